Context: an optimization exercise on an open-source flow, tuned for a short achievable clock period and few clock cycles. The choices shown serve that exercise and are no tape-out recipe.
Where RTL was checked, it was by simulation tests only, not by an equivalence proof against the original.
Order is by start time. A run may have started before the one above it ended, and the first run may already hold edits.
Some runs may be left out. An edit can pass the tests and still lose a function that they never use.
Function not checked in runs 2 to 6: the RTL went through the layout flow alone.
Power is estimated from default activity; no workload was simulated.

`flow/run.sh`:
```
#!/bin/bash
# synth_recipe.tcl (not shown) runs the flow's synth.tcl, then flattens the netlist and writes it again
# the make line also repeats each setting of config.mk as NAME=value (left out here)
make -C /OpenROAD-flow-scripts/flow DESIGN_CONFIG=/design/flow/config.mk WORK_HOME=/design/flow/orfs CLKGATE_MAP_FILE= SYNTH_SCRIPT=/design/flow/synth_recipe.tcl finish
```
`flow/config.mk`:
```
export PLATFORM = sky130hd
export DESIGN_NAME = mips
export DESIGN_NICKNAME = mips
export VERILOG_FILES = /design/flow/design.v
export SDC_FILE = /design/flow/constraint.sdc
export NUM_CORES = 4
export LEC_CHECK = 0
export CAP_MARGIN = 20
export CORE_MARGIN = 2
export CORE_UTILIZATION = 40
export SLEW_MARGIN = 20
```
`flow/constraint.sdc`:
```
create_clock -name core_clock -period 10.5 [get_ports {clk}]
set_input_delay 2.1000 -clock core_clock [delete_from_list [all_inputs] [get_ports {clk}]]
set_output_delay 2.1000 -clock core_clock [all_outputs]
set_load 0.01 [all_outputs]
```
`flow/design.v`:
```
module mips(input         clk, reset,
            output [31:0] pc,
            input  [31:0] instr,
            output        memwrite,
            output [31:0] memaddr,
            output [31:0] memwritedata,
            input  [31:0] memreaddata);
  wire        signext, shiftl16, memtoreg, branch;
  wire        pcsrc, zero;
  wire        alusrc, regdst, regwrite, jump;
  wire [2:0]  alucontrol;
  controller c(.op         (instr[31:26]), 
			      .funct      (instr[5:0]), 
					.zero       (zero),
               .signext    (signext), 
               .shiftl16   (shiftl16), 
               .memtoreg   (memtoreg), 
					.memwrite   (memwrite), 
					.pcsrc      (pcsrc),
               .alusrc     (alusrc), 
					.regdst     (regdst), 
					.regwrite   (regwrite), 
					.jump       (jump),
               .alucontrol (alucontrol));
  datapath dp( .clk        (clk), 
			      .reset      (reset), 
					.signext    (signext), 
					.shiftl16   (shiftl16), 
					.memtoreg   (memtoreg), 
					.pcsrc      (pcsrc),
               .alusrc     (alusrc), 
					.regdst     (regdst), 
					.regwrite   (regwrite), 
					.jump       (jump),
               .alucontrol (alucontrol),
               .zero       (zero), 
					.pc         (pc), 
					.instr      (instr),
               .aluout     (memaddr), 
					.writedata  (memwritedata), 
					.readdata   (memreaddata));
endmodule
module controller(input  [5:0] op, funct,
                  input        zero,
                  output       signext,
                  output       shiftl16,
                  output       memtoreg, memwrite,
                  output       pcsrc, alusrc,
                  output       regdst, regwrite,
                  output       jump,
                  output [2:0] alucontrol);
  wire [1:0] aluop;
  wire       branch;
  maindec md( .op    (op), 
			     .signext   (signext), 
			     .shiftl16  (shiftl16), 
			     .memtoreg  (memtoreg), 
				  .memwrite  (memwrite), 
				  .branch    (branch),
              .alusrc    (alusrc), 
				  .regdst    (regdst), 
				  .regwrite  (regwrite), 
				  .jump      (jump),
              .aluop     (aluop));
  aludec  ad( .funct      (funct), 
			     .aluop      (aluop), 
				  .alucontrol (alucontrol));
  assign pcsrc = branch & zero;
endmodule
module maindec(input  [5:0] op,
               output       signext,
               output       shiftl16,
               output       memtoreg, memwrite,
               output       branch, alusrc,
               output       regdst, regwrite,
               output       jump,
               output [1:0] aluop);
  reg [10:0] controls;
  assign {signext, shiftl16, regwrite, regdst, 
			 alusrc, branch, memwrite,
          memtoreg, jump, aluop} = controls;
  always @(*)
    case(op)
      6'b000000: controls <= 11'b00110000011;  
      6'b100011: controls <= 11'b10101001000;  
      6'b101011: controls <= 11'b10001010000;  
      6'b000100: controls <= 11'b10000100001;  
      6'b001000, 
      6'b001001: controls <= 11'b10101000000;  
      6'b001101: controls <= 11'b00101000010;  
      6'b001111: controls <= 11'b01101000000;  
      6'b000010: controls <= 11'b00000000100;  
      default:   controls <= 11'bxxxxxxxxxxx;  
    endcase
endmodule
module aludec(input      [5:0] funct,
              input      [1:0] aluop,
              output reg [2:0] alucontrol);
  always @(*)
    case(aluop)
      2'b00: alucontrol <= 3'b010;   
      2'b01: alucontrol <= 3'b110;   
      2'b10: alucontrol <= 3'b001;   
      default: case(funct)           
          6'b100000,
          6'b100001: alucontrol <= 3'b010;  
          6'b100010,
          6'b100011: alucontrol <= 3'b110;  
          6'b100100: alucontrol <= 3'b000;  
          6'b100101: alucontrol <= 3'b001;  
          6'b101010: alucontrol <= 3'b111;  
          default:   alucontrol <= 3'bxxx;  
        endcase
    endcase
endmodule
module datapath(input         clk, reset,
                input         signext,
                input         shiftl16,
                input         memtoreg, pcsrc,
                input         alusrc, regdst,
                input         regwrite, jump,
                input  [2:0]  alucontrol,
                output        zero,
                output [31:0] pc,
                input  [31:0] instr,
                output [31:0] aluout, writedata,
                input  [31:0] readdata);
  wire [4:0]  writereg;
  wire [31:0] pcnext, pcnextbr, pcplus4, pcbranch;
  wire [31:0] signimm, signimmsh, shiftedimm;
  wire [31:0] srca, srcb;
  wire [31:0] result;
  wire        shift;
  flopr #(32) pcreg (.clk   (clk), 
			            .reset (reset), 
						   .d     (pcnext), 
						   .q     (pc));
  adder       pcadd1 (.a (pc), 
			             .b (32'b100), 
						 	 .y (pcplus4));
  sl2         immsh (.a (signimm), 
			            .y (signimmsh));
  adder       pcadd2 (.a (pcplus4), 
			             .b (signimmsh), 
							 .y (pcbranch));
  mux2 #(32)  pcbrmux(.d0  (pcplus4), 
			             .d1  (pcbranch), 
							 .s   (pcsrc), 
							 .y   (pcnextbr));
  mux2 #(32)  pcmux (.d0   (pcnextbr), 
			            .d1   ({pcplus4[31:28], instr[25:0], 2'b00}), 
                     .s    (jump), 
							.y    (pcnext));
  regfile     rf(.clk     (clk), 
			        .we      (regwrite), 
					  .ra1     (instr[25:21]),
					  .ra2     (instr[20:16]), 
					  .wa      (writereg),
                 .wd      (result), 
					  .rd1     (srca), 
					  .rd2     (writedata));
  mux2 #(5)   wrmux(.d0  (instr[20:16]), 
			           .d1  (instr[15:11]), 
						  .s   (regdst), 
						  .y   (writereg));
  mux2 #(32)  resmux(.d0 (aluout), 
			            .d1 (readdata), 
							.s  (memtoreg), 
							.y  (result));
  sign_zero_ext  sze(.a       (instr[15:0]), 
			            .signext (signext),
			            .y       (signimm[31:0]));
  shift_left_16 sl16(.a         (signimm[31:0]), 
			            .shiftl16  (shiftl16),
			            .y         (shiftedimm[31:0]));
  mux2 #(32)  srcbmux(.d0 (writedata), 
			             .d1 (shiftedimm[31:0]), 
							 .s  (alusrc), 
							 .y  (srcb));
  alu         alu( .a       (srca), 
			          .b       (srcb), 
						 .alucont (alucontrol),
						 .result  (aluout), 
						 .zero    (zero));
endmodule
module regfile(input         clk, 
               input         we, 
               input  [4:0]  ra1, ra2, wa, 
               input  [31:0] wd, 
               output [31:0] rd1, rd2);
  reg [31:0] rf[31:0];
  always @(posedge clk)
    if (we) rf[wa] <= wd;	
  assign rd1 = (ra1 != 0) ? rf[ra1] : 0;
  assign rd2 = (ra2 != 0) ? rf[ra2] : 0;
endmodule
module alu(input      [31:0] a, b, 
           input      [2:0]  alucont, 
           output reg [31:0] result,
           output            zero);
  wire [31:0] b2, sum, slt;
  assign b2 = alucont[2] ? ~b:b; 
  assign sum = a + b2 + alucont[2];
  assign slt = sum[31];
  always@(*)
    case(alucont[1:0])
      2'b00: result <= a & b;
      2'b01: result <= a | b;
      2'b10: result <= sum;
      2'b11: result <= slt;
    endcase
  assign zero = (result == 32'b0);
endmodule
module adder(input [31:0] a, b,
             output [31:0] y);
  assign y = a + b;
endmodule
module sl2(input  [31:0] a,
           output [31:0] y);
  assign y = {a[29:0], 2'b00};
endmodule
module sign_zero_ext(input      [15:0] a,
                     input             signext,
                     output reg [31:0] y);
   always @(*)
	begin
	   if (signext)  y <= {{16{a[15]}}, a[15:0]};
	   else          y <= {16'b0, a[15:0]};
	end
endmodule
module shift_left_16(input      [31:0] a,
		               input         shiftl16,
                     output reg [31:0] y);
   always @(*)
	begin
	   if (shiftl16) y = {a[15:0],16'b0};
	   else          y = a[31:0];
	end
endmodule
module flopr #(parameter WIDTH = 8)
              (input                  clk, reset,
               input      [WIDTH-1:0] d, 
               output reg [WIDTH-1:0] q);
  always @(posedge clk, posedge reset)
    if (reset) q <= 0;
    else       q <= d;
endmodule
module flopenr #(parameter WIDTH = 8)
                (input                  clk, reset,
                 input                  en,
                 input      [WIDTH-1:0] d, 
                 output reg [WIDTH-1:0] q);
  always @(posedge clk, posedge reset)
    if      (reset) q <= 0;
    else if (en)    q <= d;
endmodule
module mux2 #(parameter WIDTH = 8)
             (input  [WIDTH-1:0] d0, d1, 
              input              s, 
              output [WIDTH-1:0] y);
  assign y = s ? d1 : d0; 
endmodule
```
==> run notes, run 1 <==
most common cell type on the critical path sky130_fd_sc_hd__o21ai_0; Die X-Extent 375 um; routed length per placed instance 35.1 um; total core area 137000 sq um; CP Cell Sequence buf_8, mux4_2, mux2i_1, nor2_1, o21ai_0, or2_2, inv_1, fa_1, a211oi_1, o211ai_1, a221oi_1, a21oi_1, o21ai_0, nand2_1, a221o_1, a41oi_1, xnor2_1, o21ai_0, buf_4, clkdlybuf4s50_1; number of enable flip-flop cells after synthesis 1024; sum of buffers and inverters on the critical path 4; H-tree depth reported by CTS 3; DRT Wirelength 197000 um; Power, Total 13.3 mW; count of vias placed by the detailed router 36800; global-route wire length before repair 274000 um; Hold/Removal Path Class reg -> reg; crit share post-route 0.978; Post-Syn Area 55100 sq um; biggest cell delay along the critical path 0.62 ns; Post-Route Utilization 0.468; die height 375 um; proportion of synthesized area in mux cells 0.245; result of the run no timing/DRC/antenna violations; number of warning messages in the yosys log 7; setup skew after layout 0.0351 ns; ratio of cells with drive above 1 in the final layout 0.278; worst slew margin relative to its limit 0.165; DR DRC count 0; initial antenna violation count 8; number of endpoints with negative hold slack in the final report 0; number of buffers added on ports 160; most common cell after layout, fill and taps aside sky130_fd_sc_hd__edfxtp_1; DRT antenna net count 0; initial core utilization 0.402; number of buffers inserted during clock tree synthesis 112; gate count after technology mapping 3434; compound-gate portion of the synthesized area 0.0692; combinational family with the most area after synthesis multiplexers; total iterations of the first detailed-routing run 6; commonest non-fill, non-tap cells in the layout sky130_fd_sc_hd__edfxtp_1, sky130_fd_sc_hd__mux4_2, sky130_fd_sc_hd__buf_4; nature of the critical path startpoint primary input; Largest delay share family, worst path compound AO/OA/AOI/OAI gates; Die Area 141000 sq um; Max Fanout on Critical Path 40; number of nets in the layout 3840; top flip-flop cell by instance count after synthesis sky130_fd_sc_hd__edfxtp_1; Power Dens Cells 207 nW/um^2; Hold Buf Count CTS 0; number of I/O pins 163; final RePlAce weighted congestion 0.971; Lkg Pwr 21.4 nW; post-route minimum period 10.27 ns; number of distinct library cells after synthesis 95; vias in the first global route 35700; proportion of register bits with asynchronous set or reset after synthesis 0.0285; Max Fclk 0.0974 GHz; Post-Place Worst Slack 0.253 ns; iteration-0 DRC count of the detailed router 4716; placed inst area 60300 sq um; clock latency at the later pin of the worst-skew pair 0.76 ns; number of register bits inferred by synthesis 1054; synthesized area per cell 16.0 sq um; routed vias/inst 6.57; clock tree from TritonCTS done; count of final setup violators 0; transition time at the pin with the least slew margin 1.25 ns; Adder-Cell Fraction of Synth Area 0.0178; Worst Setup Slack, final 0.234 ns; row count 136; GR Overflow Total 0; IR Drop Worst-Case VDD 191 uV; Critical Path End Type output pin; final instance area 64100 sq um; Clock Sinks 1054; part of the Yosys area used for sequential elements 0.572; XOR/XNOR Fraction of Synth Area 0.0170; Final Slew Violations 0; Tot GR Track Use 0.277; Clock Path Buffers 3; cell chosen for the clock root sky130_fd_sc_hd__clkbuf_16; total negative slack 0 ns; relative area change from synthesis to final layout 16.5%; Worst path slowest cell sky130_fd_sc_hd__mux4_2; DP Wirelength 125000 um; Worst Path Class, Setup in -> out; unrepaired setup endpoints after global routing false; CTS clock-pin slew for the worst setup and hold paths 0.05 ns; simple logic cell fraction of the synthesized area 0.0536; required time reported for the critical path endpoint 8.40 ns; pin count of the biggest net entering global routing 70; data arrival time of the worst path 8.17 ns; number of max-cap violations 0
[per-stage QoR]
step | instances | hold slack, ns
2_1_floorplan | 3435 | 0.623
3_3_place_gp | 5391 | 0.594
3_5_place_dp | 5392 | 0.607
4_1_cts | 5597 | 0.620
5_1_grt | 5598 | 0.647
6_report | 5601 | 0.608
[sequential cells by signal (all words and copies together) (netlist names)]
register	cells
dp.pcreg.q	30
dp.rf.rf	1024
[path summary, 6_finish.rpt]
check	cells past startpoint	to	slack (ns)	start
max	20	memaddr[30]	0.23	instr[21]
min in group asynchronous	3	dp.pcreg.q[7]	1.75	reset
max in group asynchronous	3	dp.pcreg.q[18]	8.43	reset
max reg2reg	24	dp.pcreg.q[3]	2.90	dp.rf.rf[23][1]
min reg2reg	2	dp.pcreg.q[31]	0.61	dp.pcreg.q[31]
min	2	dp.pcreg.q[31]	0.61	dp.pcreg.q[31]
[synth_stat cells, types with 19 or more instances]
cell type	number	share of area
sky130_fd_sc_hd__nand4_1	19	0.0022
sky130_fd_sc_hd__mux2_2	57	0.012
sky130_fd_sc_hd__nand3_1	36	0.0033
sky130_fd_sc_hd__a22oi_1	26	0.0035
sky130_fd_sc_hd__buf_1	25	0.0017
sky130_fd_sc_hd__o21ai_0	85	0.0077
sky130_fd_sc_hd__edfxtp_1	1024	0.56
sky130_fd_sc_hd__a21o_1	38	0.0052
sky130_fd_sc_hd__mux4_2	486	0.20
sky130_fd_sc_hd__o22ai_1	37	0.0042
sky130_fd_sc_hd__xnor2_1	72	0.011
sky130_fd_sc_hd__buf_4	30	0.0041
sky130_fd_sc_hd__maj3_1	19	0.0035
sky130_fd_sc_hd__buf_2	62	0.0056
sky130_fd_sc_hd__clkbuf_1	126	0.0086
sky130_fd_sc_hd__and3_1	25	0.0028
sky130_fd_sc_hd__nor3_1	75	0.0068
sky130_fd_sc_hd__inv_1	44	0.0030
sky130_fd_sc_hd__ha_1	60	0.014
sky130_fd_sc_hd__mux2i_1	188	0.034
sky130_fd_sc_hd__a31oi_1	21	0.0024
sky130_fd_sc_hd__nor2b_1	24	0.0027
sky130_fd_sc_hd__a21oi_1	112	0.010
sky130_fd_sc_hd__a221oi_1	32	0.0051
sky130_fd_sc_hd__o221ai_1	26	0.0041
sky130_fd_sc_hd__a211oi_1	43	0.0059
sky130_fd_sc_hd__dfrtp_1	30	0.014
sky130_fd_sc_hd__nor2_1	190	0.013
sky130_fd_sc_hd__xor2_1	32	0.0051
sky130_fd_sc_hd__nand2_1	145	0.0099
[power breakdown]
part	internal [mW]	switching [mW]
combinational	1.23	2.27
clock	2.39	1.72
sequential	5.59	0.0993
total	9.22	4.08
[worst min-delay path, stage by stage, from the launching register on]
cell and delay, ns:
sky130_fd_sc_hd__dfrtp_1 0.36, sky130_fd_sc_hd__xnor2_1 0.14, sky130_fd_sc_hd__xnor2_1 0.07
[kinds of logic after synthesis]
logic type               Yosys count
flip-flops                      1054
multiplexers                     732
AND/OR/NAND/NOR                  613
AO/OA/AOI/OAI                    549
buffers and inverters            299
XOR/XNOR                         105
adder cells (fa/ha/maj)           81
other                              1
[routing by layer]
layer  vias to the layer above  track usage  part of all wire
met3                       390       0.0639              0.11
met4                         6        0.109             0.045
met1                     19300        0.392              0.40
met2                      2288        0.414              0.44
li1                      14800            -                 -
met5                         -            0           0.00019
[what timing repair did]
item | in CTS | in global routing
gates resized for setup | 0 | 3
endpoints found under the setup margin | 0 | 2
buffers inserted | 0 | 0
hold endpoints to repair | 0 | 0
[area by class of cell]
type	instances	area [sq um]
Clock inverter	81	892
Antenna cell	4	10.0
Sequential cell	1054	31500
Clock buffer	124	2890
Multi-Input combinational cell	2082	22600
Timing Repair Buffer	415	3850
Inverter	47	181
Tap cell	1794	2240
Fill cell	11700	72800
Testbench counts, summed over its fixed seeds: cycles 29,408.
==> run 2, diff against run 1 <==
==> flow/design.v (replaced) <==
module mips(input         clk, reset,
            output [31:0] pc,
            input  [31:0] instr,
            output        memwrite,
            output [31:0] memaddr,
            output [31:0] memwritedata,
            input  [31:0] memreaddata);
  reg [31:0] pc_f;
  reg        v_d;
  reg [31:0] ir_d, pcp4_d;
  reg [31:0] a_e, t_e, imm_e, tgt_e;
  reg        fa_m_e, fa_w_e, fa_r_e;           
  reg        ft_m_e, ft_w_e, ft_r_e;           
  reg        fb_m_e, fb_w_e, fb_r_e, fb_i_e;   
  reg        s_add_e, s_sub_e, s_and_e, s_or_e, s_slt_e;
  reg        we_e, mw_e, ld_e, cbeq_e;
  reg [4:0]  rd_e;
  reg [31:0] alu_m, wd_m;
  reg        we_m, mw_m, ld_m;
  reg [4:0]  rd_m;
  reg [31:0] res_w;
  reg        we_w;
  reg [4:0]  rd_w;
  reg [31:0] rf [1:31];
  assign pc = pc_f;
  wire [31:0] pcp4_f = pc_f + 32'd4;
  wire [5:0] op = ir_d[31:26];
  wire [5:0] fn = ir_d[5:0];
  wire [4:0] rs = ir_d[25:21];
  wire [4:0] rt = ir_d[20:16];
  wire [4:0] rdf = ir_d[15:11];
  wire is_r    = (op == 6'b000000);
  wire is_lw   = (op == 6'b100011);
  wire is_sw   = (op == 6'b101011);
  wire is_beq  = (op == 6'b000100);
  wire is_addi = (op == 6'b001000) | (op == 6'b001001);
  wire is_ori  = (op == 6'b001101);
  wire is_lui  = (op == 6'b001111);
  wire is_j    = (op == 6'b000010);
  wire f_add = is_r & (fn[5:1] == 5'b10000);
  wire f_sub = is_r & (fn[5:1] == 5'b10001);
  wire f_and = is_r & (fn == 6'b100100);
  wire f_or  = is_r & (fn == 6'b100101);
  wire f_slt = is_r & (fn == 6'b101010);
  wire ubeq = is_beq & (rs == rt);             
  wire cbeq = is_beq & (rs != rt);             
  wire use_rs = is_r | is_lw | is_sw | cbeq | is_addi | is_ori | is_lui;
  wire use_rt = is_r | is_sw | cbeq;
  wire use_imm = is_lw | is_sw | is_addi | is_ori | is_lui;
  wire [4:0] dst = is_r ? rdf : rt;
  wire writes = (is_r | is_lw | is_addi | is_ori | is_lui) & (dst != 5'd0);
  wire [31:0] sext = {{16{ir_d[15]}}, ir_d[15:0]};
  wire [31:0] imm_d = is_lui ? {ir_d[15:0], 16'h0} :
                      is_ori ? {16'h0, ir_d[15:0]} : sext;
  wire [31:0] btgt_d = pcp4_d + {sext[29:0], 2'b00};
  wire [31:0] jtgt_d = {pcp4_d[31:28], ir_d[25:0], 2'b00};
  wire [31:0] rf_rs = (rs == 5'd0) ? 32'h0 : (we_w & (rd_w == rs)) ? res_w : rf[rs];
  wire [31:0] rf_rt = (rt == 5'd0) ? 32'h0 : (we_w & (rd_w == rt)) ? res_w : rf[rt];
  wire rs_e = we_e & (rd_e == rs);
  wire rs_m = we_m & (rd_m == rs);
  wire rt_e = we_e & (rd_e == rt);
  wire rt_m = we_m & (rd_m == rt);
  wire stall_h = v_d & ld_e & ((use_rs & rs_e) | (use_rt & rt_e));
  wire [31:0] fa = ({32{fa_m_e}} & alu_m) | ({32{fa_w_e}} & res_w) | ({32{fa_r_e}} & a_e);
  wire [31:0] ft = ({32{ft_m_e}} & alu_m) | ({32{ft_w_e}} & res_w) | ({32{ft_r_e}} & t_e);
  wire [31:0] fb = ({32{fb_m_e}} & alu_m) | ({32{fb_w_e}} & res_w) | ({32{fb_r_e}} & t_e) |
                   ({32{fb_i_e}} & imm_e);
  wire [31:0] sum  = fa + fb;
  wire [31:0] diff = fa - fb;
  wire [31:0] alu  = ({32{s_add_e}} & sum) | ({32{s_sub_e}} & diff) |
                     ({32{s_and_e}} & (fa & fb)) | ({32{s_or_e}} & (fa | fb)) |
                     {31'h0, s_slt_e & diff[31]};
  wire ex_redirect = cbeq_e & (fa == ft);
  wire id_redirect = v_d & (is_j | ubeq);
  wire stall = stall_h & ~ex_redirect;
  wire flush_d = ex_redirect | id_redirect;    
  wire bubble_e = ex_redirect | stall_h | ~v_d;
  assign memaddr = alu_m;
  assign memwritedata = wd_m;
  assign memwrite = mw_m;
  always @(posedge clk or posedge reset)
    if (reset) begin
      pc_f <= 32'h0;
      v_d <= 1'b0;
      we_e <= 1'b0; mw_e <= 1'b0; ld_e <= 1'b0; cbeq_e <= 1'b0;
      we_m <= 1'b0; mw_m <= 1'b0;
      we_w <= 1'b0;
    end else begin
      if (ex_redirect)      pc_f <= tgt_e;
      else if (stall)       pc_f <= pc_f;
      else if (id_redirect) pc_f <= is_j ? jtgt_d : btgt_d;
      else                  pc_f <= pcp4_f;
      if (flush_d)    v_d <= 1'b0;
      else if (!stall) v_d <= 1'b1;
      we_e   <= ~bubble_e & writes;
      mw_e   <= ~bubble_e & is_sw;
      ld_e   <= ~bubble_e & is_lw;
      cbeq_e <= ~bubble_e & cbeq;
      we_m <= we_e;
      mw_m <= mw_e;
      we_w <= we_m;
    end
  always @(posedge clk) begin
    if (!stall) begin
      ir_d   <= instr;
      pcp4_d <= pcp4_f;
    end
    a_e   <= rf_rs;
    t_e   <= rf_rt;
    imm_e <= imm_d;
    tgt_e <= btgt_d;
    rd_e  <= dst;
    fa_m_e <= rs_e;
    fa_w_e <= ~rs_e & rs_m;
    fa_r_e <= ~rs_e & ~rs_m;
    ft_m_e <= rt_e;
    ft_w_e <= ~rt_e & rt_m;
    ft_r_e <= ~rt_e & ~rt_m;
    fb_m_e <= ~use_imm & rt_e;
    fb_w_e <= ~use_imm & ~rt_e & rt_m;
    fb_r_e <= ~use_imm & ~rt_e & ~rt_m;
    fb_i_e <= use_imm;
    s_add_e <= f_add | is_lw | is_sw | is_addi | is_lui;
    s_sub_e <= f_sub;
    s_and_e <= f_and;
    s_or_e  <= f_or | is_ori;
    s_slt_e <= f_slt;
    alu_m <= alu;
    wd_m  <= ft;
    ld_m  <= ld_e;
    rd_m  <= rd_e;
    res_w <= ld_m ? memreaddata : alu_m;
    rd_w  <= rd_m;
    if (we_w) rf[rd_w] <= res_w;
  end
endmodule
--- a/flow/config.mk
+++ b/flow/config.mk
@@ -5,7 +5,9 @@
 export SDC_FILE = /design/flow/constraint.sdc
 export NUM_CORES = 4
 export LEC_CHECK = 0
+export ABC_CLOCK_PERIOD_IN_PS = 2500
 export CAP_MARGIN = 20
 export CORE_MARGIN = 2
 export CORE_UTILIZATION = 40
+export SETUP_SLACK_MARGIN = 5
 export SLEW_MARGIN = 20
==> run 2 against run 1 <==
Still clean. Power is 8.1% higher. Register-to-register slack better by 3.0 ns. Synthesized cell count is 33% higher. Clock skew is 0.0072 ns lower. Core utilization is 1.1 points lower. Combinational power is 22% lower. Via count is 19% higher. Critical endpoint is now alu_m[28].
==> run notes, run 2 <==
count of final setup violators 0; commonest non-fill, non-tap cells in the layout sky130_fd_sc_hd__edfxtp_1, sky130_fd_sc_hd__mux4_2, sky130_fd_sc_hd__a21oi_1; top cell types by occurrence after synthesis sky130_fd_sc_hd__edfxtp_1, sky130_fd_sc_hd__mux4_2, sky130_fd_sc_hd__a21oi_1; die height 409 um; Post-Place Worst Slack 5.72 ns; Post-Syn Area 65600 sq um; reg2reg path depth 13; placed inst area 69900 sq um; DR DRC count 0; gate count after technology mapping 4574; pin count of the biggest net entering global routing 118; Die X-Extent 409 um; data arrival time of the worst path 5.36 ns; Endpoint, Worst Hold tgt_e[1]; DRT Wirelength 221000 um; number of endpoints with negative hold slack in the final report 0; total negative slack 0 ns; top flip-flop cell by instance count after synthesis sky130_fd_sc_hd__edfxtp_1; Final Slew Violations 0; number of register bits inferred by synthesis 1351; Worst Setup Slack, final 5.85 ns; GR Overflow Total 0; DRT antenna net count 0; relative area change from synthesis to final layout 13.5%; result of the run no timing/DRC/antenna violations; Post-Route Utilization 0.457; Die Area 167000 sq um; global-route wire length before repair 315000 um; final RePlAce weighted congestion 0.947; post-route minimum period 4.65 ns; iteration-0 DRC count of the detailed router 5862; row count 148; number of enable flip-flop cells after synthesis 1056; clock latency at the later pin of the worst-skew pair 0.79 ns; clock tree from TritonCTS done; worst slew margin relative to its limit 0.240; final instance area 74500 sq um; IR Drop Worst-Case VDD 189 uV; Hold/Removal Path Class reg -> reg; Resized Gates After CTS 0; number of max-cap violations 0; Worst path slowest cell sky130_fd_sc_hd__a222oi_1; Hold Buf Count CTS 0; Clock Path Buffers 3; number of I/O pins 163; required time reported for the critical path endpoint 11.22 ns; Max Fanout on Critical Path 36; flip-flop count of the largest register, all copies and words added 992; proportion of register bits with asynchronous set or reset after synthesis 0.0296; transition time at the pin with the least slew margin 1.13 ns; initial antenna violation count 7; Area contributors post-synth sky130_fd_sc_hd__edfxtp_1, sky130_fd_sc_hd__mux4_2, sky130_fd_sc_hd__dfxtp_1; cell chosen for the clock root sky130_fd_sc_hd__clkbuf_16; most common cell after layout, fill and taps aside sky130_fd_sc_hd__edfxtp_1; Tot GR Track Use 0.260; vias in the first global route 43900; part of the Yosys area used for sequential elements 0.576; setup skew after layout 0.0278 ns; CP Cell Sequence a222oi_1, inv_1, ha_1, nor3_1, a221oi_1, nor3_1, o32ai_2, o21ai_1, a221oi_1, and2_1, o221ai_1, and3_1, a22oi_1; capture instance of the worst register-to-register path alu_m[28]; Worst Path Class, Setup reg -> reg; Worst R2R Start res_w[4]; Post-CTS Setup Bufs 0; number of buffers added on ports 162; register-to-register setup slack 5.85 ns; area fraction of the dominant cell type after synthesis 0.483; Lkg Pwr 25.8 nW; H-tree depth reported by CTS 4; hold path depth 0; biggest cell delay along the critical path 0.68 ns; count of vias placed by the detailed router 43900; routed length per placed instance 31.7 um; total core area 163000 sq um; number of buffers inserted during clock tree synthesis 145; number of warning messages in the yosys log 1; unrepaired setup endpoints after global routing false; worst min-delay path startpoint pcp4_d[1]; Power Dens Cells 193 nW/um^2; Max Fclk 0.215 GHz; CTS clock-pin slew for the worst setup and hold paths 0.06 ns; largest reg by FF count rf; routed vias/inst 6.30; DP Wirelength 133000 um; cell type contributing the most total cell area after synthesis sky130_fd_sc_hd__edfxtp_1; synthesized area per cell 14.3 sq um; number of distinct library cells after synthesis 86; Critical Path End Type register; ratio of cells with drive above 1 in the final layout 0.198; total iterations of the first detailed-routing run 11; antenna diode instance count 0; crit share post-route 0.443; top-count cell post-synth sky130_fd_sc_hd__edfxtp_1; initial core utilization 0.403; Clock Sinks 1351; nature of the critical path startpoint register; number of nets in the layout 4873
-- run 2: cell count changes after synthesis, sizes merged, moves of 32 or more --
| cell | previous run | this run |
|---|---|---|
| clkbuf | 126 | 205 |
| mux4 | 486 | 430 |
| mux2 | 57 | 106 |
| a222oi | 0 | 64 |
| edfxtp | 1024 | 1056 |
| nor2 | 191 | 256 |
| ha | 60 | 126 |
| a21oi | 113 | 341 |
| a22oi | 26 | 69 |
| a221oi | 37 | 78 |
| dfxtp | 0 | 255 |
| inv | 46 | 152 |
| o21ai | 89 | 149 |
-- run 2: cell type report --
cell class	instances	area (sq um)
clock inverters	72	559
inverters	153	576
multi-input cells	2739	26100
well taps	2175	2720
fillers	14200	88300
clock buffers	193	4010
flip-flops and latches	1351	37800
repair buffers	288	2690
-- run 2: logic make-up (layout without fill, tap and decap cells) --
kind of cell             after synthesis  count (layout)  synth area share
flip-flops                          1351            1351             0.576
AO/OA/AOI/OAI                        991             991             0.101
AND/OR/NAND/NOR                      756             756            0.0539
multiplexers                         726             726             0.195
buffers and inverters                484             706            0.0304
XOR/XNOR                             137             137            0.0183
adder cells (fa/ha/maj)              129             129            0.0249
-- run 2: worst max-delay path by stage --
stage,startpoint,to
floorplan,res_w[1],pc_f[28]
global placement,res_w[0],alu_m[26]
detailed placement,res_w[0],alu_m[26]
CTS,res_w[0],alu_m[26]
global route,res_w[4],alu_m[28]
finish,res_w[4],alu_m[28]
-- run 2: power by group --
part / internal, mW / switching [mW] / total [mW]
Clock: 2.82 / 2.15 / 4.97
Sequential: 6.31 / 0.359 / 6.66
Combinational: 1.09 / 1.66 / 2.74
-- run 2: metrics by stage --
| stage | cells | total power [mW] | hold WS (ns) |
|---|---|---|---|
| final | 6971 | 14.4 | 0.385 |
| after global routing | 6971 | 14.9 | 0.399 |
| after CTS | 6970 | 14.4 | 0.382 |
| after detailed placement | 6705 | 9.48 | 0.358 |
| after global placement | 6705 | 9.46 | 0.356 |
| after floorplan | 4574 | 8.35 | 0.331 |
-- run 2: routing by layer --
layer,routed length [um],vias to the layer above,track usage
met3,17500,463,0.0471
met4,10100,8,0.115
met1,87100,22800,0.341
met2,106000,2309,0.421
li1,-,18400,-
met5,53,-,0
-- run 2: worst max-delay path, delay by kind of cell, from the launching register on --
kind	cells	cell delay [ns]
simple gates	4	0.75
buf+inv	1	0.14
fa+ha+maj	1	0.48
flops	1	0.66
compound gates	7	2.54
==> run 3, diff against run 2 <==
--- a/flow/design.v
+++ b/flow/design.v
@@ -22,8 +22,34 @@
   reg        we_w;
   reg [4:0]  rd_w;
   reg [31:0] rf [1:31];
+  localparam NB = 8;
+  reg [NB-1:0] bv;
+  reg [29:0]   btag [0:NB-1];
+  reg [31:0]   btgt [0:NB-1];
+  reg [31:0]   bword [0:NB-1];
+  reg [2:0]    bptr;
+  reg          pred_d, jpre_d;
+  reg          wdl_e;                        
+  reg [2:0]    pidx_d;
+  reg [31:0]   pword_d;
   assign pc = pc_f;
   wire [31:0] pcp4_f = pc_f + 32'd4;
+  reg  [NB-1:0] bhit;
+  reg  [31:0]   phit_tgt, phit_word;
+  reg  [2:0]    phit_idx;
+  integer k;
+  always @(*) begin
+    phit_tgt = 32'h0; phit_word = 32'h0; phit_idx = 3'd0;
+    for (k = 0; k < NB; k = k + 1) begin
+      bhit[k] = bv[k] & (btag[k] == pc_f[31:2]);
+      phit_tgt  = phit_tgt  | ({32{bhit[k]}} & btgt[k]);
+      phit_word = phit_word | ({32{bhit[k]}} & bword[k]);
+      phit_idx  = phit_idx  | ({3{bhit[k]}} & k[2:0]);
+    end
+  end
+  wire pred_f = |bhit;
+  wire jpre_f = (instr[31:26] == 6'b000010) & ~pred_f;
+  wire [31:0] jtgt_f = {pcp4_f[31:28], instr[25:0], 2'b00};
   wire [5:0] op = ir_d[31:26];
   wire [5:0] fn = ir_d[5:0];
   wire [4:0] rs = ir_d[25:21];
@@ -60,7 +86,8 @@
   wire rs_m = we_m & (rd_m == rs);
   wire rt_e = we_e & (rd_e == rt);
   wire rt_m = we_m & (rd_m == rt);
-  wire stall_h = v_d & ld_e & ((use_rs & rs_e) | (use_rt & rt_e));
+  wire wdl = is_sw & ld_e & rt_e;              
+  wire stall_h = v_d & ld_e & ((use_rs & rs_e) | (use_rt & ~is_sw & rt_e));
   wire [31:0] fa = ({32{fa_m_e}} & alu_m) | ({32{fa_w_e}} & res_w) | ({32{fa_r_e}} & a_e);
   wire [31:0] ft = ({32{ft_m_e}} & alu_m) | ({32{ft_w_e}} & res_w) | ({32{ft_r_e}} & t_e);
   wire [31:0] fb = ({32{fb_m_e}} & alu_m) | ({32{fb_w_e}} & res_w) | ({32{fb_r_e}} & t_e) |
@@ -71,7 +98,10 @@
                      ({32{s_and_e}} & (fa & fb)) | ({32{s_or_e}} & (fa | fb)) |
                      {31'h0, s_slt_e & diff[31]};
   wire ex_redirect = cbeq_e & (fa == ft);
-  wire id_redirect = v_d & (is_j | ubeq);
+  wire uncond = is_j | ubeq;
+  wire pred_ok = pred_d & (ir_d == pword_d);
+  wire id_redirect = v_d & (pred_d ? ~pred_ok : (uncond & ~jpre_d));
+  wire btb_wr = v_d & uncond & ~pred_ok & ~jpre_d & ~ex_redirect;
   wire stall = stall_h & ~ex_redirect;
   wire flush_d = ex_redirect | id_redirect;    
   wire bubble_e = ex_redirect | stall_h | ~v_d;
@@ -82,14 +112,22 @@
     if (reset) begin
       pc_f <= 32'h0;
       v_d <= 1'b0;
+      bv <= {NB{1'b0}};
+      bptr <= 3'd0;
       we_e <= 1'b0; mw_e <= 1'b0; ld_e <= 1'b0; cbeq_e <= 1'b0;
       we_m <= 1'b0; mw_m <= 1'b0;
       we_w <= 1'b0;
     end else begin
       if (ex_redirect)      pc_f <= tgt_e;
       else if (stall)       pc_f <= pc_f;
-      else if (id_redirect) pc_f <= is_j ? jtgt_d : btgt_d;
+      else if (id_redirect) pc_f <= ~uncond ? pcp4_d : is_j ? jtgt_d : btgt_d;
+      else if (pred_f)      pc_f <= phit_tgt;
+      else if (jpre_f)      pc_f <= jtgt_f;
       else                  pc_f <= pcp4_f;
+      if (btb_wr) begin
+        bv[pred_d ? pidx_d : bptr] <= 1'b1;
+        if (!pred_d) bptr <= bptr + 3'd1;
+      end
       if (flush_d)    v_d <= 1'b0;
       else if (!stall) v_d <= 1'b1;
       we_e   <= ~bubble_e & writes;
@@ -104,11 +142,21 @@
     if (!stall) begin
       ir_d   <= instr;
       pcp4_d <= pcp4_f;
+      pred_d <= pred_f;
+      jpre_d <= jpre_f;
+      pidx_d <= phit_idx;
+      pword_d <= phit_word;
+    end
+    if (btb_wr) begin
+      btag[pred_d ? pidx_d : bptr]  <= pcp4_d[31:2] - 30'd1;
+      btgt[pred_d ? pidx_d : bptr]  <= is_j ? jtgt_d : btgt_d;
+      bword[pred_d ? pidx_d : bptr] <= ir_d;
     end
     a_e   <= rf_rs;
     t_e   <= rf_rt;
     imm_e <= imm_d;
     tgt_e <= btgt_d;
+    wdl_e <= wdl;
     rd_e  <= dst;
     fa_m_e <= rs_e;
     fa_w_e <= ~rs_e & rs_m;
@@ -126,7 +174,7 @@
     s_or_e  <= f_or | is_ori;
     s_slt_e <= f_slt;
     alu_m <= alu;
-    wd_m  <= ft;
+    wd_m  <= wdl_e ? memreaddata : ft;
     ld_m  <= ld_e;
     rd_m  <= rd_e;
     res_w <= ld_m ? memreaddata : alu_m;
==> flow/flow/run.sh (new file) <==
#!/bin/bash
set -eo pipefail
TARGET_NS=${TARGET_NS:-3.4}
export SETUP_SLACK_MARGIN=$(python3 -c "print(round($FLOW_PERIOD_NS - $TARGET_NS, 3))")
echo "SETUP_SLACK_MARGIN=$SETUP_SLACK_MARGIN" > run_settings.log
cp standard.sh standard_sh.txt
bash standard.sh > standard.log 2>&1
==> flow/standard.sh (new file) <==
#!/bin/bash
# synth_recipe.tcl (not shown) runs the flow's synth.tcl, then flattens the netlist and writes it again
# the make line also repeats each setting of config.mk as NAME=value (left out here)
make -C /OpenROAD-flow-scripts/flow DESIGN_CONFIG=/design/flow/config.mk WORK_HOME=/design/flow/orfs CLKGATE_MAP_FILE= SYNTH_SCRIPT=/design/flow/synth_recipe.tcl "${@:-finish}"
--- a/flow/config.mk
+++ b/flow/config.mk
@@ -9,5 +9,4 @@
 export CAP_MARGIN = 20
 export CORE_MARGIN = 2
 export CORE_UTILIZATION = 40
-export SETUP_SLACK_MARGIN = 5
 export SLEW_MARGIN = 20
removed: flow/run.sh
==> run 3 against run 2 <==
Maximum frequency is 5.1% higher. Global-route usage rose by 4.2 points. Worst setup slack better by 0.23 ns. Via count up 57%. Clock-buffer cell count increased by 83. Register-to-register slack better by 0.23 ns. Non-clock buffer count up 695. Sequential cell count is 801 higher. Design area up 65%. Routed wire length increased by 74%. Sequential power grew 62%. Synthesized cell count grew 40%. Critical endpoint is now btgt[6][21]. Largest cell class unchanged.
==> run notes, run 3 <==
result of the run no timing/DRC/antenna violations; number of buffers added on ports 162; Clock Path Buffers 3; Final Slew Violations 0; routed length per placed instance 36.3 um; top-count cell post-synth sky130_fd_sc_hd__edfxtp_1; Critical Path End Type register; H-tree depth reported by CTS 4; number of enable flip-flop cells after synthesis 1845; number of nets in the layout 7388; Worst Path Class, Setup reg -> reg; flip-flop count of the largest register, all copies and words added 992; Hold/Removal Path Class reg -> reg; number of warning messages in the yosys log 1; area fraction of the dominant cell type after synthesis 0.571; total negative slack 0 ns; commonest non-fill, non-tap cells in the layout sky130_fd_sc_hd__edfxtp_1, sky130_fd_sc_hd__mux4_2, sky130_fd_sc_hd__buf_4; part of the Yosys area used for sequential elements 0.636; initial antenna violation count 21; Post-Route Utilization 0.509; Post-Syn Area 97100 sq um; number of distinct library cells after synthesis 96; GR Overflow Total 0; top flip-flop cell by instance count after synthesis sky130_fd_sc_hd__edfxtp_1; top cell types by occurrence after synthesis sky130_fd_sc_hd__edfxtp_1, sky130_fd_sc_hd__mux4_2, sky130_fd_sc_hd__xnor2_1; Clock Sinks 2152; number of filler cells placed in the layout 19500; registers with the most flip-flops rf x992, btgt x256, bword x256; Lkg Pwr 42.8 nW; worst slack on hold paths 0.377 ns; Die X-Extent 497 um; number of max-cap violations 0; Max Fanout on Critical Path 7; Largest delay share family, worst path simple AND/OR/NAND/NOR gates; cell type contributing the most total cell area after synthesis sky130_fd_sc_hd__edfxtp_1; number of buffers inserted during clock tree synthesis 222; CTS clock-pin slew for the worst setup and hold paths 0.06 ns; clock tree from TritonCTS done; Post-Place Worst Slack 4.66 ns; crit share post-route 0.421; data arrival time of the worst path 5.04 ns; Max Fclk 0.226 GHz; largest reg by FF count rf; DRT Wirelength 384000 um; Area contributors post-synth sky130_fd_sc_hd__edfxtp_1, sky130_fd_sc_hd__mux4_2, sky130_fd_sc_hd__dfxtp_1; number of endpoints with negative hold slack in the final report 0; number of I/O pins 163; vias in the first global route 66100; proportion of register bits with asynchronous set or reset after synthesis 0.0237; IR Drop Worst-Case VDD 167 uV; initial core utilization 0.403; count of vias placed by the detailed router 68800; Die Area 247000 sq um; transition time at the pin with the least slew margin 1.11 ns; total iterations of the first detailed-routing run 9; Power, Total 24.4 mW; Tot GR Track Use 0.301; iteration-0 DRC count of the detailed router 11100; nature of the critical path startpoint register; worst slew margin relative to its limit 0.260; relative area change from synthesis to final layout 26.4%; routed vias/inst 6.51; ratio of cells with drive above 1 in the final layout 0.308; DR DRC count 0; DRT antenna net count 0; global-route wire length before repair 522000 um; synthesized area per cell 15.2 sq um; number of register bits inferred by synthesis 2152; required time reported for the critical path endpoint 11.11 ns; cell chosen for the clock root sky130_fd_sc_hd__clkbuf_16; DP Wirelength 203000 um; Power Dens Cells 199 nW/um^2; sum of buffers and inverters on the critical path 12; clock latency at the later pin of the worst-skew pair 0.93 ns; biggest cell delay along the critical path 0.71 ns; CP Cell Sequence buf_12, a222oi_1, buf_4, buf_6, buf_6, buf_6, buf_6, xnor2_4, nand4_1, nor4_2, nand4_1, or4_4, nand3_4, inv_6, buf_12, nand2_8, buf_6, nor2_4, buf_12, buf_4, buf_16; die height 497 um; total core area 241000 sq um; most common cell type on the critical path sky130_fd_sc_hd__buf_6; setup skew after layout 0.0956 ns; gate count after technology mapping 6395; most common cell after layout, fill and taps aside sky130_fd_sc_hd__edfxtp_1; unrepaired setup endpoints after global routing true; Worst path slowest cell sky130_fd_sc_hd__or4_4; final RePlAce weighted congestion 0.947; count of final setup violators 0; Worst Setup Slack, final 6.08 ns; post-route minimum period 4.42 ns; row count 180; pin count of the biggest net entering global routing 54
run 3: cell count changes after synthesis, moves of 28 or more:
| cell | delta |
|---|---|
| sky130_fd_sc_hd__buf_1 | +42 |
| sky130_fd_sc_hd__a222oi_1 | +63 |
| sky130_fd_sc_hd__clkbuf_1 | +41 |
| sky130_fd_sc_hd__nand4_1 | +112 |
| sky130_fd_sc_hd__xor2_1 | +56 |
| sky130_fd_sc_hd__a22oi_1 | +124 |
| sky130_fd_sc_hd__nand2_1 | +91 |
| sky130_fd_sc_hd__xnor2_1 | +243 |
| sky130_fd_sc_hd__mux2i_1 | +45 |
| sky130_fd_sc_hd__nor2_1 | +53 |
| sky130_fd_sc_hd__nand3_1 | +28 |
| sky130_fd_sc_hd__edfxtp_1 | +789 |
run 3: worst paths after layout:
| kind | cells past startpoint | slack, ns | to | from |
|---|---|---|---|---|
| max | 21 | 6.08 | btgt[6][21] | fa_m_e |
| min in group asynchronous | 3 | 1.79 | mw_m | reset |
| max in group asynchronous | 3 | 7.83 | pc_f[25] | reset |
| min | 0 | 0.38 | tgt_e[1] | pcp4_d[1] |
| max reg2reg | 21 | 6.08 | btgt[6][21] | fa_m_e |
| min reg2reg | 0 | 0.38 | tgt_e[1] | pcp4_d[1] |
run 3: through the flow:
| stage | instance area, sq um | cells |
|---|---|---|
| final | 123000 | 10600 |
| after global routing | 123000 | 10600 |
| after CTS | 121000 | 10400 |
| after detailed placement | 103000 | 9532 |
| after global placement | 103000 | 9532 |
| after floorplan | 97500 | 6395 |
run 3: worst register-to-register path: stages, from the launching register on:
cell                       delay [ns]
sky130_fd_sc_hd__dfxtp_4         0.37
sky130_fd_sc_hd__buf_12          0.16
sky130_fd_sc_hd__a222oi_1        0.42
sky130_fd_sc_hd__buf_4           0.18
sky130_fd_sc_hd__buf_6           0.08
sky130_fd_sc_hd__buf_6           0.08
sky130_fd_sc_hd__buf_6           0.08
sky130_fd_sc_hd__buf_6           0.10
sky130_fd_sc_hd__xnor2_4         0.13
sky130_fd_sc_hd__nand4_1         0.13
sky130_fd_sc_hd__nor4_2          0.35
sky130_fd_sc_hd__nand4_1         0.20
sky130_fd_sc_hd__or4_4           0.71
sky130_fd_sc_hd__nand3_4         0.21
sky130_fd_sc_hd__inv_6           0.08
sky130_fd_sc_hd__buf_12          0.13
sky130_fd_sc_hd__nand2_8         0.08
sky130_fd_sc_hd__buf_6           0.12
sky130_fd_sc_hd__nor2_4          0.09
sky130_fd_sc_hd__buf_12          0.18
sky130_fd_sc_hd__buf_4           0.15
sky130_fd_sc_hd__buf_16          0.15
run 3: final cells by class:
| class | count | area [sq um] | area share |
|---|---|---|---|
| flip-flops and latches | 2152 | 62000 | 0.505 |
| multi-input cells | 3658 | 35500 | 0.289 |
| repair buffers | 983 | 13100 | 0.106 |
| clock buffers | 276 | 5850 | 0.0476 |
| well taps | 3185 | 3990 | 0.0325 |
| clock inverters | 134 | 1600 | 0.0130 |
| inverters | 171 | 679 | 0.00553 |
| diodes | 11 | 27.5 | 0.000224 |
run 3: layer usage:
| layer | global-route usage | up-vias | part of all wire |
|---|---|---|---|
| li1 | - | 27100 | - |
| met1 | 0.403 | 35300 | 0.37 |
| met2 | 0.458 | 5249 | 0.44 |
| met3 | 0.0757 | 1147 | 0.13 |
| met4 | 0.150 | 2 | 0.061 |
| met5 | 0 | - | 0.000034 |
run 3: power breakdown:
| group | internal (mW) | switching [mW] | total [mW] |
|---|---|---|---|
| Sequential | 10.2 | 0.589 | 10.8 |
| Combinational | 2.19 | 3.32 | 5.51 |
| Clock | 4.57 | 3.53 | 8.10 |
run 3: cell families (layout without fill, tap and decap cells):
logic type                 after synthesis  in the layout  share of synthesized area
muxes                                  802            802                      0.141
other                                    0             11                          0
buffers and inverters                  602           1564                     0.0250
xor gates and xnor gates               436            436                     0.0393
DFF                                   2152           2152                      0.636
AOI/OAI and AO/OA                     1185           1185                     0.0860
adders and majority gates              134            134                     0.0175
and+or+nand+nor                       1084           1101                     0.0542
run 3: what timing repair did:
action / 4_1_cts / 5_1_grt
gates cloned: 124 / 24
buffers inserted: 382 / 87
pin swaps: 130 / 104
hold endpoints to repair: 0 / 0
gates resized for setup: 1265 / 264
endpoints found under the setup margin: 1309 / 1176
hold buffers: 0 / 0
==> run 4, diff against run 3 <==
--- a/flow/design.v
+++ b/flow/design.v
@@ -15,7 +15,8 @@
   reg        s_add_e, s_sub_e, s_and_e, s_or_e, s_slt_e;
   reg        we_e, mw_e, ld_e, cbeq_e;
   reg [4:0]  rd_e;
-  reg [31:0] alu_m, wd_m;
+  reg [31:0] alu_m, wd_m, maddr_m;
+  reg        el_e;                           
   reg        we_m, mw_m, ld_m;
   reg [4:0]  rd_m;
   reg [31:0] res_w;
@@ -87,6 +88,8 @@
   wire rt_e = we_e & (rd_e == rt);
   wire rt_m = we_m & (rd_m == rt);
   wire wdl = is_sw & ld_e & rt_e;              
+  wire memop_e = ld_e | mw_e;
+  wire el = is_lw & (rs == 5'd0) & ~memop_e;
   wire stall_h = v_d & ld_e & ((use_rs & rs_e) | (use_rt & ~is_sw & rt_e));
   wire [31:0] fa = ({32{fa_m_e}} & alu_m) | ({32{fa_w_e}} & res_w) | ({32{fa_r_e}} & a_e);
   wire [31:0] ft = ({32{ft_m_e}} & alu_m) | ({32{ft_w_e}} & res_w) | ({32{ft_r_e}} & t_e);
@@ -94,18 +97,18 @@
                    ({32{fb_i_e}} & imm_e);
   wire [31:0] sum  = fa + fb;
   wire [31:0] diff = fa - fb;
-  wire [31:0] alu  = ({32{s_add_e}} & sum) | ({32{s_sub_e}} & diff) |
+  wire [31:0] alu  = ({32{el_e}} & memreaddata) | ({32{s_add_e}} & sum) | ({32{s_sub_e}} & diff) |
                      ({32{s_and_e}} & (fa & fb)) | ({32{s_or_e}} & (fa | fb)) |
                      {31'h0, s_slt_e & diff[31]};
   wire ex_redirect = cbeq_e & (fa == ft);
   wire uncond = is_j | ubeq;
   wire pred_ok = pred_d & (ir_d == pword_d);
   wire id_redirect = v_d & (pred_d ? ~pred_ok : (uncond & ~jpre_d));
-  wire btb_wr = v_d & uncond & ~pred_ok & ~jpre_d & ~ex_redirect;
+  wire btb_wr = v_d & uncond & ~pred_ok & ~jpre_d;
   wire stall = stall_h & ~ex_redirect;
   wire flush_d = ex_redirect | id_redirect;    
   wire bubble_e = ex_redirect | stall_h | ~v_d;
-  assign memaddr = alu_m;
+  assign memaddr = maddr_m;
   assign memwritedata = wd_m;
   assign memwrite = mw_m;
   always @(posedge clk or posedge reset)
@@ -114,7 +117,7 @@
       v_d <= 1'b0;
       bv <= {NB{1'b0}};
       bptr <= 3'd0;
-      we_e <= 1'b0; mw_e <= 1'b0; ld_e <= 1'b0; cbeq_e <= 1'b0;
+      we_e <= 1'b0; mw_e <= 1'b0; ld_e <= 1'b0; cbeq_e <= 1'b0; el_e <= 1'b0;
       we_m <= 1'b0; mw_m <= 1'b0;
       we_w <= 1'b0;
     end else begin
@@ -132,7 +135,8 @@
       else if (!stall) v_d <= 1'b1;
       we_e   <= ~bubble_e & writes;
       mw_e   <= ~bubble_e & is_sw;
-      ld_e   <= ~bubble_e & is_lw;
+      ld_e   <= ~bubble_e & is_lw & ~el;
+      el_e   <= ~bubble_e & el;
       cbeq_e <= ~bubble_e & cbeq;
       we_m <= we_e;
       mw_m <= mw_e;
@@ -168,12 +172,13 @@
     fb_w_e <= ~use_imm & ~rt_e & rt_m;
     fb_r_e <= ~use_imm & ~rt_e & ~rt_m;
     fb_i_e <= use_imm;
-    s_add_e <= f_add | is_lw | is_sw | is_addi | is_lui;
+    s_add_e <= f_add | (is_lw & ~el) | is_sw | is_addi | is_lui;
     s_sub_e <= f_sub;
     s_and_e <= f_and;
     s_or_e  <= f_or | is_ori;
     s_slt_e <= f_slt;
     alu_m <= alu;
+    maddr_m <= (~bubble_e & el) ? sext : sum;
     wd_m  <= wdl_e ? memreaddata : ft;
     ld_m  <= ld_e;
     rd_m  <= rd_e;
==> flow/flow/run.sh (replaced) <==
#!/bin/bash
set -eo pipefail
TARGET_NS=${TARGET_NS:-3.3}
export SETUP_SLACK_MARGIN=$(python3 -c "print(round($FLOW_PERIOD_NS - $TARGET_NS, 3))")
echo "SETUP_SLACK_MARGIN=$SETUP_SLACK_MARGIN" > run_settings.log
cp standard.sh standard_sh.txt
bash standard.sh > standard.log 2>&1
--- a/flow/config.mk
+++ b/flow/config.mk
@@ -8,5 +8,5 @@
 export ABC_CLOCK_PERIOD_IN_PS = 2500
 export CAP_MARGIN = 20
 export CORE_MARGIN = 2
-export CORE_UTILIZATION = 40
+export CORE_UTILIZATION = 55
 export SLEW_MARGIN = 20
==> run 4 against run 3 <==
Maximum frequency is 15% higher. Synthesized cell count is 2.7% higher. Routed wire length is 0.49% higher. Synthesized area is 2.0% higher. Register-to-register slack better by 0.57 ns. Largest power group unchanged. Sequential cell count is 33 higher. Highest routed layer unchanged. Power is 0.51% higher. Hold slack better by 0.0030 ns. Cell count is 6.9% lower.
==> run notes, run 4 <==
global-route layer with the greatest usage met2; unrepaired setup endpoints after global routing true; H-tree depth reported by CTS 4; Area contributors post-synth sky130_fd_sc_hd__edfxtp_1, sky130_fd_sc_hd__mux4_2, sky130_fd_sc_hd__dfxtp_1; non-filler instance count after layout 9838; clock latency at the later pin of the worst-skew pair 0.89 ns; setup skew after layout 0.0352 ns; Hold/Removal Path Class reg -> reg; Endpoint, Worst Hold tgt_e[0]; number of filler cells placed in the layout 12000; area fraction of the dominant cell type after synthesis 0.559; Die X-Extent 428 um; cell chosen for the clock root sky130_fd_sc_hd__clkbuf_16; Power Dens Cells 201 nW/um^2; Critical Path End Type register; flip-flop count of the largest register, all copies and words added 992; number of I/O pins 163; Max Fclk 0.259 GHz; transition time at the pin with the least slew margin 1.19 ns; Worst R2R Start fa_m_e; Post-Syn Area 99000 sq um; global routing usage on met2 0.621; total instance count after detailed placement 8807; total iterations of the first detailed-routing run 13; gate count after technology mapping 6565; CTS clock-pin slew for the worst setup and hold paths 0.07 ns; number of register bits inferred by synthesis 2185; Clock Path Buffers 3; hold path depth 0; number of buffers inserted during clock tree synthesis 221; Tot GR Track Use 0.402; global-route wire length before repair 516000 um; Die Area 183000 sq um; Hold Buf Count CTS 0; iteration-0 DRC count of the detailed router 11500; most common cell after layout, fill and taps aside sky130_fd_sc_hd__edfxtp_1; GR Overflow Total 0; nature of the critical path startpoint register; synthesized area per cell 15.1 sq um; post-route minimum period 3.85 ns; proportion of register bits with asynchronous set or reset after synthesis 0.0238; registers with the most flip-flops rf x992, btgt x256, bword x256; required time reported for the critical path endpoint 11.26 ns; number of warning messages in the yosys log 1; DRT antenna net count 0; Max Fanout on Critical Path 7; vias in the first global route 65400; part of the Yosys area used for sequential elements 0.631; pin count of the biggest net entering global routing 105; number of nets in the layout 7480; number of enable flip-flop cells after synthesis 1845; largest reg by FF count rf; relative area change from synthesis to final layout 23.5%; worst min-delay path startpoint pcp4_d[0]; routed vias/inst 7.08; met3 track demand over resource 0.0884; clock tree from TritonCTS done; DR DRC count 0; ratio of cells with drive above 1 in the final layout 0.317; IR Drop Worst-Case VDD 169 uV; DRT Wirelength 386000 um; Clock Sinks 2185; result of the run no timing/DRC/antenna violations; count of vias placed by the detailed router 69700; register-to-register setup slack 6.65 ns; cell type contributing the most total cell area after synthesis sky130_fd_sc_hd__edfxtp_1; Final Slew Violations 0; area of the multi-input gates 37600 sq um; reg2reg path depth 17; worst slew margin relative to its limit 0.206; total negative slack 0 ns; FF+latch area 62700 sq um; number of endpoints with negative hold slack in the final report 0; number of buffers added on ports 162; routed length per placed instance 39.2 um; top-count cell post-synth sky130_fd_sc_hd__edfxtp_1; top flip-flop cell by instance count after synthesis sky130_fd_sc_hd__edfxtp_1; global-route met1 utilization 0.529; total core area 179000 sq um; die height 428 um; initial core utilization 0.554; data arrival time of the worst path 4.62 ns; capture instance of the worst register-to-register path maddr_m[31]; row count 155; top cell types by occurrence after synthesis sky130_fd_sc_hd__edfxtp_1, sky130_fd_sc_hd__mux4_2, sky130_fd_sc_hd__nor2_1; DP Wirelength 206000 um; number of max-cap violations 0; Lkg Pwr 43.2 nW; Worst Path Class, Setup reg -> reg; initial antenna violation count 22; final RePlAce weighted congestion 0.948; crit share post-route 0.367; count of final setup violators 0; commonest non-fill, non-tap cells in the layout sky130_fd_sc_hd__edfxtp_1, sky130_fd_sc_hd__mux4_2, sky130_fd_sc_hd__buf_4; number of distinct library cells after synthesis 94
==> run 4: cell types whose count changed in the layout (fill, tap and decap cells not counted), sizes merged, moves of 33 or more <==
cell    change
nor2       +56
xor2       +58
a21oi      -71
buf        -64
a221oi     +33
clkbuf     +40
a211oi     +93
nand4      -51
nand2      -34
a22o       +68
mux2       -42
==> run 4: where the power goes <==
part	switching, mW	internal [mW]
Sequential	0.557	10.3
Combinational	3.39	2.43
Clock	3.44	4.42
==> run 4: layout make-up <==
type,count,area share
Inverter,203,0.00679
Antenna cell,10,0.000205
Clock buffer,310,0.0518
Timing Repair Buffer,929,0.0893
Tap cell,2355,0.0241
Sequential cell,2185,0.513
Timing Repair inverter,4,0.000450
Clock inverter,105,0.00687
Multi-Input combinational cell,3737,0.308
==> run 4: stage by stage <==
step	hold WS, ns	utilization	setup WS, ns	area, sq um	total power [mW]
2_1_floorplan	0.339	-	6.65	99500	13.3
3_3_place_gp	0.352	0.581	5.27	104000	15.1
3_5_place_dp	0.358	0.582	5.34	104000	15.2
4_1_cts	0.373	0.666	6.71	119000	23.9
5_1_grt	0.391	0.685	6.59	122000	25.1
6_report	0.380	0.685	6.65	122000	24.5
==> run 4: worst max-delay path, stage by stage (launching register included) <==
cell and delay [ns]:
sky130_fd_sc_hd__dfxtp_4 0.40, sky130_fd_sc_hd__buf_4 0.17, sky130_fd_sc_hd__buf_16 0.14, sky130_fd_sc_hd__a222oi_1 0.31
sky130_fd_sc_hd__buf_4 0.17, sky130_fd_sc_hd__buf_4 0.11, sky130_fd_sc_hd__inv_1 0.08, sky130_fd_sc_hd__ha_4 0.31
sky130_fd_sc_hd__inv_2 0.08, sky130_fd_sc_hd__o41ai_4 0.41, sky130_fd_sc_hd__nor3b_4 0.32, sky130_fd_sc_hd__o31a_1 0.24
sky130_fd_sc_hd__a41oi_2 0.21, sky130_fd_sc_hd__a21oi_2 0.25, sky130_fd_sc_hd__buf_4 0.18, sky130_fd_sc_hd__a31oi_2 0.09
sky130_fd_sc_hd__xor2_1 0.20, sky130_fd_sc_hd__o21ai_1 0.07
==> run 4: how the worst max path moves through the flow <==
stage,startpoint,slack [ns],end
floorplan,ir_d[30],6.65,btag[0][0]
global placement,res_w[25],5.27,pc_f[20]
detailed placement,res_w[25],5.34,pc_f[20]
CTS,fa_m_e,6.71,alu_m[30]
global route,fa_m_e,6.59,alu_m[27]
finish,fa_m_e,6.65,maddr_m[31]
==> run 4: cells by family (layout without fill, tap and decap cells) <==
family,Yosys count,in the layout,synth area share
flip-flops,2185,2185,0.631
AO/OA/AOI/OAI,1237,1237,0.0901
AND/OR/NAND/NOR,1095,1114,0.0532
multiplexers,791,791,0.140
buffers and inverters,662,1551,0.0279
XOR/XNOR,462,462,0.0409
adder cells (fa/ha/maj),133,133,0.0170
other,0,10,0
==> run 4: what timing repair did <==
item,CTS,global route
endpoints found under the setup margin,1380,1092
gates resized for setup,1191,366
cloned,57,30
pin swaps,229,214
buffers inserted,397,122
hold endpoints to repair,0,0
==> run 4: layer usage <==
metal / share of wire / up-vias
li1: - / 27600
met1: 0.35 / 35500
met2: 0.45 / 5267
met3: 0.12 / 1288
met4: 0.078 / 14
met5: 0.00020 / -
==> run 5, diff against run 4 <==
--- a/flow/design.v
+++ b/flow/design.v
@@ -6,6 +6,7 @@
             output [31:0] memwritedata,
             input  [31:0] memreaddata);
   reg [31:0] pc_f;
+  reg [31:0] pc_o;                           
   reg        v_d;
   reg [31:0] ir_d, pcp4_d;
   reg [31:0] a_e, t_e, imm_e, tgt_e;
@@ -18,6 +19,8 @@
   reg [31:0] alu_m, wd_m, maddr_m;
   reg        el_e;                           
   reg        we_m, mw_m, ld_m;
+  reg        redir;                          
+  reg [31:0] tgt_m;
   reg [4:0]  rd_m;
   reg [31:0] res_w;
   reg        we_w;
@@ -33,7 +36,7 @@
   reg          wdl_e;                        
   reg [2:0]    pidx_d;
   reg [31:0]   pword_d;
-  assign pc = pc_f;
+  assign pc = pc_o;
   wire [31:0] pcp4_f = pc_f + 32'd4;
   reg  [NB-1:0] bhit;
   reg  [31:0]   phit_tgt, phit_word;
@@ -95,19 +98,20 @@
   wire [31:0] ft = ({32{ft_m_e}} & alu_m) | ({32{ft_w_e}} & res_w) | ({32{ft_r_e}} & t_e);
   wire [31:0] fb = ({32{fb_m_e}} & alu_m) | ({32{fb_w_e}} & res_w) | ({32{fb_r_e}} & t_e) |
                    ({32{fb_i_e}} & imm_e);
-  wire [31:0] sum  = fa + fb;
-  wire [31:0] diff = fa - fb;
+  wire [31:0] sum, diff;
+  ksadd add_u (.a(fa), .b(fb),  .cin(1'b0), .y(sum));
+  ksadd sub_u (.a(fa), .b(~fb), .cin(1'b1), .y(diff));
   wire [31:0] alu  = ({32{el_e}} & memreaddata) | ({32{s_add_e}} & sum) | ({32{s_sub_e}} & diff) |
                      ({32{s_and_e}} & (fa & fb)) | ({32{s_or_e}} & (fa | fb)) |
                      {31'h0, s_slt_e & diff[31]};
-  wire ex_redirect = cbeq_e & (fa == ft);
+  wire taken_e = cbeq_e & (fa == ft);
   wire uncond = is_j | ubeq;
   wire pred_ok = pred_d & (ir_d == pword_d);
   wire id_redirect = v_d & (pred_d ? ~pred_ok : (uncond & ~jpre_d));
   wire btb_wr = v_d & uncond & ~pred_ok & ~jpre_d;
-  wire stall = stall_h & ~ex_redirect;
-  wire flush_d = ex_redirect | id_redirect;    
-  wire bubble_e = ex_redirect | stall_h | ~v_d;
+  wire stall = stall_h & ~redir;
+  wire flush_d = redir | id_redirect;          
+  wire bubble_e = redir | stall_h | ~v_d;      
   assign memaddr = maddr_m;
   assign memwritedata = wd_m;
   assign memwrite = mw_m;
@@ -118,10 +122,10 @@
       bv <= {NB{1'b0}};
       bptr <= 3'd0;
       we_e <= 1'b0; mw_e <= 1'b0; ld_e <= 1'b0; cbeq_e <= 1'b0; el_e <= 1'b0;
-      we_m <= 1'b0; mw_m <= 1'b0;
+      we_m <= 1'b0; redir <= 1'b0;
       we_w <= 1'b0;
     end else begin
-      if (ex_redirect)      pc_f <= tgt_e;
+      if (redir)            pc_f <= tgt_m;
       else if (stall)       pc_f <= pc_f;
       else if (id_redirect) pc_f <= ~uncond ? pcp4_d : is_j ? jtgt_d : btgt_d;
       else if (pred_f)      pc_f <= phit_tgt;
@@ -138,12 +142,24 @@
       ld_e   <= ~bubble_e & is_lw & ~el;
       el_e   <= ~bubble_e & el;
       cbeq_e <= ~bubble_e & cbeq;
-      we_m <= we_e;
-      mw_m <= mw_e;
+      we_m <= we_e & ~redir;
+      redir <= taken_e & ~redir;
       we_w <= we_m;
     end
   always @(posedge clk) begin
-    if (!stall) begin
+    if (reset) begin
+      pc_o <= 32'h0;
+      mw_m <= 1'b0;
+    end else begin
+      if (redir)            pc_o <= tgt_m;
+      else if (stall)       pc_o <= pc_f;
+      else if (id_redirect) pc_o <= ~uncond ? pcp4_d : is_j ? jtgt_d : btgt_d;
+      else if (pred_f)      pc_o <= phit_tgt;
+      else if (jpre_f)      pc_o <= jtgt_f;
+      else                  pc_o <= pcp4_f;
+      mw_m <= mw_e & ~redir;
+    end
+    if (!stall_h) begin
       ir_d   <= instr;
       pcp4_d <= pcp4_f;
       pred_d <= pred_f;
@@ -178,6 +194,7 @@
     s_or_e  <= f_or | is_ori;
     s_slt_e <= f_slt;
     alu_m <= alu;
+    tgt_m <= tgt_e;
     maddr_m <= (~bubble_e & el) ? sext : sum;
     wd_m  <= wdl_e ? memreaddata : ft;
     ld_m  <= ld_e;
@@ -187,3 +204,20 @@
     if (we_w) rf[rd_w] <= res_w;
   end
 endmodule
+module ksadd(input  [31:0] a, b,
+             input         cin,
+             output [31:0] y);
+  wire [31:0] p0 = a ^ b;
+  wire [31:0] g0 = (a & b) | {31'h0, p0[0] & cin};
+  wire [31:0] g1, p1, g2, p2, g3, p3, g4, p4, g5, p5;
+  assign g1 = g0 | (p0 & {g0[30:0], 1'b0});
+  assign p1 = p0 & {p0[30:0], 1'b0};
+  assign g2 = g1 | (p1 & {g1[29:0], 2'b0});
+  assign p2 = p1 & {p1[29:0], 2'b0};
+  assign g3 = g2 | (p2 & {g2[27:0], 4'b0});
+  assign p3 = p2 & {p2[27:0], 4'b0};
+  assign g4 = g3 | (p3 & {g3[23:0], 8'b0});
+  assign p4 = p3 & {p3[23:0], 8'b0};
+  assign g5 = g4 | (p4 & {g4[15:0], 16'b0});
+  assign y = p0 ^ {g5[30:0], cin};
+endmodule
==> run 5 against run 4 <==
Worst setup slack better by 0.12 ns. Clock-buffer cell count up 8. Global-route usage down 0.70 points. Cell count down 0.35%. Hold slack got worse by 0.059 ns. Sequential power hardly changed. Synthesized area increased by 1.3%. Design area hardly changed. Critical path depth grew 1. Via count down 1.2%.
==> run notes, run 5 <==
flip-flop count of the largest register, all copies and words added 992; gate count after technology mapping 6579; setup skew after layout 0.0450 ns; cell chosen for the clock root sky130_fd_sc_hd__clkbuf_16; synthesized area per cell 15.2 sq um; Die Area 186000 sq um; Hold/Removal Path Class reg -> reg; required time reported for the critical path endpoint 11.30 ns; DRT antenna net count 0; non-filler instance count after layout 9804; number of buffers inserted during clock tree synthesis 228; Worst path slowest cell sky130_fd_sc_hd__dfxtp_4; number of filler cells placed in the layout 12400; die height 431 um; proportion of register bits with asynchronous set or reset after synthesis 0.0231; total negative slack 0 ns; relative area change from synthesis to final layout 21.9%; Power Dens Cells 207 nW/um^2; count of final setup violators 0; most common cell after layout, fill and taps aside sky130_fd_sc_hd__edfxtp_1; number of buffers added on ports 162; Post-Syn Area 100000 sq um; Max Fanout on Critical Path 6; row count 156; clock latency at the later pin of the worst-skew pair 0.89 ns; registers with the most flip-flops rf x992, btgt x256, bword x256; data arrival time of the worst path 4.53 ns; nature of the critical path startpoint register; worst slew margin relative to its limit 0.199; number of endpoints with negative hold slack in the final report 0; most common cell type on the critical path sky130_fd_sc_hd__buf_4; part of the total power dissipated in the clock network 0.335; unrepaired setup endpoints after global routing true; Hold Buf Count CTS 0; total iterations of the first detailed-routing run 12; transition time at the pin with the least slew margin 1.20 ns; total instance count after detailed placement 8893; reported net switching power 7.43 mW; Tot GR Track Use 0.395; Die X-Extent 431 um; Area contributors post-synth sky130_fd_sc_hd__edfxtp_1, sky130_fd_sc_hd__mux4_2, sky130_fd_sc_hd__dfxtp_1; final RePlAce weighted congestion 0.938; biggest cell delay along the critical path 0.39 ns; H-tree depth reported by CTS 4; routed length per placed instance 38.6 um; sum of buffers and inverters on the critical path 6; crit share post-route 0.356; DRT Wirelength 378000 um; Clock Sinks 2250; count of vias placed by the detailed router 68800; top flip-flop cell by instance count after synthesis sky130_fd_sc_hd__edfxtp_1; number of max-cap violations 0; DP Wirelength 213000 um; global-route wire length before repair 510000 um; Reg power frac 0.442; commonest non-fill, non-tap cells in the layout sky130_fd_sc_hd__edfxtp_1, sky130_fd_sc_hd__mux4_2, sky130_fd_sc_hd__buf_4; largest reg by FF count rf; initial core utilization 0.554; number of enable flip-flop cells after synthesis 1845; number of I/O pins 163; initial antenna violation count 11; number of nets in the layout 7433; number of warning messages in the yosys log 1; Clock Path Buffers 3; routed vias/inst 7.02; cell type contributing the most total cell area after synthesis sky130_fd_sc_hd__edfxtp_1; CP Cell Sequence buf_8, buf_4, a222oi_1, buf_4, inv_2, ha_4, a211oi_4, o21bai_2, o211ai_1, buf_4, a31oi_4, o21ai_4, buf_6, a21oi_2, o21a_1, o21a_1, o311a_1, a21oi_2; top cell types by occurrence after synthesis sky130_fd_sc_hd__edfxtp_1, sky130_fd_sc_hd__mux4_2, sky130_fd_sc_hd__dfxtp_1; Max Fclk 0.268 GHz; number of distinct library cells after synthesis 95; power share of the combinational group 0.223; pin count of the biggest net entering global routing 65; GR Overflow Total 0; Critical Path End Type register; number of register bits inferred by synthesis 2250; Largest delay share family, worst path compound AO/OA/AOI/OAI gates; part of the Yosys area used for sequential elements 0.636; iteration-0 DRC count of the detailed router 11500; clock tree from TritonCTS done; Worst Path Class, Setup reg -> reg; CTS clock-pin slew for the worst setup and hold paths 0.06 ns; internal power component 17.9 mW; ratio of cells with drive above 1 in the final layout 0.309; switching fraction of total power 0.293; result of the run no timing/DRC/antenna violations; top-count cell post-synth sky130_fd_sc_hd__edfxtp_1; Final Slew Violations 0; total core area 181000 sq um; post-route minimum period 3.73 ns; vias in the first global route 65000; area fraction of the dominant cell type after synthesis 0.552; IR Drop Worst-Case VDD 154 uV; DR DRC count 0; Lkg Pwr 43.1 nW
==> run 5: cell type report <==
type,instances,area [sq um],area share
tap,2370,2970,0.0242
sequential,2250,64000,0.523
clock inverter,109,1340,0.0109
inverter,163,649,0.00531
antenna,3,7.51,0.0000614
multi-input combinational,3713,37200,0.304
timing repair buffer,878,9760,0.0798
clock buffer,318,6460,0.0528
==> run 5: metal layers <==
| metal | GRT usage | wire length, um |
|---|---|---|
| met5 | 0 | 80 |
| met4 | 0.181 | 21900 |
| met3 | 0.103 | 49800 |
| met2 | 0.595 | 168000 |
| met1 | 0.542 | 138000 |
==> run 5: repair_timing <==
| action | 4_1_cts | 5_1_grt |
|---|---|---|
| gates resized for setup | 1065 | 352 |
| endpoints found under the setup margin | 1390 | 881 |
| buffers inserted | 268 | 155 |
| gates cloned | 39 | 19 |
| pin swaps | 166 | 186 |
==> run 5: through the flow <==
stage                      util  setup slack (ns)  area [sq um]  total power, mW  hold WS (ns)
after detailed placement  0.583              5.48        106000             15.8         0.312
after CTS                 0.658              6.88        119000             24.7         0.321
after floorplan               -              6.86        101000             13.8         0.310
after global placement    0.583              5.46        105000             15.7         0.310
final                     0.676              6.77        122000             25.4         0.320
after global routing      0.676              6.70        122000             26.0         0.331
==> run 5: worst reg2reg max path: stages (launching register included) <==
cell and delay, ns:
sky130_fd_sc_hd__dfxtp_4 0.39, sky130_fd_sc_hd__buf_8 0.16, sky130_fd_sc_hd__buf_4 0.15, sky130_fd_sc_hd__a222oi_1 0.30, sky130_fd_sc_hd__buf_4 0.20, sky130_fd_sc_hd__inv_2 0.07
sky130_fd_sc_hd__ha_4 0.26, sky130_fd_sc_hd__a211oi_4 0.22, sky130_fd_sc_hd__o21bai_2 0.12, sky130_fd_sc_hd__o211ai_1 0.20, sky130_fd_sc_hd__buf_4 0.17, sky130_fd_sc_hd__a31oi_4 0.11
sky130_fd_sc_hd__o21ai_4 0.22, sky130_fd_sc_hd__buf_6 0.12, sky130_fd_sc_hd__a21oi_2 0.05, sky130_fd_sc_hd__o21a_1 0.20, sky130_fd_sc_hd__o21a_1 0.20, sky130_fd_sc_hd__o311a_1 0.37
sky130_fd_sc_hd__a21oi_2 0.16
==> run 5: final timing paths <==
path	from	end	slack (ns)	depth (start not counted)
worst max-delay path	fa_m_e	alu_m[25]	6.77	18
worst min-delay path	tgt_e[30]	tgt_m[30]	0.32	0
worst max register to register	fa_m_e	alu_m[25]	6.77	18
worst min register to register	tgt_e[30]	tgt_m[30]	0.32	0
max in group asynchronous	reset	pc_f[5]	7.76	4
min in group asynchronous	reset	pc_f[25]	1.94	4
==> run 5: power groups by stage <==
stage / Clock (mW) / Combinational [mW] / Sequential [mW]
after floorplan: 0 / 2.62 / 11.2
after detailed placement: 0 / 4.40 / 11.4
after global routing: 8.88 / 5.90 / 11.2
after CTS: 8.54 / 5.02 / 11.2
final: 8.50 / 5.66 / 11.2
after global placement: 0 / 4.37 / 11.4
==> run 5: cells by family after synthesis <==
logic type,count (synthesis),synth area share
AO/OA/AOI/OAI,1239,0.0886
XOR/XNOR,453,0.0396
adder cells (fa/ha/maj),133,0.0168
buffers and inverters,622,0.0258
flip-flops,2250,0.636
multiplexers,800,0.141
AND/OR/NAND/NOR,1082,0.0528
==> run 6, diff against run 5 <==
--- a/flow/design.v
+++ b/flow/design.v
@@ -9,10 +9,10 @@
   reg [31:0] pc_o;                           
   reg        v_d;
   reg [31:0] ir_d, pcp4_d;
-  reg [31:0] a_e, t_e, imm_e, tgt_e;
-  reg        fa_m_e, fa_w_e, fa_r_e;           
-  reg        ft_m_e, ft_w_e, ft_r_e;           
-  reg        fb_m_e, fb_w_e, fb_r_e, fb_i_e;   
+  reg [31:0] a_e, t_e, b_e, tgt_e;
+  reg        fa_m_e, fa_r_e;                   
+  reg        ft_m_e, ft_r_e;                   
+  reg        fb_m_e, fb_r_e;                   
   reg        s_add_e, s_sub_e, s_and_e, s_or_e, s_slt_e;
   reg        we_e, mw_e, ld_e, cbeq_e;
   reg [4:0]  rd_e;
@@ -90,14 +90,16 @@
   wire rs_m = we_m & (rd_m == rs);
   wire rt_e = we_e & (rd_e == rt);
   wire rt_m = we_m & (rd_m == rt);
+  wire [31:0] res_m = ld_m ? memreaddata : alu_m;
+  wire [31:0] v_rs = rs_m ? res_m : rf_rs;
+  wire [31:0] v_rt = rt_m ? res_m : rf_rt;
   wire wdl = is_sw & ld_e & rt_e;              
   wire memop_e = ld_e | mw_e;
   wire el = is_lw & (rs == 5'd0) & ~memop_e;
   wire stall_h = v_d & ld_e & ((use_rs & rs_e) | (use_rt & ~is_sw & rt_e));
-  wire [31:0] fa = ({32{fa_m_e}} & alu_m) | ({32{fa_w_e}} & res_w) | ({32{fa_r_e}} & a_e);
-  wire [31:0] ft = ({32{ft_m_e}} & alu_m) | ({32{ft_w_e}} & res_w) | ({32{ft_r_e}} & t_e);
-  wire [31:0] fb = ({32{fb_m_e}} & alu_m) | ({32{fb_w_e}} & res_w) | ({32{fb_r_e}} & t_e) |
-                   ({32{fb_i_e}} & imm_e);
+  wire [31:0] fa = ({32{fa_m_e}} & alu_m) | ({32{fa_r_e}} & a_e);
+  wire [31:0] ft = ({32{ft_m_e}} & alu_m) | ({32{ft_r_e}} & t_e);
+  wire [31:0] fb = ({32{fb_m_e}} & alu_m) | ({32{fb_r_e}} & b_e);
   wire [31:0] sum, diff;
   ksadd add_u (.a(fa), .b(fb),  .cin(1'b0), .y(sum));
   ksadd sub_u (.a(fa), .b(~fb), .cin(1'b1), .y(diff));
@@ -172,22 +174,18 @@
       btgt[pred_d ? pidx_d : bptr]  <= is_j ? jtgt_d : btgt_d;
       bword[pred_d ? pidx_d : bptr] <= ir_d;
     end
-    a_e   <= rf_rs;
-    t_e   <= rf_rt;
-    imm_e <= imm_d;
+    a_e   <= v_rs;
+    t_e   <= v_rt;
+    b_e   <= use_imm ? imm_d : v_rt;
     tgt_e <= btgt_d;
     wdl_e <= wdl;
     rd_e  <= dst;
     fa_m_e <= rs_e;
-    fa_w_e <= ~rs_e & rs_m;
-    fa_r_e <= ~rs_e & ~rs_m;
+    fa_r_e <= ~rs_e;
     ft_m_e <= rt_e;
-    ft_w_e <= ~rt_e & rt_m;
-    ft_r_e <= ~rt_e & ~rt_m;
+    ft_r_e <= ~rt_e;
     fb_m_e <= ~use_imm & rt_e;
-    fb_w_e <= ~use_imm & ~rt_e & rt_m;
-    fb_r_e <= ~use_imm & ~rt_e & ~rt_m;
-    fb_i_e <= use_imm;
+    fb_r_e <= use_imm | ~rt_e;
     s_add_e <= f_add | (is_lw & ~el) | is_sw | is_addi | is_lui;
     s_sub_e <= f_sub;
     s_and_e <= f_and;
@@ -199,7 +197,7 @@
     wd_m  <= wdl_e ? memreaddata : ft;
     ld_m  <= ld_e;
     rd_m  <= rd_e;
-    res_w <= ld_m ? memreaddata : alu_m;
+    res_w <= res_m;
     rd_w  <= rd_m;
     if (we_w) rf[rd_w] <= res_w;
   end
--- a/flow/config.mk
+++ b/flow/config.mk
@@ -8,5 +8,5 @@
 export ABC_CLOCK_PERIOD_IN_PS = 2500
 export CAP_MARGIN = 20
 export CORE_MARGIN = 2
-export CORE_UTILIZATION = 55
+export CORE_UTILIZATION = 50
 export SLEW_MARGIN = 20
==> run 6 against run 5 <==
Still clean. Sequential power barely moved. Clock-buffer cell count fell by 8. Combinational power fell by 8.0%. Largest cell class unchanged. Largest power group unchanged. Highest routed layer unchanged.
==> run notes, run 6 <==
number of warning messages in the yosys log 1; largest reg by FF count rf; number of buffers added on ports 162; count of vias placed by the detailed router 67100; top flip-flop cell by instance count after synthesis sky130_fd_sc_hd__edfxtp_1; number of I/O pins 163; crit share post-route 0.348; cell chosen for the clock root sky130_fd_sc_hd__clkbuf_16; clock latency at the later pin of the worst-skew pair 0.90 ns; area fraction of the dominant cell type after synthesis 0.552; DP Wirelength 197000 um; proportion of register bits with asynchronous set or reset after synthesis 0.0230; DRT Wirelength 361000 um; final RePlAce weighted congestion 0.953; worst slew margin relative to its limit 0.203; relative area change from synthesis to final layout 23.0%; registers with the most flip-flops rf x992, btgt x256, bword x256; part of the total power dissipated in the clock network 0.340; flip-flop count of the largest register, all copies and words added 992; most common cell type on the critical path sky130_fd_sc_hd__buf_4; Area contributors post-synth sky130_fd_sc_hd__edfxtp_1, sky130_fd_sc_hd__mux4_2, sky130_fd_sc_hd__dfxtp_1; row count 164; unrepaired setup endpoints after global routing true; iteration-0 DRC count of the detailed router 9962; vias in the first global route 64700; synthesized area per cell 15.4 sq um; total iterations of the first detailed-routing run 8; DR DRC count 0; switching fraction of total power 0.293; number of distinct library cells after synthesis 91; number of nets in the layout 7305; Die Area 204000 sq um; gate count after technology mapping 6519; Die X-Extent 452 um; setup skew after layout 0.0381 ns; Critical Path End Type register; Worst path slowest cell sky130_fd_sc_hd__dfxtp_4; Worst Path Class, Setup reg -> reg; required time reported for the critical path endpoint 11.27 ns; count of final setup violators 0; transition time at the pin with the least slew margin 1.19 ns; Clock Sinks 2256; internal power component 17.8 mW; placed inst area 106000 sq um; worst slack on hold paths 0.309 ns; DRT antenna net count 0; number of enable flip-flop cells after synthesis 1845; result of the run no timing/DRC/antenna violations; Clock Path Buffers 3; total negative slack 0 ns; power share of the combinational group 0.207; routed length per placed instance 36.2 um; most common cell after layout, fill and taps aside sky130_fd_sc_hd__edfxtp_1; total core area 200000 sq um; number of endpoints with negative hold slack in the final report 0; clock tree from TritonCTS done; initial antenna violation count 18; Max Fclk 0.273 GHz; Lkg Pwr 43.3 nW; Final Slew Violations 0; post-route minimum period 3.66 ns; IR Drop Worst-Case VDD 197 uV; top cell types by occurrence after synthesis sky130_fd_sc_hd__edfxtp_1, sky130_fd_sc_hd__mux4_2, sky130_fd_sc_hd__dfxtp_1; Tot GR Track Use 0.344; number of register bits inferred by synthesis 2256; Hold/Removal Path Class reg -> reg; Power Dens Cells 204 nW/um^2; ratio of cells with drive above 1 in the final layout 0.325; final instance area 124000 sq um; Reg power frac 0.453; number of buffers inserted during clock tree synthesis 232; reported net switching power 7.37 mW; GR Overflow Total 0; top-count cell post-synth sky130_fd_sc_hd__edfxtp_1; die height 452 um; number of filler cells placed in the layout 14500; commonest non-fill, non-tap cells in the layout sky130_fd_sc_hd__edfxtp_1, sky130_fd_sc_hd__mux4_2, sky130_fd_sc_hd__buf_4; cell type contributing the most total cell area after synthesis sky130_fd_sc_hd__edfxtp_1; biggest cell delay along the critical path 0.36 ns; pin count of the biggest net entering global routing 63; data arrival time of the worst path 4.43 ns; routed vias/inst 6.73; initial core utilization 0.503; nature of the critical path startpoint register; CP Cell Sequence buf_12, buf_16, a22oi_2, inv_2, buf_4, ha_4, nand2b_4, o311ai_4, a311oi_4, o21ai_2, a31o_4, o211ai_1, a21oi_2, o311ai_2, buf_4, a21oi_1, a22o_1; H-tree depth reported by CTS 4; part of the Yosys area used for sequential elements 0.636; CTS clock-pin slew for the worst setup and hold paths 0.06 ns; Post-Syn Area 100000 sq um; number of max-cap violations 0; global-route wire length before repair 495000 um; Max Fanout on Critical Path 8
[run 6: changes by cell type in the layout (fill, tap and decap cells not counted), sizes merged, moves of 31 or more]
cell	delta
a21oi	+31
a222oi	-64
a22o	+33
buf	-97
inv	+38
mux2	-48
mux4	+63
nand2	-70
nor2	+44
nor2b	-36
o21ai	-44
o22ai	+68
xnor2	-82
xor2	+81
[run 6: stage by stage]
step / utilization / total power [mW] / setup slack (ns) / cells
final: 0.619 / 25.2 / 6.84 / 9972
after floorplan: - / 13.7 / 6.65 / 6519
after global placement: 0.529 / 15.4 / 5.22 / 9067
after detailed placement: 0.529 / 15.4 / 5.17 / 9067
after global routing: 0.619 / 25.8 / 6.81 / 9970
after CTS: 0.603 / 24.6 / 6.84 / 9828
[run 6: path summary, 6_finish.rpt]
check / start / slack [ns] / depth (start not counted) / endpoint
hold reg to reg: tgt_e[31] / 0.31 / 0 / tgt_m[31]
max in group asynchronous: reset / 8.04 / 3 / redir
setup reg to reg: fa_m_e / 6.84 / 17 / alu_m[29]
min in group asynchronous: reset / 1.64 / 2 / pc_f[1]
setup / recovery: fa_m_e / 6.84 / 17 / alu_m[29]
hold / removal: tgt_e[31] / 0.31 / 0 / tgt_m[31]
[run 6: final cells by class]
class	count	area (sq um)	area share
repair inverters	6	93.8	0.000760
flip-flops and latches	2256	64200	0.520
inverters	201	820	0.00663
clock inverters	129	1500	0.0121
well taps	2656	3320	0.0269
repair buffers	789	9310	0.0754
multi-input cells	3620	37900	0.307
clock buffers	310	6370	0.0516
diodes	5	12.5	0.000101
[run 6: timing repair]
action | in CTS | in global routing
pin swaps | 151 | 176
resized for setup | 1227 | 413
endpoints found under the hold margin | 0 | 0
setup endpoints to repair | 1427 | 744
cloned | 54 | 14
setup buffers | 268 | 125
hold buffers | 0 | 0
[run 6: worst max-delay path: cells and delay by family, from the launching register on]
family          cells  cell delay (ns)
buf+inv             5             0.72
flops               1             0.36
simple gates        1             0.07
compound gates     10             2.23
fa+ha+maj           1             0.17
[run 6: power groups by stage]
stage / combinational [mW] / clock [mW] / sequential [mW]
floorplan: 2.49 / 0 / 11.2
global placement: 3.85 / 0 / 11.5
detailed placement: 3.88 / 0 / 11.5
CTS: 4.63 / 8.61 / 11.4
global route: 5.45 / 8.98 / 11.4
finish: 5.21 / 8.55 / 11.4
[run 6: cells by family (layout without fill, tap and decap cells)]
family / after synthesis / count (layout) / synth area share
compound gates: 1203 / 1204 / 0.0836
xor+xnor: 452 / 452 / 0.0394
fa+ha+maj: 133 / 133 / 0.0168
buf+inv: 649 / 1435 / 0.0267
flops: 2256 / 2256 / 0.636
mux: 809 / 809 / 0.148
other cells: 0 / 5 / 0
simple gates: 1017 / 1022 / 0.0489
[run 6: layer usage]
metal | up-vias | GRT usage | share of wire
met3 | 931 | 0.0698 | 0.10
met2 | 4304 | 0.529 | 0.45
met5 | - | 0 | 0.00020
li1 | 27100 | - | -
met4 | 10 | 0.169 | 0.062
met1 | 34700 | 0.469 | 0.38
==> run 7, diff against run 6 <==
==> flow/design.v (replaced) <==
module mips(input         clk, reset,
            output [31:0] pc,
            input  [31:0] instr,
            output        memwrite,
            output [31:0] memaddr,
            output [31:0] memwritedata,
            input  [31:0] memreaddata);
  reg [31:0] pc_f;
  reg [31:0] pc_o;                           
  reg        seq_f;                          
  reg        v_d;
  reg [31:0] ir_d, pcp4_d;
  reg        jpre_d, seq_d, unc_d, isj_d;
  reg [31:0] a_e, t_e, b_e, tgt_e;
  reg        fa_s_e, fa_d_e, fa_t_e, fa_l_e, fa_r_e;
  reg        fb_s_e, fb_d_e, fb_t_e, fb_l_e, fb_r_e;
  reg        ft_m_e, ft_r_e;                   
  reg        s_add_e, s_sub_e, s_and_e, s_or_e, s_slt_e;
  reg        we_e, mw_e, ld_e, cbeq_e;
  reg        el_e;                           
  reg        wdl_e;                          
  reg [4:0]  rd_e;
  reg [31:0] wd_m, maddr_m;
  reg [31:0] sum_m, diff_m, lo_m;              
  reg        slt_m;
  reg        s_add_m, s_sub_m, s_slt_m;      
  reg        we_m, mw_m, ld_m;
  reg        redir;                          
  reg [31:0] tgt_m;
  reg [4:0]  rd_m;
  reg [31:0] res_w;
  reg        we_w;
  reg [4:0]  rd_w;
  reg [31:0] rf [1:31];
  localparam NB = 8;
  reg [NB-1:0] bv;
  reg [29:0]   btag [0:NB-1];
  reg [31:0]   btgt [0:NB-1];
  reg [2:0]    bptr;
  assign pc = pc_o;
  wire [31:0] pcp4_f = pc_f + 32'd4;
  reg  [NB-1:0] bhit;
  reg  [31:0]   hit_tgt;
  integer k;
  always @(*) begin
    hit_tgt = 32'h0;
    for (k = 0; k < NB; k = k + 1) begin
      bhit[k] = bv[k] & (btag[k] == pc_f[31:2]);
      hit_tgt = hit_tgt | ({32{bhit[k]}} & btgt[k]);
    end
  end
  wire skip_f = |bhit;
  wire isj_f = (instr[31:26] == 6'b000010);
  wire unc_f = isj_f | ((instr[31:26] == 6'b000100) & (instr[25:21] == instr[20:16]));
  wire [31:0] jtgt_f = {pcp4_f[31:28], instr[25:0], 2'b00};
  wire [5:0] op = ir_d[31:26];
  wire [5:0] fn = ir_d[5:0];
  wire [4:0] rs = ir_d[25:21];
  wire [4:0] rt = ir_d[20:16];
  wire [4:0] rdf = ir_d[15:11];
  wire is_r    = (op == 6'b000000);
  wire is_lw   = (op == 6'b100011);
  wire is_sw   = (op == 6'b101011);
  wire is_beq  = (op == 6'b000100);
  wire is_addi = (op == 6'b001000) | (op == 6'b001001);
  wire is_ori  = (op == 6'b001101);
  wire is_lui  = (op == 6'b001111);
  wire f_add = is_r & (fn[5:1] == 5'b10000);
  wire f_sub = is_r & (fn[5:1] == 5'b10001);
  wire f_and = is_r & (fn == 6'b100100);
  wire f_or  = is_r & (fn == 6'b100101);
  wire f_slt = is_r & (fn == 6'b101010);
  wire cbeq = is_beq & (rs != rt);             
  wire use_rs = is_r | is_lw | is_sw | cbeq | is_addi | is_ori | is_lui;
  wire use_rt = is_r | is_sw | cbeq;
  wire use_imm = is_lw | is_sw | is_addi | is_ori | is_lui;
  wire [4:0] dst = is_r ? rdf : rt;
  wire writes = (is_r | is_lw | is_addi | is_ori | is_lui) & (dst != 5'd0);
  wire [31:0] sext = {{16{ir_d[15]}}, ir_d[15:0]};
  wire [31:0] imm_d = is_lui ? {ir_d[15:0], 16'h0} :
                      is_ori ? {16'h0, ir_d[15:0]} : sext;
  wire [31:0] btgt_d = pcp4_d + {sext[29:0], 2'b00};
  wire [31:0] jtgt_d = {pcp4_d[31:28], ir_d[25:0], 2'b00};
  wire [31:0] utgt_d = isj_d ? jtgt_d : btgt_d;
  wire [31:0] rf_rs = (rs == 5'd0) ? 32'h0 : (we_w & (rd_w == rs)) ? res_w : rf[rs];
  wire [31:0] rf_rt = (rt == 5'd0) ? 32'h0 : (we_w & (rd_w == rt)) ? res_w : rf[rt];
  wire [31:0] alu_m = lo_m | ({32{s_add_m}} & sum_m) | ({32{s_sub_m}} & diff_m) |
                      {31'h0, s_slt_m & slt_m};
  wire rs_e = we_e & (rd_e == rs);
  wire rs_m = we_m & (rd_m == rs);
  wire rt_e = we_e & (rd_e == rt);
  wire rt_m = we_m & (rd_m == rt);
  wire [31:0] res_m = ld_m ? memreaddata : alu_m;
  wire [31:0] v_rs = rs_m ? res_m : rf_rs;
  wire [31:0] v_rt = rt_m ? res_m : rf_rt;
  wire wdl = is_sw & ld_e & rt_e;              
  wire memop_e = ld_e | mw_e;
  wire el = is_lw & (rs == 5'd0) & ~memop_e;   
  wire stall_h = v_d & ld_e & ((use_rs & rs_e) | (use_rt & ~is_sw & rt_e));
  wire [31:0] fa = ({32{fa_s_e}} & sum_m) | ({32{fa_d_e}} & diff_m) | ({32{fa_l_e}} & lo_m) |
                   {31'h0, fa_t_e & slt_m} | ({32{fa_r_e}} & a_e);
  wire [31:0] fb = ({32{fb_s_e}} & sum_m) | ({32{fb_d_e}} & diff_m) | ({32{fb_l_e}} & lo_m) |
                   {31'h0, fb_t_e & slt_m} | ({32{fb_r_e}} & b_e);
  wire [31:0] ft = ({32{ft_m_e}} & alu_m) | ({32{ft_r_e}} & t_e);
  wire [31:0] sum, diff;
  ksadd add_u (.a(fa), .b(fb),  .cin(1'b0), .y(sum));
  ksadd sub_u (.a(fa), .b(~fb), .cin(1'b1), .y(diff));
  wire [31:0] lo   = ({32{el_e}} & memreaddata) | ({32{s_and_e}} & (fa & fb)) |
                     ({32{s_or_e}} & (fa | fb));
  wire taken_e = cbeq_e & (fa == ft);
  wire id_redirect = v_d & unc_d & ~jpre_d;    
  wire btb_wr = v_d & unc_d & seq_d;           
  wire stall = stall_h & ~redir;
  wire flush_d = redir | id_redirect;          
  wire bubble_e = redir | stall_h | ~v_d;      
  wire [31:0] npc = redir       ? tgt_m :
                    stall       ? pc_f :
                    id_redirect ? utgt_d :
                    isj_f       ? jtgt_f :
                    skip_f      ? hit_tgt : pcp4_f;
  wire nseq = ~redir & ~id_redirect & ~isj_f & ~skip_f;
  assign memaddr = maddr_m;
  assign memwritedata = wd_m;
  assign memwrite = mw_m;
  always @(posedge clk or posedge reset)
    if (reset) begin
      pc_f <= 32'h0;
      seq_f <= 1'b0;
      v_d <= 1'b0;
      bv <= {NB{1'b0}};
      bptr <= 3'd0;
      we_e <= 1'b0; mw_e <= 1'b0; ld_e <= 1'b0; cbeq_e <= 1'b0; el_e <= 1'b0;
      we_m <= 1'b0; redir <= 1'b0;
      we_w <= 1'b0;
    end else begin
      pc_f <= npc;
      if (!stall) seq_f <= nseq;
      if (btb_wr) begin
        bv[bptr] <= 1'b1;
        bptr <= bptr + 3'd1;
      end
      if (flush_d)    v_d <= 1'b0;
      else if (!stall) v_d <= 1'b1;
      we_e   <= ~bubble_e & writes;
      mw_e   <= ~bubble_e & is_sw;
      ld_e   <= ~bubble_e & is_lw & ~el;
      el_e   <= ~bubble_e & el;
      cbeq_e <= ~bubble_e & cbeq;
      we_m <= we_e & ~redir;
      redir <= taken_e & ~redir;
      we_w <= we_m;
    end
  always @(posedge clk) begin
    if (reset) begin
      pc_o <= 32'h0;
      mw_m <= 1'b0;
    end else begin
      pc_o <= npc;
      mw_m <= mw_e & ~redir;
    end
    if (!stall_h) begin
      ir_d   <= instr;
      pcp4_d <= pcp4_f;
      jpre_d <= isj_f;
      seq_d  <= seq_f;
      unc_d  <= unc_f;
      isj_d  <= isj_f;
    end
    if (btb_wr) begin
      btag[bptr] <= pcp4_d[31:2] - 30'd2;
      btgt[bptr] <= utgt_d;
    end
    a_e   <= v_rs;
    t_e   <= v_rt;
    b_e   <= use_imm ? imm_d : v_rt;
    tgt_e <= btgt_d;
    wdl_e <= wdl;
    rd_e  <= dst;
    fa_s_e <= rs_e & s_add_e;
    fa_d_e <= rs_e & s_sub_e;
    fa_t_e <= rs_e & s_slt_e;
    fa_l_e <= rs_e & (s_and_e | s_or_e | el_e);
    fa_r_e <= ~rs_e;
    fb_s_e <= ~use_imm & rt_e & s_add_e;
    fb_d_e <= ~use_imm & rt_e & s_sub_e;
    fb_t_e <= ~use_imm & rt_e & s_slt_e;
    fb_l_e <= ~use_imm & rt_e & (s_and_e | s_or_e | el_e);
    fb_r_e <= use_imm | ~rt_e;
    ft_m_e <= rt_e;
    ft_r_e <= ~rt_e;
    s_add_e <= f_add | (is_lw & ~el) | is_sw | is_addi | is_lui;
    s_sub_e <= f_sub;
    s_and_e <= f_and;
    s_or_e  <= f_or | is_ori;
    s_slt_e <= f_slt;
    sum_m <= sum;
    diff_m <= diff;
    lo_m <= lo;
    slt_m <= diff[31];
    s_add_m <= s_add_e;
    s_sub_m <= s_sub_e;
    s_slt_m <= s_slt_e;
    tgt_m <= tgt_e;
    maddr_m <= (~bubble_e & el) ? sext : sum;
    wd_m  <= wdl_e ? memreaddata : ft;
    ld_m  <= ld_e;
    rd_m  <= rd_e;
    res_w <= res_m;
    rd_w  <= rd_m;
    if (we_w) rf[rd_w] <= res_w;
  end
endmodule
module ksadd(input  [31:0] a, b,
             input         cin,
             output [31:0] y);
  wire [31:0] p0 = a ^ b;
  wire [31:0] g0 = (a & b) | {31'h0, p0[0] & cin};
  wire [31:0] g1, p1, g2, p2, g3, p3, g4, p4, g5, p5;
  assign g1 = g0 | (p0 & {g0[30:0], 1'b0});
  assign p1 = p0 & {p0[30:0], 1'b0};
  assign g2 = g1 | (p1 & {g1[29:0], 2'b0});
  assign p2 = p1 & {p1[29:0], 2'b0};
  assign g3 = g2 | (p2 & {g2[27:0], 4'b0});
  assign p3 = p2 & {p2[27:0], 4'b0};
  assign g4 = g3 | (p3 & {g3[23:0], 8'b0});
  assign p4 = p3 & {p3[23:0], 8'b0};
  assign g5 = g4 | (p4 & {g4[15:0], 16'b0});
  assign y = p0 ^ {g5[30:0], cin};
endmodule
==> run 7 against run 6 <==
Combinational power is 5.0% higher. Global-route usage down 0.41 points. First-iteration DRC count decreased by 8.9%. Design area shrank 11%. Hold slack gained 0.012 ns. Clock power decreased by 11%. Sequential share of layout area fell by 0.55 points. Largest cell class unchanged. Largest power group unchanged. Highest routed layer unchanged.
==> run notes, run 7 <==
cell type contributing the most total cell area after synthesis sky130_fd_sc_hd__edfxtp_1; total core area 183000 sq um; crit share post-route 0.354; number of I/O pins 163; nature of the critical path startpoint register; worst slew margin relative to its limit 0.173; Lkg Pwr 38.7 nW; GR Overflow Total 0; number of max-cap violations 0; required time reported for the critical path endpoint 11.24 ns; Max Fanout on Critical Path 10; Die Area 188000 sq um; global-route wire length before repair 446000 um; number of nets in the layout 6822; total negative slack 0 ns; result of the run no timing/DRC/antenna violations; Tot GR Track Use 0.340; Hold/Removal Path Class reg -> reg; count of vias placed by the detailed router 61500; row count 157; initial core utilization 0.503; die height 433 um; clock latency at the later pin of the worst-skew pair 0.89 ns; part of the Yosys area used for sequential elements 0.615; number of enable flip-flop cells after synthesis 1555; flip-flop count of the largest register, all copies and words added 992; pin count of the biggest net entering global routing 76; Clock Path Buffers 3; largest reg by FF count rf; vias in the first global route 58700; final instance area 111000 sq um; final RePlAce weighted congestion 0.965; Area contributors post-synth sky130_fd_sc_hd__edfxtp_1, sky130_fd_sc_hd__mux4_2, sky130_fd_sc_hd__dfxtp_1; count of final setup violators 0; met3 track demand over resource 0.0908; most common cell after layout, fill and taps aside sky130_fd_sc_hd__edfxtp_1; post-route minimum period 3.72 ns; top flip-flop cell by instance count after synthesis sky130_fd_sc_hd__edfxtp_1; global routing usage on met2 0.497; DR DRC count 0; number of register bits inferred by synthesis 2039; Final Slew Violations 0; area fraction of the dominant cell type after synthesis 0.507; data arrival time of the worst path 4.45 ns; DRT antenna net count 0; routed length per placed instance 35.0 um; number of distinct library cells after synthesis 90; Post-Route Utilization 0.604; relative area change from synthesis to final layout 20.0%; routed vias/inst 6.63; DP Wirelength 181000 um; global-route layer with the greatest usage met2; initial antenna violation count 10; H-tree depth reported by CTS 4; Worst Path Class, Setup reg -> reg; transition time at the pin with the least slew margin 1.21 ns; proportion of register bits with asynchronous set or reset after synthesis 0.0260; gate count after technology mapping 6197; placed inst area 97100 sq um; Critical Path End Type register; top-count cell post-synth sky130_fd_sc_hd__edfxtp_1; commonest non-fill, non-tap cells in the layout sky130_fd_sc_hd__edfxtp_1, sky130_fd_sc_hd__mux4_2, sky130_fd_sc_hd__dfxtp_1; number of buffers added on ports 162; global-route met1 utilization 0.477; ratio of cells with drive above 1 in the final layout 0.298; unrepaired setup endpoints after global routing true; registers with the most flip-flops rf x992, btgt x256, btag x240; DRT Wirelength 324000 um; Clock Sinks 2039; Power Dens Cells 212 nW/um^2; setup skew after layout 0.0465 ns; total iterations of the first detailed-routing run 6; iteration-0 DRC count of the detailed router 9079; Max Fclk 0.269 GHz; CTS clock-pin slew for the worst setup and hold paths 0.07 ns; Post-Syn Area 92100 sq um; synthesized area per cell 14.9 sq um; cell chosen for the clock root sky130_fd_sc_hd__clkbuf_16; Die X-Extent 433 um; number of buffers inserted during clock tree synthesis 211; top cell types by occurrence after synthesis sky130_fd_sc_hd__edfxtp_1, sky130_fd_sc_hd__mux4_2, sky130_fd_sc_hd__dfxtp_1; clock tree from TritonCTS done; number of endpoints with negative hold slack in the final report 0; number of warning messages in the yosys log 1; register-to-register setup slack 6.78 ns; IR Drop Worst-Case VDD 154 uV
==> run 7: power by group <==
part	internal, mW	total, mW	switching [mW]
Combinational	2.09	5.47	3.38
Sequential	9.75	10.3	0.583
Clock	4.34	7.58	3.25
Total	16.2	23.4	7.21
==> run 7: cell type report <==
class / count / area, sq um
diodes: 4 / 10.0
clock buffers: 283 / 5990
clock inverters: 116 / 975
fillers: 13900 / 72500
inverters: 199 / 779
multi-input cells: 3542 / 36000
flip-flops and latches: 2039 / 56900
well taps: 2464 / 3080
repair buffers: 630 / 6840
==> run 7: timing repair <==
action,CTS,global route
endpoints found under the setup margin,653,490
gates resized for setup,914,221
pin swaps,114,101
endpoints found under the hold margin,0,0
cloned,24,9
setup buffers,217,65
hold buffers,0,0
==> run 7: kinds of logic (layout without fill, tap and decap cells) <==
| logic type | Yosys count | after routing | share of synthesized area |
|---|---|---|---|
| AOI/OAI and AO/OA | 1058 | 1059 | 0.0793 |
| xor gates and xnor gates | 441 | 441 | 0.0419 |
| adders and majority gates | 133 | 133 | 0.0183 |
| buffers and inverters | 622 | 1228 | 0.0273 |
| DFF | 2039 | 2039 | 0.615 |
| muxes | 785 | 785 | 0.161 |
| other | 0 | 4 | 0 |
| and+or+nand+nor | 1119 | 1124 | 0.0578 |
==> run 7: metrics by stage <==
stage               hold slack [ns]  power (mW)  std cells  setup slack [ns]
global placement              0.310        14.9       8557              5.85
CTS                           0.315        23.0       9197              6.87
floorplan                     0.310        13.0       6197              6.41
finish                        0.321        23.4       9277              6.78
detailed placement            0.313        15.0       8557              5.83
global route                  0.333        24.0       9273              6.65
==> run 7: per-layer routing <==
| layer | up-vias | part of all wire |
|---|---|---|
| met5 | - | 0.00031 |
| met4 | 2 | 0.050 |
| li1 | 25200 | - |
| met1 | 31900 | 0.39 |
| met3 | 671 | 0.12 |
| met2 | 3802 | 0.44 |
==> run 7: final timing paths <==
| kind | end | start | cells after the start |
|---|---|---|---|
| setup / recovery | diff_m[30] | fb_r_e | 14 |
| hold / removal | tgt_m[5] | tgt_e[5] | 0 |
| setup reg to reg | diff_m[30] | fb_r_e | 14 |
| hold reg to reg | tgt_m[5] | tgt_e[5] | 0 |
| max in group asynchronous | pc_f[4] | reset | 4 |
| min in group asynchronous | seq_f | reset | 4 |
==> run 7: critical path, stage by stage, from the launching register on <==
cell and delay [ns]:
sky130_fd_sc_hd__dfxtp_4 0.39, sky130_fd_sc_hd__buf_12 0.16, sky130_fd_sc_hd__a22oi_1 0.19, sky130_fd_sc_hd__nand2_1 0.15, sky130_fd_sc_hd__ha_4 0.27, sky130_fd_sc_hd__buf_2 0.16
sky130_fd_sc_hd__nor4_4 0.31, sky130_fd_sc_hd__nand4_1 0.22, sky130_fd_sc_hd__or3_4 0.39, sky130_fd_sc_hd__a21oi_4 0.35, sky130_fd_sc_hd__o311ai_4 0.16, sky130_fd_sc_hd__a31oi_4 0.24
sky130_fd_sc_hd__a221o_1 0.25, sky130_fd_sc_hd__mux2i_1 0.21, sky130_fd_sc_hd__o2111ai_1 0.14
Testbench counts for the RTL of run 7, summed over its fixed seeds: cycles 28,873.
==> run 8, diff against run 7 <==
==> flow/flow/run.sh (replaced) <==
#!/bin/bash
set -eo pipefail
TARGET_NS=${TARGET_NS:-3.0}
export SETUP_SLACK_MARGIN=$(python3 -c "print(round($FLOW_PERIOD_NS - $TARGET_NS, 3))")
echo "SETUP_SLACK_MARGIN=$SETUP_SLACK_MARGIN" > run_settings.log
cp standard.sh standard_sh.txt
bash standard.sh > standard.log 2>&1
--- a/flow/config.mk
+++ b/flow/config.mk
@@ -5,7 +5,7 @@
 export SDC_FILE = /design/flow/constraint.sdc
 export NUM_CORES = 4
 export LEC_CHECK = 0
-export ABC_CLOCK_PERIOD_IN_PS = 2500
+export ABC_CLOCK_PERIOD_IN_PS = 1000
 export CAP_MARGIN = 20
 export CORE_MARGIN = 2
 export CORE_UTILIZATION = 50
==> run 8 against run 7 <==
Clock-buffer cell count up 4. Routed wire length up 5.8%. Critical path depth up 2. Sequential cell count unchanged. Core utilization up 2.5 points. Global-route usage up 1.6 points. Clock skew down 0.014 ns. Synthesized area unchanged. Maximum frequency up 3.7%. Design area up 4.2%. Largest cell class unchanged.
==> run notes, run 8 <==
cell chosen for the clock root sky130_fd_sc_hd__clkbuf_16; nature of the critical path startpoint register; transition time at the pin with the least slew margin 1.24 ns; relative area change from synthesis to final layout 25.0%; die height 433 um; initial core utilization 0.503; largest reg by FF count rf; CP Cell Sequence buf_12, a222oi_1, nand2_1, ha_2, inv_2, fa_2, nand2b_4, a21oi_4, o2111ai_4, a2111oi_4, buf_4, o41ai_4, o31ai_4, a211o_1, or4b_1, nand3_1; Clock Path Buffers 3; IR Drop Worst-Case VDD 154 uV; Largest delay share family, worst path compound AO/OA/AOI/OAI gates; Power Dens Cells 211 nW/um^2; Final Slew Violations 0; Critical Path End Type register; Max Fanout on Critical Path 5; top cell types by occurrence after synthesis sky130_fd_sc_hd__edfxtp_1, sky130_fd_sc_hd__mux4_2, sky130_fd_sc_hd__dfxtp_1; clock latency at the later pin of the worst-skew pair 0.88 ns; unrepaired setup endpoints after global routing true; gate count after technology mapping 6197; number of max-cap violations 0; worst min-delay path startpoint tgt_e[0]; initial antenna violation count 16; cell type contributing the most total cell area after synthesis sky130_fd_sc_hd__edfxtp_1; Lkg Pwr 40.7 nW; ratio of cells with drive above 1 in the final layout 0.352; pin count of the biggest net entering global routing 71; worst slack on hold paths 0.325 ns; number of distinct library cells after synthesis 90; iteration-0 DRC count of the detailed router 10100; Hold Buf Count CTS 0; DP Wirelength 191000 um; number of enable flip-flop cells after synthesis 1555; final RePlAce weighted congestion 0.964; number of warning messages in the yosys log 1; worst slew margin relative to its limit 0.171; top flip-flop cell by instance count after synthesis sky130_fd_sc_hd__edfxtp_1; Worst R2R Start fa_r_e; GR Overflow Total 0; proportion of register bits with asynchronous set or reset after synthesis 0.0260; hold path depth 0; Post-Syn Area 92100 sq um; total core area 183000 sq um; registers with the most flip-flops rf x992, btgt x256, btag x240; required time reported for the critical path endpoint 11.32 ns; Tot GR Track Use 0.356; row count 157; vias in the first global route 60400; Power, Total 24.3 mW; number of filler cells placed in the layout 13300; total negative slack 0 ns; result of the run no timing/DRC/antenna violations; Hold/Removal Path Class reg -> reg; Crit. Startpoint fa_r_e; routed vias/inst 6.71; CTS clock-pin slew for the worst setup and hold paths 0.06 ns; Clock Sinks 2039; DRT antenna net count 0; data arrival time of the worst path 4.40 ns; commonest non-fill, non-tap cells in the layout sky130_fd_sc_hd__edfxtp_1, sky130_fd_sc_hd__mux4_2, sky130_fd_sc_hd__buf_4; clock tree from TritonCTS done; biggest cell delay along the critical path 0.50 ns; number of register bits inferred by synthesis 2039; sum of buffers and inverters on the critical path 3; synthesized area per cell 14.9 sq um; part of the Yosys area used for sequential elements 0.615; Die Area 188000 sq um; area fraction of the dominant cell type after synthesis 0.507; Worst Path Class, Setup reg -> reg; most common cell after layout, fill and taps aside sky130_fd_sc_hd__edfxtp_1; Area contributors post-synth sky130_fd_sc_hd__edfxtp_1, sky130_fd_sc_hd__mux4_2, sky130_fd_sc_hd__dfxtp_1; number of nets in the layout 7050; number of endpoints with negative hold slack in the final report 0; global-route wire length before repair 465000 um; post-route minimum period 3.58 ns; Crit path depth 16; Post-Route Utilization 0.629; Worst path slowest cell sky130_fd_sc_hd__or4b_1; count of vias placed by the detailed router 63800; top-count cell post-synth sky130_fd_sc_hd__edfxtp_1; flip-flop count of the largest register, all copies and words added 992; DR DRC count 0; count of final setup violators 0; number of I/O pins 163; total iterations of the first detailed-routing run 6; number of buffers inserted during clock tree synthesis 210; reg2reg path depth 16; setup skew after layout 0.0325 ns; routed length per placed instance 36.1 um; crit share post-route 0.341; number of buffers added on ports 162; DRT Wirelength 343000 um; H-tree depth reported by CTS 4; Die X-Extent 433 um; Max Fclk 0.279 GHz
[run 8: where the power goes]
group,switching (mW),total (mW),internal (mW)
clock,3.27,7.60,4.33
combinational,3.70,6.36,2.66
sequential,0.619,10.4,9.75
total,7.59,24.3,16.7
[run 8: worst reg2reg max path: stages, from the launching register on]
cell	delay, ns
sky130_fd_sc_hd__dfxtp_4	0.37
sky130_fd_sc_hd__buf_12	0.13
sky130_fd_sc_hd__a222oi_1	0.21
sky130_fd_sc_hd__nand2_1	0.17
sky130_fd_sc_hd__ha_2	0.23
sky130_fd_sc_hd__inv_2	0.06
sky130_fd_sc_hd__fa_2	0.20
sky130_fd_sc_hd__nand2b_4	0.14
sky130_fd_sc_hd__a21oi_4	0.07
sky130_fd_sc_hd__o2111ai_4	0.26
sky130_fd_sc_hd__a2111oi_4	0.11
sky130_fd_sc_hd__buf_4	0.18
sky130_fd_sc_hd__o41ai_4	0.35
sky130_fd_sc_hd__o31ai_4	0.14
sky130_fd_sc_hd__a211o_1	0.32
sky130_fd_sc_hd__or4b_1	0.50
sky130_fd_sc_hd__nand3_1	0.09
[run 8: logic make-up (layout without fill, tap and decap cells)]
logic type,after synthesis,after routing,share of synthesized area
multiplexers,785,785,0.161
flip-flops,2039,2039,0.615
adder cells (fa/ha/maj),133,133,0.0183
XOR/XNOR,441,441,0.0419
AND/OR/NAND/NOR,1119,1123,0.0578
AO/OA/AOI/OAI,1058,1058,0.0793
buffers and inverters,622,1457,0.0273
other,0,9,0
[run 8: per-stage QoR]
step | area (sq um) | setup WS (ns) | cells
2_1_floorplan | 93000 | 6.48 | 6197
5_1_grt | 115000 | 6.82 | 9501
3_5_place_dp | 97400 | 5.65 | 8570
3_3_place_gp | 97400 | 5.68 | 8569
6_report | 115000 | 6.92 | 9509
4_1_cts | 112000 | 6.97 | 9325
[run 8: area by class of cell]
cell class,count,area [sq um],share of cell area
tap,2464,3080,0.0268
timing repair buffer,861,9780,0.0849
sequential,2039,56900,0.494
multi-input combinational,3540,37700,0.327
clock buffer,287,5860,0.0509
antenna,9,22.5,0.000196
inverter,199,787,0.00683
clock inverter,110,1090,0.00946
[run 8: worst paths after layout]
| path | slack, ns | end |
|---|---|---|
| worst max-delay path | 6.92 | maddr_m[30] |
| worst min-delay path | 0.32 | tgt_m[0] |
| worst max register to register | 6.92 | maddr_m[30] |
| worst min register to register | 0.32 | tgt_m[0] |
| max in group asynchronous | 7.99 | redir |
| min in group asynchronous | 1.86 | pc_f[27] |
[run 8: layer usage]
layer	up-vias	routed length (um)	GRT usage
met5	-	23	0
met4	4	17300	0.156
met3	792	45300	0.104
met2	4543	149000	0.512
met1	32900	131000	0.503
li1	25600	-	-
[run 8: what timing repair did]
item	4_1_cts	5_1_grt
setup buffers	320	157
setup endpoints to repair	1099	920
cloned	38	18
pin swaps	204	188
gates resized for setup	1254	353
==> run 9, diff against run 8 <==
--- a/flow/design.v
+++ b/flow/design.v
@@ -32,11 +32,11 @@
   reg        we_w;
   reg [4:0]  rd_w;
   reg [31:0] rf [1:31];
-  localparam NB = 8;
+  localparam NB = 4;
   reg [NB-1:0] bv;
   reg [29:0]   btag [0:NB-1];
   reg [31:0]   btgt [0:NB-1];
-  reg [2:0]    bptr;
+  reg [1:0]    bptr;
   assign pc = pc_o;
   wire [31:0] pcp4_f = pc_f + 32'd4;
   reg  [NB-1:0] bhit;
@@ -103,8 +103,8 @@
                    {31'h0, fb_t_e & slt_m} | ({32{fb_r_e}} & b_e);
   wire [31:0] ft = ({32{ft_m_e}} & alu_m) | ({32{ft_r_e}} & t_e);
   wire [31:0] sum, diff;
-  ksadd add_u (.a(fa), .b(fb),  .cin(1'b0), .y(sum));
-  ksadd sub_u (.a(fa), .b(~fb), .cin(1'b1), .y(diff));
+  ksadd #(.CIN(0)) add_u (.a(fa), .b(fb),  .y(sum));
+  ksadd #(.CIN(1)) sub_u (.a(fa), .b(~fb), .y(diff));
   wire [31:0] lo   = ({32{el_e}} & memreaddata) | ({32{s_and_e}} & (fa & fb)) |
                      ({32{s_or_e}} & (fa | fb));
   wire taken_e = cbeq_e & (fa == ft);
@@ -128,7 +128,7 @@
       seq_f <= 1'b0;
       v_d <= 1'b0;
       bv <= {NB{1'b0}};
-      bptr <= 3'd0;
+      bptr <= 2'd0;
       we_e <= 1'b0; mw_e <= 1'b0; ld_e <= 1'b0; cbeq_e <= 1'b0; el_e <= 1'b0;
       we_m <= 1'b0; redir <= 1'b0;
       we_w <= 1'b0;
@@ -137,7 +137,7 @@
       if (!stall) seq_f <= nseq;
       if (btb_wr) begin
         bv[bptr] <= 1'b1;
-        bptr <= bptr + 3'd1;
+        bptr <= bptr + 2'd1;
       end
       if (flush_d)    v_d <= 1'b0;
       else if (!stall) v_d <= 1'b1;
@@ -210,12 +210,14 @@
     if (we_w) rf[rd_w] <= res_w;
   end
 endmodule
-module ksadd(input  [31:0] a, b,
-             input         cin,
-             output [31:0] y);
+module ksadd #(parameter CIN = 0)
+             (input  [31:0] a, b,
+              output [31:0] y);
   wire [31:0] p0 = a ^ b;
-  wire [31:0] g0 = (a & b) | {31'h0, p0[0] & cin};
-  wire [31:0] g1, p1, g2, p2, g3, p3, g4, p4, g5, p5;
+  wire [31:0] g0;
+  assign g0[31:1] = a[31:1] & b[31:1];
+  assign g0[0] = CIN ? (a[0] | b[0]) : (a[0] & b[0]);
+  wire [31:0] g1, p1, g2, p2, g3, p3, g4, p4, g5;
   assign g1 = g0 | (p0 & {g0[30:0], 1'b0});
   assign p1 = p0 & {p0[30:0], 1'b0};
   assign g2 = g1 | (p1 & {g1[29:0], 2'b0});
@@ -225,5 +227,5 @@
   assign g4 = g3 | (p3 & {g3[23:0], 8'b0});
   assign p4 = p3 & {p3[23:0], 8'b0};
   assign g5 = g4 | (p4 & {g4[15:0], 16'b0});
-  assign y = p0 ^ {g5[30:0], cin};
+  assign y = p0 ^ {g5[30:0], (CIN != 0)};
 endmodule
==> run 9 against run 8 <==
Clock power decreased by 12%. Critical path type unchanged. Still clean. Highest routed layer unchanged. Clock-buffer cell count is 29 lower. Synthesized cell count shrank 7.4%.
==> run notes, run 9 <==
number of register bits inferred by synthesis 1786; commonest non-fill, non-tap cells in the layout sky130_fd_sc_hd__edfxtp_1, sky130_fd_sc_hd__mux4_2, sky130_fd_sc_hd__dfxtp_1; number of warning messages in the yosys log 1; top cell types by occurrence after synthesis sky130_fd_sc_hd__edfxtp_1, sky130_fd_sc_hd__mux4_2, sky130_fd_sc_hd__dfxtp_1; nature of the critical path startpoint register; sum of buffers and inverters on the critical path 3; data arrival time of the worst path 4.33 ns; post-route minimum period 3.60 ns; global-route met1 utilization 0.478; worst slew margin relative to its limit 0.237; Hold/Removal Path Class reg -> reg; total core area 165000 sq um; Final Slew Violations 0; part of the Yosys area used for sequential elements 0.591; initial antenna violation count 7; Tot GR Track Use 0.341; total negative slack 0 ns; Max Fanout on Critical Path 6; worst min-delay path startpoint tgt_e[30]; number of max-cap violations 0; number of nets in the layout 6442; Area contributors post-synth sky130_fd_sc_hd__edfxtp_1, sky130_fd_sc_hd__mux4_2, sky130_fd_sc_hd__dfxtp_1; biggest cell delay along the critical path 0.43 ns; DRT Wirelength 297000 um; total instance count after detailed placement 7782; IR Drop Worst-Case VDD 178 uV; initial core utilization 0.503; Hold Buf Count CTS 0; iteration-0 DRC count of the detailed router 8262; global-route layer with the greatest usage met2; most common cell after layout, fill and taps aside sky130_fd_sc_hd__edfxtp_1; number of distinct library cells after synthesis 94; global-route wire length before repair 410000 um; vias in the first global route 55100; count of vias placed by the detailed router 57600; number of enable flip-flop cells after synthesis 1307; H-tree depth reported by CTS 4; number of buffers added on ports 162; die height 412 um; clock tree from TritonCTS done; routed length per placed instance 34.6 um; setup skew after layout 0.0412 ns; DRT antenna net count 0; registers with the most flip-flops rf x992, btgt x128, btag x120; Lkg Pwr 36.4 nW; hold path depth 0; total iterations of the first detailed-routing run 26; number of I/O pins 163; top-count cell post-synth sky130_fd_sc_hd__edfxtp_1; number of endpoints with negative hold slack in the final report 0; GR Overflow Total 0; required time reported for the critical path endpoint 11.23 ns; area fraction of the dominant cell type after synthesis 0.473; relative area change from synthesis to final layout 23.7%; Critical Path End Type register; Die X-Extent 412 um; result of the run no timing/DRC/antenna violations; Post-Route Utilization 0.623; routed vias/inst 6.71; final RePlAce weighted congestion 0.933; synthesized area per cell 14.5 sq um; CP Cell Sequence buf_12, a222oi_1, nand2_1, buf_6, ha_4, inv_2, fa_2, nor2b_2, o21a_1, o21ai_4, a21oi_4, o221ai_4, a221o_1, a2111oi_4, nor3_2, o31ai_2; reg2reg path depth 16; global routing usage on met2 0.512; Largest delay share family, worst path compound AO/OA/AOI/OAI gates; Endpoint, Worst Hold tgt_m[30]; Clock Sinks 1786; CTS clock-pin slew for the worst setup and hold paths 0.06 ns; Worst path slowest cell sky130_fd_sc_hd__a2111oi_4; row count 149; Max Fclk 0.278 GHz; top flip-flop cell by instance count after synthesis sky130_fd_sc_hd__edfxtp_1; Post-Syn Area 83100 sq um; Worst Path Class, Setup reg -> reg; number of buffers inserted during clock tree synthesis 187; flip-flop count of the largest register, all copies and words added 992; crit share post-route 0.343; cell chosen for the clock root sky130_fd_sc_hd__clkbuf_16; clock latency at the later pin of the worst-skew pair 0.85 ns; Die Area 169000 sq um; transition time at the pin with the least slew margin 1.14 ns; proportion of register bits with asynchronous set or reset after synthesis 0.0269; capture instance of the worst register-to-register path maddr_m[20]; DP Wirelength 163000 um; pin count of the biggest net entering global routing 66; ratio of cells with drive above 1 in the final layout 0.352; unrepaired setup endpoints after global routing true; non-filler instance count after layout 8592; Worst R2R Start fa_l_e; met3 track demand over resource 0.0776; register-to-register setup slack 6.90 ns; largest reg by FF count rf; count of final setup violators 0; cell type contributing the most total cell area after synthesis sky130_fd_sc_hd__edfxtp_1; DR DRC count 0; gate count after technology mapping 5739; Power Dens Cells 203 nW/um^2; Clock Path Buffers 3
## run 9: cell count changes after synthesis, sizes merged, moves of 18 or more
cell	previous run	this run
o21ai	96	118
a22oi	211	182
edfxtp	1555	1307
xnor2	213	236
nor4	70	33
a222oi	61	29
nor3	61	43
xor2	228	80
nand3	81	45
nand4	51	73
## run 9: per-layer routing
layer  vias up  part of all wire
met1     29600              0.39
met4         2             0.049
li1      23500                 -
met3       727              0.12
met5         -          0.000037
met2      3778              0.45
## run 9: area by class of cell
cell class                 instances  area, sq um
multi-input combinational       3348        35600
sequential                      1786        49300
antenna                            3         7.51
inverter                         205          808
timing repair buffer             713         8130
clock inverter                    90          915
clock buffer                     258         5200
tap                             2189         2740
fill                           12000        62200
## run 9: worst max path at each step
stage	startpoint	end	slack (ns)	cells past startpoint
after floorplan	instr[26]	pc_o[7]	6.58	8
after global placement	instr[26]	pc_o[30]	5.02	9
after detailed placement	instr[26]	pc_o[30]	5.04	9
after CTS	fa_s_e	diff_m[31]	6.97	16
after global routing	fa_l_e	maddr_m[20]	6.81	16
final	fa_l_e	maddr_m[20]	6.90	16
## run 9: stage by stage
| step | hold WS, ns | worst slack [ns] | power [mW] | instance area (sq um) |
|---|---|---|---|---|
| 2_1_floorplan | 0.310 | 6.58 | 11.4 | 83700 |
| 3_3_place_gp | 0.310 | 5.02 | 12.9 | 87100 |
| 5_1_grt | 0.327 | 6.81 | 21.5 | 103000 |
| 3_5_place_dp | 0.312 | 5.04 | 12.9 | 87200 |
| 6_report | 0.325 | 6.90 | 20.9 | 103000 |
| 4_1_cts | 0.326 | 6.97 | 20.4 | 100000 |
## run 9: what timing repair did
| item | 4_1_cts | 5_1_grt |
|---|---|---|
| setup buffers | 272 | 129 |
| gates resized for setup | 1215 | 272 |
| setup endpoints to repair | 668 | 443 |
| pin swaps | 237 | 190 |
| gates cloned | 42 | 15 |
## run 9: logic make-up (layout without fill, tap and decap cells)
| group | after synthesis | in the layout | share of synthesized area |
|---|---|---|---|
| flops | 1786 | 1786 | 0.591 |
| fa+ha+maj | 135 | 135 | 0.0206 |
| buf+inv | 612 | 1266 | 0.0310 |
| compound gates | 1048 | 1049 | 0.0859 |
| simple gates | 1067 | 1073 | 0.0612 |
| other cells | 0 | 3 | 0 |
| xor+xnor | 316 | 316 | 0.0334 |
| mux | 775 | 775 | 0.177 |
## run 9: power breakdown
group          leakage (nW)  internal [mW]  total (mW)  switching [mW]
Combinational          17.3           2.30        5.08            2.79
Clock                  2.99           3.81        6.67            2.85
Sequential             16.1           8.44        9.15           0.714
Testbench counts for the RTL of run 9, summed over its fixed seeds: cycles 28,873.
==> run 10, diff against run 9 <==
==> flow/flow/run.sh (replaced) <==
#!/bin/bash
set -eo pipefail
TARGET_NS=${TARGET_NS:-2.8}
export SETUP_SLACK_MARGIN=$(python3 -c "print(round($FLOW_PERIOD_NS - $TARGET_NS, 3))")
echo "SETUP_SLACK_MARGIN=$SETUP_SLACK_MARGIN" > run_settings.log
cp standard.sh standard_sh.txt
bash standard.sh > standard.log 2>&1
--- a/flow/config.mk
+++ b/flow/config.mk
@@ -5,8 +5,10 @@
 export SDC_FILE = /design/flow/constraint.sdc
 export NUM_CORES = 4
 export LEC_CHECK = 0
-export ABC_CLOCK_PERIOD_IN_PS = 1000
+export ABC_CLOCK_PERIOD_IN_PS = 500
 export CAP_MARGIN = 20
 export CORE_MARGIN = 2
 export CORE_UTILIZATION = 50
+export CTS_CLUSTER_DIAMETER = 120
+export CTS_CLUSTER_SIZE = 24
 export SLEW_MARGIN = 20
==> run 10 against run 9 <==
Combinational power grew 5.5%. Sequential share of layout area up 0.59 points. Core utilization shrank 0.74 points. Highest routed layer unchanged. Synthesized area unchanged. Hold slack worse by 0.00056 ns. Maximum frequency down 1.1%. Die area unchanged. Register-to-register slack got worse by 0.04 ns. Worst setup slack lost 0.041 ns. Routed wire length increased by 1.8%. Still clean.
==> run notes, run 10 <==
number of enable flip-flop cells after synthesis 1307; crit share post-route 0.347; biggest cell delay along the critical path 0.43 ns; Hold Buf Count CTS 0; GR Overflow Total 0; post-route minimum period 3.64 ns; number of warning messages in the yosys log 1; Clock Path Buffers 3; area fraction of the dominant cell type after synthesis 0.473; Die Area 169000 sq um; Max Fanout on Critical Path 8; number of I/O pins 163; Post-Route Utilization 0.615; Critical Path End Type register; DR DRC count 0; clock tree from TritonCTS done; register-to-register setup slack 6.86 ns; worst min-delay path startpoint tgt_e[26]; DP Wirelength 166000 um; flip-flop count of the largest register, all copies and words added 992; proportion of register bits with asynchronous set or reset after synthesis 0.0269; die height 412 um; placed inst area 87300 sq um; cell chosen for the clock root sky130_fd_sc_hd__clkbuf_16; Worst path slowest cell sky130_fd_sc_hd__dfxtp_4; initial core utilization 0.503; count of final setup violators 0; cell type contributing the most total cell area after synthesis sky130_fd_sc_hd__edfxtp_1; number of buffers inserted during clock tree synthesis 84; CTS clock-pin slew for the worst setup and hold paths 0.11 ns; synthesized area per cell 14.5 sq um; initial antenna violation count 10; routed length per placed instance 35.7 um; DRT antenna net count 0; top cell types by occurrence after synthesis sky130_fd_sc_hd__edfxtp_1, sky130_fd_sc_hd__mux4_2, sky130_fd_sc_hd__dfxtp_1; reg2reg path depth 17; area of the multi-input gates 36600 sq um; total negative slack 0 ns; unrepaired setup endpoints after global routing true; Max Fclk 0.275 GHz; number of endpoints with negative hold slack in the final report 0; setup skew after layout 0.0500 ns; final instance area 102000 sq um; registers with the most flip-flops rf x992, btgt x128, btag x120; Hold/Removal Path Class reg -> reg; transition time at the pin with the least slew margin 1.14 ns; top flip-flop cell by instance count after synthesis sky130_fd_sc_hd__edfxtp_1; most common cell after layout, fill and taps aside sky130_fd_sc_hd__edfxtp_1; required time reported for the critical path endpoint 11.14 ns; global-route wire length before repair 418000 um; number of register bits inferred by synthesis 1786; total core area 165000 sq um; relative area change from synthesis to final layout 22.3%; pin count of the biggest net entering global routing 66; top-count cell post-synth sky130_fd_sc_hd__edfxtp_1; vias in the first global route 55300; number of filler cells placed in the layout 12200; Die X-Extent 412 um; data arrival time of the worst path 4.28 ns; part of the Yosys area used for sequential elements 0.591; Worst R2R Start fa_l_e; FF+latch area 49300 sq um; clock latency at the later pin of the worst-skew pair 0.77 ns; gate count after technology mapping 5739; routed vias/inst 6.77; number of max-cap violations 0; DRT Wirelength 302000 um; number of nets in the layout 6416; capture instance of the worst register-to-register path maddr_m[28]; result of the run no timing/DRC/antenna violations; number of distinct library cells after synthesis 94; H-tree depth reported by CTS 3; iteration-0 DRC count of the detailed router 8193; ratio of cells with drive above 1 in the final layout 0.366; Clock Sinks 1786; Tot GR Track Use 0.348; worst slew margin relative to its limit 0.232; count of vias placed by the detailed router 57300; Final Slew Violations 0; total iterations of the first detailed-routing run 26; IR Drop Worst-Case VDD 134 uV; Worst Path Class, Setup reg -> reg; Endpoint, Worst Hold tgt_m[26]; hold path depth 0; final RePlAce weighted congestion 0.919; row count 149; Post-Syn Area 83100 sq um; Lkg Pwr 35.5 nW; commonest non-fill, non-tap cells in the layout sky130_fd_sc_hd__edfxtp_1, sky130_fd_sc_hd__mux4_2, sky130_fd_sc_hd__buf_4; Power Dens Cells 181 nW/um^2; CP Cell Sequence buf_12, a222oi_1, nand2_1, buf_4, buf_6, ha_4, inv_2, fa_2, nor2b_1, o21a_1, o21ai_4, a211oi_4, o21ai_2, a211o_1, a31oi_4, xnor2_4, mux2_2; number of buffers added on ports 162; nature of the critical path startpoint register; largest reg by FF count rf; Area contributors post-synth sky130_fd_sc_hd__edfxtp_1, sky130_fd_sc_hd__mux4_2, sky130_fd_sc_hd__dfxtp_1
==> run 10: cell counts after synthesis <==
Identical to the previous run, type by type.
==> run 10: worst max-delay path: cells and delay by family, from the launching register on <==
kind                     cells  cell delay [ns]
AO/OA/AOI/OAI                7             1.51
buffers and inverters        4             0.43
AND/OR/NAND/NOR              2             0.26
multiplexers                 1             0.27
adder cells (fa/ha/maj)      2             0.48
XOR/XNOR                     1             0.13
flip-flops                   1             0.43
==> run 10: metal layers <==
layer / vias up / global-route usage / part of all wire
li1: 23300 / - / -
met1: 29700 / 0.471 / 0.37
met2: 3593 / 0.548 / 0.46
met3: 758 / 0.0706 / 0.11
met4: 10 / 0.153 / 0.056
met5: - / 0 / 0.00019
==> run 10: area by class of cell <==
class	instances	area share
clock buffers	138	0.0227
repair inverters	2	0.000173
multi-input cells	3348	0.361
diodes	4	0.0000986
inverters	205	0.00787
clock inverters	9	0.00122
repair buffers	788	0.0945
flip-flops and latches	1786	0.486
well taps	2189	0.0270
==> run 10: report_power, final <==
group / total [mW] / internal, mW / switching, mW / leakage, nW
registers: 9.21 / 8.43 / 0.777 / 16.1
logic: 5.36 / 2.49 / 2.87 / 18.3
clock network: 3.85 / 1.54 / 2.31 / 1.16
total: 18.4 / 12.5 / 5.95 / 35.5
==> run 10: how the worst max path moves through the flow <==
stage | start | endpoint | slack (ns) | cells after the start
global route | fa_s_e | diff_m[31] | 6.84 | 15
floorplan | instr[26] | pc_o[7] | 6.58 | 8
global placement | instr[26] | pc_o[30] | 5.43 | 9
detailed placement | instr[26] | pc_o[30] | 5.44 | 9
finish | fa_l_e | maddr_m[28] | 6.86 | 17
CTS | fa_s_e | diff_m[31] | 6.95 | 15
==> run 10: kinds of logic after synthesis <==
logic type,count (synthesis),share of synthesized area
compound gates,1048,0.0859
mux,775,0.177
buf+inv,612,0.0310
simple gates,1067,0.0612
xor+xnor,316,0.0334
flops,1786,0.591
fa+ha+maj,135,0.0206
==> run 10: what timing repair did <==
item                       4_1_cts  5_1_grt
cloned                          75       10
setup buffers                  295      148
setup endpoints to repair     1007      614
resized for setup             1419      327
pin swaps                      273      183
==> run 10: metrics by stage <==
step / instances / total power, mW / hold WS [ns] / worst slack, ns
finish: 8469 / 18.4 / 0.324 / 6.86
global route: 8465 / 19.0 / 0.327 / 6.84
CTS: 8307 / 17.8 / 0.325 / 6.95
detailed placement: 7790 / 12.9 / 0.312 / 5.44
global placement: 7790 / 12.9 / 0.310 / 5.43
floorplan: 5739 / 11.5 / 0.310 / 6.58
==> run 11, diff against run 10 <==
--- a/flow/design.v
+++ b/flow/design.v
@@ -12,18 +12,19 @@
   reg [31:0] ir_d, pcp4_d;
   reg        jpre_d, seq_d, unc_d, isj_d;
   reg [31:0] a_e, t_e, b_e, tgt_e;
-  reg        fa_s_e, fa_d_e, fa_t_e, fa_l_e, fa_r_e;
-  reg        fb_s_e, fb_d_e, fb_t_e, fb_l_e, fb_r_e;
+  reg        fa_s_e, fa_t_e, fa_l_e, fa_r_e;
+  reg        fb_s_e, fb_t_e, fb_l_e, fb_sn_e, fb_tn_e, fb_ln_e, fb_r_e;
+  reg        cin_e;
   reg        ft_m_e, ft_r_e;                   
-  reg        s_add_e, s_sub_e, s_and_e, s_or_e, s_slt_e;
+  reg        s_sum_e, s_and_e, s_or_e, s_slt_e;
   reg        we_e, mw_e, ld_e, cbeq_e;
   reg        el_e;                           
   reg        wdl_e;                          
   reg [4:0]  rd_e;
   reg [31:0] wd_m, maddr_m;
-  reg [31:0] sum_m, diff_m, lo_m;              
+  reg [31:0] sum_m, lo_m;                     
   reg        slt_m;
-  reg        s_add_m, s_sub_m, s_slt_m;      
+  reg        s_sum_m, s_slt_m;               
   reg        we_m, mw_m, ld_m;
   reg        redir;                          
   reg [31:0] tgt_m;
@@ -66,6 +67,7 @@
   wire is_ori  = (op == 6'b001101);
   wire is_lui  = (op == 6'b001111);
   wire f_add = is_r & (fn[5:1] == 5'b10000);
+  wire inv   = is_r & ((fn[5:1] == 5'b10001) | (fn == 6'b101010));    
   wire f_sub = is_r & (fn[5:1] == 5'b10001);
   wire f_and = is_r & (fn == 6'b100100);
   wire f_or  = is_r & (fn == 6'b100101);
@@ -84,8 +86,7 @@
   wire [31:0] utgt_d = isj_d ? jtgt_d : btgt_d;
   wire [31:0] rf_rs = (rs == 5'd0) ? 32'h0 : (we_w & (rd_w == rs)) ? res_w : rf[rs];
   wire [31:0] rf_rt = (rt == 5'd0) ? 32'h0 : (we_w & (rd_w == rt)) ? res_w : rf[rt];
-  wire [31:0] alu_m = lo_m | ({32{s_add_m}} & sum_m) | ({32{s_sub_m}} & diff_m) |
-                      {31'h0, s_slt_m & slt_m};
+  wire [31:0] alu_m = lo_m | ({32{s_sum_m}} & sum_m) | {31'h0, s_slt_m & slt_m};
   wire rs_e = we_e & (rd_e == rs);
   wire rs_m = we_m & (rd_m == rs);
   wire rt_e = we_e & (rd_e == rt);
@@ -97,14 +98,15 @@
   wire memop_e = ld_e | mw_e;
   wire el = is_lw & (rs == 5'd0) & ~memop_e;   
   wire stall_h = v_d & ld_e & ((use_rs & rs_e) | (use_rt & ~is_sw & rt_e));
-  wire [31:0] fa = ({32{fa_s_e}} & sum_m) | ({32{fa_d_e}} & diff_m) | ({32{fa_l_e}} & lo_m) |
+  wire [31:0] fa = ({32{fa_s_e}} & sum_m) | ({32{fa_l_e}} & lo_m) |
                    {31'h0, fa_t_e & slt_m} | ({32{fa_r_e}} & a_e);
-  wire [31:0] fb = ({32{fb_s_e}} & sum_m) | ({32{fb_d_e}} & diff_m) | ({32{fb_l_e}} & lo_m) |
-                   {31'h0, fb_t_e & slt_m} | ({32{fb_r_e}} & b_e);
+  wire [31:0] fb = ({32{fb_s_e}} & sum_m) | ({32{fb_sn_e}} & ~sum_m) |
+                   ({32{fb_l_e}} & lo_m) | ({32{fb_ln_e}} & ~lo_m) |
+                   {31'h0, fb_t_e & slt_m} | {{31{fb_tn_e}}, fb_tn_e & ~slt_m} |
+                   ({32{fb_r_e}} & b_e);
   wire [31:0] ft = ({32{ft_m_e}} & alu_m) | ({32{ft_r_e}} & t_e);
-  wire [31:0] sum, diff;
-  ksadd #(.CIN(0)) add_u (.a(fa), .b(fb),  .y(sum));
-  ksadd #(.CIN(1)) sub_u (.a(fa), .b(~fb), .y(diff));
+  wire [31:0] sum;
+  ksadd add_u (.a(fa), .b(fb), .cin(cin_e), .y(sum));
   wire [31:0] lo   = ({32{el_e}} & memreaddata) | ({32{s_and_e}} & (fa & fb)) |
                      ({32{s_or_e}} & (fa | fb));
   wire taken_e = cbeq_e & (fa == ft);
@@ -172,33 +174,32 @@
     end
     a_e   <= v_rs;
     t_e   <= v_rt;
-    b_e   <= use_imm ? imm_d : v_rt;
+    b_e   <= use_imm ? imm_d : inv ? ~v_rt : v_rt;
     tgt_e <= btgt_d;
     wdl_e <= wdl;
     rd_e  <= dst;
-    fa_s_e <= rs_e & s_add_e;
-    fa_d_e <= rs_e & s_sub_e;
+    fa_s_e <= rs_e & s_sum_e;
     fa_t_e <= rs_e & s_slt_e;
     fa_l_e <= rs_e & (s_and_e | s_or_e | el_e);
     fa_r_e <= ~rs_e;
-    fb_s_e <= ~use_imm & rt_e & s_add_e;
-    fb_d_e <= ~use_imm & rt_e & s_sub_e;
-    fb_t_e <= ~use_imm & rt_e & s_slt_e;
-    fb_l_e <= ~use_imm & rt_e & (s_and_e | s_or_e | el_e);
+    fb_s_e  <= ~use_imm & rt_e & s_sum_e & ~inv;
+    fb_t_e  <= ~use_imm & rt_e & s_slt_e & ~inv;
+    fb_l_e  <= ~use_imm & rt_e & (s_and_e | s_or_e | el_e) & ~inv;
+    fb_sn_e <= ~use_imm & rt_e & s_sum_e & inv;
+    fb_tn_e <= ~use_imm & rt_e & s_slt_e & inv;
+    fb_ln_e <= ~use_imm & rt_e & (s_and_e | s_or_e | el_e) & inv;
     fb_r_e <= use_imm | ~rt_e;
+    cin_e  <= inv;
     ft_m_e <= rt_e;
     ft_r_e <= ~rt_e;
-    s_add_e <= f_add | (is_lw & ~el) | is_sw | is_addi | is_lui;
-    s_sub_e <= f_sub;
+    s_sum_e <= f_add | f_sub | (is_lw & ~el) | is_sw | is_addi | is_lui;
     s_and_e <= f_and;
     s_or_e  <= f_or | is_ori;
     s_slt_e <= f_slt;
     sum_m <= sum;
-    diff_m <= diff;
     lo_m <= lo;
-    slt_m <= diff[31];
-    s_add_m <= s_add_e;
-    s_sub_m <= s_sub_e;
+    slt_m <= sum[31];
+    s_sum_m <= s_sum_e;
     s_slt_m <= s_slt_e;
     tgt_m <= tgt_e;
     maddr_m <= (~bubble_e & el) ? sext : sum;
@@ -210,13 +211,11 @@
     if (we_w) rf[rd_w] <= res_w;
   end
 endmodule
-module ksadd #(parameter CIN = 0)
-             (input  [31:0] a, b,
-              output [31:0] y);
+module ksadd(input  [31:0] a, b,
+             input         cin,
+             output [31:0] y);
   wire [31:0] p0 = a ^ b;
-  wire [31:0] g0;
-  assign g0[31:1] = a[31:1] & b[31:1];
-  assign g0[0] = CIN ? (a[0] | b[0]) : (a[0] & b[0]);
+  wire [31:0] g0 = (a & b) | {31'h0, p0[0] & cin};
   wire [31:0] g1, p1, g2, p2, g3, p3, g4, p4, g5;
   assign g1 = g0 | (p0 & {g0[30:0], 1'b0});
   assign p1 = p0 & {p0[30:0], 1'b0};
@@ -227,5 +226,5 @@
   assign g4 = g3 | (p3 & {g3[23:0], 8'b0});
   assign p4 = p3 & {p3[23:0], 8'b0};
   assign g5 = g4 | (p4 & {g4[15:0], 16'b0});
-  assign y = p0 ^ {g5[30:0], (CIN != 0)};
+  assign y = p0 ^ {g5[30:0], cin};
 endmodule
==> flow/flow/run.sh (replaced) <==
#!/bin/bash
set -eo pipefail
TARGET_NS=${TARGET_NS:-3.0}
export SETUP_SLACK_MARGIN=$(python3 -c "print(round($FLOW_PERIOD_NS - $TARGET_NS, 3))")
echo "SETUP_SLACK_MARGIN=$SETUP_SLACK_MARGIN" > run_settings.log
cp standard.sh standard_sh.txt
bash standard.sh > standard.log 2>&1
==> flow/config.mk (replaced) <==
export PLATFORM = sky130hd
export DESIGN_NAME = mips
export DESIGN_NICKNAME = mips
export VERILOG_FILES = /design/flow/design.v
export SDC_FILE = /design/flow/constraint.sdc
export NUM_CORES = 4
export LEC_CHECK = 0
export ABC_CLOCK_PERIOD_IN_PS = 1000
export CAP_MARGIN = 20
export CORE_MARGIN = 2
export CORE_UTILIZATION = 50
export SLEW_MARGIN = 20
==> run 11 against run 10 <==
Sequential share of layout area is 0.37 points higher. Die area is 2.5% lower. Routed wire length is 4.0% lower. Synthesized cell count is 4.6% lower. Sequential power is 2.7% lower. First-iteration DRC count is 1.4% higher. Via count is 3.1% lower. Combinational power is about 20% lower.
==> run notes, run 11 <==
Final Slew Violations 0; proportion of register bits with asynchronous set or reset after synthesis 0.0274; commonest non-fill, non-tap cells in the layout sky130_fd_sc_hd__edfxtp_1, sky130_fd_sc_hd__mux4_2, sky130_fd_sc_hd__buf_4; number of buffers inserted during clock tree synthesis 185; total core area 161000 sq um; clock latency at the later pin of the worst-skew pair 0.85 ns; data arrival time of the worst path 4.51 ns; unrepaired setup endpoints after global routing true; IR Drop Worst-Case VDD 188 uV; nature of the critical path startpoint register; Hold Buf Count CTS 0; number of distinct library cells after synthesis 86; worst slew margin relative to its limit 0.234; DP Wirelength 159000 um; Hold/Removal Path Class reg -> reg; cell type contributing the most total cell area after synthesis sky130_fd_sc_hd__edfxtp_1; Die Area 165000 sq um; H-tree depth reported by CTS 4; register-to-register setup slack 6.77 ns; Lkg Pwr 35.1 nW; number of endpoints with negative hold slack in the final report 0; number of nets in the layout 6143; flip-flop count of the largest register, all copies and words added 992; DRT antenna net count 0; routed vias/inst 6.69; Clock Sinks 1755; registers with the most flip-flops rf x992, btgt x128, btag x120; top-count cell post-synth sky130_fd_sc_hd__edfxtp_1; gate count after technology mapping 5474; top flip-flop cell by instance count after synthesis sky130_fd_sc_hd__edfxtp_1; ratio of cells with drive above 1 in the final layout 0.349; Area contributors post-synth sky130_fd_sc_hd__edfxtp_1, sky130_fd_sc_hd__mux4_2, sky130_fd_sc_hd__dfxtp_1; worst min-delay path startpoint tgt_e[26]; number of buffers added on ports 162; count of vias placed by the detailed router 55600; Power, Total 20.1 mW; total iterations of the first detailed-routing run 8; most common cell after layout, fill and taps aside sky130_fd_sc_hd__edfxtp_1; clock tree from TritonCTS done; number of warning messages in the yosys log 1; transition time at the pin with the least slew margin 1.15 ns; DRT Wirelength 290000 um; number of max-cap violations 0; Power Dens Cells 202 nW/um^2; Critical Path End Type register; Max Fanout on Critical Path 8; reg2reg path depth 13; total negative slack 0 ns; top cell types by occurrence after synthesis sky130_fd_sc_hd__edfxtp_1, sky130_fd_sc_hd__mux4_2, sky130_fd_sc_hd__dfxtp_1; row count 147; vias in the first global route 52700; worst slack on hold paths 0.324 ns; Endpoint, Worst Hold tgt_m[26]; Worst Path Class, Setup reg -> reg; post-route minimum period 3.73 ns; initial core utilization 0.504; part of the Yosys area used for sequential elements 0.598; CTS clock-pin slew for the worst setup and hold paths 0.06 ns; Tot GR Track Use 0.343; capture instance of the worst register-to-register path maddr_m[31]; hold path depth 0; cell chosen for the clock root sky130_fd_sc_hd__clkbuf_16; result of the run no timing/DRC/antenna violations; relative area change from synthesis to final layout 22.9%; Die X-Extent 406 um; number of enable flip-flop cells after synthesis 1307; die height 406 um; number of register bits inferred by synthesis 1755; largest reg by FF count rf; global-route wire length before repair 397000 um; Crit. Startpoint fa_s_e; Max Fclk 0.268 GHz; synthesized area per cell 14.8 sq um; initial antenna violation count 9; iteration-0 DRC count of the detailed router 8304; Post-Place Worst Slack 5.32 ns; routed length per placed instance 35.0 um; final RePlAce weighted congestion 0.943; crit share post-route 0.355; GR Overflow Total 0; Post-Syn Area 81000 sq um; Worst R2R Start fa_s_e; required time reported for the critical path endpoint 11.28 ns; pin count of the biggest net entering global routing 69; count of final setup violators 0; Clock Path Buffers 3; number of I/O pins 163; area fraction of the dominant cell type after synthesis 0.485; setup skew after layout 0.0316 ns; DR DRC count 0; number of filler cells placed in the layout 12000; Worst Setup Slack, final 6.77 ns
-- run 11: cell count changes after synthesis, moves of 57 or more --
cell                      delta
sky130_fd_sc_hd__nor2_1     -57
sky130_fd_sc_hd__a22oi_1   -131
sky130_fd_sc_hd__mux2_2    +100
sky130_fd_sc_hd__nand2_1   -103
sky130_fd_sc_hd__inv_1      -57
-- run 11: worst max path at each step --
stage | cells past startpoint | endpoint | slack (ns)
after floorplan | 8 | pc_f[29] | 6.31
after global placement | 9 | pc_o[13] | 5.41
after detailed placement | 9 | pc_f[1] | 5.32
after CTS | 13 | maddr_m[31] | 6.83
after global routing | 13 | maddr_m[31] | 6.75
final | 13 | maddr_m[31] | 6.77
-- run 11: critical path, stage by stage (launching register included) --
cell	delay [ns]
sky130_fd_sc_hd__dfxtp_4	0.41
sky130_fd_sc_hd__buf_4	0.21
sky130_fd_sc_hd__a222oi_1	0.42
sky130_fd_sc_hd__inv_1	0.18
sky130_fd_sc_hd__ha_4	0.35
sky130_fd_sc_hd__and4_4	0.25
sky130_fd_sc_hd__nand4_1	0.16
sky130_fd_sc_hd__nor4_4	0.34
sky130_fd_sc_hd__o31a_1	0.21
sky130_fd_sc_hd__a31o_4	0.16
sky130_fd_sc_hd__a41o_1	0.24
sky130_fd_sc_hd__a21o_1	0.20
sky130_fd_sc_hd__xor2_2	0.29
sky130_fd_sc_hd__mux2_4	0.21
-- run 11: final cells by class --
type / instances / area, sq um / area share
clock buffers: 258 / 5250 / 0.0528
inverters: 149 / 599 / 0.00602
diodes: 5 / 12.5 / 0.000126
well taps: 2160 / 2700 / 0.0272
repair inverters: 1 / 30.0 / 0.000302
repair buffers: 697 / 7640 / 0.0768
clock inverters: 89 / 1010 / 0.0101
flip-flops and latches: 1755 / 48700 / 0.490
multi-input cells: 3184 / 33500 / 0.337
-- run 11: kinds of logic after synthesis --
| group | count (synthesis) | share of synthesized area |
|---|---|---|
| flops | 1755 | 0.598 |
| simple gates | 985 | 0.0604 |
| compound gates | 932 | 0.0786 |
| mux | 830 | 0.183 |
| buf+inv | 538 | 0.0273 |
| xor+xnor | 330 | 0.0359 |
| fa+ha+maj | 104 | 0.0163 |
-- run 11: stage by stage --
stage	util	std cells	area [sq um]
global placement	0.530	7525	85200
detailed placement	0.530	7525	85200
floorplan	-	5474	81200
global route	0.619	8293	99500
CTS	0.602	8159	96800
finish	0.619	8298	99500
-- run 11: per-layer routing --
| metal | wire length, um | global-route usage | share of wire | vias up |
|---|---|---|---|---|
| li1 | - | - | - | 22600 |
| met1 | 112000 | 0.478 | 0.39 | 28500 |
| met2 | 129000 | 0.515 | 0.44 | 3762 |
| met3 | 36300 | 0.0918 | 0.12 | 728 |
| met4 | 13300 | 0.133 | 0.046 | 8 |
| met5 | 98 | 0 | 0.00034 | - |
-- run 11: report_power, final --
group          switching [mW]  internal (mW)
clock                    2.85           3.93
sequential              0.706           8.25
combinational            2.34           1.97
-- run 11: timing repair --
item / in CTS / in global routing
cloned: 34 / 10
setup endpoints to repair: 666 / 537
buffers inserted: 253 / 123
gates resized for setup: 1022 / 281
pin swaps: 157 / 108
Testbench counts for the RTL of run 11, summed over its fixed seeds: cycles 28,873.
==> run 12, diff against run 11 <==
--- a/flow/design.v
+++ b/flow/design.v
@@ -96,7 +96,7 @@
   wire [31:0] v_rt = rt_m ? res_m : rf_rt;
   wire wdl = is_sw & ld_e & rt_e;              
   wire memop_e = ld_e | mw_e;
-  wire el = is_lw & (rs == 5'd0) & ~memop_e;   
+  wire el = 1'b0;                              
   wire stall_h = v_d & ld_e & ((use_rs & rs_e) | (use_rt & ~is_sw & rt_e));
   wire [31:0] fa = ({32{fa_s_e}} & sum_m) | ({32{fa_l_e}} & lo_m) |
                    {31'h0, fa_t_e & slt_m} | ({32{fa_r_e}} & a_e);
@@ -202,7 +202,7 @@
     s_sum_m <= s_sum_e;
     s_slt_m <= s_slt_e;
     tgt_m <= tgt_e;
-    maddr_m <= (~bubble_e & el) ? sext : sum;
+    maddr_m <= sum;
     wd_m  <= wdl_e ? memreaddata : ft;
     ld_m  <= ld_e;
     rd_m  <= rd_e;
==> run 12 against run 11 <==
Still clean. Sequential cell count is 33 lower. First-iteration DRC count is 12% lower. Die area is 2.2% lower. Combinational power is 5.1% lower. Sequential share of layout area is 0.87 points higher. Clock-buffer cell count is 4 lower. Routed wire length is 5.2% lower. Worst setup slack better by 0.14 ns. Synthesized cell count is 4.5% lower. Clock power is 4.0% lower. Core utilization is 0.70 points lower.
==> run notes, run 12 <==
result of the run no timing/DRC/antenna violations; Final Slew Violations 0; cell type contributing the most total cell area after synthesis sky130_fd_sc_hd__edfxtp_1; Worst R2R Start fa_s_e; Crit. Startpoint fa_s_e; clock latency at the later pin of the worst-skew pair 0.83 ns; registers with the most flip-flops rf x992, btgt x128, btag x120; DP Wirelength 152000 um; most common cell after layout, fill and taps aside sky130_fd_sc_hd__edfxtp_1; setup skew after layout 0.0336 ns; number of endpoints with negative hold slack in the final report 0; cell chosen for the clock root sky130_fd_sc_hd__clkbuf_16; number of distinct library cells after synthesis 81; Tot GR Track Use 0.333; number of filler cells placed in the layout 11700; largest reg by FF count rf; synthesized area per cell 15.1 sq um; placed inst area 83100 sq um; number of buffers added on ports 162; number of warning messages in the yosys log 1; CTS clock-pin slew for the worst setup and hold paths 0.06 ns; final instance area 96600 sq um; Max Fanout on Critical Path 13; iteration-0 DRC count of the detailed router 7309; Clock Path Buffers 3; routed vias/inst 6.69; GR Overflow Total 0; register-to-register setup slack 6.90 ns; number of enable flip-flop cells after synthesis 1307; Area contributors post-synth sky130_fd_sc_hd__edfxtp_1, sky130_fd_sc_hd__mux4_2, sky130_fd_sc_hd__dfxtp_1; CP Cell Sequence buf_12, a222oi_1, inv_1, ha_1, o21ai_2, o21bai_2, o211ai_1, buf_4, a211oi_4, o21ai_2, o31ai_4, or4b_4, a2111o_1, o311ai_1; ratio of cells with drive above 1 in the final layout 0.346; flip-flop count of the largest register, all copies and words added 992; required time reported for the critical path endpoint 11.22 ns; pin count of the biggest net entering global routing 71; DR DRC count 0; clock tree from TritonCTS done; Post-Syn Area 79200 sq um; worst min-delay path startpoint tgt_e[1]; total core area 158000 sq um; Clock Sinks 1722; transition time at the pin with the least slew margin 1.16 ns; H-tree depth reported by CTS 4; worst slack on hold paths 0.318 ns; commonest non-fill, non-tap cells in the layout sky130_fd_sc_hd__edfxtp_1, sky130_fd_sc_hd__mux4_2, sky130_fd_sc_hd__buf_4; final RePlAce weighted congestion 0.937; Power Dens Cells 200 nW/um^2; top flip-flop cell by instance count after synthesis sky130_fd_sc_hd__edfxtp_1; reg2reg path depth 14; row count 146; most common cell type on the critical path sky130_fd_sc_hd__o21ai_2; total iterations of the first detailed-routing run 9; DRT antenna net count 0; Post-Place Worst Slack 5.55 ns; Max Fclk 0.278 GHz; routed length per placed instance 34.7 um; die height 402 um; number of register bits inferred by synthesis 1722; count of final setup violators 0; hold path depth 0; IR Drop Worst-Case VDD 185 uV; initial core utilization 0.502; number of max-cap violations 0; Critical Path End Type register; number of nets in the layout 5872; global-route wire length before repair 383000 um; Worst path slowest cell sky130_fd_sc_hd__or4b_4; Hold/Removal Path Class reg -> reg; initial antenna violation count 10; area fraction of the dominant cell type after synthesis 0.496; number of buffers inserted during clock tree synthesis 181; Endpoint, Worst Hold tgt_m[1]; count of vias placed by the detailed router 53000; relative area change from synthesis to final layout 22.0%; nature of the critical path startpoint register; post-route minimum period 3.60 ns; Worst Setup Slack, final 6.90 ns; worst slew margin relative to its limit 0.226; biggest cell delay along the critical path 0.55 ns; top-count cell post-synth sky130_fd_sc_hd__edfxtp_1; number of I/O pins 163; sum of buffers and inverters on the critical path 3; capture instance of the worst register-to-register path sum_m[31]; Largest delay share family, worst path compound AO/OA/AOI/OAI gates; total negative slack 0 ns; Die X-Extent 402 um; Die Area 162000 sq um; crit share post-route 0.343; proportion of register bits with asynchronous set or reset after synthesis 0.0273; data arrival time of the worst path 4.32 ns; Hold Buf Count CTS 0; top cell types by occurrence after synthesis sky130_fd_sc_hd__edfxtp_1, sky130_fd_sc_hd__mux4_2, sky130_fd_sc_hd__dfxtp_1; gate count after technology mapping 5229; vias in the first global route 51100; unrepaired setup endpoints after global routing true; Lkg Pwr 34.0 nW; part of the Yosys area used for sequential elements 0.604; DRT Wirelength 275000 um; Worst Path Class, Setup reg -> reg
[run 12: changes by cell type after synthesis, sizes merged, moves of 20 or more]
cell / change
mux2: -65
a211oi: -37
clkbuf: -27
a22oi: -39
mux4: +40
nand2: +25
xor2: +22
and3: +32
nand4: -22
nor2: -39
dfxtp: -32
nor2b: -20
[run 12: cell families after synthesis]
family          Yosys count  synth area share
mux                     799             0.189
xor+xnor                335            0.0371
flops                  1722             0.604
buf+inv                 512            0.0262
fa+ha+maj               104            0.0167
simple gates            904            0.0555
compound gates          853            0.0722
[run 12: worst register-to-register path, delay by kind of cell, from the launching register on]
family                     cells  cell delay, ns
buffers and inverters          3            0.41
DFF                            1            0.37
adders and majority gates      1            0.36
AOI/OAI and AO/OA              9            1.82
and+or+nand+nor                1            0.55
[run 12: worst max path at each step]
| stage | end | slack (ns) | cells past startpoint |
|---|---|---|---|
| 6_report | sum_m[31] | 6.90 | 14 |
| 5_1_grt | sum_m[31] | 6.80 | 14 |
| 4_1_cts | sum_m[31] | 6.93 | 15 |
| 3_5_place_dp | pc_o[4] | 5.55 | 9 |
| 3_3_place_gp | pc_o[3] | 5.58 | 9 |
| 2_1_floorplan | pc_o[10] | 6.62 | 10 |
[run 12: what timing repair did]
action,CTS,global route
setup endpoints to repair,580,776
resized for setup,1057,227
gates cloned,37,14
endpoints found under the hold margin,0,0
buffers inserted,236,112
pin swaps,148,129
[run 12: final cells by class]
type / instances / area, sq um / share of cell area
Timing Repair Buffer: 656 / 7420 / 0.0768
Tap cell: 2072 / 2590 / 0.0268
Multi-Input combinational cell: 3001 / 31900 / 0.330
Inverter: 140 / 548 / 0.00567
Antenna cell: 3 / 7.51 / 0.0000777
Clock buffer: 254 / 5170 / 0.0536
Sequential cell: 1722 / 48100 / 0.498
Clock inverter: 85 / 815 / 0.00843
[run 12: layer usage]
layer  track usage  routed length, um  part of all wire
met4         0.127              12200             0.044
met1         0.471             108000              0.39
met3        0.0678              29600              0.11
met2         0.511             126000              0.46
met5             0                 93           0.00034
[run 12: metrics by stage]
step / power, mW / std cells / util
floorplan: 10.6 / 5229 / -
global placement: 11.9 / 7191 / 0.527
CTS: 19.0 / 7803 / 0.598
detailed placement: 11.9 / 7191 / 0.527
global route: 19.9 / 7930 / 0.612
finish: 19.3 / 7933 / 0.612
[run 12: power breakdown]
part | total [mW] | internal (mW) | switching, mW
clock | 6.51 | 3.74 | 2.76
sequential | 8.74 | 8.11 | 0.636
combinational | 4.09 | 1.93 | 2.16
total | 19.3 | 13.8 | 5.56
Testbench counts for the RTL of run 12, summed over its fixed seeds: cycles 29,072.
==> run 13, diff against run 12 <==
==> flow/design.v: back to that of run 9 <==
--- a/flow/config.mk
+++ b/flow/config.mk
@@ -9,4 +9,5 @@
 export CAP_MARGIN = 20
 export CORE_MARGIN = 2
 export CORE_UTILIZATION = 50
+export PLACE_DENSITY = 0.7
 export SLEW_MARGIN = 20
==> run 13 against run 12 <==
Routed wire length rose by 6.8%. Still clean on timing, DRC and antenna. Die area increased by 4.8%. Clock-buffer cell count shrank 8. Clock skew is 0.028 ns higher. Largest power group unchanged. Combinational power grew 25%. Non-clock buffer count grew 7. Worst setup slack lost 0.092 ns. Core utilization grew 0.62 points. Design area up 5.6%. Sequential share of layout area decreased by 1.5 points. Synthesized cell count up 9.8%.
==> run notes, run 13 <==
registers with the most flip-flops rf x992, btgt x128, btag x120; Worst path slowest cell sky130_fd_sc_hd__a222oi_1; top-count cell post-synth sky130_fd_sc_hd__edfxtp_1; Lkg Pwr 36.0 nW; top cell types by occurrence after synthesis sky130_fd_sc_hd__edfxtp_1, sky130_fd_sc_hd__mux4_2, sky130_fd_sc_hd__dfxtp_1; total core area 165000 sq um; Max Fclk 0.271 GHz; setup skew after layout 0.0614 ns; number of enable flip-flop cells after synthesis 1307; most common cell after layout, fill and taps aside sky130_fd_sc_hd__edfxtp_1; H-tree depth reported by CTS 4; number of buffers inserted during clock tree synthesis 178; most common cell type on the critical path sky130_fd_sc_hd__buf_6; Worst Path Class, Setup reg -> reg; gate count after technology mapping 5739; data arrival time of the worst path 4.42 ns; post-route minimum period 3.69 ns; count of vias placed by the detailed router 58300; worst slew margin relative to its limit 0.231; Final Slew Violations 0; Die Area 169000 sq um; total iterations of the first detailed-routing run 25; IR Drop Worst-Case VDD 184 uV; Power Dens Cells 205 nW/um^2; number of filler cells placed in the layout 11600; CTS clock-pin slew for the worst setup and hold paths 0.07 ns; vias in the first global route 56100; number of I/O pins 163; number of nets in the layout 6383; Hold/Removal Path Class reg -> reg; crit share post-route 0.351; ratio of cells with drive above 1 in the final layout 0.346; Tot GR Track Use 0.332; total negative slack 0 ns; Largest delay share family, worst path compound AO/OA/AOI/OAI gates; proportion of register bits with asynchronous set or reset after synthesis 0.0269; sum of buffers and inverters on the critical path 5; routed vias/inst 6.84; flip-flop count of the largest register, all copies and words added 992; relative area change from synthesis to final layout 22.8%; Max Fanout on Critical Path 6; biggest cell delay along the critical path 0.43 ns; Die X-Extent 412 um; unrepaired setup endpoints after global routing true; largest reg by FF count rf; nature of the critical path startpoint register; area fraction of the dominant cell type after synthesis 0.473; clock latency at the later pin of the worst-skew pair 0.85 ns; Post-Syn Area 83100 sq um; Area contributors post-synth sky130_fd_sc_hd__edfxtp_1, sky130_fd_sc_hd__mux4_2, sky130_fd_sc_hd__dfxtp_1; Clock Path Buffers 3; DRT Wirelength 294000 um; initial antenna violation count 12; pin count of the biggest net entering global routing 65; GR Overflow Total 0; Power, Total 20.9 mW; cell type contributing the most total cell area after synthesis sky130_fd_sc_hd__edfxtp_1; Clock Sinks 1786; required time reported for the critical path endpoint 11.23 ns; number of register bits inferred by synthesis 1786; number of warning messages in the yosys log 1; initial core utilization 0.503; part of the Yosys area used for sequential elements 0.591; row count 149; result of the run no timing/DRC/antenna violations; Critical Path End Type register; top flip-flop cell by instance count after synthesis sky130_fd_sc_hd__edfxtp_1; die height 412 um; clock tree from TritonCTS done; number of distinct library cells after synthesis 94; DRT antenna net count 0; count of final setup violators 0; commonest non-fill, non-tap cells in the layout sky130_fd_sc_hd__edfxtp_1, sky130_fd_sc_hd__mux4_2, sky130_fd_sc_hd__dfxtp_1; transition time at the pin with the least slew margin 1.15 ns; cell chosen for the clock root sky130_fd_sc_hd__clkbuf_16; global-route wire length before repair 403000 um; number of max-cap violations 0; number of buffers added on ports 162; DP Wirelength 160000 um; routed length per placed instance 34.5 um; DR DRC count 0; final RePlAce weighted congestion 0.954; number of endpoints with negative hold slack in the final report 0; iteration-0 DRC count of the detailed router 9369; synthesized area per cell 14.5 sq um; CP Cell Sequence a222oi_1, nand2_2, buf_4, buf_6, ha_4, buf_6, a211oi_4, o21ai_2, nand3_2, a21oi_4, o31ai_4, buf_4, buf_6, o211ai_1, a21oi_2, xnor2_2, mux2_4
-- run 13: worst paths after layout --
path                       slack [ns]  depth (start not counted)      start     endpoint
setup / recovery                 6.81                         17     fa_l_e  maddr_m[29]
hold / removal                   0.31                          0  tgt_e[22]    tgt_m[22]
setup reg to reg                 6.81                         17     fa_l_e  maddr_m[29]
hold reg to reg                  0.31                          0  tgt_e[22]    tgt_m[22]
max in group asynchronous        8.10                          4      reset      pc_f[2]
min in group asynchronous        1.82                          3      reset      bptr[0]
-- run 13: area by class of cell --
cell class                      instances  area, sq um  area share
Clock inverter                         87          962     0.00943
Multi-Input combinational cell       3347        35400       0.347
Antenna cell                            1         2.50   0.0000245
Timing Repair Buffer                  663         7730      0.0758
Clock buffer                          246         5030      0.0493
Inverter                              205          817     0.00801
Timing Repair inverter                  1         11.3    0.000110
Sequential cell                      1786        49300       0.484
Tap cell                             2189         2740      0.0269
-- run 13: cells by family after synthesis --
group / share of synthesized area
DFF: 0.591
buffers and inverters: 0.0310
and+or+nand+nor: 0.0612
muxes: 0.177
AOI/OAI and AO/OA: 0.0859
xor gates and xnor gates: 0.0334
adders and majority gates: 0.0206
-- run 13: metrics by stage --
stage / util / instance area [sq um] / setup WS (ns) / hold WS, ns / cells
2_1_floorplan: - / 83700 / 6.58 / 0.310 / 5739
3_3_place_gp: 0.528 / 87200 / 5.11 / 0.310 / 7784
3_5_place_dp: 0.528 / 87200 / 5.00 / 0.312 / 7784
4_1_cts: 0.601 / 99200 / 7.01 / 0.319 / 8388
5_1_grt: 0.618 / 102000 / 6.78 / 0.320 / 8524
6_report: 0.618 / 102000 / 6.81 / 0.314 / 8525
-- run 13: power by group --
group,internal [mW],total [mW],switching (mW),leakage [nW]
logic,2.31,5.11,2.80,17.0
clock network,3.72,6.56,2.85,2.93
registers,8.45,9.19,0.747,16.1
total,14.5,20.9,6.40,36.0
-- run 13: what timing repair did --
action,4_1_cts,5_1_grt
gates cloned,41,22
hold buffers,0,0
buffers inserted,230,114
endpoints found under the setup margin,599,416
resized for setup,1179,303
endpoints found under the hold margin,0,0
pin swaps,196,178
-- run 13: layer usage --
layer | track usage | part of all wire
met1 | 0.433 | 0.35
met5 | 0 | 0.00034
met4 | 0.187 | 0.072
met3 | 0.0934 | 0.13
met2 | 0.503 | 0.45
Testbench counts for the RTL of run 13, summed over its fixed seeds: cycles 28,873.
==> run 14, diff against run 13 <==
--- a/flow/design.v
+++ b/flow/design.v
@@ -12,18 +12,19 @@
   reg [31:0] ir_d, pcp4_d;
   reg        jpre_d, seq_d, unc_d, isj_d;
   reg [31:0] a_e, t_e, b_e, tgt_e;
-  reg        fa_s_e, fa_d_e, fa_t_e, fa_l_e, fa_r_e;
-  reg        fb_s_e, fb_d_e, fb_t_e, fb_l_e, fb_r_e;
+  reg        fa_s_e, fa_t_e;
+  reg        fb_s_e, fb_t_e, fb_sn_e, fb_tn_e;
+  reg        cin_e;
   reg        ft_m_e, ft_r_e;                   
-  reg        s_add_e, s_sub_e, s_and_e, s_or_e, s_slt_e;
+  reg        s_sum_e, s_and_e, s_or_e, s_slt_e;
   reg        we_e, mw_e, ld_e, cbeq_e;
   reg        el_e;                           
   reg        wdl_e;                          
   reg [4:0]  rd_e;
   reg [31:0] wd_m, maddr_m;
-  reg [31:0] sum_m, diff_m, lo_m;              
+  reg [31:0] sum_m, lo_m;                     
   reg        slt_m;
-  reg        s_add_m, s_sub_m, s_slt_m;      
+  reg        s_sum_m, s_slt_m;               
   reg        we_m, mw_m, ld_m;
   reg        redir;                          
   reg [31:0] tgt_m;
@@ -66,6 +67,7 @@
   wire is_ori  = (op == 6'b001101);
   wire is_lui  = (op == 6'b001111);
   wire f_add = is_r & (fn[5:1] == 5'b10000);
+  wire inv   = is_r & ((fn[5:1] == 5'b10001) | (fn == 6'b101010));    
   wire f_sub = is_r & (fn[5:1] == 5'b10001);
   wire f_and = is_r & (fn == 6'b100100);
   wire f_or  = is_r & (fn == 6'b100101);
@@ -84,8 +86,7 @@
   wire [31:0] utgt_d = isj_d ? jtgt_d : btgt_d;
   wire [31:0] rf_rs = (rs == 5'd0) ? 32'h0 : (we_w & (rd_w == rs)) ? res_w : rf[rs];
   wire [31:0] rf_rt = (rt == 5'd0) ? 32'h0 : (we_w & (rd_w == rt)) ? res_w : rf[rt];
-  wire [31:0] alu_m = lo_m | ({32{s_add_m}} & sum_m) | ({32{s_sub_m}} & diff_m) |
-                      {31'h0, s_slt_m & slt_m};
+  wire [31:0] alu_m = lo_m | ({32{s_sum_m}} & sum_m) | {31'h0, s_slt_m & slt_m};
   wire rs_e = we_e & (rd_e == rs);
   wire rs_m = we_m & (rd_m == rs);
   wire rt_e = we_e & (rd_e == rt);
@@ -95,19 +96,24 @@
   wire [31:0] v_rt = rt_m ? res_m : rf_rt;
   wire wdl = is_sw & ld_e & rt_e;              
   wire memop_e = ld_e | mw_e;
-  wire el = is_lw & (rs == 5'd0) & ~memop_e;   
+  wire el = 1'b0;                              
   wire stall_h = v_d & ld_e & ((use_rs & rs_e) | (use_rt & ~is_sw & rt_e));
-  wire [31:0] fa = ({32{fa_s_e}} & sum_m) | ({32{fa_d_e}} & diff_m) | ({32{fa_l_e}} & lo_m) |
-                   {31'h0, fa_t_e & slt_m} | ({32{fa_r_e}} & a_e);
-  wire [31:0] fb = ({32{fb_s_e}} & sum_m) | ({32{fb_d_e}} & diff_m) | ({32{fb_l_e}} & lo_m) |
-                   {31'h0, fb_t_e & slt_m} | ({32{fb_r_e}} & b_e);
+  wire [31:0] fa = (fa_s_e ? sum_m : a_e) | {31'h0, fa_t_e & slt_m};
+  wire [31:0] fb = (fb_s_e ? sum_m : fb_sn_e ? ~sum_m : b_e) |
+                   {31'h0, (fb_t_e & slt_m) | (fb_tn_e & ~slt_m)};
   wire [31:0] ft = ({32{ft_m_e}} & alu_m) | ({32{ft_r_e}} & t_e);
-  wire [31:0] sum, diff;
-  ksadd #(.CIN(0)) add_u (.a(fa), .b(fb),  .y(sum));
-  ksadd #(.CIN(1)) sub_u (.a(fa), .b(~fb), .y(diff));
+  wire [31:0] sum;
+  ksadd add_u (.a(fa), .b(fb), .cin(cin_e), .y(sum));
   wire [31:0] lo   = ({32{el_e}} & memreaddata) | ({32{s_and_e}} & (fa & fb)) |
                      ({32{s_or_e}} & (fa | fb));
   wire taken_e = cbeq_e & (fa == ft);
+  wire lop_e = s_and_e | s_or_e | el_e;
+  wire fwl_a = rs_e & lop_e;
+  wire fwt_a = rs_e & s_slt_e;
+  wire fbn   = ~use_imm & rt_e;
+  wire fws_b = fbn & s_sum_e;
+  wire fwl_b = fbn & lop_e;
+  wire fwt_b = fbn & s_slt_e;
   wire id_redirect = v_d & unc_d & ~jpre_d;    
   wire btb_wr = v_d & unc_d & seq_d;           
   wire stall = stall_h & ~redir;
@@ -170,38 +176,35 @@
       btag[bptr] <= pcp4_d[31:2] - 30'd2;
       btgt[bptr] <= utgt_d;
     end
-    a_e   <= v_rs;
+    a_e   <= fwl_a ? lo : fwt_a ? 32'h0 : v_rs;
     t_e   <= v_rt;
-    b_e   <= use_imm ? imm_d : v_rt;
+    b_e   <= use_imm ? imm_d :
+             fwl_b ? (inv ? ~lo : lo) :
+             fwt_b ? (inv ? 32'hfffffffe : 32'h0) :
+             (inv ? ~v_rt : v_rt);
     tgt_e <= btgt_d;
     wdl_e <= wdl;
     rd_e  <= dst;
-    fa_s_e <= rs_e & s_add_e;
-    fa_d_e <= rs_e & s_sub_e;
-    fa_t_e <= rs_e & s_slt_e;
-    fa_l_e <= rs_e & (s_and_e | s_or_e | el_e);
-    fa_r_e <= ~rs_e;
-    fb_s_e <= ~use_imm & rt_e & s_add_e;
-    fb_d_e <= ~use_imm & rt_e & s_sub_e;
-    fb_t_e <= ~use_imm & rt_e & s_slt_e;
-    fb_l_e <= ~use_imm & rt_e & (s_and_e | s_or_e | el_e);
-    fb_r_e <= use_imm | ~rt_e;
+    fa_s_e <= rs_e & s_sum_e;
+    fa_t_e <= fwt_a;
+    fb_s_e  <= fws_b & ~inv;
+    fb_sn_e <= fws_b & inv;
+    fb_t_e  <= fwt_b & ~inv;
+    fb_tn_e <= fwt_b & inv;
+    cin_e  <= inv;
     ft_m_e <= rt_e;
     ft_r_e <= ~rt_e;
-    s_add_e <= f_add | (is_lw & ~el) | is_sw | is_addi | is_lui;
-    s_sub_e <= f_sub;
+    s_sum_e <= f_add | f_sub | (is_lw & ~el) | is_sw | is_addi | is_lui;
     s_and_e <= f_and;
     s_or_e  <= f_or | is_ori;
     s_slt_e <= f_slt;
     sum_m <= sum;
-    diff_m <= diff;
     lo_m <= lo;
-    slt_m <= diff[31];
-    s_add_m <= s_add_e;
-    s_sub_m <= s_sub_e;
+    slt_m <= sum[31];
+    s_sum_m <= s_sum_e;
     s_slt_m <= s_slt_e;
     tgt_m <= tgt_e;
-    maddr_m <= (~bubble_e & el) ? sext : sum;
+    maddr_m <= sum;
     wd_m  <= wdl_e ? memreaddata : ft;
     ld_m  <= ld_e;
     rd_m  <= rd_e;
@@ -210,13 +213,11 @@
     if (we_w) rf[rd_w] <= res_w;
   end
 endmodule
-module ksadd #(parameter CIN = 0)
-             (input  [31:0] a, b,
-              output [31:0] y);
+module ksadd(input  [31:0] a, b,
+             input         cin,
+             output [31:0] y);
   wire [31:0] p0 = a ^ b;
-  wire [31:0] g0;
-  assign g0[31:1] = a[31:1] & b[31:1];
-  assign g0[0] = CIN ? (a[0] | b[0]) : (a[0] & b[0]);
+  wire [31:0] g0 = (a & b) | {31'h0, p0[0] & cin};
   wire [31:0] g1, p1, g2, p2, g3, p3, g4, p4, g5;
   assign g1 = g0 | (p0 & {g0[30:0], 1'b0});
   assign p1 = p0 & {p0[30:0], 1'b0};
@@ -227,5 +228,5 @@
   assign g4 = g3 | (p3 & {g3[23:0], 8'b0});
   assign p4 = p3 & {p3[23:0], 8'b0};
   assign g5 = g4 | (p4 & {g4[15:0], 16'b0});
-  assign y = p0 ^ {g5[30:0], (CIN != 0)};
+  assign y = p0 ^ {g5[30:0], cin};
 endmodule
--- a/flow/config.mk
+++ b/flow/config.mk
@@ -9,5 +9,4 @@
 export CAP_MARGIN = 20
 export CORE_MARGIN = 2
 export CORE_UTILIZATION = 50
-export PLACE_DENSITY = 0.7
 export SLEW_MARGIN = 20
==> run 14 against run 13 <==
Combinational power decreased by about 20%. Design area fell by 3.8%. Non-clock buffer count down 31. Critical endpoint is now pc_o[27]. Highest routed layer unchanged. Worst setup slack gained 0.00053 ns. Sequential cell count decreased by 69. Die area shrank 3.2%. Synthesized cell count fell by 5.8%.
==> run notes, run 14 <==
result of the run no timing/DRC/antenna violations; number of warning messages in the yosys log 1; number of max-cap violations 0; total negative slack 0 ns; top-count cell post-synth sky130_fd_sc_hd__edfxtp_1; part of the Yosys area used for sequential elements 0.593; CTS clock-pin slew for the worst setup and hold paths 0.06 ns; IR Drop Worst-Case VDD 186 uV; number of buffers added on ports 162; post-route minimum period 3.69 ns; Clock Path Buffers 3; GR Overflow Total 0; global-route met1 utilization 0.470; Critical Path End Type register; count of vias placed by the detailed router 54400; Area contributors post-synth sky130_fd_sc_hd__edfxtp_1, sky130_fd_sc_hd__mux4_2, sky130_fd_sc_hd__dfxtp_1; relative area change from synthesis to final layout 22.2%; total iterations of the first detailed-routing run 6; cell type contributing the most total cell area after synthesis sky130_fd_sc_hd__edfxtp_1; cell chosen for the clock root sky130_fd_sc_hd__clkbuf_16; Post-Syn Area 80400 sq um; synthesized area per cell 14.9 sq um; Lkg Pwr 35.0 nW; global routing usage on met2 0.520; initial antenna violation count 13; Hold/Removal Path Class reg -> reg; part of the total power dissipated in the clock network 0.344; total instance count after detailed placement 7379; routed vias/inst 6.72; Max Fclk 0.271 GHz; switching fraction of total power 0.290; Worst Setup Slack, final 6.81 ns; flip-flop count of the largest register, all copies and words added 992; initial core utilization 0.502; top flip-flop cell by instance count after synthesis sky130_fd_sc_hd__edfxtp_1; Power Dens Cells 199 nW/um^2; routed length per placed instance 35.1 um; die height 405 um; largest reg by FF count rf; pin count of the biggest net entering global routing 65; setup skew after layout 0.0221 ns; non-filler instance count after layout 8098; DP Wirelength 163000 um; top cell types by occurrence after synthesis sky130_fd_sc_hd__edfxtp_1, sky130_fd_sc_hd__mux4_2, sky130_fd_sc_hd__dfxtp_1; vias in the first global route 52100; global-route layer with the greatest usage met2; total core area 160000 sq um; commonest non-fill, non-tap cells in the layout sky130_fd_sc_hd__edfxtp_1, sky130_fd_sc_hd__mux4_2, sky130_fd_sc_hd__buf_4; number of I/O pins 163; met3 track demand over resource 0.0732; transition time at the pin with the least slew margin 1.16 ns; number of distinct library cells after synthesis 94; Worst Path Class, Setup in -> reg; count of final setup violators 0; power share of the combinational group 0.210; gate count after technology mapping 5405; nature of the critical path startpoint primary input; worst slack on hold paths 0.319 ns; crit share post-route 0.351; Reg power frac 0.446; Final Slew Violations 0; number of nets in the layout 6018; worst slew margin relative to its limit 0.226; row count 147; Clock Sinks 1717; required time reported for the critical path endpoint 11.23 ns; global-route wire length before repair 391000 um; clock tree from TritonCTS done; H-tree depth reported by CTS 4; number of enable flip-flop cells after synthesis 1307; Power, Total 19.5 mW; proportion of register bits with asynchronous set or reset after synthesis 0.0274; Post-Place Worst Slack 5.15 ns; internal power component 13.9 mW; final RePlAce weighted congestion 0.935; data arrival time of the worst path 4.42 ns; number of endpoints with negative hold slack in the final report 0; Tot GR Track Use 0.338; Die X-Extent 405 um; number of register bits inferred by synthesis 1717; reported net switching power 5.67 mW; DRT Wirelength 284000 um; number of buffers inserted during clock tree synthesis 183; most common cell after layout, fill and taps aside sky130_fd_sc_hd__edfxtp_1; iteration-0 DRC count of the detailed router 7472; registers with the most flip-flops rf x992, btgt x128, btag x120; DR DRC count 0; ratio of cells with drive above 1 in the final layout 0.339; Max Fanout on Critical Path 4; area fraction of the dominant cell type after synthesis 0.488; DRT antenna net count 0; clock latency at the later pin of the worst-skew pair 0.83 ns; unrepaired setup endpoints after global routing true; Die Area 164000 sq um; Hold Buf Count CTS 0
-- run 14: cell count changes after synthesis, moves of 68 or more --
cell	delta
sky130_fd_sc_hd__nand2_1	-130
sky130_fd_sc_hd__dfxtp_1	-68
sky130_fd_sc_hd__a22oi_1	-81
sky130_fd_sc_hd__a21oi_1	-90
sky130_fd_sc_hd__nor2_1	-87
-- run 14: layout make-up --
class	instances	area (sq um)
fill	11800	61900
sequential	1717	48000
multi-input combinational	3119	33200
timing repair buffer	632	7320
clock buffer	265	5420
tap	2086	2610
clock inverter	81	855
inverter	194	792
timing repair inverter	1	7.51
antenna	3	7.51
-- run 14: kinds of logic (layout without fill, tap and decap cells) --
logic type	count (synthesis)	count (layout)	synth area share
AOI/OAI and AO/OA	922	922	0.0804
xor gates and xnor gates	294	294	0.0323
adders and majority gates	104	104	0.0165
buffers and inverters	575	1173	0.0310
DFF	1717	1717	0.593
muxes	845	845	0.187
other	0	3	0
and+or+nand+nor	948	954	0.0598
-- run 14: power groups by stage --
stage | Combinational [mW] | Sequential [mW] | Clock [mW]
after floorplan | 2.22 | 8.43 | 0
after global placement | 3.08 | 8.83 | 0
after detailed placement | 3.11 | 8.85 | 0
after CTS | 3.78 | 8.67 | 6.78
after global routing | 4.33 | 8.75 | 7.05
final | 4.10 | 8.71 | 6.73
-- run 14: layer usage --
layer  share of wire  wire length, um
met3            0.11            30100
met5         0.00041              116
met4           0.047            13300
met2            0.46           131000
met1            0.39           110000
-- run 14: path summary, 6_finish.rpt --
| path | from | to | slack [ns] | cells after the start |
|---|---|---|---|---|
| worst max-delay path | instr[26] | pc_o[27] | 6.81 | 9 |
| worst min-delay path | tgt_e[11] | tgt_m[11] | 0.32 | 0 |
| worst max register to register | pc_f[5] | pc_o[5] | 7.00 | 8 |
| worst min register to register | tgt_e[11] | tgt_m[11] | 0.32 | 0 |
| max in group asynchronous | reset | pc_f[14] | 8.44 | 3 |
| min in group asynchronous | reset | pc_f[31] | 1.81 | 3 |
-- run 14: critical path, stage by stage --
cell	delay, ns
sky130_fd_sc_hd__buf_6	0.09
sky130_fd_sc_hd__or4_4	0.65
sky130_fd_sc_hd__or3_4	0.44
sky130_fd_sc_hd__nand2_8	0.10
sky130_fd_sc_hd__buf_6	0.11
sky130_fd_sc_hd__or3_4	0.14
sky130_fd_sc_hd__nor2_1	0.05
sky130_fd_sc_hd__or3_4	0.42
sky130_fd_sc_hd__a2111oi_4	0.30
-- run 14: stage by stage --
stage / utilization / cell area (sq um)
final: 0.613 / 98200
after floorplan: - / 80700
after CTS: 0.599 / 95900
after detailed placement: 0.526 / 84200
after global placement: 0.526 / 84200
after global routing: 0.613 / 98200
-- run 14: timing repair --
| action | CTS | global route |
|---|---|---|
| pin swaps | 134 | 137 |
| endpoints found under the setup margin | 702 | 578 |
| resized for setup | 1049 | 262 |
| gates cloned | 40 | 16 |
| setup buffers | 227 | 87 |
Testbench counts for the RTL of run 14, summed over its fixed seeds: cycles 29,072.
==> run 15, diff against run 14 <==
==> flow/flow/run.sh (replaced) <==
#!/bin/bash
set -eo pipefail
TARGET_NS=${TARGET_NS:-2.7}
export SETUP_SLACK_MARGIN=$(python3 -c "print(round($FLOW_PERIOD_NS - $TARGET_NS, 3))")
echo "SETUP_SLACK_MARGIN=$SETUP_SLACK_MARGIN" > run_settings.log
cp standard.sh standard_sh.txt
bash standard.sh > standard.log 2>&1
--- a/flow/config.mk
+++ b/flow/config.mk
@@ -5,7 +5,7 @@
 export SDC_FILE = /design/flow/constraint.sdc
 export NUM_CORES = 4
 export LEC_CHECK = 0
-export ABC_CLOCK_PERIOD_IN_PS = 1000
+export ABC_CLOCK_PERIOD_IN_PS = 700
 export CAP_MARGIN = 20
 export CORE_MARGIN = 2
 export CORE_UTILIZATION = 50
==> run 15 against run 14 <==
Still clean on timing, DRC and antenna. Worst setup slack better by 0.11 ns. First-iteration DRC count up 12%. Clock power down 2%. Sequential power about the same. Power up 2.8%. Register-to-register slack better by 0.13 ns. Hold slack better by 0.0015 ns. Sequential cell count unchanged. Critical endpoint unchanged.
==> run notes, run 15 <==
clock latency at the later pin of the worst-skew pair 0.84 ns; post-route minimum period 3.58 ns; total core area 160000 sq um; flip-flop count of the largest register, all copies and words added 992; Area contributors post-synth sky130_fd_sc_hd__edfxtp_1, sky130_fd_sc_hd__mux4_2, sky130_fd_sc_hd__dfxtp_1; cell type contributing the most total cell area after synthesis sky130_fd_sc_hd__edfxtp_1; row count 147; Lkg Pwr 36.7 nW; part of the Yosys area used for sequential elements 0.593; registers with the most flip-flops rf x992, btgt x128, btag x120; number of buffers added on ports 162; gate count after technology mapping 5405; wl on met1 113000 um; setup skew after layout 0.0309 ns; global-route wire length before repair 410000 um; Critical Path End Type register; ratio of cells with drive above 1 in the final layout 0.392; synthesized area per cell 14.9 sq um; total instance count after detailed placement 7386; routed vias/inst 6.75; count of final setup violators 0; result of the run no timing/DRC/antenna violations; DRT Wirelength 301000 um; Max Fanout on Critical Path 3; placed inst area 84500 sq um; data arrival time of the worst path 4.30 ns; DP Wirelength 162000 um; Post-Syn Area 80400 sq um; worst slack on hold paths 0.320 ns; Power Dens Cells 196 nW/um^2; Clock Path Buffers 3; Post-Place Worst Slack 5.17 ns; pin count of the biggest net entering global routing 64; Tot GR Track Use 0.358; number of buffers inserted during clock tree synthesis 180; number of endpoints with negative hold slack in the final report 0; total iterations of the first detailed-routing run 6; worst slew margin relative to its limit 0.238; DR DRC count 0; largest reg by FF count rf; Post-Route Utilization 0.640; crit share post-route 0.341; most common cell after layout, fill and taps aside sky130_fd_sc_hd__edfxtp_1; total negative slack 0 ns; Power, Total 20.1 mW; vias in the first global route 53200; cell chosen for the clock root sky130_fd_sc_hd__clkbuf_16; number of warning messages in the yosys log 1; routed length per placed instance 36.2 um; Worst Path Class, Setup in -> reg; clock tree from TritonCTS done; relative area change from synthesis to final layout 27.5%; IR Drop Worst-Case VDD 182 uV; Clock Sinks 1717; final instance area 102000 sq um; DRT antenna net count 0; transition time at the pin with the least slew margin 1.14 ns; Die Area 164000 sq um; final RePlAce weighted congestion 0.912; Hold/Removal Path Class reg -> reg; proportion of register bits with asynchronous set or reset after synthesis 0.0274; Top Metal Used met5; GR Overflow Total 0; iteration-0 DRC count of the detailed router 8402; Worst Setup Slack, final 6.92 ns; top cell types by occurrence after synthesis sky130_fd_sc_hd__edfxtp_1, sky130_fd_sc_hd__mux4_2, sky130_fd_sc_hd__dfxtp_1; top flip-flop cell by instance count after synthesis sky130_fd_sc_hd__edfxtp_1; area fraction of the dominant cell type after synthesis 0.488; Final Slew Violations 0; Hold Buf Count CTS 0; initial antenna violation count 9; top-count cell post-synth sky130_fd_sc_hd__edfxtp_1; number of distinct library cells after synthesis 94; Die X-Extent 405 um; number of max-cap violations 0; Max Fclk 0.279 GHz; commonest non-fill, non-tap cells in the layout sky130_fd_sc_hd__edfxtp_1, sky130_fd_sc_hd__mux4_2, sky130_fd_sc_hd__buf_4; H-tree depth reported by CTS 4; non-filler instance count after layout 8324; met3 wire length 37100 um; die height 405 um; unrepaired setup endpoints after global routing true; initial core utilization 0.502; number of nets in the layout 6248; number of register bits inferred by synthesis 1717; CTS clock-pin slew for the worst setup and hold paths 0.06 ns; number of enable flip-flop cells after synthesis 1307; nature of the critical path startpoint primary input; count of vias placed by the detailed router 56200; detailed route wirelength on metal2 135000 um; number of I/O pins 163; required time reported for the critical path endpoint 11.22 ns
==> run 15: cell counts after synthesis <==
Identical to the previous run, type by type.
==> run 15: routing by layer <==
layer / global-route usage / vias to the layer above
li1: - / 22700
met1: 0.496 / 28800
met2: 0.538 / 3889
met3: 0.0881 / 782
met4: 0.156 / 4
met5: 0 / -
==> run 15: worst max-delay path: stages <==
cell	delay [ns]
sky130_fd_sc_hd__buf_6	0.09
sky130_fd_sc_hd__or4_4	0.54
sky130_fd_sc_hd__or3_4	0.45
sky130_fd_sc_hd__nand2_4	0.12
sky130_fd_sc_hd__buf_6	0.12
sky130_fd_sc_hd__or3_4	0.14
sky130_fd_sc_hd__nor2_2	0.04
sky130_fd_sc_hd__or3_4	0.42
sky130_fd_sc_hd__a2111oi_4	0.27
==> run 15: what timing repair did <==
action | in CTS | in global routing
gates cloned | 60 | 15
endpoints found under the setup margin | 935 | 501
pin swaps | 215 | 224
gates resized for setup | 1361 | 380
setup buffers | 353 | 167
==> run 15: area by class of cell <==
cell class	instances	area, sq um
Antenna cell	4	10.0
Clock buffer	236	4990
Clock inverter	102	1060
Fill cell	11300	57500
Inverter	194	786
Multi-Input combinational cell	3119	34800
Sequential cell	1717	48000
Tap cell	2086	2610
Timing Repair Buffer	865	10200
Timing Repair inverter	1	16.3
==> run 15: worst paths after layout <==
check / start / to / slack [ns] / cells after the start
min in group asynchronous: reset / pc_f[27] / 1.61 / 3
worst max-delay path: instr[29] / pc_o[27] / 6.92 / 9
worst max register to register: pc_f[20] / pc_o[27] / 7.13 / 11
max in group asynchronous: reset / pc_f[17] / 8.47 / 3
worst min-delay path: tgt_e[14] / tgt_m[14] / 0.32 / 0
worst min register to register: tgt_e[14] / tgt_m[14] / 0.32 / 0
==> run 15: cell families after synthesis <==
kind of cell             count (synthesis)  share of synthesized area
flip-flops                            1717                      0.593
XOR/XNOR                               294                     0.0323
multiplexers                           845                      0.187
adder cells (fa/ha/maj)                104                     0.0165
AND/OR/NAND/NOR                        948                     0.0598
AO/OA/AOI/OAI                          922                     0.0804
buffers and inverters                  575                     0.0310
==> run 15: power by group <==
part           internal (mW)  switching [mW]
Sequential              8.07           0.658
Clock                   3.81            2.79
Combinational           2.30            2.46
Total                   14.2            5.91
==> run 16, diff against run 15 <==
==> flow/design.v: back to that of run 9 <==
==> run 16 against run 15 <==
Maximum frequency is 1.3% lower. Critical path depth is 7 higher. Register-to-register slack worse by 0.26 ns. Sequential power is 5.7% higher. Clock skew is 0.0044 ns higher. Design area is 6.5% higher. Clock power is 5.3% higher. Largest cell class unchanged.
==> run notes, run 16 <==
ratio of cells with drive above 1 in the final layout 0.423; cell chosen for the clock root sky130_fd_sc_hd__clkbuf_16; count of final setup violators 0; worst slack on hold paths 0.318 ns; total iterations of the first detailed-routing run 28; non-filler instance count after layout 8931; synthesized area per cell 14.5 sq um; number of buffers inserted during clock tree synthesis 189; crit share post-route 0.346; post-route minimum period 3.63 ns; number of endpoints with negative hold slack in the final report 0; DP Wirelength 163000 um; largest reg by FF count rf; setup skew after layout 0.0353 ns; total negative slack 0 ns; cell type contributing the most total cell area after synthesis sky130_fd_sc_hd__edfxtp_1; nature of the critical path startpoint register; Power Dens Cells 201 nW/um^2; Lkg Pwr 39.1 nW; global-route layer with the greatest usage met2; initial core utilization 0.503; flip-flop count of the largest register, all copies and words added 992; number of I/O pins 163; part of the Yosys area used for sequential elements 0.591; final RePlAce weighted congestion 0.935; power share of the combinational group 0.261; total core area 165000 sq um; CTS clock-pin slew for the worst setup and hold paths 0.07 ns; Reg power frac 0.422; count of vias placed by the detailed router 59800; top flip-flop cell by instance count after synthesis sky130_fd_sc_hd__edfxtp_1; initial antenna violation count 2; Critical Path End Type register; DR DRC count 0; number of enable flip-flop cells after synthesis 1307; Tot GR Track Use 0.359; routed length per placed instance 35.1 um; number of filler cells placed in the layout 11400; top cell types by occurrence after synthesis sky130_fd_sc_hd__edfxtp_1, sky130_fd_sc_hd__mux4_2, sky130_fd_sc_hd__dfxtp_1; Power, Total 21.9 mW; Final Slew Violations 0; Max Fanout on Critical Path 6; registers with the most flip-flops rf x992, btgt x128, btag x120; Worst R2R Start fa_s_e; vias in the first global route 57300; transition time at the pin with the least slew margin 1.21 ns; met3 track demand over resource 0.0842; IR Drop Worst-Case VDD 186 uV; number of nets in the layout 6774; required time reported for the critical path endpoint 11.29 ns; Worst Path Class, Setup reg -> reg; DRT Wirelength 314000 um; Post-Route Utilization 0.662; result of the run no timing/DRC/antenna violations; number of warning messages in the yosys log 1; number of register bits inferred by synthesis 1786; relative area change from synthesis to final layout 31.4%; GR Overflow Total 0; unrepaired setup endpoints after global routing true; global routing usage on met2 0.550; gate count after technology mapping 5739; Clock Path Buffers 3; switching fraction of total power 0.309; reported net switching power 6.77 mW; Post-Syn Area 83100 sq um; Hold/Removal Path Class reg -> reg; most common cell after layout, fill and taps aside sky130_fd_sc_hd__edfxtp_1; part of the total power dissipated in the clock network 0.318; Area contributors post-synth sky130_fd_sc_hd__edfxtp_1, sky130_fd_sc_hd__mux4_2, sky130_fd_sc_hd__dfxtp_1; Die Area 169000 sq um; worst slew margin relative to its limit 0.190; number of max-cap violations 0; row count 149; clock tree from TritonCTS done; pin count of the biggest net entering global routing 66; number of buffers added on ports 162; Crit. Startpoint fa_s_e; proportion of register bits with asynchronous set or reset after synthesis 0.0269; routed vias/inst 6.70; top-count cell post-synth sky130_fd_sc_hd__edfxtp_1; die height 412 um; commonest non-fill, non-tap cells in the layout sky130_fd_sc_hd__edfxtp_1, sky130_fd_sc_hd__mux4_2, sky130_fd_sc_hd__buf_4; data arrival time of the worst path 4.42 ns; global-route wire length before repair 428000 um; internal power component 15.1 mW; iteration-0 DRC count of the detailed router 8297; worst min-delay path startpoint tgt_e[9]; Clock Sinks 1786; DRT antenna net count 0; Die X-Extent 412 um; number of distinct library cells after synthesis 94; H-tree depth reported by CTS 4; total instance count after detailed placement 7786; Hold Buf Count CTS 0; area fraction of the dominant cell type after synthesis 0.473; Max Fclk 0.275 GHz; clock latency at the later pin of the worst-skew pair 0.87 ns; global-route met1 utilization 0.475
==> run 16: final cells by class <==
| class | instances | area, sq um | area share |
|---|---|---|---|
| Sequential cell | 1786 | 49300 | 0.452 |
| Timing Repair inverter | 1 | 8.76 | 0.0000802 |
| Antenna cell | 1 | 2.50 | 0.0000229 |
| Clock buffer | 252 | 5220 | 0.0478 |
| Tap cell | 2189 | 2740 | 0.0251 |
| Multi-Input combinational cell | 3352 | 37400 | 0.343 |
| Inverter | 205 | 807 | 0.00739 |
| Clock inverter | 107 | 1210 | 0.0111 |
| Timing Repair Buffer | 1038 | 12400 | 0.114 |
==> run 16: logic make-up (layout without fill, tap and decap cells) <==
logic type / Yosys count / after routing / synth area share
flops: 1786 / 1786 / 0.591
simple gates: 1067 / 1077 / 0.0612
compound gates: 1048 / 1049 / 0.0859
mux: 775 / 775 / 0.177
buf+inv: 612 / 1603 / 0.0310
xor+xnor: 316 / 316 / 0.0334
fa+ha+maj: 135 / 135 / 0.0206
other cells: 0 / 1 / 0
==> run 16: path summary, 6_finish.rpt <==
check | slack, ns | endpoint | depth (start not counted)
max | 6.87 | diff_m[28] | 16
min | 0.32 | tgt_m[9] | 0
max reg2reg | 6.87 | diff_m[28] | 16
min reg2reg | 0.32 | tgt_m[9] | 0
max in group asynchronous | 7.93 | pc_f[27] | 4
min in group asynchronous | 1.81 | pc_f[4] | 3
==> run 16: per-stage QoR <==
step	area [sq um]	setup WS (ns)
2_1_floorplan	84000	6.58
4_1_cts	104000	6.93
3_5_place_dp	87400	5.39
5_1_grt	109000	6.77
6_report	109000	6.87
3_3_place_gp	87400	5.38
==> run 16: repair_timing <==
action / in CTS / in global routing
buffers inserted: 436 / 243
resized for setup: 1504 / 489
gates cloned: 85 / 20
pin swaps: 278 / 282
endpoints found under the setup margin: 936 / 685
==> run 16: per-layer routing <==
metal | part of all wire | wire [um] | vias up
met4 | 0.068 | 21400 | 2
li1 | - | - | 24200
met2 | 0.45 | 143000 | 4007
met5 | 0.000022 | 7 | -
met1 | 0.36 | 114000 | 30700
met3 | 0.11 | 35300 | 952
==> run 16: power groups by stage <==
| stage | combinational [mW] | sequential [mW] | clock (mW) |
|---|---|---|---|
| 2_1_floorplan | 2.62 | 8.87 | 0 |
| 3_3_place_gp | 3.64 | 9.26 | 0 |
| 3_5_place_dp | 3.67 | 9.27 | 0 |
| 4_1_cts | 4.83 | 9.17 | 6.98 |
| 5_1_grt | 5.97 | 9.26 | 7.26 |
| 6_report | 5.71 | 9.23 | 6.95 |
==> run 16: worst max-delay path, stage by stage, from the launching register on <==
cell and delay [ns]:
sky130_fd_sc_hd__dfxtp_4 0.35, sky130_fd_sc_hd__buf_12 0.14, sky130_fd_sc_hd__buf_12 0.13, sky130_fd_sc_hd__buf_4 0.16
sky130_fd_sc_hd__a22oi_1 0.22, sky130_fd_sc_hd__nand2_2 0.14, sky130_fd_sc_hd__ha_4 0.30, sky130_fd_sc_hd__or3_4 0.39
sky130_fd_sc_hd__nor4_4 0.36, sky130_fd_sc_hd__buf_4 0.17, sky130_fd_sc_hd__buf_4 0.10, sky130_fd_sc_hd__a21oi_2 0.09
sky130_fd_sc_hd__o311ai_4 0.32, sky130_fd_sc_hd__a21oi_2 0.10, sky130_fd_sc_hd__buf_6 0.16, sky130_fd_sc_hd__o41ai_4 0.24
sky130_fd_sc_hd__xnor2_1 0.17
Testbench counts for the RTL of run 16, summed over its fixed seeds: cycles 28,873.

what the ideal ports hide:
The results above use ideal ports. As a check the final layouts listed here were re-extracted and re-timed, cells and wires unchanged.
Step 1, drivers: a clkbuf_16 drives clk and a buf_2 each remaining input, both assumed.
Step 2 times the ports against the registers' clock, not the clock port: input delays grow and output delays shrink by t, the midpoint of the rising clock arrivals with the driver on.
Slacks: ideal ports / drivers / drivers and shift; pairs: ideal ports / drivers.
| run | t (ns) | slack for setup (ns) | worst hold slack (ns) | slew at the worst register clock pin (ns) | worst slew at a driven data input, ns |
|---|---|---|---|---|---|
| run 1 | 0.818 | 0.234 / 0.173 / 0.173 | 0.608 / 0.608 / 0.608 | 0.07 / 0.07 | 0.15 |
| run 2 | 0.873 | 5.851 / 5.851 / 5.851 | 0.385 / 0.385 / 0.385 | 0.06 / 0.06 | 0.06 |
| run 3 | 0.958 | 6.076 / 6.076 / 5.905 | 0.377 / 0.377 / 0.377 | 0.07 / 0.07 | 0.07 |
| run 4 | 0.976 | 6.646 / 6.646 / 6.008 | 0.380 / 0.380 / 0.380 | 0.07 / 0.07 | 0.05 |
| run 5 | 0.968 | 6.765 / 6.765 / 6.316 | 0.320 / 0.320 / 0.320 | 0.07 / 0.07 | 0.05 |
| run 6 | 0.970 | 6.841 / 6.841 / 6.257 | 0.309 / 0.309 / 0.309 | 0.07 / 0.07 | 0.06 |
| run 7 | 0.948 | 6.785 / 6.785 / 6.298 | 0.321 / 0.321 / 0.321 | 0.07 / 0.07 | 0.05 |
| run 8 | 0.951 | 6.916 / 6.916 / 6.224 | 0.325 / 0.325 / 0.325 | 0.07 / 0.07 | 0.09 |
| run 9 | 0.909 | 6.901 / 6.901 / 6.119 | 0.325 / 0.325 / 0.325 | 0.07 / 0.07 | 0.05 |
| run 10 | 0.825 | 6.860 / 6.860 / 6.239 | 0.324 / 0.324 / 0.324 | 0.12 / 0.12 | 0.05 |
| run 11 | 0.928 | 6.768 / 6.768 / 6.047 | 0.324 / 0.324 / 0.324 | 0.07 / 0.07 | 0.06 |
| run 12 | 0.897 | 6.903 / 6.903 / 6.319 | 0.318 / 0.318 / 0.318 | 0.07 / 0.07 | 0.09 |
| run 13 | 0.898 | 6.811 / 6.811 / 6.142 | 0.314 / 0.314 / 0.314 | 0.07 / 0.07 | 0.20 |
| run 14 | 0.903 | 6.812 / 6.860 / 5.957 | 0.319 / 0.319 / 0.319 | 0.07 / 0.07 | 0.08 |
| run 15 | 0.910 | 6.918 / 6.951 / 6.060 | 0.320 / 0.320 / 0.320 | 0.06 / 0.06 | 0.07 |
| run 16 | 0.936 | 6.869 / 6.869 / 6.133 | 0.318 / 0.318 / 0.318 | 0.07 / 0.07 | 0.04 |
After both steps every run listed still meets setup and hold. The setup slack of run 15, which loses most, moves by +0.033 ns with the drivers and by -0.858 ns with both steps.
